From an optimization exercise on the open Yosys and OpenROAD flow, aimed at small area, a short achievable clock period and few clock cycles; shortcuts taken in it are not production practice.
In this exercise RTL edits were held to simulation tests only and were not proved equivalent to the original.
The runs stand in the order in which they began. Some may have run side by side, so a run need not build on the results above it, and the first need not be the original design.
Some runs may be left out. An edit can pass the tests and still lose a function that they never use.
Power is estimated from default activity; no workload was simulated.

==> design.v <==
`timescale 1ns/10ps
module  CONV(
	input		clk,
	input		reset,
	output	reg	busy,	
	input		ready,	
	output reg [11:0] iaddr,
	input	[19:0]	idata,	
	output reg cwr,
	output reg [11:0] 	caddr_wr,
	output reg [19:0] 	cdata_wr,
	output reg crd,
	output reg [11:0] 	caddr_rd,
	input	 [19:0]	cdata_rd,
	output reg [2:0] 	csel
	);
  parameter RST   = 4'd0,
            READY = 4'd1,
            CONV_R0= 4'd2,
            CONV0  = 4'd3,
            CONV_W0  = 4'd4,
            MAX_R = 4'd5,
            MAX   = 4'd6,
            MAX_W   = 4'd7,
            WAIT = 4'd8,
            FC_R = 4'd9,
            FC = 4'd10,
            FC_W = 4'd11,
            DONE  = 4'd12;
  reg [3:0] state, n_state;
  reg [3:0] counter;
  reg signed [6:0] row, col;
  reg signed [19:0] ifmap;
  reg signed [19:0] weight;
  reg signed [39:0] answer_temp;
  reg signed [19:0] answer;
  reg conv0_done;
  reg conv1_done;
  reg max0_done;
  reg max1_done;
  reg signed [19:0] max_value;
  reg toggle;
  always@(posedge clk or posedge reset)begin
    if(reset)begin
      state <= RST;
    end else begin
      state <= n_state;
    end
  end
  always@(posedge clk or posedge reset)begin
    if(reset)begin
      counter <= 4'd0;
    end else if(state!=n_state || counter==4'd10)begin
      counter <= 4'd0;
    end else begin
      counter <= counter + 4'd1;
    end
  end
  always@(posedge clk or posedge reset)begin
    if(reset)begin
      row <= -7'd1;
      col <= 7'd63;
    end else if(state==CONV_R0)begin
      if(row==7'd63 && col==7'd63)begin
        row <= 7'd0;
        col <= 7'd0;
      end else if(col==7'd63)begin
        row <= row + 7'd1;
        col <= 7'd0;
      end else begin
        row <= row;
        col <= col + 7'd1;
      end
    end else if(state==WAIT)begin
      row <= 7'd0;
      col <= -7'd2;
    end else if(state==MAX_R)begin
      if(row==7'd62 && col==7'd62)begin
        row <= 7'd0;
        col <= 7'd0;
      end else if(col==7'd62)begin
        row <= row + 7'd2;
        col <= 7'd0;
      end else begin
        row <= row;
        col <= col + 7'd2;
      end
    end
  end
  always@(posedge clk)begin
    case(counter)
      4'd0:iaddr <= {row[5:0]-6'd1, col[5:0]-6'd1};
      4'd1:iaddr <= {row[5:0]-6'd1, col[5:0]     };
      4'd2:iaddr <= {row[5:0]-6'd1, col[5:0]+6'd1};
      4'd3:iaddr <= {row[5:0]     , col[5:0]-6'd1};
      4'd4:iaddr <= {row[5:0]     , col[5:0]     };
      4'd5:iaddr <= {row[5:0]     , col[5:0]+6'd1};
      4'd6:iaddr <= {row[5:0]+6'd1, col[5:0]-6'd1};
      4'd7:iaddr <= {row[5:0]+6'd1, col[5:0]     };
      4'd8:iaddr <= {row[5:0]+6'd1, col[5:0]+6'd1};
      default:iaddr <= 12'd0;
    endcase
  end
  always@(posedge clk)begin
    if(state==WAIT || state==FC_R)begin
      caddr_rd <= 12'd0;
    end else if(state==FC_W && ~toggle)begin
      caddr_rd <= caddr_rd + 12'd1;
    end else if(n_state>=FC)begin
      caddr_rd <= caddr_rd;
    end else begin
      case(counter)
        4'd0:caddr_rd <= {row[5:0]     , col[5:0]     };
        4'd1:caddr_rd <= {row[5:0]     , col[5:0]+6'd1};
        4'd2:caddr_rd <= {row[5:0]+6'd1, col[5:0]     };
        4'd3:caddr_rd <= {row[5:0]+6'd1, col[5:0]+6'd1};
        default:caddr_rd <= 12'd0;
      endcase
    end
  end
  always@(posedge clk)begin
    crd <= 1'b1;
  end
  always@(posedge clk)begin
    case(counter)
      4'd1:ifmap <= (row==7'd0  || col==7'd0 )?20'd0:idata;
      4'd2:ifmap <= (row==7'd0               )?20'd0:idata;
      4'd3:ifmap <= (row==7'd0  || col==7'd63)?20'd0:idata;
      4'd4:ifmap <= (              col==7'd0 )?20'd0:idata;
      4'd5:ifmap <=                                  idata;
      4'd6:ifmap <= (              col==7'd63)?20'd0:idata;
      4'd7:ifmap <= (row==7'd63 || col==7'd0 )?20'd0:idata;
      4'd8:ifmap <= (row==7'd63 || col==7'd0 )?20'd0:idata;
      4'd9:ifmap <= (row==7'd63 || col==7'd63)?20'd0:idata;
      default:ifmap <= idata;
    endcase
  end
  always@(posedge clk)begin
    if(counter==4'd1)begin
      max_value <= cdata_rd;
    end else begin
      max_value <= (cdata_rd>max_value)?cdata_rd:max_value;
    end
  end
  always@(*)begin
    answer <= (answer_temp[39] && answer_temp[15])?{answer_temp[39], answer_temp[34:16]}-20'd1:
              (~answer_temp[39] && answer_temp[15])?{answer_temp[39], answer_temp[34:16]}+20'd1:
              {answer_temp[39], answer_temp[34:16]};
  end
  always@(posedge clk)begin
    if(state==CONV_W0)begin
      cdata_wr <= (answer[19])?20'd0:answer;
    end else if(state==MAX_W)begin
      cdata_wr <= max_value;
    end else if(state==FC)begin
      cdata_wr <= cdata_rd;
    end
  end
  always@(posedge clk or posedge reset)begin
    if(reset)begin
      caddr_wr <= 12'b1111_1111_1111;
    end else if(state==CONV_W0)begin
      caddr_wr <= caddr_wr + 12'd1;
    end else if(state==MAX_W)begin
      if(caddr_wr==12'd1023)begin
        caddr_wr <= 12'd0;
      end else begin
        caddr_wr <= caddr_wr + 12'd1;
      end
    end else if(state==FC_R)begin
      caddr_wr <= 12'd0;
    end else if(state==FC_W)begin
      caddr_wr <= caddr_wr + 12'd1;
    end
  end
  always@(posedge clk)begin
    cwr <= (state==CONV_W0 || state==MAX_W || state==FC)?1'b1:1'b0;
  end
  always@(posedge clk)begin
    csel <= (~conv0_done)?3'b001:
            (~conv1_done)?3'b010:
            (n_state==MAX && ~max0_done)?3'b001:
            (n_state==MAX && max0_done)?3'b010:
            (~max0_done)?3'b011:
            (~max1_done)?3'b100:
            (n_state==FC && ~toggle)?3'b011:
            (n_state==FC &&  toggle)?3'b100:
            (n_state==FC_W)?3'b101:
            3'b000;
  end
  always@(posedge clk)begin
    if(~conv0_done)begin
      case(counter)
        4'd1:weight <= 20'h0A89E;
        4'd2:weight <= 20'h092D5;
        4'd3:weight <= 20'h06D43;
        4'd4:weight <= 20'h01004;
        4'd5:weight <= 20'hF8F71;
        4'd6:weight <= 20'hF6E54;
        4'd7:weight <= 20'hFA6D7;
        4'd8:weight <= 20'hFC834;
        4'd9:weight <= 20'hFAC19;
        default:weight <= 20'd0;
      endcase
    end else begin
      case(counter)
        4'd1:weight <= 20'hFDB55;
        4'd2:weight <= 20'h02992;
        4'd3:weight <= 20'hFC994;
        4'd4:weight <= 20'h050FD;
        4'd5:weight <= 20'h02F20;
        4'd6:weight <= 20'h0202D;
        4'd7:weight <= 20'h03BD7;
        4'd8:weight <= 20'hFD369;
        4'd9:weight <= 20'h05E68;
        default:weight <= 20'd0;
      endcase
    end
  end
  always@(posedge clk)begin
    if(counter==4'd0 && state==CONV0)begin
      answer_temp <= (~conv0_done)?$signed({20'h01310, 16'd0}):$signed({20'hF7295, 16'd0});
    end else begin
      answer_temp <= answer_temp + ifmap*weight;
    end
  end
  always@(posedge clk or posedge reset)begin
    if(reset)begin
      conv0_done <= 1'b0;
    end else if(n_state==CONV_R0 && row==7'd63 && col==7'd63)begin
      conv0_done <= 1'b1;
    end
  end
  always@(posedge clk or posedge reset)begin
    if(reset)begin
      conv1_done <= 1'b0;
    end else if(state==WAIT && row==7'd63 && col==7'd63)begin
      conv1_done <= 1'b1;
    end
  end
  always@(posedge clk or posedge reset)begin
    if(reset)begin
      max0_done <= 1'b0;
    end else if(state==MAX_R && row==7'd62 && col==7'd62)begin
      max0_done <= 1'b1;
    end
  end
  always@(posedge clk or posedge reset)begin
    if(reset)begin
      max1_done <= 1'b0;
    end else if(state==WAIT && row==7'd62 && col==7'd62)begin
      max1_done <= 1'b1;
    end
  end
  always@(posedge clk or posedge reset)begin
    if(reset)begin
      toggle <= 1'b0;
    end else if(state==FC_R)begin
      toggle <= 1'b1;
    end else if(state==FC_W)begin
      toggle <= ~toggle;
    end
  end
  always@(posedge clk or posedge reset)begin
    if(reset)begin
      busy <= 1'b0;
    end else if(n_state==CONV_R0)begin
      busy <= 1'b1;
    end else if(n_state==DONE)begin
      busy <= 1'b0;
    end else begin
      busy <= busy;
    end
  end
  always@(*)begin
    case(state)
      RST:begin
        n_state = (~reset)?READY:RST;
      end
      READY:begin
        n_state = (ready)?CONV_R0:READY;
      end
      CONV_R0:begin
        n_state = CONV0;
      end
      CONV0:begin
        n_state = (counter==4'd10)?CONV_W0:
                  CONV0;
      end
      CONV_W0:begin
        n_state = (row==7'd63 && col==7'd63 && conv0_done)?WAIT:
                  CONV_R0;
      end
      WAIT:begin
        n_state = (max0_done)?FC_R:
                  MAX_R;
      end
      MAX_R:begin
        n_state = MAX;
      end
      MAX:begin
        n_state = (counter==4'd4)?MAX_W:
                  MAX;
      end
      MAX_W:begin
        n_state = (row==7'd62 && col==7'd62 && max0_done)?WAIT:
                  MAX_R;
      end
      FC_R:begin
        n_state = FC;
      end
      FC:begin
        n_state = FC_W;
      end
      FC_W:begin
        n_state = (caddr_wr==12'd2047)?DONE:
                  FC;
      end
      DONE:begin
        n_state = DONE;
      end
      default:begin
        n_state = RST;
      end
    endcase
  end
endmodule
==> run.sh <==
#!/bin/bash
# synth_recipe.tcl (not shown) runs the flow's synth.tcl, then flattens the netlist and writes it again
# the make line also repeats each setting of config.mk as NAME=value (left out here)
make -C /OpenROAD-flow-scripts/flow DESIGN_CONFIG=/design/flow/config.mk WORK_HOME=/design/flow/orfs CLKGATE_MAP_FILE= SYNTH_SCRIPT=/design/flow/synth_recipe.tcl finish
==> config.mk <==
export PLATFORM = sky130hd
export DESIGN_NAME = CONV
export DESIGN_NICKNAME = CONV
export VERILOG_FILES = /design/flow/design.v
export SDC_FILE = /design/flow/constraint.sdc
export NUM_CORES = 4
export LEC_CHECK = 0
export CAP_MARGIN = 20
export CORE_MARGIN = 2
export CORE_UTILIZATION = 40
export SLEW_MARGIN = 20
==> constraint.sdc <==
create_clock -name core_clock -period 9.0 [get_ports {clk}]
set_input_delay 1.8000 -clock core_clock [delete_from_list [all_inputs] [get_ports {clk}]]
set_output_delay 1.8000 -clock core_clock [all_outputs]
set_load 0.01 [all_outputs]
==> qor.txt, run 1 <==
Setup CP Type - flip-flop to flip-flop
DR vias/cell - 5.04
Critical Path RT - 9.39 ns
clock root buffer - clkbuf_16
Critical Path Sink Type - flip-flop
synth unique cells - 97
Buf/Inv on CP - 3
Starting Density - 40.4%
num rows - 94
worst hold margin - 0.486 ns
Setup Buffers After CTS - 0
syn_nets - 3668
most common cell in the synthesized netlist - inv_1
n_diodes - 0
GRT Residual Overflow - 0
setup total negative slack - 0 ns
layout net count - 3681
area grow syn2layout - 8.97%
antenna-violating nets left - 0
largest area contributor in the netlist - fa_1
clock tree buffer depth - 2
via count - 19600
clk sink count - 185
Synth Cell Area - 0.0265 mm2
First-pass DRT Iterations - 5
drt drc - 0
Seq. cell area - 0.00434 mm2
htree depth - 4
Final Skew - 0.0241 ns
clock latency (worst-skew pair) - 0.50 ns
CP Launch Type - flip-flop
outcome - timing/DRC/antenna clean
dpl hpwl - 53500 um
Worst Tran Pin Value - 1.05 ns
Synth top area share - 34.8%
Synth Register Bits - 185
layout cells sized above 1 - 4.11%
Post-Syn Area per Cell - 8.87 um2
Overall Global Routing Usage - 20.2%
Die Y - 262 um
hold_buf cts - 0
ys flop type - dfxtp_1
CTS Buf Count - 17
Min-Delay Path Class - flip-flop to flip-flop
max incr delay on CP - 1.03 ns
Worst Path Arrival - 8.09 ns
fraction of the cycle the final worst path needs - 85.6%
RSZ-0062 raised after global routing - no
DR WL/cell - 16.9 um
initial antenna violation count - 2
Die X-Extent - 262 um
Worst path top cell family by delay - adder cells
largest net degree at the start of global routing - 50
I/O Pins - 105
Synth top cells by count - inv_1 (689), fa_1 (461), nand2_1 (318)
endpoints failing hold - 0
Placer Congestion - 0.875
fillers - 6462
Final Max Slew Viols - 0
Crit-path slowest cell - fa_1
CP max FO - 20
first-pass GRT wire length - 108000 um
Synth Warn # - 1
register area share after synthesis - 16.3%
CTS resizes - 0
vias in the first global route - 20200
CTS tree - done
EDFF count, synth - 40
# setup viols final - 0
Area contributors post-synth - fa_1 (35%), inv_1 (9.7%), ha_1 (8.1%)
ys async rst share - 21.6%
Core ar. - 0.0657 mm2
IO buf count - 103
max_cap viols - 0
initial drt markers - 1190
final wirelength - 65700 um
Die Area - 0.0684 mm2
Mapped Cells - 2993
f_max - 130 MHz
Worst slew margin - 30.0%
Clock transition at path regs - 0.08 ns
crit-path most repeated cell - fa_1
footprint of the multi-input gates - 0.0191 mm2
Final Critical Period - 7.70 ns
crit path cell chain - nand2_1 > fa_1 > fa_1 > inv_1 > fa_1 > fa_1 > fa_1 > fa_1 > inv_1 > fa_1 > inv_1 > ha_1 > nand2_1 > o21ai_0 > nor2_1 > nand2_1 > a21oi_1 > nor2_1 > a311o_1 > mux2i_1 > nor4_1
[routing by layer]
metal	up-vias	GRT usage (%)	part of all wire, %
met3	52	2.81	4.4
met1	9860	26.2	43
met4	0	4.25	1.3
met2	408	35.9	52
met5	-	0	0
li1	9264	-	-
[layout make-up]
type,count,area share (%)
clock buffers,17,1.47
clock inverters,15,0.662
inverters,693,8.99
multi-input cells,1982,66.0
flip-flops and latches,185,15.0
well taps,864,3.74
repair buffers,127,4.19
[worst register-to-register path, stage by stage (launching register included)]
cell	delay (ns)
dfxtp_1	0.86
nand2_1	0.30
fa_1	0.66
fa_1	1.03
inv_1	0.18
fa_1	0.54
fa_1	0.44
fa_1	0.50
fa_1	0.50
inv_1	0.05
fa_1	0.47
inv_1	0.04
ha_1	0.34
nand2_1	0.11
o21ai_0	0.14
nor2_1	0.13
nand2_1	0.06
a21oi_1	0.33
nor2_1	0.17
a311o_1	0.35
mux2i_1	0.12
nor4_1	0.26
[flip-flops by register name, summed over array words and instances (netlist names)]
register,count
max0_done,1
caddr_wr,12
ifmap,20
max_value,20
counter,4
cdata_wr,20
weight,17
iaddr,12
row,7
answer_temp,40
busy,1
col,7
cwr,1
max1_done,1
toggle,1
caddr_rd,12
conv0_done,1
conv1_done,1
csel,3
state,4
[kinds of logic (layout without fill, tap and decap cells)]
kind of cell	count (synthesis)	count (layout)	share of synthesized area [%]
fa+ha+maj	634	634	42.9
buf+inv	826	852	11.8
mux	10	10	0.391
simple gates	828	828	15.5
compound gates	422	422	10.2
flops	185	185	16.3
other cells	1	1	0.0141
xor+xnor	87	87	2.87
[worst paths after layout]
path | startpoint | endpoint | slack (ns) | cells after the start
max in group asynchronous | reset | row[5] | 6.31 | 3
hold reg to reg | caddr_rd[11] | caddr_rd[11] | 0.49 | 2
hold / removal | caddr_rd[11] | caddr_rd[11] | 0.49 | 2
min in group asynchronous | reset | conv1_done | 1.84 | 2
setup reg to reg | weight[2] | answer_temp[39] | 1.30 | 21
setup / recovery | weight[2] | answer_temp[39] | 1.30 | 21
[through the flow]
step | cells | util [%] | cell area (um2) | setup WS, ns
after floorplan | 2993 | - | 26500 | 1.79
final | 3883 | 44.0 | 28900 | 1.30
after global routing | 3883 | 44.0 | 28900 | 0.772
after global placement | 3851 | 43.1 | 28300 | 1.51
after CTS | 3883 | 44.0 | 28900 | 1.36
after detailed placement | 3851 | 43.1 | 28300 | 1.39
[cells in the final DEF (no fill, tap or decap), drive strengths merged, types with 12 or more instances in the layout]
cell,netlist,layout
xor2,22,22
a31oi,19,19
a22oi,31,31
dfrtp,15,15
dfstp,25,25
fa,461,461
inv,691,701
o31ai,15,15
a21oi,105,105
buf,24,24
nand4,21,21
xnor2,65,65
nor3,27,27
and2,169,169
clkdlybuf4s50,0,103
nand2b,23,23
and3,18,18
o22ai,17,17
ha,171,171
a21o,22,22
nor2,131,131
nand2,321,321
o21ai,128,128
dfxtp,105,105
nand3,36,36
nor2b,41,41
edfxtp,40,40
nor4,12,12
clkbuf,109,17
Testbench counts, summed over its fixed seeds: cycles 749,598.
Power of run 1 is not shown: default switching activity piles up to over one toggle a cycle in this logic, so the estimate is an artifact.
==> inputs of run 2 (changes only) <==
==> design.v (replaced) <==
`timescale 1ns/10ps
module CONV(
  input             clk,
  input             reset,
  output reg        busy,
  input             ready,
  output reg [11:0] iaddr,
  input      [19:0] idata,
  output reg        cwr,
  output reg [11:0] caddr_wr,
  output reg [19:0] cdata_wr,
  output            crd,
  output reg [11:0] caddr_rd,
  input      [19:0] cdata_rd,
  output reg [2:0]  csel
);
  assign crd = 1'b1;
  localparam S_IDLE = 2'd0, S_OPS = 2'd1, S_FLUSH = 2'd2, S_DONE = 2'd3;
  reg [1:0] st;
  reg [6:0] R;             
  reg [5:0] c;
  reg [1:0] ph;
  reg [6:0] n;             
  reg       op1, fl1;
  reg [6:0] R1; reg [5:0] c1; reg [1:0] ph1; reg [6:0] n1;
  reg       op2, fl2;
  reg [6:0] R2; reg [5:0] c2; reg [1:0] ph2; reg [6:0] n2;
  reg signed [19:0] X;
  reg [19:0] O1;           
  reg [19:0] m0, m1;       
  reg [19:0] b0, b1;       
  reg pcap0, pcap1, pev0, pev1, ccap0, ccap1, last;
  wire first2 = (ph2 == ((R2 == 7'd0) ? 2'd1 : 2'd0));
  wire col0   = (c2 == 6'd0);
  wire [1:0] slot2 = ph2 - ((R2 == 7'd0) ? 2'd1 : 2'd0);
  wire [6:0] WR = (c2 >= 6'd2) ? R2 : R2 - 7'd1;
  wire [5:0] WC = c2 - 6'd2;    
  wire WRok = ~WR[6] && (WR <= 7'd63);
  wire WRodd = WR[0];
  wire [6:0] rr1 = R1 + {5'd0, ph1} - 7'd1;
  wire [6:0] rr0 = R + {5'd0, ph} - 7'd1;
  wire signed [20:0] F0 = X;
  wire signed [23:0] F1 = F0 + (F0 <<< 2);  
  wire signed [22:0] F2 = F0 - (F0 <<< 2);  
  wire signed [25:0] F3 = F1 + (F0 <<< 4);  
  wire signed [24:0] F4 = F0 + (F0 <<< 3);  
  wire signed [27:0] F5 = F1 - (F1 <<< 4);  
  wire signed [23:0] F6 = F0 - (F0 <<< 3);  
  wire signed [28:0] F7 = F0 + (F0 <<< 7);  
  wire signed [35:0] F8 = F0 - (F3 <<< 10);  
  wire signed [30:0] F9 = F5 - (F0 <<< 9);  
  wire signed [31:0] F10 = F0 + (F0 <<< 10);  
  wire signed [37:0] M000 = (F1 <<< 5) -(F8 <<< 1);  
  wire signed [37:0] M001 = (F3 <<< 0) -(F9 <<< 6);  
  wire signed [37:0] M002 = (F0 <<< 15) -(F2 <<< 0) +(F5 <<< 6);  
  wire signed [37:0] M010 = (F10 <<< 2);  
  wire signed [37:0] M011 = (F0 <<< 0) -(F4 <<< 4) +(F6 <<< 12);  
  wire signed [37:0] M012 = -(F0 <<< 15) +(F3 <<< 2) -(F4 <<< 9);  
  wire signed [37:0] M020 = -(F0 <<< 0) -(F1 <<< 3) +(F1 <<< 11) -(F7 <<< 8);  
  wire signed [37:0] M021 = (F0 <<< 6) +(F2 <<< 2) +(F6 <<< 11);  
  wire signed [37:0] M022 = -(F2 <<< 3) +(F8 <<< 0);  
  wire signed [37:0] M100 = (F1 <<< 0) +(F9 <<< 4);  
  wire signed [37:0] M101 = -(F0 <<< 7) +(F3 <<< 9) +(F4 <<< 1);  
  wire signed [37:0] M102 = (F1 <<< 2) +(F1 <<< 9) -(F7 <<< 7);  
  wire signed [37:0] M110 = (F0 <<< 8) +(F1 <<< 12) +(F2 <<< 0);  
  wire signed [37:0] M111 = -(F2 <<< 12) +(F6 <<< 5);  
  wire signed [37:0] M112 = (F0 <<< 0) -(F1 <<< 2) +(F7 <<< 6);  
  wire signed [37:0] M120 = (F0 <<< 14) -(F1 <<< 3) -(F10 <<< 0);  
  wire signed [37:0] M121 = -(F0 <<< 14) -(F1 <<< 5) +(F1 <<< 10) +(F4 <<< 0);  
  wire signed [37:0] M122 = (F2 <<< 3) +(F2 <<< 7) -(F2 <<< 13);  
  reg signed [37:0] P00;
  always @* case (ph2) 2'd0: P00 = M000; 2'd1: P00 = M010; default: P00 = M020; endcase
  reg signed [37:0] P01;
  always @* case (ph2) 2'd0: P01 = M001; 2'd1: P01 = M011; default: P01 = M021; endcase
  reg signed [37:0] P02;
  always @* case (ph2) 2'd0: P02 = M002; 2'd1: P02 = M012; default: P02 = M022; endcase
  reg signed [37:0] P10;
  always @* case (ph2) 2'd0: P10 = M100; 2'd1: P10 = M110; default: P10 = M120; endcase
  reg signed [37:0] P11;
  always @* case (ph2) 2'd0: P11 = M101; 2'd1: P11 = M111; default: P11 = M121; endcase
  reg signed [37:0] P12;
  always @* case (ph2) 2'd0: P12 = M102; 2'd1: P12 = M112; default: P12 = M122; endcase
  wire signed [37:0] BIAS0 = 38'sh00_1310_0000;
  wire signed [37:0] BIAS1 = {{2{1'b1}}, 36'hF_7295_0000};
  reg signed [37:0] A0, B0, C0, A1, B1, C1;
  wire skipB = col0 && (ph2 == 2'd2);
  always @(posedge clk) begin
    A0 <= (first2 ? B0 : A0) + (col0 ? 38'sd0 : P02);
    B0 <= (first2 ? (col0 ? BIAS0 : C0) : B0) + (skipB ? 38'sd0 : P01);
    C0 <= (first2 ? BIAS0 : C0) + P00;
    A1 <= (first2 ? B1 : A1) + (col0 ? 38'sd0 : P12);
    B1 <= (first2 ? (col0 ? BIAS1 : C1) : B1) + (skipB ? 38'sd0 : P11);
    C1 <= (first2 ? BIAS1 : C1) + P10;
  end
  function [19:0] rnd;
    input [37:0] a;
    reg [19:0] t;
    begin
      t = {a[37], a[34:16]};
      if (a[15]) t = a[37] ? t - 20'd1 : t + 20'd1;
      rnd = t[19] ? 20'd0 : t;
    end
  endfunction
  wire [19:0] R0v = rnd(A0);
  wire [19:0] R1v = rnd(A1);
  reg        fc_do, ch_do, ch_rd;
  reg        fk;
  reg [4:0]  fj, fp;
  always @* begin
    fc_do = 1'b0; ch_do = 1'b0; ch_rd = 1'b0; fk = 1'b0; fj = 5'd0;
    fp = (WRodd && WC != 6'd0) ? WR[5:1] : WR[5:1] - 5'd1;
    if (fl2) fp = 5'd31;
    if (op2 && slot2 == 2'd2) begin
      if (WRok && WRodd && WC != 6'd0) begin
        fc_do = 1'b1; fk = ~WC[0]; fj = WC[0] ? WC[5:1] : WC[5:1] - 5'd1;
      end else if (WRok && !WRodd && WR >= 7'd2 && WC == 6'd0) begin
        fc_do = 1'b1; fk = 1'b1; fj = 5'd31;
      end else if (WRok && !WRodd && WR >= 7'd2) begin
        ch_do = 1'b1; fk = ~WC[0]; fj = WC[0] ? WC[5:1] : WC[5:1] - 5'd1;
        ch_rd = (fj != 5'd31);
      end else if (WRok && WRodd && WR >= 7'd3 && WC == 6'd0) begin
        ch_do = 1'b1; fk = 1'b1; fj = 5'd31;
      end
    end else if (fl2) begin
      if (n2 == 7'd0) begin
        fc_do = 1'b1; fk = 1'b1; fj = 5'd31;
      end else begin
        ch_do = 1'b1; fk = ~n2[0]; fj = n2[0] ? n2[5:1] : n2[5:1] - 5'd1;
        ch_rd = (fj != 5'd31);
      end
    end
  end
  wire [4:0] fj1 = fj + 5'd1;
  always @(posedge clk or posedge reset) begin
    if (reset) begin
      st <= S_IDLE; busy <= 1'b0; cwr <= 1'b0;
      R <= 7'd0; c <= 6'd0; ph <= 2'd0; n <= 7'd0;
      op1 <= 1'b0; fl1 <= 1'b0; op2 <= 1'b0; fl2 <= 1'b0;
      pcap0 <= 1'b0; pcap1 <= 1'b0; ccap0 <= 1'b0; ccap1 <= 1'b0; last <= 1'b0;
    end else begin
      case (st)
        S_IDLE: if (ready) begin
          st <= S_OPS; busy <= 1'b1; R <= 7'd0; c <= 6'd0; ph <= 2'd1;
        end
        S_OPS: begin
          if (ph == 2'd2) begin
            ph <= 2'd0;
            if ((R == 7'd64) ? (c == 6'd1) : (c == 6'd63)) begin
              c <= 6'd0; R <= R + 7'd1;
              if (R == 7'd64) begin st <= S_FLUSH; n <= 7'd0; end
            end else c <= c + 6'd1;
          end else ph <= ph + 2'd1;
        end
        S_FLUSH: begin
          if (n == 7'd64) st <= S_DONE;
          n <= n + 7'd1;
        end
        default: ;
      endcase
      op1 <= (st == S_OPS); fl1 <= (st == S_FLUSH);
      op2 <= op1; fl2 <= fl1;
      cwr <= 1'b0;
      pcap0 <= 1'b0; pcap1 <= 1'b0; ccap0 <= 1'b0; ccap1 <= 1'b0;
      if (op2 && WRok && slot2 == 2'd0) begin
        cwr <= 1'b1; pcap0 <= WRodd;
      end
      if (op2 && WRok && slot2 == 2'd1) begin
        cwr <= 1'b1; pcap1 <= WRodd;
      end
      if (fc_do || ch_do) cwr <= 1'b1;
      if (ch_do && ch_rd) begin ccap0 <= ~fk; ccap1 <= fk; end
      last <= fl2 && (n2 == 7'd64);
      if (last) busy <= 1'b0;
    end
  end
  always @(posedge clk) begin
    {R1, c1, ph1, n1} <= {R, c, ph, n};
    {R2, c2, ph2, n2} <= {R1, c1, ph1, n1};
    iaddr <= {rr0[5:0], c};
    X <= (op1 && !rr1[6] && rr1 <= 7'd63) ? idata : 20'sd0;
    if (op2 && slot2 == 2'd0) O1 <= R1v;
    if (op2 && slot2 == 2'd0) begin
      cdata_wr <= R0v; csel <= 3'd1; caddr_wr <= {WR[5:0], WC};
      caddr_rd <= {WR[5:0] - 6'd1, WC};
      pev0 <= ~WC[0];
    end else if (op2 && slot2 == 2'd1) begin
      cdata_wr <= O1; csel <= 3'd2; caddr_wr <= {WR[5:0], WC};
      pev1 <= ~WC[0];
    end else if (fc_do) begin
      cdata_wr <= fk ? m1 : m0;
      csel <= fj[0] ? 3'd5 : (fk ? 3'd4 : 3'd3);
      caddr_wr <= fj[0] ? {fp, fj, fk} : {2'd0, fp, fj};
      if (fj == 5'd0) begin
        if (fk) b1 <= m1; else b0 <= m0;
      end
    end else if (ch_do) begin
      cdata_wr <= fk ? b1 : b0;
      csel <= fj[0] ? (fk ? 3'd4 : 3'd3) : 3'd5;
      caddr_wr <= fj[0] ? {2'd0, fp, fj} : {fp, fj, fk};
      caddr_rd <= fj1[0] ? {fp, fj1, fk} : {2'd0, fp, fj1};
    end
    if (ccap0) b0 <= cdata_rd;
    if (ccap1) b1 <= cdata_rd;
    if (pcap0) m0 <= pev0 ? max2(cdata_rd, cdata_wr) : max2(m0, max2(cdata_rd, cdata_wr));
    if (pcap1) m1 <= pev1 ? max2(cdata_rd, cdata_wr) : max2(m1, max2(cdata_rd, cdata_wr));
  end
  function [19:0] max2;
    input [19:0] a, b;
    max2 = (a > b) ? a : b;
  endfunction
endmodule
==> qor.txt, run 2 <==
Synth Warn # - 1 (unchanged)
outcome - finished with violations
register area share after synthesis - 14.9% (-1.5 points)
Mapped Cells - 9613 (+220%)
crit-path most repeated cell - buf_4
DR vias/cell - 5.84 (+16%)
num rows - 159 (+69%)
Setup CP Type - flip-flop to flip-flop
final wirelength - 387000 um (+490%)
max_cap viols - 0 (unchanged)
endpoints failing hold - 0 (unchanged)
Core ar. - 0.188 mm2 (+190%)
DR WL/cell - 27.3 um (+61%)
post-layout util - 53.5% (+9.5 points)
Synth Register Bits - 481 (+160%)
dpl hpwl - 320000 um (+500%)
largest net degree at the start of global routing - 113 (+130%)
layout cells sized above 1 - 24.6% (+20 points)
syn_nets - 11100 (+200%)
CTS Buf Count - 67 (+50)
Area contributors post-synth - ha_1 (20%), dfxtp_1 (8.0%), xnor2_1 (6.9%)
Final Max Slew Viols - 0 (unchanged)
Clock transition at path regs - 0.06 ns (-0.02 ns)
f_max - 110 MHz (-15%)
layout net count - 13100 (+260%)
Die Y - 439 um (+68%)
largest area contributor in the netlist - ha_1
leading cell type in the layout, fill and taps excluded - buf_4
flop2flop setup slack - -0.11 ns (-1.40 ns)
CTS tree - done
# setup viols final - 5 (+5)
most common cell in the synthesized netlist - ha_1
setup ws final - -0.107 ns (-1.40 ns)
Die X-Extent - 439 um (+68%)
Crit-path slowest cell - fa_1
area grow syn2layout - 32.9%
fraction of the cycle the final worst path needs - 101% (+16 points)
Buf/Inv on CP - 6 (+3)
first-pass GRT wire length - 546000 um (+410%)
IO buf count - 103 (unchanged)
synth unique cells - 103 (+6.2%)
Post-Syn Area per Cell - 7.87 um2 (-11%)
via count - 82800 (+320%)
initial antenna violation count - 36 (+34)
Overall Global Routing Usage - 38.9% (+19 points)
Placer Congestion - 1.08 (+23%)
Die Area - 0.193 mm2 (+180%)
Critical Path RT - 9.58 ns (+0.19 ns)
Final Critical Period - 9.11 ns (+1.40 ns)
RSZ-0062 raised after global routing - yes
CP Launch Type - flip-flop
Synth Cell Area - 0.0757 mm2 (+180%)
antenna-violating nets left - 0 (unchanged)
ys async rst share - 7.28% (-14 points)
Worst Tran Pin Value - 1.18 ns (+0.131 ns)
placed cells - 14000 (+260%)
most frequent cells in the layout - buf_4 (2055), ha_1 (1145), nand2_1 (853)
ys flop type - dfxtp_1
clk sink count - 481 (+160%)
Starting Density - 40.3% (-0.092 points)
fin cells - 14200 (+270%)
Worst path top cell family by delay - compound AO/OA/AOI/OAI gates
Worst Path Arrival - 9.68 ns (+1.59 ns)
Min-Delay Path Class - flip-flop to flip-flop
Critical Path Sink Type - flip-flop
vias in the first global route - 79800 (+300%)
clock latency (worst-skew pair) - 0.74 ns (+0.24 ns)
max incr delay on CP - 0.51 ns (-0.52 ns)
htree depth - 3 (-1)
violated checks - setup timing
Final Skew - 0.0584 ns (+0.0343 ns)
Synth top area share - 19.7% (-15 points)
EDFF count, synth - 145 (+260%)
CP max FO - 7 (-65%)
drt drc - 0 (unchanged)
Synth top cells by count - ha_1 (1194), a21oi_1 (882), nand2_1 (866)
clock tree buffer depth - 3 (+1)
GRT Residual Overflow - 0 (unchanged)
clock root buffer - clkbuf_16
First-pass DRT Iterations - 17 (+12)
Worst slew margin - 20.7% (-9.3 points)
initial drt markers - 8250 (+590%)
I/O Pins - 105 (unchanged)
[run 2: area by class of cell]
class | instances | area (um2)
multi-input cells | 8006 | 63300
fillers | 18000 | 87300
flip-flops and latches | 481 | 11300
repair buffers | 2206 | 17200
well taps | 2495 | 3120
inverters | 856 | 3240
clock inverters | 36 | 487
clock buffers | 86 | 1880
diodes | 9 | 22.5
[run 2: routing by layer]
| metal | part of all wire (%) | wire [um] | up-vias | GRT usage (%) |
|---|---|---|---|---|
| li1 | - | - | 38100 | - |
| met1 | 42 | 164000 | 40000 | 52.3 |
| met2 | 42 | 164000 | 3773 | 59.9 |
| met3 | 9.5 | 36800 | 846 | 7.33 |
| met4 | 5.7 | 22000 | 22 | 18.4 |
| met5 | 0.040 | 154 | - | 0 |
[run 2: cell families (layout without fill, tap and decap cells)]
kind of cell / after synthesis / count (layout) / synth area share, %
AOI/OAI and AO/OA: 2839 / 2839 / 23.9
xor gates and xnor gates: 895 / 895 / 10.4
adders and majority gates: 1462 / 1462 / 26.6
buffers and inverters: 1126 / 3184 / 5.62
DFF: 481 / 481 / 14.9
muxes: 145 / 145 / 2.04
other: 1 / 10 / 0.00496
and+or+nand+nor: 2664 / 2664 / 16.5
[run 2: path summary, 6_finish.rpt]
check | from | to | cells after the start
max in group asynchronous | reset | c[1] | 3
min in group asynchronous | reset | cwr | 3
setup / recovery | X[10] | A0[37] | 40
hold reg to reg | n1[3] | n2[3] | 0
setup reg to reg | X[10] | A0[37] | 40
hold / removal | n1[3] | n2[3] | 0
[run 2: metrics by stage]
| step | worst slack, ns | hold WS [ns] | TNS (ns) | instance area (um2) |
|---|---|---|---|---|
| floorplan | -0.297 | 0.310 | -1.75 | 76300 |
| global placement | -0.625 | 0.311 | -7.87 | 94800 |
| detailed placement | -0.751 | 0.312 | -10.51 | 94800 |
| CTS | -0.0462 | 0.328 | -0.0462 | 98200 |
| global route | -0.389 | 0.332 | -3.68 | 101000 |
| finish | -0.107 | 0.327 | -0.269 | 101000 |
[run 2: what timing repair did]
item | CTS | global route
gates cloned | 0 | 0
hold buffers | 0 | 0
pin swaps | 74 | 194
setup buffers | 35 | 61
endpoints found under the setup margin | 42 | 49
gates resized for setup | 154 | 408
Testbench counts for the RTL of run 2, summed over its fixed seeds: cycles 74,172.
Power of run 2 is left out for the same reason.
==> inputs of run 3 (changes only) <==
--- a/design.v
+++ b/design.v
@@ -25,7 +25,7 @@
   reg [6:0] R1; reg [5:0] c1; reg [1:0] ph1; reg [6:0] n1;
   reg       op2, fl2;
   reg [6:0] R2; reg [5:0] c2; reg [1:0] ph2; reg [6:0] n2;
-  reg signed [19:0] X;
+  wire signed [19:0] Xin = (op1 && !rr1[6] && rr1 <= 7'd63) ? idata : 20'sd0;
   reg [19:0] O1;           
   reg [19:0] m0, m1;       
   reg [19:0] b0, b1;       
@@ -39,58 +39,207 @@
   wire WRodd = WR[0];
   wire [6:0] rr1 = R1 + {5'd0, ph1} - 7'd1;
   wire [6:0] rr0 = R + {5'd0, ph} - 7'd1;
-  wire signed [20:0] F0 = X;
-  wire signed [23:0] F1 = F0 + (F0 <<< 2);  
-  wire signed [22:0] F2 = F0 - (F0 <<< 2);  
-  wire signed [25:0] F3 = F1 + (F0 <<< 4);  
-  wire signed [24:0] F4 = F0 + (F0 <<< 3);  
-  wire signed [27:0] F5 = F1 - (F1 <<< 4);  
-  wire signed [23:0] F6 = F0 - (F0 <<< 3);  
-  wire signed [28:0] F7 = F0 + (F0 <<< 7);  
-  wire signed [35:0] F8 = F0 - (F3 <<< 10);  
-  wire signed [30:0] F9 = F5 - (F0 <<< 9);  
-  wire signed [31:0] F10 = F0 + (F0 <<< 10);  
-  wire signed [37:0] M000 = (F1 <<< 5) -(F8 <<< 1);  
-  wire signed [37:0] M001 = (F3 <<< 0) -(F9 <<< 6);  
-  wire signed [37:0] M002 = (F0 <<< 15) -(F2 <<< 0) +(F5 <<< 6);  
-  wire signed [37:0] M010 = (F10 <<< 2);  
-  wire signed [37:0] M011 = (F0 <<< 0) -(F4 <<< 4) +(F6 <<< 12);  
-  wire signed [37:0] M012 = -(F0 <<< 15) +(F3 <<< 2) -(F4 <<< 9);  
-  wire signed [37:0] M020 = -(F0 <<< 0) -(F1 <<< 3) +(F1 <<< 11) -(F7 <<< 8);  
-  wire signed [37:0] M021 = (F0 <<< 6) +(F2 <<< 2) +(F6 <<< 11);  
-  wire signed [37:0] M022 = -(F2 <<< 3) +(F8 <<< 0);  
-  wire signed [37:0] M100 = (F1 <<< 0) +(F9 <<< 4);  
-  wire signed [37:0] M101 = -(F0 <<< 7) +(F3 <<< 9) +(F4 <<< 1);  
-  wire signed [37:0] M102 = (F1 <<< 2) +(F1 <<< 9) -(F7 <<< 7);  
-  wire signed [37:0] M110 = (F0 <<< 8) +(F1 <<< 12) +(F2 <<< 0);  
-  wire signed [37:0] M111 = -(F2 <<< 12) +(F6 <<< 5);  
-  wire signed [37:0] M112 = (F0 <<< 0) -(F1 <<< 2) +(F7 <<< 6);  
-  wire signed [37:0] M120 = (F0 <<< 14) -(F1 <<< 3) -(F10 <<< 0);  
-  wire signed [37:0] M121 = -(F0 <<< 14) -(F1 <<< 5) +(F1 <<< 10) +(F4 <<< 0);  
-  wire signed [37:0] M122 = (F2 <<< 3) +(F2 <<< 7) -(F2 <<< 13);  
-  reg signed [37:0] P00;
-  always @* case (ph2) 2'd0: P00 = M000; 2'd1: P00 = M010; default: P00 = M020; endcase
-  reg signed [37:0] P01;
-  always @* case (ph2) 2'd0: P01 = M001; 2'd1: P01 = M011; default: P01 = M021; endcase
-  reg signed [37:0] P02;
-  always @* case (ph2) 2'd0: P02 = M002; 2'd1: P02 = M012; default: P02 = M022; endcase
-  reg signed [37:0] P10;
-  always @* case (ph2) 2'd0: P10 = M100; 2'd1: P10 = M110; default: P10 = M120; endcase
-  reg signed [37:0] P11;
-  always @* case (ph2) 2'd0: P11 = M101; 2'd1: P11 = M111; default: P11 = M121; endcase
-  reg signed [37:0] P12;
-  always @* case (ph2) 2'd0: P12 = M102; 2'd1: P12 = M112; default: P12 = M122; endcase
+  wire signed [37:0] G1 = Xin;
+  reg signed [19:0] F1r;
+  wire signed [37:0] F1 = F1r;
+  wire signed [37:0] G3 = G1 + (G1 <<< 1);  
+  reg signed [21:0] F3r;
+  wire signed [37:0] F3 = F3r;
+  wire signed [37:0] G5 = G1 + (G1 <<< 2);  
+  reg signed [22:0] F5r;
+  wire signed [37:0] F5 = F5r;
+  wire signed [37:0] G9 = G1 + (G1 <<< 3);  
+  wire signed [37:0] G13 = G1 + (G3 <<< 2);  
+  reg signed [23:0] F13r;
+  wire signed [37:0] F13 = F13r;
+  wire signed [37:0] G169 = G9 + (G5 <<< 5);  
+  reg signed [27:0] F169r;
+  wire signed [37:0] F169 = F169r;
+  wire signed [37:0] G1169 = G1 + (G9 <<< 4) + (G1 <<< 10);  
+  reg signed [30:0] F1169r;
+  wire signed [37:0] F1169 = F1169r;
+  always @(posedge clk) begin
+    F1r <= Xin;
+    F3r <= G3[21:0];
+    F5r <= G5[22:0];
+    F13r <= G13[23:0];
+    F169r <= G169[27:0];
+    F1169r <= G1169[30:0];
+  end
+  wire skipA = col0;
+  wire skipB = col0 && (ph2 == 2'd2);
+  reg signed [37:0] T00_0; reg N00_0;
+  always @* begin
+    T00_0 = 38'sd0; N00_0 = 1'b0;
+    if (!1'b0) case (ph2)
+      2'd0: T00_0 = (F169 <<< 8);
+      2'd1: T00_0 = (F1 <<< 12);
+      default: begin T00_0 = ~(F169 <<< 7); N00_0 = 1'b1; end
+    endcase
+  end
+  reg signed [37:0] T00_1; reg N00_1;
+  always @* begin
+    T00_1 = 38'sd0; N00_1 = 1'b0;
+    if (!1'b0) case (ph2)
+      2'd0: begin T00_1 = ~(F1 <<< 1); N00_1 = 1'b1; end
+      2'd1: ;
+      default: begin T00_1 = ~(F1 <<< 10); N00_1 = 1'b1; end
+    endcase
+  end
+  reg signed [37:0] T00_2; reg N00_2;
+  always @* begin
+    T00_2 = 38'sd0; N00_2 = 1'b0;
+    if (!1'b0) case (ph2)
+      2'd0: begin T00_2 = ~(F3 <<< 5); N00_2 = 1'b1; end
+      2'd1: T00_2 = (F1 <<< 2);
+      default: begin T00_2 = ~(F169 <<< 0); N00_2 = 1'b1; end
+    endcase
+  end
+  reg signed [37:0] T01_0; reg N01_0;
+  always @* begin
+    T01_0 = 38'sd0; N01_0 = 1'b0;
+    if (!skipB) case (ph2)
+      2'd0: T01_0 = (F169 <<< 0);
+      2'd1: begin T01_0 = ~(F3 <<< 13); N01_0 = 1'b1; end
+      default: begin T01_0 = ~(F3 <<< 13); N01_0 = 1'b1; end
+    endcase
+  end
+  reg signed [37:0] T01_1; reg N01_1;
+  always @* begin
+    T01_1 = 38'sd0; N01_1 = 1'b0;
+    if (!skipB) case (ph2)
+      2'd0: T01_1 = (F3 <<< 2);
+      2'd1: begin T01_1 = ~(F169 <<< 5); N01_1 = 1'b1; end
+      default: T01_1 = (F5 <<< 11);
+    endcase
+  end
+  reg signed [37:0] T01_2; reg N01_2;
+  always @* begin
+    T01_2 = 38'sd0; N01_2 = 1'b0;
+    if (!skipB) case (ph2)
+      2'd0: T01_2 = (F1169 <<< 5);
+      2'd1: T01_2 = (F1169 <<< 0);
+      default: T01_2 = (F13 <<< 2);
+    endcase
+  end
+  reg signed [37:0] T02_0; reg N02_0;
+  always @* begin
+    T02_0 = 38'sd0; N02_0 = 1'b0;
+    if (!skipA) case (ph2)
+      2'd0: T02_0 = (F13 <<< 11);
+      2'd1: T02_0 = (F1 <<< 6);
+      default: begin T02_0 = ~(F1 <<< 4); N02_0 = 1'b1; end
+    endcase
+  end
+  reg signed [37:0] T02_1; reg N02_1;
+  always @* begin
+    T02_1 = 38'sd0; N02_1 = 1'b0;
+    if (!skipA) case (ph2)
+      2'd0: begin T02_1 = ~(F5 <<< 0); N02_1 = 1'b1; end
+      2'd1: begin T02_1 = ~(F1169 <<< 5); N02_1 = 1'b1; end
+      default: begin T02_1 = ~(F169 <<< 7); N02_1 = 1'b1; end
+    endcase
+  end
+  reg signed [37:0] T02_2; reg N02_2;
+  always @* begin
+    T02_2 = 38'sd0; N02_2 = 1'b0;
+    if (!skipA) case (ph2)
+      2'd0: T02_2 = (F169 <<< 3);
+      2'd1: T02_2 = (F13 <<< 2);
+      default: T02_2 = (F169 <<< 0);
+    endcase
+  end
+  reg signed [37:0] T10_0; reg N10_0;
+  always @* begin
+    T10_0 = 38'sd0; N10_0 = 1'b0;
+    if (!1'b0) case (ph2)
+      2'd0: begin T10_0 = ~(F3 <<< 0); N10_0 = 1'b1; end
+      2'd1: begin T10_0 = ~(F3 <<< 0); N10_0 = 1'b1; end
+      default: begin T10_0 = ~(F1169 <<< 0); N10_0 = 1'b1; end
+    endcase
+  end
+  reg signed [37:0] T10_1; reg N10_1;
+  always @* begin
+    T10_1 = 38'sd0; N10_1 = 1'b0;
+    if (!1'b0) case (ph2)
+      2'd0: begin T10_1 = ~(F1169 <<< 3); N10_1 = 1'b1; end
+      2'd1: T10_1 = (F5 <<< 12);
+      default: T10_1 = (F1 <<< 14);
+    endcase
+  end
+  reg signed [37:0] T10_2; reg N10_2;
+  always @* begin
+    T10_2 = 38'sd0; N10_2 = 1'b0;
+    if (!1'b0) case (ph2)
+      2'd0: begin T10_2 = ~(F1 <<< 5); N10_2 = 1'b1; end
+      2'd1: T10_2 = (F1 <<< 8);
+      default: T10_2 = (F13 <<< 3);
+    endcase
+  end
+  reg signed [37:0] T11_0; reg N11_0;
+  always @* begin
+    T11_0 = 38'sd0; N11_0 = 1'b0;
+    if (!skipB) case (ph2)
+      2'd0: begin T11_0 = ~(F5 <<< 0); N11_0 = 1'b1; end
+      2'd1: ;
+      default: begin T11_0 = ~(F3 <<< 8); N11_0 = 1'b1; end
+    endcase
+  end
+  reg signed [37:0] T11_1; reg N11_1;
+  always @* begin
+    T11_1 = 38'sd0; N11_1 = 1'b0;
+    if (!skipB) case (ph2)
+      2'd0: begin T11_1 = ~(F169 <<< 0); N11_1 = 1'b1; end
+      2'd1: T11_1 = (F13 <<< 9);
+      default: T11_1 = (F169 <<< 0);
+    endcase
+  end
+  reg signed [37:0] T11_2; reg N11_2;
+  always @* begin
+    T11_2 = 38'sd0; N11_2 = 1'b0;
+    if (!skipB) case (ph2)
+      2'd0: T11_2 = (F169 <<< 6);
+      2'd1: T11_2 = (F169 <<< 5);
+      default: begin T11_2 = ~(F169 <<< 6); N11_2 = 1'b1; end
+    endcase
+  end
+  reg signed [37:0] T12_0; reg N12_0;
+  always @* begin
+    T12_0 = 38'sd0; N12_0 = 1'b0;
+    if (!skipA) case (ph2)
+      2'd0: begin T12_0 = ~(F13 <<< 10); N12_0 = 1'b1; end
+      2'd1: T12_0 = (F5 <<< 0);
+      default: T12_0 = (F13 <<< 10);
+    endcase
+  end
+  reg signed [37:0] T12_1; reg N12_1;
+  always @* begin
+    T12_1 = 38'sd0; N12_1 = 1'b0;
+    if (!skipA) case (ph2)
+      2'd0: begin T12_1 = ~(F5 <<< 7); N12_1 = 1'b1; end
+      2'd1: T12_1 = (F1 <<< 13);
+      default: T12_1 = (F169 <<< 6);
+    endcase
+  end
+  reg signed [37:0] T12_2; reg N12_2;
+  always @* begin
+    T12_2 = 38'sd0; N12_2 = 1'b0;
+    if (!skipA) case (ph2)
+      2'd0: T12_2 = (F5 <<< 2);
+      2'd1: T12_2 = (F5 <<< 3);
+      default: T12_2 = (F5 <<< 3);
+    endcase
+  end
   wire signed [37:0] BIAS0 = 38'sh00_1310_0000;
   wire signed [37:0] BIAS1 = {{2{1'b1}}, 36'hF_7295_0000};
   reg signed [37:0] A0, B0, C0, A1, B1, C1;
-  wire skipB = col0 && (ph2 == 2'd2);
   always @(posedge clk) begin
-    A0 <= (first2 ? B0 : A0) + (col0 ? 38'sd0 : P02);
-    B0 <= (first2 ? (col0 ? BIAS0 : C0) : B0) + (skipB ? 38'sd0 : P01);
-    C0 <= (first2 ? BIAS0 : C0) + P00;
-    A1 <= (first2 ? B1 : A1) + (col0 ? 38'sd0 : P12);
-    B1 <= (first2 ? (col0 ? BIAS1 : C1) : B1) + (skipB ? 38'sd0 : P11);
-    C1 <= (first2 ? BIAS1 : C1) + P10;
+    A0 <= (first2 ? B0 : A0) + T02_0 + T02_1 + T02_2 + {37'd0, N02_0} + {37'd0, N02_1} + {37'd0, N02_2};
+    B0 <= (first2 ? (col0 ? BIAS0 : C0) : B0) + T01_0 + T01_1 + T01_2 + {37'd0, N01_0} + {37'd0, N01_1} + {37'd0, N01_2};
+    C0 <= (first2 ? BIAS0 : C0) + T00_0 + T00_1 + T00_2 + {37'd0, N00_0} + {37'd0, N00_1} + {37'd0, N00_2};
+    A1 <= (first2 ? B1 : A1) + T12_0 + T12_1 + T12_2 + {37'd0, N12_0} + {37'd0, N12_1} + {37'd0, N12_2};
+    B1 <= (first2 ? (col0 ? BIAS1 : C1) : B1) + T11_0 + T11_1 + T11_2 + {37'd0, N11_0} + {37'd0, N11_1} + {37'd0, N11_2};
+    C1 <= (first2 ? BIAS1 : C1) + T10_0 + T10_1 + T10_2 + {37'd0, N10_0} + {37'd0, N10_1} + {37'd0, N10_2};
   end
   function [19:0] rnd;
     input [37:0] a;
@@ -177,7 +326,6 @@
     {R1, c1, ph1, n1} <= {R, c, ph, n};
     {R2, c2, ph2, n2} <= {R1, c1, ph1, n1};
     iaddr <= {rr0[5:0], c};
-    X <= (op1 && !rr1[6] && rr1 <= 7'd63) ? idata : 20'sd0;
     if (op2 && slot2 == 2'd0) O1 <= R1v;
     if (op2 && slot2 == 2'd0) begin
       cdata_wr <= R0v; csel <= 3'd1; caddr_wr <= {WR[5:0], WC};
==> qor.txt, run 3 <==
Synth Register Bits - 594 (+23%)
I/O Pins - 105 (unchanged)
Synth Cell Area - 0.0590 mm2 (-22%)
Worst Path Arrival - 8.28 ns (-1.40 ns)
final wirelength - 217000 um (-44%)
EDFF count, synth - 145 (unchanged)
Hold Path Stages - 0 (unchanged)
Die Y - 388 um (-12%)
ys flop type - dfxtp_1
initial drt markers - 5840 (-29%)
crit-path most repeated cell - inv_1
Clock transition at path regs - 0.06 ns (about the same)
flop2flop setup slack - 1.29 ns (+1.39 ns)
clock tree buffer depth - 3 (unchanged)
antenna-violating nets left - 0 (unchanged)
num rows - 140 (-12%)
CTS tree - done
clock root buffer - clkbuf_16
Overall Global Routing Usage - 28.2% (-11 points)
clk sink count - 594 (+23%)
CP Launch Type - flip-flop
Mapped Cells - 7108 (-26%)
vias in the first global route - 52000 (-35%)
dpl hpwl - 171000 um (-47%)
fillers - 14500 (-19%)
placed cells - 8900 (-36%)
hold_sp - n1[1]
drt drc - 0 (unchanged)
DR WL/cell - 24.0 um (-12%)
leading cell type in the layout, fill and taps excluded - nand2_1
CP max FO - 32 (+25)
endpoints failing hold - 0 (unchanged)
fraction of the cycle the final worst path needs - 85.7% (-15 points)
Synth Warn # - 1 (unchanged)
Die X-Extent - 388 um (-12%)
CTS Buf Count - 78 (+16%)
WHS Endpoint - n2[1]
largest area contributor in the netlist - fa_1
First-pass DRT Iterations - 6 (-11)
synth unique cells - 92 (-11%)
via count - 52800 (-36%)
most frequent cells in the layout - nand2_1 (932), inv_1 (665), o21ai_0 (529)
register area share after synthesis - 22.9% (+8.0 points)
Final Max Slew Viols - 0 (unchanged)
Area contributors post-synth - fa_1 (15%), dfxtp_1 (14%), ha_1 (11%)
GRT Residual Overflow - 0 (unchanged)
Crit-path slowest cell - a311oi_1
outcome - timing/DRC/antenna clean
Setup Buffers After CTS - 0 (-100%)
Placer Congestion - 1.02 (-5.2%)
Starting Density - 40.4% (+0.098 points)
Post-Syn Area per Cell - 8.30 um2 (+5.5%)
setup total negative slack - 0 ns (+0.269 ns)
ys async rst share - 5.89% (-1.4 points)
Final Skew - 0.0430 ns (-0.0154 ns)
# setup viols final - 0 (-5)
Synth top cells by count - nand2_1 (934), inv_1 (669), o21ai_0 (530)
Setup CP Type - flip-flop to flip-flop
RSZ-0062 raised after global routing - no
layout cells sized above 1 - 5.14% (-19 points)
Min-Delay Path Class - flip-flop to flip-flop
max_cap viols - 0 (unchanged)
Critical Path RT - 9.56 ns (-0.02 ns)
clock latency (worst-skew pair) - 0.73 ns (about the same)
Worst Tran Pin Value - 1.13 ns (-0.0520 ns)
htree depth - 3 (unchanged)
largest net degree at the start of global routing - 196 (+73%)
hold_buf cts - 0 (unchanged)
syn_nets - 8098 (-27%)
R2R depth - 30 (-25%)
area grow syn2layout - 9.69%
fin cells - 9045 (-36%)
worst r2r src - R1[1]
DR vias/cell - 5.84 (about the same)
Critical Path Sink Type - flip-flop
initial antenna violation count - 3 (-92%)
f_max - 130 MHz (+18%)
Die Area - 0.151 mm2 (-22%)
max incr delay on CP - 0.55 ns (+0.04 ns)
Synth top area share - 15.0% (-4.8 points)
layout net count - 8053 (-39%)
Final Critical Period - 7.71 ns (-1.39 ns)
most common cell in the synthesized netlist - nand2_1
CTS resizes - 0 (-100%)
Core ar. - 0.146 mm2 (-22%)
Crit Reg-Reg Endpoint - F169r[26]
Worst slew margin - 24.0% (+3.2 points)
first-pass GRT wire length - 324000 um (-41%)
IO buf count - 103 (unchanged)
-- run 3: cell types whose count changed after synthesis, moves of 67 or more --
cell	delta
ha_1	-688
xor2_1	-184
dfxtp_1	+113
a211oi_1	-67
o21bai_1	-125
nand3_1	-77
nand2_1	+68
fa_1	+190
xnor2_1	-341
a21o_1	-169
inv_1	-180
nand2b_1	-71
a21oi_1	-385
nor2_1	-203
-- run 3: critical path, delay by kind of cell (launching register included) --
family	cells	cell delay (ns)
buf+inv	6	0.65
fa+ha+maj	7	1.95
xor+xnor	1	0.29
flops	1	0.32
compound gates	11	3.02
simple gates	5	1.33
-- run 3: cell families after synthesis --
| group | count (synthesis) | share of synthesized area (%) |
|---|---|---|
| fa+ha+maj | 951 | 25.8 |
| xor+xnor | 368 | 5.48 |
| compound gates | 1860 | 19.8 |
| mux | 161 | 2.87 |
| buf+inv | 983 | 6.31 |
| other cells | 1 | 0.00636 |
| simple gates | 2190 | 16.9 |
| flops | 594 | 22.9 |
-- run 3: routing by layer --
metal / up-vias / track usage (%) / part of all wire (%)
met1: 25500 / 38.1 / 42
met5: - / 0 / 0.022
met3: 514 / 4.97 / 9.0
met2: 2502 / 44.2 / 44
li1: 24300 / - / -
met4: 6 / 12.4 / 4.8
-- run 3: stage by stage --
stage / hold slack [ns] / instance area, um2 / worst slack, ns / util, %
after floorplan: 0.310 / 59000 / 0.479 / -
after global placement: 0.312 / 62000 / 1.00 / 42.4
after detailed placement: 0.312 / 62000 / 0.891 / 42.4
after CTS: 0.326 / 64700 / 1.33 / 44.3
after global routing: 0.331 / 64700 / 0.548 / 44.3
final: 0.326 / 64700 / 1.29 / 44.3
-- run 3: final cells by class --
type / count / area (um2) / share of cell area (%)
Multi-Input combinational cell: 5531 / 41900 / 64.7
Antenna cell: 2 / 5.00 / 0.00773
Timing Repair Buffer: 187 / 1700 / 2.63
Clock inverter: 43 / 574 / 0.888
Tap cell: 1917 / 2400 / 3.71
Clock buffer: 100 / 2120 / 3.27
Inverter: 671 / 2520 / 3.90
Sequential cell: 594 / 13500 / 20.9
-- run 3: worst max path at each step --
stage | from | to | slack (ns)
after detailed placement | idata[4] | F1169r[28] | 0.89
after global placement | idata[4] | F1169r[28] | 1.00
final | R1[1] | F169r[26] | 1.29
after floorplan | cdata_rd[5] | m1[0] | 0.48
after global routing | R1[1] | F169r[27] | 0.55
after CTS | ph1[1] | F169r[26] | 1.33
Testbench counts for the RTL of run 3, summed over its fixed seeds: cycles 74,172.
Power of run 3 is not shown: the default activity estimate is doubtful for this run.
==> inputs of run 4 (changes only) <==
--- a/design.v
+++ b/design.v
@@ -23,9 +23,12 @@
   reg [6:0] n;             
   reg       op1, fl1;
   reg [6:0] R1; reg [5:0] c1; reg [1:0] ph1; reg [6:0] n1;
+  reg       opm, flm;
+  reg [6:0] Rm; reg [5:0] cm; reg [1:0] phm; reg [6:0] nm;
   reg       op2, fl2;
   reg [6:0] R2; reg [5:0] c2; reg [1:0] ph2; reg [6:0] n2;
-  wire signed [19:0] Xin = (op1 && !rr1[6] && rr1 <= 7'd63) ? idata : 20'sd0;
+  reg v1;   
+  wire signed [19:0] Xin = v1 ? idata : 20'sd0;
   reg [19:0] O1;           
   reg [19:0] m0, m1;       
   reg [19:0] b0, b1;       
@@ -39,32 +42,67 @@
   wire WRodd = WR[0];
   wire [6:0] rr1 = R1 + {5'd0, ph1} - 7'd1;
   wire [6:0] rr0 = R + {5'd0, ph} - 7'd1;
-  wire signed [37:0] G1 = Xin;
+  reg signed [19:0] Xr;
   reg signed [19:0] F1r;
   wire signed [37:0] F1 = F1r;
-  wire signed [37:0] G3 = G1 + (G1 <<< 1);  
+  wire signed [21:0] G3x = Xr;
+  wire [21:0] G3 = (G3x <<< 0) + (G3x <<< 1);  
   reg signed [21:0] F3r;
   wire signed [37:0] F3 = F3r;
-  wire signed [37:0] G5 = G1 + (G1 <<< 2);  
+  wire signed [22:0] G5x = Xr;
+  wire [22:0] G5 = (G5x <<< 0) + (G5x <<< 2);  
   reg signed [22:0] F5r;
   wire signed [37:0] F5 = F5r;
-  wire signed [37:0] G9 = G1 + (G1 <<< 3);  
-  wire signed [37:0] G13 = G1 + (G3 <<< 2);  
+  wire signed [23:0] G13x = Xr;
+  wire [23:0] cs1a = (G13x <<< 0);
+  wire [23:0] cs1b = (G13x <<< 2);
+  wire [23:0] cs1c = (G13x <<< 3);
+  wire [23:0] cs1s = cs1a ^ cs1b ^ cs1c;
+  wire [23:0] cs1m = (cs1a & cs1b) | (cs1a & cs1c) | (cs1b & cs1c);
+  wire [23:0] cs1k = {cs1m[22:0], 1'b0};
+  wire [23:0] G13 = cs1s + cs1k;  
   reg signed [23:0] F13r;
   wire signed [37:0] F13 = F13r;
-  wire signed [37:0] G169 = G9 + (G5 <<< 5);  
+  wire signed [27:0] G169x = Xr;
+  wire [27:0] cs2a = (G169x <<< 0);
+  wire [27:0] cs2b = (G169x <<< 3);
+  wire [27:0] cs2c = (G169x <<< 5);
+  wire [27:0] cs2s = cs2a ^ cs2b ^ cs2c;
+  wire [27:0] cs2m = (cs2a & cs2b) | (cs2a & cs2c) | (cs2b & cs2c);
+  wire [27:0] cs2k = {cs2m[26:0], 1'b0};
+  wire [27:0] cs3a = (G169x <<< 7);
+  wire [27:0] cs3b = cs2s;
+  wire [27:0] cs3c = cs2k;
+  wire [27:0] cs3s = cs3a ^ cs3b ^ cs3c;
+  wire [27:0] cs3m = (cs3a & cs3b) | (cs3a & cs3c) | (cs3b & cs3c);
+  wire [27:0] cs3k = {cs3m[26:0], 1'b0};
+  wire [27:0] G169 = cs3s + cs3k;  
   reg signed [27:0] F169r;
   wire signed [37:0] F169 = F169r;
-  wire signed [37:0] G1169 = G1 + (G9 <<< 4) + (G1 <<< 10);  
+  wire signed [30:0] G1169x = Xr;
+  wire [30:0] cs4a = (G1169x <<< 0);
+  wire [30:0] cs4b = (G1169x <<< 4);
+  wire [30:0] cs4c = (G1169x <<< 7);
+  wire [30:0] cs4s = cs4a ^ cs4b ^ cs4c;
+  wire [30:0] cs4m = (cs4a & cs4b) | (cs4a & cs4c) | (cs4b & cs4c);
+  wire [30:0] cs4k = {cs4m[29:0], 1'b0};
+  wire [30:0] cs5a = (G1169x <<< 10);
+  wire [30:0] cs5b = cs4s;
+  wire [30:0] cs5c = cs4k;
+  wire [30:0] cs5s = cs5a ^ cs5b ^ cs5c;
+  wire [30:0] cs5m = (cs5a & cs5b) | (cs5a & cs5c) | (cs5b & cs5c);
+  wire [30:0] cs5k = {cs5m[29:0], 1'b0};
+  wire [30:0] G1169 = cs5s + cs5k;  
   reg signed [30:0] F1169r;
   wire signed [37:0] F1169 = F1169r;
   always @(posedge clk) begin
-    F1r <= Xin;
-    F3r <= G3[21:0];
-    F5r <= G5[22:0];
-    F13r <= G13[23:0];
-    F169r <= G169[27:0];
-    F1169r <= G1169[30:0];
+    Xr <= Xin;
+    F1r <= Xr;
+    F3r <= G3;
+    F5r <= G5;
+    F13r <= G13;
+    F169r <= G169;
+    F1169r <= G1169;
   end
   wire skipA = col0;
   wire skipB = col0 && (ph2 == 2'd2);
@@ -73,7 +111,7 @@
     T00_0 = 38'sd0; N00_0 = 1'b0;
     if (!1'b0) case (ph2)
       2'd0: T00_0 = (F169 <<< 8);
-      2'd1: T00_0 = (F1 <<< 12);
+      2'd1: T00_0 = (F1 <<< 2);
       default: begin T00_0 = ~(F169 <<< 7); N00_0 = 1'b1; end
     endcase
   end
@@ -82,7 +120,7 @@
     T00_1 = 38'sd0; N00_1 = 1'b0;
     if (!1'b0) case (ph2)
       2'd0: begin T00_1 = ~(F1 <<< 1); N00_1 = 1'b1; end
-      2'd1: ;
+      2'd1: T00_1 = (F1 <<< 12);
       default: begin T00_1 = ~(F1 <<< 10); N00_1 = 1'b1; end
     endcase
   end
@@ -91,7 +129,7 @@
     T00_2 = 38'sd0; N00_2 = 1'b0;
     if (!1'b0) case (ph2)
       2'd0: begin T00_2 = ~(F3 <<< 5); N00_2 = 1'b1; end
-      2'd1: T00_2 = (F1 <<< 2);
+      2'd1: ;
       default: begin T00_2 = ~(F169 <<< 0); N00_2 = 1'b1; end
     endcase
   end
@@ -190,7 +228,7 @@
     T11_1 = 38'sd0; N11_1 = 1'b0;
     if (!skipB) case (ph2)
       2'd0: begin T11_1 = ~(F169 <<< 0); N11_1 = 1'b1; end
-      2'd1: T11_1 = (F13 <<< 9);
+      2'd1: T11_1 = (F169 <<< 5);
       default: T11_1 = (F169 <<< 0);
     endcase
   end
@@ -199,7 +237,7 @@
     T11_2 = 38'sd0; N11_2 = 1'b0;
     if (!skipB) case (ph2)
       2'd0: T11_2 = (F169 <<< 6);
-      2'd1: T11_2 = (F169 <<< 5);
+      2'd1: T11_2 = (F13 <<< 9);
       default: begin T11_2 = ~(F169 <<< 6); N11_2 = 1'b1; end
     endcase
   end
@@ -233,13 +271,91 @@
   wire signed [37:0] BIAS0 = 38'sh00_1310_0000;
   wire signed [37:0] BIAS1 = {{2{1'b1}}, 36'hF_7295_0000};
   reg signed [37:0] A0, B0, C0, A1, B1, C1;
+  wire [37:0] cs6a = (first2 ? BIAS0 : C0);
+  wire [37:0] cs6b = T00_0;
+  wire [37:0] cs6c = T00_1;
+  wire [37:0] cs6s = cs6a ^ cs6b ^ cs6c;
+  wire [37:0] cs6m = (cs6a & cs6b) | (cs6a & cs6c) | (cs6b & cs6c);
+  wire [37:0] cs6k = {cs6m[36:0], N00_0};
+  wire [37:0] cs7a = T00_2;
+  wire [37:0] cs7b = cs6s;
+  wire [37:0] cs7c = cs6k;
+  wire [37:0] cs7s = cs7a ^ cs7b ^ cs7c;
+  wire [37:0] cs7m = (cs7a & cs7b) | (cs7a & cs7c) | (cs7b & cs7c);
+  wire [37:0] cs7k = {cs7m[36:0], N00_1};
+  wire [37:0] NX00 = cs7s + cs7k + N00_2;
+  wire [37:0] cs8a = (first2 ? (col0 ? BIAS0 : C0) : B0);
+  wire [37:0] cs8b = T01_0;
+  wire [37:0] cs8c = T01_1;
+  wire [37:0] cs8s = cs8a ^ cs8b ^ cs8c;
+  wire [37:0] cs8m = (cs8a & cs8b) | (cs8a & cs8c) | (cs8b & cs8c);
+  wire [37:0] cs8k = {cs8m[36:0], N01_0};
+  wire [37:0] cs9a = T01_2;
+  wire [37:0] cs9b = cs8s;
+  wire [37:0] cs9c = cs8k;
+  wire [37:0] cs9s = cs9a ^ cs9b ^ cs9c;
+  wire [37:0] cs9m = (cs9a & cs9b) | (cs9a & cs9c) | (cs9b & cs9c);
+  wire [37:0] cs9k = {cs9m[36:0], N01_1};
+  wire [37:0] NX01 = cs9s + cs9k + N01_2;
+  wire [37:0] cs10a = (first2 ? B0 : A0);
+  wire [37:0] cs10b = T02_0;
+  wire [37:0] cs10c = T02_1;
+  wire [37:0] cs10s = cs10a ^ cs10b ^ cs10c;
+  wire [37:0] cs10m = (cs10a & cs10b) | (cs10a & cs10c) | (cs10b & cs10c);
+  wire [37:0] cs10k = {cs10m[36:0], N02_0};
+  wire [37:0] cs11a = T02_2;
+  wire [37:0] cs11b = cs10s;
+  wire [37:0] cs11c = cs10k;
+  wire [37:0] cs11s = cs11a ^ cs11b ^ cs11c;
+  wire [37:0] cs11m = (cs11a & cs11b) | (cs11a & cs11c) | (cs11b & cs11c);
+  wire [37:0] cs11k = {cs11m[36:0], N02_1};
+  wire [37:0] NX02 = cs11s + cs11k + N02_2;
+  wire [37:0] cs12a = (first2 ? BIAS1 : C1);
+  wire [37:0] cs12b = T10_0;
+  wire [37:0] cs12c = T10_1;
+  wire [37:0] cs12s = cs12a ^ cs12b ^ cs12c;
+  wire [37:0] cs12m = (cs12a & cs12b) | (cs12a & cs12c) | (cs12b & cs12c);
+  wire [37:0] cs12k = {cs12m[36:0], N10_0};
+  wire [37:0] cs13a = T10_2;
+  wire [37:0] cs13b = cs12s;
+  wire [37:0] cs13c = cs12k;
+  wire [37:0] cs13s = cs13a ^ cs13b ^ cs13c;
+  wire [37:0] cs13m = (cs13a & cs13b) | (cs13a & cs13c) | (cs13b & cs13c);
+  wire [37:0] cs13k = {cs13m[36:0], N10_1};
+  wire [37:0] NX10 = cs13s + cs13k + N10_2;
+  wire [37:0] cs14a = (first2 ? (col0 ? BIAS1 : C1) : B1);
+  wire [37:0] cs14b = T11_0;
+  wire [37:0] cs14c = T11_1;
+  wire [37:0] cs14s = cs14a ^ cs14b ^ cs14c;
+  wire [37:0] cs14m = (cs14a & cs14b) | (cs14a & cs14c) | (cs14b & cs14c);
+  wire [37:0] cs14k = {cs14m[36:0], N11_0};
+  wire [37:0] cs15a = T11_2;
+  wire [37:0] cs15b = cs14s;
+  wire [37:0] cs15c = cs14k;
+  wire [37:0] cs15s = cs15a ^ cs15b ^ cs15c;
+  wire [37:0] cs15m = (cs15a & cs15b) | (cs15a & cs15c) | (cs15b & cs15c);
+  wire [37:0] cs15k = {cs15m[36:0], N11_1};
+  wire [37:0] NX11 = cs15s + cs15k + N11_2;
+  wire [37:0] cs16a = (first2 ? B1 : A1);
+  wire [37:0] cs16b = T12_0;
+  wire [37:0] cs16c = T12_1;
+  wire [37:0] cs16s = cs16a ^ cs16b ^ cs16c;
+  wire [37:0] cs16m = (cs16a & cs16b) | (cs16a & cs16c) | (cs16b & cs16c);
+  wire [37:0] cs16k = {cs16m[36:0], N12_0};
+  wire [37:0] cs17a = T12_2;
+  wire [37:0] cs17b = cs16s;
+  wire [37:0] cs17c = cs16k;
+  wire [37:0] cs17s = cs17a ^ cs17b ^ cs17c;
+  wire [37:0] cs17m = (cs17a & cs17b) | (cs17a & cs17c) | (cs17b & cs17c);
+  wire [37:0] cs17k = {cs17m[36:0], N12_1};
+  wire [37:0] NX12 = cs17s + cs17k + N12_2;
   always @(posedge clk) begin
-    A0 <= (first2 ? B0 : A0) + T02_0 + T02_1 + T02_2 + {37'd0, N02_0} + {37'd0, N02_1} + {37'd0, N02_2};
-    B0 <= (first2 ? (col0 ? BIAS0 : C0) : B0) + T01_0 + T01_1 + T01_2 + {37'd0, N01_0} + {37'd0, N01_1} + {37'd0, N01_2};
-    C0 <= (first2 ? BIAS0 : C0) + T00_0 + T00_1 + T00_2 + {37'd0, N00_0} + {37'd0, N00_1} + {37'd0, N00_2};
-    A1 <= (first2 ? B1 : A1) + T12_0 + T12_1 + T12_2 + {37'd0, N12_0} + {37'd0, N12_1} + {37'd0, N12_2};
-    B1 <= (first2 ? (col0 ? BIAS1 : C1) : B1) + T11_0 + T11_1 + T11_2 + {37'd0, N11_0} + {37'd0, N11_1} + {37'd0, N11_2};
-    C1 <= (first2 ? BIAS1 : C1) + T10_0 + T10_1 + T10_2 + {37'd0, N10_0} + {37'd0, N10_1} + {37'd0, N10_2};
+    A0 <= NX02;
+    B0 <= NX01;
+    C0 <= NX00;
+    A1 <= NX12;
+    B1 <= NX11;
+    C1 <= NX10;
   end
   function [19:0] rnd;
     input [37:0] a;
@@ -284,7 +400,7 @@
     if (reset) begin
       st <= S_IDLE; busy <= 1'b0; cwr <= 1'b0;
       R <= 7'd0; c <= 6'd0; ph <= 2'd0; n <= 7'd0;
-      op1 <= 1'b0; fl1 <= 1'b0; op2 <= 1'b0; fl2 <= 1'b0;
+      op1 <= 1'b0; fl1 <= 1'b0; opm <= 1'b0; flm <= 1'b0; op2 <= 1'b0; fl2 <= 1'b0;
       pcap0 <= 1'b0; pcap1 <= 1'b0; ccap0 <= 1'b0; ccap1 <= 1'b0; last <= 1'b0;
     end else begin
       case (st)
@@ -307,7 +423,7 @@
         default: ;
       endcase
       op1 <= (st == S_OPS); fl1 <= (st == S_FLUSH);
-      op2 <= op1; fl2 <= fl1;
+      opm <= op1; flm <= fl1; op2 <= opm; fl2 <= flm;
       cwr <= 1'b0;
       pcap0 <= 1'b0; pcap1 <= 1'b0; ccap0 <= 1'b0; ccap1 <= 1'b0;
       if (op2 && WRok && slot2 == 2'd0) begin
@@ -324,8 +440,10 @@
   end
   always @(posedge clk) begin
     {R1, c1, ph1, n1} <= {R, c, ph, n};
-    {R2, c2, ph2, n2} <= {R1, c1, ph1, n1};
+    {Rm, cm, phm, nm} <= {R1, c1, ph1, n1};
+    {R2, c2, ph2, n2} <= {Rm, cm, phm, nm};
     iaddr <= {rr0[5:0], c};
+    v1 <= (st == S_OPS) && !rr0[6] && rr0 <= 7'd63;
     if (op2 && slot2 == 2'd0) O1 <= R1v;
     if (op2 && slot2 == 2'd0) begin
       cdata_wr <= R0v; csel <= 3'd1; caddr_wr <= {WR[5:0], WC};
@@ -349,9 +467,18 @@
     end
     if (ccap0) b0 <= cdata_rd;
     if (ccap1) b1 <= cdata_rd;
-    if (pcap0) m0 <= pev0 ? max2(cdata_rd, cdata_wr) : max2(m0, max2(cdata_rd, cdata_wr));
-    if (pcap1) m1 <= pev1 ? max2(cdata_rd, cdata_wr) : max2(m1, max2(cdata_rd, cdata_wr));
+    if (pcap0) m0 <= max3(pev0, m0, cdata_rd, cdata_wr);
+    if (pcap1) m1 <= max3(pev1, m1, cdata_rd, cdata_wr);
   end
+  function [19:0] max3;
+    input fresh;
+    input [19:0] m, r, v;
+    reg rv, rm, vm;
+    begin
+      rv = r > v; rm = fresh || r > m; vm = fresh || v > m;
+      max3 = (rv && rm) ? r : (!rv && vm) ? v : m;
+    end
+  endfunction
   function [19:0] max2;
     input [19:0] a, b;
     max2 = (a > b) ? a : b;
==> qor.txt, run 4 <==
outcome - timing/DRC/antenna clean
Crit Reg-Reg Endpoint - B1[36]
clk sink count - 639 (+7.6%)
syn_nets - 8239 (+1.7%)
antenna-violating nets left - 0 (unchanged)
Critical Path RT - 9.61 ns (+0.05 ns)
Post-Syn Area per Cell - 8.59 um2 (+3.5%)
via count - 54600 (+3.3%)
CTS resizes - 0 (unchanged)
worst hold margin - 0.323 ns (-0.00272 ns)
worst r2r src - c2[1]
EDFF count, synth - 145 (unchanged)
Core ar. - 0.152 mm2 (+4.1%)
Placer Congestion - 1.06 (+3.8%)
First-pass DRT Iterations - 7 (+1)
largest area contributor in the netlist - fa_1
Final Critical Period - 8.35 ns (+0.636 ns)
initial drt markers - 6601 (+13%)
drt drc - 0 (unchanged)
CP Launch Type - flip-flop
hold_buf cts - 0 (unchanged)
Clock transition at path regs - 0.06 ns (about the same)
Setup CP Type - flip-flop to flip-flop
CP max FO - 33 (+3.1%)
Worst Tran Pin Value - 1.21 ns (+0.0766 ns)
max_cap viols - 0 (unchanged)
largest net degree at the start of global routing - 92 (-53%)
Hold Path Stages - 0 (unchanged)
hold_sp - R1[2]
clock root buffer - clkbuf_16
Die Y - 396 um (+2.0%)
vias in the first global route - 53500 (+2.9%)
CTS tree - done
ys flop type - dfxtp_1
layout cells sized above 1 - 4.77% (-0.36 points)
num rows - 143 (+2.1%)
layout net count - 8233 (+2.2%)
top sig layer - met5
dpl hpwl - 181000 um (+6.1%)
synth unique cells - 94 (+2.2%)
Synth top area share - 17.3% (+2.3 points)
Worst Path Arrival - 8.96 ns (+0.68 ns)
Overall Global Routing Usage - 28.9% (+0.71 points)
flop2flop setup slack - 0.65 ns (-0.64 ns)
endpoints failing hold - 0 (unchanged)
register area share after synthesis - 23.5% (+0.59 points)
Final Skew - 0.0535 ns (+0.0105 ns)
Setup Buffers After CTS - 0 (unchanged)
final wirelength - 231000 um (+6.5%)
Worst slew margin - 19.7% (-4.3 points)
ys async rst share - 5.79% (-0.10 points)
fin cells - 9241 (+2.2%)
DR vias/cell - 5.91 (+1.1%)
RSZ-0062 raised after global routing - no
Critical Path Sink Type - flip-flop
WHS Endpoint - Rm[2]
most frequent cells in the layout - nand2_1 (749), inv_1 (725), a21oi_1 (599)
I/O Pins - 105 (unchanged)
Synth Warn # - 1 (unchanged)
setup total negative slack - 0 ns (unchanged)
Area contributors post-synth - fa_1 (17%), dfxtp_1 (15%), ha_1 (11%)
Synth top cells by count - nand2_1 (750), inv_1 (729), a21oi_1 (599)
initial antenna violation count - 9 (+6)
Die X-Extent - 396 um (+2.0%)
IO buf count - 103 (unchanged)
Mapped Cells - 7146 (+0.53%)
Met3 Wirelength - 25700 um (+32%)
Synth Register Bits - 639 (+7.6%)
GRT Residual Overflow - 0 (unchanged)
area grow syn2layout - 10.0%
DR WL/cell - 25.0 um (+4.2%)
fraction of the cycle the final worst path needs - 92.8% (+7.1 points)
Die Area - 0.157 mm2 (+4.0%)
first-pass GRT wire length - 341000 um (+5.2%)
leading cell type in the layout, fill and taps excluded - nand2_1
R2R depth - 23 (-23%)
WL met1 - 101000 um (+9.3%)
placed cell areas - 0.0646 mm2 (+4.2%)
Final Max Slew Viols - 0 (unchanged)
fillers - 15000 (+3.3%)
CTS Buf Count - 81 (+3.8%)
fin area - 0.0675 mm2 (+4.4%)
clock latency (worst-skew pair) - 0.72 ns (about the same)
# setup viols final - 0 (unchanged)
most common cell in the synthesized netlist - nand2_1
met2 routed WL - 94900 um (about the same)
placed cells - 9087 (+2.1%)
clock tree buffer depth - 3 (unchanged)
Min-Delay Path Class - flip-flop to flip-flop
Synth Cell Area - 0.0614 mm2 (+4.1%)
htree depth - 3 (unchanged)
f_max - 120 MHz (-7.6%)
Starting Density - 40.4% (about the same)
run 4: cell types whose count changed after synthesis, sizes merged, moves of 29 or more:
cell,previous run,this run
a21oi,498,599
and2,122,86
and3,43,78
dfxtp,414,457
fa,441,529
inv,669,731
mux2i,94,123
nand2,934,750
nor2b,109,72
o21ai,533,585
o22a,32,1
run 4: cells by family after synthesis:
group	count (synthesis)	synth area share (%)
other cells	1	0.00611
simple gates	1932	14.5
xor+xnor	377	5.41
flops	639	23.5
compound gates	1949	19.4
buf+inv	1022	6.32
mux	176	3.00
fa+ha+maj	1050	27.9
run 4: worst max-delay path by stage:
stage / slack (ns) / from / cells after the start / end
2_1_floorplan: 2.15 / ph2[0] / 30 / B1[36]
3_3_place_gp: 0.19 / R2[5] / 21 / A1[37]
3_5_place_dp: 0.91 / c2[1] / 23 / B1[36]
4_1_cts: 0.85 / c2[1] / 23 / B1[36]
5_1_grt: 0.61 / c2[1] / 23 / B1[36]
6_report: 0.65 / c2[1] / 23 / B1[36]
run 4: stage by stage:
stage	util [%]	worst slack, ns
after detailed placement	42.5	0.910
final	44.4	0.651
after floorplan	-	2.15
after CTS	44.4	0.850
after global placement	42.5	0.190
after global routing	44.4	0.608
run 4: cell type report:
cell class | instances | area, um2 | area share (%)
clock buffer | 103 | 2280 | 3.38
antenna | 3 | 7.51 | 0.0111
clock inverter | 48 | 624 | 0.924
tap | 2030 | 2540 | 3.76
timing repair buffer | 198 | 1740 | 2.58
multi-input combinational | 5485 | 43100 | 63.9
inverter | 735 | 2770 | 4.10
sequential | 639 | 14400 | 21.4
run 4: worst max-delay path, stage by stage, from the launching register on:
cell	delay, ns
dfxtp_1	0.55
inv_1	0.12
ha_1	0.25
and3_4	0.28
inv_4	0.32
buf_4	0.47
nor2_1	0.07
buf_4	0.23
nand2_1	0.11
buf_4	0.33
nand3_1	0.21
fa_1	0.55
inv_1	0.07
fa_1	0.46
ha_1	0.38
nand3_1	0.16
a2111oi_0	0.92
o311ai_0	0.42
a21boi_0	1.01
a21boi_0	0.28
a21o_1	0.28
a21boi_0	0.32
nor2_1	0.10
o311ai_0	0.26
run 4: layer usage:
layer,global-route usage (%),up-vias
met2,42.1,2851
li1,-,24500
met4,10.9,8
met1,41.0,26600
met5,0,-
met3,7.48,571
Testbench counts for the RTL of run 4, summed over its fixed seeds: cycles 74,178.
Power of run 4 is not shown: the default activity estimate is doubtful for this run.
==> inputs of run 5 (changes only) <==
--- a/config.mk
+++ b/config.mk
@@ -8,4 +8,5 @@
 export CAP_MARGIN = 20
 export CORE_MARGIN = 2
 export CORE_UTILIZATION = 40
+export SETUP_SLACK_MARGIN = 4.0
 export SLEW_MARGIN = 20
==> qor.txt, run 5 <==
outcome - timing/DRC/antenna clean
fraction of the cycle the final worst path needs - 62.4% (-30 points)
Final Skew - 0.0597 ns (+0.00622 ns)
EDFF count, synth - 145 (unchanged)
First-pass DRT Iterations - 13 (+6)
Synth Register Bits - 639 (unchanged)
largest net degree at the start of global routing - 89 (-3.3%)
Synth Warn # - 1 (unchanged)
RSZ-0062 raised after global routing - yes
first-pass GRT wire length - 370000 um (+8.3%)
num rows - 143 (unchanged)
Setup crit start - ph2[1]
CTS tree - done
initial drt markers - 6590 (-0.17%)
WHS Endpoint - c2[1]
syn_nets - 8239 (unchanged)
Final Critical Period - 5.61 ns (-2.73 ns)
Die Area - 0.157 mm2 (unchanged)
# setup viols final - 0 (unchanged)
via count - 57500 (+5.3%)
clock root buffer - clkbuf_16
Worst slew margin - 18.8% (-0.85 points)
Synth Cell Area - 0.0614 mm2 (unchanged)
Worst Tran Pin Value - 1.21 ns (+0.0000607 ns)
fillers - 14200 (-5.5%)
Core ar. - 0.152 mm2 (unchanged)
Hold Path Stages - 0 (unchanged)
Overall Global Routing Usage - 31.7% (+2.7 points)
footprint of the multi-input gates - 0.0471 mm2 (+9.3%)
I/O Pins - 105 (unchanged)
clk sink count - 639 (unchanged)
initial antenna violation count - 13 (+4)
worst hold margin - 0.323 ns (+0.000628 ns)
Final Max Slew Viols - 0 (unchanged)
Mapped Cells - 7146 (unchanged)
leading cell type in the layout, fill and taps excluded - nand2_1
Area contributors post-synth - fa_1 (17%), dfxtp_1 (15%), ha_1 (11%)
ys async rst share - 5.79% (unchanged)
vias in the first global route - 55900 (+4.4%)
worst r2r src - ph2[1]
htree depth - 3 (unchanged)
Die Y - 396 um (unchanged)
placed cell areas - 0.0648 mm2 (+0.22%)
clock latency (worst-skew pair) - 0.73 ns (about the same)
setup total negative slack - 0 ns (unchanged)
Worst Path Arrival - 6.22 ns (-2.74 ns)
flop2flop setup slack - 3.39 ns (+2.73 ns)
Critical Path RT - 9.61 ns (about the same)
R2R depth - 18 (-22%)
final wirelength - 256000 um (+11%)
ys flop type - dfxtp_1
CTS Buf Count - 83 (+2.5%)
CP max FO - 71 (+120%)
DR WL/cell - 26.7 um (+6.6%)
area grow syn2layout - 23.6%
n_diodes - 0 (-3)
Synth top area share - 17.3% (unchanged)
clock tree buffer depth - 3 (unchanged)
layout cells sized above 1 - 17.2% (+12 points)
f_max - 178 MHz (+49%)
CP Launch Type - flip-flop
hold_buf cts - 0 (unchanged)
Starting Density - 40.4% (unchanged)
layout net count - 8591 (+4.3%)
DR vias/cell - 5.99 (+1.4%)
Seq. cell area - 0.0145 mm2 (+0.17%)
IO buf count - 103 (unchanged)
hold_sp - cm[1]
register area share after synthesis - 23.5% (unchanged)
GRT Residual Overflow - 0 (unchanged)
Setup CP Type - flip-flop to flip-flop
most frequent cells in the layout - nand2_1 (711), inv_1 (681), fa_1 (517)
largest area contributor in the netlist - fa_1
setup ws final - 3.39 ns (+2.73 ns)
Die X-Extent - 396 um (unchanged)
pre-CTS setup slack - 1.59 ns (+0.680 ns)
synth unique cells - 94 (unchanged)
endpoints failing hold - 0 (unchanged)
Synth top cells by count - nand2_1 (750), inv_1 (729), a21oi_1 (599)
Min-Delay Path Class - flip-flop to flip-flop
fin area - 0.0759 mm2 (+12%)
Crit Reg-Reg Endpoint - A1[37]
Placer Congestion - 1.05 (-1.5%)
Clock transition at path regs - 0.06 ns (about the same)
dpl hpwl - 184000 um (+1.9%)
antenna-violating nets left - 0 (unchanged)
drt drc - 0 (unchanged)
Post-Syn Area per Cell - 8.59 um2 (unchanged)
Critical Path Sink Type - flip-flop
most common cell in the synthesized netlist - nand2_1
max_cap viols - 0 (unchanged)
run 5: changes by cell type in the layout (fill, tap and decap cells not counted), sizes merged, moves of 3 or more:
cell and change:
clkinv +7, nand2 +4, diode -3, bufbuf +13
clkbuf +5, buf +329
run 5: cell families after synthesis:
kind of cell / share of synthesized area (%)
buffers and inverters: 6.32
other: 0.00611
muxes: 3.00
xor gates and xnor gates: 5.41
DFF: 23.5
adders and majority gates: 27.9
AOI/OAI and AO/OA: 19.4
and+or+nand+nor: 14.5
run 5: worst max-delay path by stage:
stage                  end  cells after the start
floorplan           B1[34]                     30
global placement    B1[34]                     24
detailed placement  B1[34]                     24
CTS                 B1[25]                     26
global route        B1[24]                     30
finish              A1[37]                     18
run 5: stage by stage:
stage | std cells | utilization, %
after detailed placement | 9077 | 42.6
after global placement | 9077 | 42.6
after global routing | 9597 | 49.9
after CTS | 9464 | 48.2
final | 9597 | 49.9
after floorplan | 7146 | -
run 5: final cells by class:
cell class	instances	area share, %
Clock buffer	105	3.03
Clock inverter	49	0.824
Inverter	735	3.76
Multi-Input combinational cell	5492	62.1
Sequential cell	639	19.1
Tap cell	2030	3.35
Timing Repair Buffer	543	7.82
Timing Repair inverter	4	0.0659
run 5: timing repair:
action / 4_1_cts / 5_1_grt
gates cloned: 34 / 3
buffers inserted: 199 / 129
pin swaps: 228 / 327
gates resized for setup: 680 / 364
endpoints found under the setup margin: 351 / 283
run 5: layer usage:
layer	up-vias	track usage [%]	share of wire [%]
met1	28000	43.1	41
met3	879	9.23	12
li1	25300	-	-
met4	12	15.2	6.1
met2	3299	45.9	41
met5	-	0.708	0.082
run 5: worst max-delay path, stage by stage (launching register included):
cell       delay, ns
dfxtp_4         0.51
inv_16          0.15
nor2_1          0.82
nor3b_1         0.29
fa_1            0.60
inv_1           0.06
fa_1            0.49
inv_1           0.06
ha_4            0.30
and4_4          0.24
nand4_1         0.21
o211ai_1        0.63
a21oi_2         0.11
buf_6           0.16
o31ai_4         0.25
a2111oi_2       0.11
o21bai_1        0.22
a21oi_2         0.08
xnor2_1         0.12
Power of run 5 is not shown: the default activity estimate is doubtful for this run.
==> run 6: too many edits to list; what changed since run 5 <==
design.v: 486 -> 1681 lines; modules unchanged: 0
  CONV: edited, 485 -> 1680 lines, shown in part
==> module CONV, changes in run 6, first 48 of 1803 lines <==
@@ -32,12 +32,19 @@
   reg [19:0] m0, m1;       
   reg [19:0] b0, b1;       
   reg pcap0, pcap1, pev0, pev1, ccap0, ccap1, last;
-  wire first2 = (ph2 == ((R2 == 7'd0) ? 2'd1 : 2'd0));
-  wire col0   = (c2 == 6'd0);
-  wire [1:0] slot2 = ph2 - ((R2 == 7'd0) ? 2'd1 : 2'd0);
-  wire [6:0] WR = (c2 >= 6'd2) ? R2 : R2 - 7'd1;
-  wire [5:0] WC = c2 - 6'd2;    
-  wire WRok = ~WR[6] && (WR <= 7'd63);
+  reg first2, col0, WRok;
+  reg [1:0] slot2;
+  reg [6:0] WR;            
+  reg [5:0] WC;
+  wire [6:0] WRm = (cm >= 6'd2) ? Rm : Rm - 7'd1;
+  always @(posedge clk) begin
+    first2 <= (phm == ((Rm == 7'd0) ? 2'd1 : 2'd0));
+    col0   <= (cm == 6'd0);
+    slot2  <= phm - ((Rm == 7'd0) ? 2'd1 : 2'd0);
+    WR     <= WRm;
+    WC     <= cm - 6'd2;   
+    WRok   <= ~WRm[6] && (WRm <= 7'd63);
+  end
   wire WRodd = WR[0];
   wire [6:0] rr1 = R1 + {5'd0, ph1} - 7'd1;
   wire [6:0] rr0 = R + {5'd0, ph} - 7'd1;
@@ -45,53 +52,516 @@
   reg signed [19:0] F1r;
   wire signed [37:0] F1 = F1r;
   wire signed [21:0] G3x = Xr;
-  wire [21:0] G3 = (G3x <<< 0) + (G3x <<< 1);  
+  wire [21:0] bk1a = (G3x <<< 0);
+  wire [21:0] bk1b = (G3x <<< 1);
+  wire [21:0] bk1p = bk1a ^ bk1b;
+  wire [21:0] bk1g0 = bk1a & bk1b;
+  wire bk1G0 = bk1g0[0] | (bk1p[0] & 1'b0);
+  wire bk1G_1 = bk1g0[1] | (bk1p[1] & bk1G0);
+  wire bk1P_1 = bk1p[1] & bk1p[0];
+  wire bk1G_2 = bk1g0[3] | (bk1p[3] & bk1g0[2]);
+  wire bk1P_2 = bk1p[3] & bk1p[2];
+  wire bk1G_3 = bk1g0[5] | (bk1p[5] & bk1g0[4]);
+  wire bk1P_3 = bk1p[5] & bk1p[4];
+  wire bk1G_4 = bk1g0[7] | (bk1p[7] & bk1g0[6]);
+  wire bk1P_4 = bk1p[7] & bk1p[6];
+  wire bk1G_5 = bk1g0[9] | (bk1p[9] & bk1g0[8]);
+  wire bk1P_5 = bk1p[9] & bk1p[8];
+  wire bk1G_6 = bk1g0[11] | (bk1p[11] & bk1g0[10]);
+  wire bk1P_6 = bk1p[11] & bk1p[10];
==> qor.txt, run 6 <==
Synth top cells by count - inv_1 (1044), fa_1 (684), dfxtp_1 (469)
most frequent cells in the layout - inv_1 (1023), fa_1 (665), ha_1 (441)
via count - 46800 (-19%)
Worst Tran Pin Value - 1.11 ns (-0.0956 ns)
Hold Path Stages - 0 (unchanged)
Setup CP Type - flip-flop to flip-flop
area grow syn2layout - 16.8%
layout net count - 7391 (-14%)
largest area contributor in the netlist - fa_1
endpoints failing hold - 0 (unchanged)
initial antenna violation count - 6 (-7)
Final Skew - 0.0404 ns (-0.0193 ns)
Critical Path RT - 9.63 ns (+0.02 ns)
leading cell type in the layout, fill and taps excluded - inv_1
fraction of the cycle the final worst path needs - 59.8% (-2.6 points)
IO buf count - 103 (unchanged)
Synth Cell Area - 0.0580 mm2 (-5.5%)
met2 usage - 41.0% (-4.8 points)
Overall Global Routing Usage - 27.0% (-4.6 points)
Starting Density - 40.3% (about the same)
First-pass DRT Iterations - 10 (-3)
syn_nets - 7217 (-12%)
Synth top area share - 23.6% (+6.3 points)
clk sink count - 651 (+1.9%)
Seq. cell area - 0.0148 mm2 (+2.2%)
num rows - 139 (-2.8%)
Placer Congestion - 0.967 (-7.4%)
max_cap viols - 0 (unchanged)
I/O Pins - 105 (unchanged)
Core ar. - 0.144 mm2 (-5.4%)
setup total negative slack - 0 ns (unchanged)
Clock transition at path regs - 0.06 ns (about the same)
Min-Delay Path Class - flip-flop to flip-flop
R2R depth - 21 (+3)
Die X-Extent - 385 um (-2.7%)
largest net degree at the start of global routing - 68 (-24%)
Area contributors post-synth - fa_1 (24%), dfxtp_1 (16%), ha_1 (10%)
clock latency (worst-skew pair) - 0.72 ns (about the same)
fillers - 13500 (-4.9%)
Worst Path Arrival - 6.02 ns (-0.20 ns)
register area share after synthesis - 25.3% (+1.8 points)
Die Area - 0.148 mm2 (-5.4%)
Final Max Slew Viols - 0 (unchanged)
layer with the highest usage - met2
met1 GRT Util - 36.3% (-6.7 points)
vias in the first global route - 47000 (-16%)
drt drc - 0 (unchanged)
hold_buf cts - 0 (unchanged)
final wirelength - 205000 um (-20%)
initial drt markers - 4804 (-27%)
outcome - timing/DRC/antenna clean
clock root buffer - clkbuf_16
ys flop type - dfxtp_1
synth unique cells - 90 (-4.3%)
Post-Syn Area per Cell - 9.63 um2 (+12%)
EDFF count, synth - 145 (unchanged)
RSZ-0062 raised after global routing - yes
DR vias/cell - 5.72 (-4.4%)
met3 usage - 7.14% (-2.1 points)
CP max FO - 9 (-87%)
f_max - 186 MHz (+4.3%)
footprint of the multi-input gates - 0.0397 mm2 (-16%)
GRT Residual Overflow - 0 (unchanged)
ys async rst share - 5.68% (-0.11 points)
Synth Warn # - 1 (unchanged)
Final Critical Period - 5.38 ns (-0.230 ns)
flop2flop setup slack - 3.62 ns (+0.23 ns)
dpl hpwl - 146000 um (-21%)
CP Launch Type - flip-flop
Mapped Cells - 6024 (-16%)
antenna-violating nets left - 0 (unchanged)
Critical Path Sink Type - flip-flop
DR WL/cell - 25.0 um (-6.2%)
Synth Register Bits - 651 (+1.9%)
CTS tree - done
Worst slew margin - 26.0% (+7.2 points)
# setup viols final - 0 (unchanged)
most common cell in the synthesized netlist - inv_1
first-pass GRT wire length - 300000 um (-19%)
Die Y - 385 um (-2.7%)
htree depth - 3 (unchanged)
CTS Buf Count - 84 (+1.2%)
clock tree buffer depth - 3 (unchanged)
layout cells sized above 1 - 13.7% (-3.5 points)
## run 6: layout make-up
class,instances,share of cell area [%]
well taps,1903,3.51
flip-flops and latches,651,21.8
multi-input cells,4057,58.5
clock buffers,115,3.50
inverters,1048,5.93
diodes,2,0.00738
clock inverters,43,0.698
repair buffers,356,6.01
## run 6: path summary, 6_finish.rpt
| path | startpoint | endpoint |
|---|---|---|
| worst max-delay path | SEL0[2] | C0[37] |
| worst min-delay path | ph1[0] | phm[0] |
| worst max register to register | SEL0[2] | C0[37] |
| worst min register to register | ph1[0] | phm[0] |
| max in group asynchronous | reset | R[6] |
| min in group asynchronous | reset | cwr |
## run 6: per-stage QoR
step / instance area (um2) / utilization, % / setup WS (ns) / hold slack [ns] / std cells
2_1_floorplan: 58700 / - / 3.95 / 0.310 / 6024
4_1_cts: 66200 / 46.1 / 3.60 / 0.321 / 8098
5_1_grt: 67800 / 47.1 / 3.51 / 0.329 / 8174
6_report: 67800 / 47.1 / 3.62 / 0.319 / 8175
3_5_place_dp: 61500 / 42.7 / 2.34 / 0.312 / 7846
3_3_place_gp: 61500 / 42.7 / 2.46 / 0.311 / 7845
## run 6: worst max-delay path, cell delays in order (launching register included)
cell and delay [ns]:
dfxtp_4 0.48, clkinv_8 0.15, nor2_2 0.27, nor2_1 0.11
fa_1 0.51, fa_1 0.61, inv_1 0.06, ha_1 0.30
and4_4 0.23, a221oi_4 0.32, nand3_2 0.20, a21oi_4 0.26
o21ai_2 0.10, a41oi_2 0.17, nand2_1 0.09, a41o_1 0.26
fa_2 0.38, xnor2_2 0.14, xnor2_1 0.13, xnor2_1 0.14
xnor2_1 0.23, xnor2_1 0.14
## run 6: per-layer routing
| layer | wire length, um | share of wire, % |
|---|---|---|
| met3 | 21200 | 10 |
| met4 | 11100 | 5.4 |
| met2 | 87800 | 43 |
| met1 | 84400 | 41 |
| met5 | 12 | 0.0059 |
## run 6: kinds of logic after synthesis
group	after synthesis	synth area share, %
compound gates	1340	15.5
xor+xnor	261	3.95
fa+ha+maj	1151	33.7
buf+inv	1317	8.59
flops	651	25.3
mux	218	4.09
other cells	1	0.00646
simple gates	1085	8.91
## run 6: what timing repair did
item,4_1_cts,5_1_grt
endpoints found under the setup margin,133,52
pin swaps,54,73
buffers inserted,79,62
gates cloned,15,12
resized for setup,219,192
Testbench counts for the RTL of run 6, summed over its fixed seeds: cycles 74,178.
Power of run 6 is not shown: the default activity estimate is doubtful for this run.
==> inputs of run 7 (changes only) <==
--- a/config.mk
+++ b/config.mk
@@ -8,5 +8,5 @@
 export CAP_MARGIN = 20
 export CORE_MARGIN = 2
 export CORE_UTILIZATION = 40
-export SETUP_SLACK_MARGIN = 4.0
+export SETUP_SLACK_MARGIN = 5.0
 export SLEW_MARGIN = 20
==> qor.txt, run 7 <==
first-pass GRT wire length - 309000 um (+3.1%)
Synth Warn # - 1 (unchanged)
Setup crit start - first2
clock tree buffer depth - 3 (unchanged)
crit path cell chain - nor2b_4 > buf_12 > nand2_4 > o21ai_4 > fa_1 > fa_1 > ha_2 > fa_2 > a211oi_4 > o21ai_2 > a31oi_2 > o211ai_1 > buf_4 > buf_4 > buf_6 > buf_6 > buf_6 > a21oi_4 > o21bai_1 > a21o_1 > a21o_1 > a21oi_2 > fa_2 > inv_1
dpl hpwl - 147000 um (+1.0%)
Critical Path Sink Type - flip-flop
ys flop type - dfxtp_1
layout cells sized above 1 - 21.3% (+7.6 points)
largest area contributor in the netlist - fa_1
clock latency (worst-skew pair) - 0.74 ns (+0.02 ns)
clock root buffer - clkbuf_16
R2R depth - 24 (+14%)
First-pass DRT Iterations - 10 (unchanged)
ys async rst share - 5.68% (unchanged)
fin area - 0.0720 mm2 (+6.2%)
IO buf count - 103 (unchanged)
GRT Residual Overflow - 0 (unchanged)
placed cells - 7843 (-0.038%)
CTS Buf Count - 84 (unchanged)
area grow syn2layout - 24.1%
Core ar. - 0.144 mm2 (unchanged)
hold_sp - n1[6]
Worst Tran Pin Value - 1.02 ns (-0.0900 ns)
Final Skew - 0.0753 ns (+0.0349 ns)
register area share after synthesis - 25.3% (unchanged)
most frequent cells in the layout - inv_1 (991), fa_1 (582), ha_1 (404)
Hold Path Stages - 0 (unchanged)
Worst slew margin - 31.3% (+5.3 points)
placed cell areas - 0.0621 mm2 (+0.96%)
Starting Density - 40.3% (unchanged)
CTS tree - done
Die Y - 385 um (unchanged)
most common cell in the synthesized netlist - inv_1
largest net degree at the start of global routing - 47 (-31%)
Critical Path RT - 9.67 ns (+0.04 ns)
Mapped Cells - 6024 (unchanged)
CP max FO - 8 (-1)
Final Critical Period - 5.23 ns (-0.158 ns)
Synth top area share - 23.6% (unchanged)
fraction of the cycle the final worst path needs - 58.1% (-1.8 points)
Setup CP Type - flip-flop to flip-flop
Crit-path slowest cell - fa_1
crit-path most repeated cell - buf_6
Synth top cells by count - inv_1 (1044), fa_1 (684), dfxtp_1 (469)
initial antenna violation count - 6 (unchanged)
Synth Register Bits - 651 (unchanged)
top sig layer - met5
outcome - timing/DRC/antenna clean
Final Max Slew Viols - 0 (unchanged)
RSZ-0062 raised after global routing - yes
antenna-violating nets left - 0 (unchanged)
Overall Global Routing Usage - 28.0% (+0.92 points)
f_max - 191 MHz (+3.0%)
Die Area - 0.148 mm2 (unchanged)
Synth Cell Area - 0.0580 mm2 (unchanged)
# setup viols final - 0 (unchanged)
via count - 48100 (+2.8%)
hold_buf cts - 0 (unchanged)
Clock transition at path regs - 0.07 ns (about the same)
Post-Syn Area per Cell - 9.63 um2 (unchanged)
Die X-Extent - 385 um (unchanged)
I/O Pins - 105 (unchanged)
syn_nets - 7217 (unchanged)
fin cells - 8393 (+2.7%)
num rows - 139 (unchanged)
leading cell type in the layout, fill and taps excluded - inv_1
WL met1 - 85900 um (+1.8%)
max incr delay on CP - 0.50 ns (-0.11 ns)
clk sink count - 651 (unchanged)
EDFF count, synth - 145 (unchanged)
Placer Congestion - 0.976 (+0.92%)
layout net count - 7610 (+3.0%)
worst r2r src - first2
endpoints failing hold - 0 (unchanged)
final wirelength - 212000 um (+3.5%)
worst hold margin - 0.321 ns (+0.00149 ns)
htree depth - 3 (unchanged)
setup total negative slack - 0 ns (unchanged)
synth unique cells - 90 (unchanged)
drt drc - 0 (unchanged)
Worst Path Arrival - 5.90 ns (-0.12 ns)
Met3 Wirelength - 23100 um (+8.8%)
max_cap viols - 0 (unchanged)
vias in the first global route - 48700 (+3.7%)
met2 routed WL - 91400 um (+4.1%)
initial drt markers - 5274 (+9.8%)
Area contributors post-synth - fa_1 (24%), dfxtp_1 (16%), ha_1 (10%)
Min-Delay Path Class - flip-flop to flip-flop
DR WL/cell - 25.2 um (+0.82%)
DR vias/cell - 5.73 (+0.18%)
CP Launch Type - flip-flop
==> run 7: cell counts after synthesis <==
Identical to the previous run, type by type.
==> run 7: cells by family after synthesis <==
logic type	Yosys count	share of synthesized area [%]
AOI/OAI and AO/OA	1340	15.5
xor gates and xnor gates	261	3.95
adders and majority gates	1151	33.7
buffers and inverters	1317	8.59
DFF	651	25.3
muxes	218	4.09
other	1	0.00646
and+or+nand+nor	1085	8.91
==> run 7: cell type report <==
cell class | count | area, um2
sequential | 651 | 14900
multi-input combinational | 4062 | 41400
antenna | 4 | 10.0
timing repair inverter | 4 | 37.5
clock inverter | 48 | 727
tap | 1903 | 2380
inverter | 1048 | 4060
fill | 12800 | 71800
clock buffer | 107 | 2360
timing repair buffer | 566 | 6260
==> run 7: final timing paths <==
check	endpoint	slack, ns
max	B0[22]	3.77
min	nm[6]	0.32
max reg2reg	B0[22]	3.77
min reg2reg	nm[6]	0.32
max in group asynchronous	n[4]	7.10
min in group asynchronous	cwr	1.48
==> run 7: timing repair <==
action	4_1_cts	5_1_grt
gates resized for setup	496	297
pin swaps	167	205
setup buffers	243	110
cloned	30	8
endpoints found under the hold margin	0	0
setup endpoints to repair	302	292
==> run 7: worst max-delay path: cells and delay by family, from the launching register on <==
kind            cells  cell delay [ns]
fa+ha+maj           5             2.03
simple gates        2             0.27
buf+inv             7             0.86
flops               1             0.48
compound gates     10             1.53
==> run 7: routing by layer <==
metal / global-route usage (%) / up-vias
met5: 0 / -
met4: 12.3 / 6
met3: 7.92 / 685
met2: 42.3 / 2554
met1: 37.2 / 23800
li1: - / 21100
==> run 7: per-stage QoR <==
| stage | utilization, % | setup WS (ns) |
|---|---|---|
| floorplan | - | 3.99 |
| global placement | 43.1 | 2.63 |
| detailed placement | 43.2 | 2.62 |
| CTS | 48.5 | 3.73 |
| global route | 50.1 | 3.59 |
| finish | 50.1 | 3.77 |
Power of run 7 is not shown: the default activity estimate is doubtful for this run.
==> inputs of run 8 (changes only) <==
==> design.v (replaced) <==
`timescale 1ns/10ps
module CONV(
  input             clk,
  input             reset,
  output reg        busy,
  input             ready,
  output reg [11:0] iaddr,
  input      [19:0] idata,
  output reg        cwr,
  output reg [11:0] caddr_wr,
  output reg [19:0] cdata_wr,
  output            crd,
  output reg [11:0] caddr_rd,
  input      [19:0] cdata_rd,
  output reg [2:0]  csel
);
  assign crd = 1'b1;
  localparam S_IDLE = 2'd0, S_OPS = 2'd1, S_FLUSH = 2'd2, S_DONE = 2'd3;
  reg [1:0] st;
  reg [6:0] R;             
  reg [5:0] c;
  reg [1:0] ph;
  reg [6:0] n;             
  reg       op1, fl1;
  reg [6:0] R1; reg [5:0] c1; reg [1:0] ph1; reg [6:0] n1;
  reg       opm, flm;
  reg [6:0] Rm; reg [5:0] cm; reg [1:0] phm; reg [6:0] nm;
  reg       op2, fl2;
  reg [6:0] R2; reg [5:0] c2; reg [1:0] ph2; reg [6:0] n2;
  reg v1;   
  wire signed [19:0] Xin = v1 ? idata : 20'sd0;
  reg [19:0] m0, m1;       
  reg [19:0] b0, b1;       
  reg pcap0, pcap1, pev0, pev1, ccap0, ccap1, last;
  reg first2, col0, WRok;
  reg [1:0] slot2;
  reg [6:0] WR;            
  reg [5:0] WC;
  wire [6:0] WRm = (cm >= 6'd2) ? Rm : Rm - 7'd1;
  always @(posedge clk) begin
    first2 <= (phm == ((Rm == 7'd0) ? 2'd1 : 2'd0));
    col0   <= (cm == 6'd0);
    slot2  <= phm - ((Rm == 7'd0) ? 2'd1 : 2'd0);
    WR     <= WRm;
    WC     <= cm - 6'd2;   
    WRok   <= ~WRm[6] && (WRm <= 7'd63);
  end
  reg op3, fl3, WRok3;
  reg [1:0] slot3;
  reg [6:0] WR3, n3;
  reg [5:0] WC3;
  always @(posedge clk) begin
    slot3 <= slot2; WR3 <= WR; WC3 <= WC; WRok3 <= WRok; n3 <= n2;
  end
  wire WRodd = WR3[0];
  wire [6:0] rr1 = R1 + {5'd0, ph1} - 7'd1;
  wire [6:0] rr0 = R + {5'd0, ph} - 7'd1;
  reg signed [19:0] Xr;
  reg signed [19:0] F1r;
  wire signed [37:0] F1 = F1r;
  wire signed [21:0] G3x = Xr;
  wire [21:0] G3 = (G3x <<< 0) + (G3x <<< 1);  
  reg signed [21:0] F3r;
  wire signed [37:0] F3 = F3r;
  wire signed [22:0] G5x = Xr;
  wire [22:0] G5 = (G5x <<< 0) + (G5x <<< 2);  
  reg signed [22:0] F5r;
  wire signed [37:0] F5 = F5r;
  wire signed [23:0] G13x = Xr;
  wire [23:0] cs1a = (G13x <<< 0);
  wire [23:0] cs1b = (G13x <<< 2);
  wire [23:0] cs1c = (G13x <<< 3);
  wire [23:0] cs1s = cs1a ^ cs1b ^ cs1c;
  wire [23:0] cs1m = (cs1a & cs1b) | (cs1a & cs1c) | (cs1b & cs1c);
  wire [23:0] cs1k = {cs1m[22:0], 1'b0};
  wire [23:0] G13 = cs1s + cs1k;  
  reg signed [23:0] F13r;
  wire signed [37:0] F13 = F13r;
  wire signed [27:0] G169x = Xr;
  wire [27:0] cs2a = (G169x <<< 0);
  wire [27:0] cs2b = (G169x <<< 3);
  wire [27:0] cs2c = (G169x <<< 5);
  wire [27:0] cs2s = cs2a ^ cs2b ^ cs2c;
  wire [27:0] cs2m = (cs2a & cs2b) | (cs2a & cs2c) | (cs2b & cs2c);
  wire [27:0] cs2k = {cs2m[26:0], 1'b0};
  wire [27:0] cs3a = (G169x <<< 7);
  wire [27:0] cs3b = cs2s;
  wire [27:0] cs3c = cs2k;
  wire [27:0] cs3s = cs3a ^ cs3b ^ cs3c;
  wire [27:0] cs3m = (cs3a & cs3b) | (cs3a & cs3c) | (cs3b & cs3c);
  wire [27:0] cs3k = {cs3m[26:0], 1'b0};
  wire [27:0] G169 = cs3s + cs3k;  
  reg signed [27:0] F169r;
  wire signed [37:0] F169 = F169r;
  wire signed [30:0] G1169x = Xr;
  wire [30:0] cs4a = (G1169x <<< 0);
  wire [30:0] cs4b = (G1169x <<< 4);
  wire [30:0] cs4c = (G1169x <<< 7);
  wire [30:0] cs4s = cs4a ^ cs4b ^ cs4c;
  wire [30:0] cs4m = (cs4a & cs4b) | (cs4a & cs4c) | (cs4b & cs4c);
  wire [30:0] cs4k = {cs4m[29:0], 1'b0};
  wire [30:0] cs5a = (G1169x <<< 10);
  wire [30:0] cs5b = cs4s;
  wire [30:0] cs5c = cs4k;
  wire [30:0] cs5s = cs5a ^ cs5b ^ cs5c;
  wire [30:0] cs5m = (cs5a & cs5b) | (cs5a & cs5c) | (cs5b & cs5c);
  wire [30:0] cs5k = {cs5m[29:0], 1'b0};
  wire [30:0] G1169 = cs5s + cs5k;  
  reg signed [30:0] F1169r;
  wire signed [37:0] F1169 = F1169r;
  always @(posedge clk) begin
    Xr <= Xin;
    F1r <= Xr;
    F3r <= G3;
    F5r <= G5;
    F13r <= G13;
    F169r <= G169;
    F1169r <= G1169;
  end
  reg [2:0] SEL0, SEL1, SEL2;
  always @(posedge clk) begin
    SEL0 <= {phm == 2'd2, phm == 2'd1, phm == 2'd0};
    SEL1 <= (cm == 6'd0 && phm == 2'd2) ? 3'b000 : {phm == 2'd2, phm == 2'd1, phm == 2'd0};
    SEL2 <= (cm == 6'd0) ? 3'b000 : {phm == 2'd2, phm == 2'd1, phm == 2'd0};
  end
  wire [37:0] T00_0 = ({38{SEL0[0]}} & (F169 <<< 8)) | ({38{SEL0[1]}} & (F1 <<< 12)) | ({38{SEL0[2]}} & ~(F169 <<< 7));
  wire N00_0 = SEL0[2];
  wire [37:0] T00_1 = ({38{SEL0[0]}} & ~(F1 <<< 1)) | ({38{SEL0[2]}} & ~(F1 <<< 10));
  wire N00_1 = SEL0[0] | SEL0[2];
  wire [37:0] T00_2 = ({38{SEL0[0]}} & ~(F3 <<< 5)) | ({38{SEL0[1]}} & (F1 <<< 2)) | ({38{SEL0[2]}} & ~(F169 <<< 0));
  wire N00_2 = SEL0[0] | SEL0[2];
  wire [37:0] T01_0 = ({38{SEL1[0]}} & (F169 <<< 0)) | ({38{SEL1[1]}} & ~(F3 <<< 13)) | ({38{SEL1[2]}} & ~(F3 <<< 13));
  wire N01_0 = SEL1[1] | SEL1[2];
  wire [37:0] T01_1 = ({38{SEL1[0]}} & (F3 <<< 2)) | ({38{SEL1[1]}} & ~(F169 <<< 5)) | ({38{SEL1[2]}} & (F5 <<< 11));
  wire N01_1 = SEL1[1];
  wire [37:0] T01_2 = ({38{SEL1[0]}} & (F1169 <<< 5)) | ({38{SEL1[1]}} & (F1169 <<< 0)) | ({38{SEL1[2]}} & (F13 <<< 2));
  wire N01_2 = 1'b0;
  wire [37:0] T02_0 = ({38{SEL2[0]}} & (F13 <<< 11)) | ({38{SEL2[1]}} & (F1 <<< 6)) | ({38{SEL2[2]}} & ~(F1 <<< 4));
  wire N02_0 = SEL2[2];
  wire [37:0] T02_1 = ({38{SEL2[0]}} & ~(F5 <<< 0)) | ({38{SEL2[1]}} & ~(F1169 <<< 5)) | ({38{SEL2[2]}} & ~(F169 <<< 7));
  wire N02_1 = SEL2[0] | SEL2[1] | SEL2[2];
  wire [37:0] T02_2 = ({38{SEL2[0]}} & (F169 <<< 3)) | ({38{SEL2[1]}} & (F13 <<< 2)) | ({38{SEL2[2]}} & (F169 <<< 0));
  wire N02_2 = 1'b0;
  wire [37:0] T10_0 = ({38{SEL0[0]}} & ~(F3 <<< 0)) | ({38{SEL0[1]}} & ~(F3 <<< 0)) | ({38{SEL0[2]}} & ~(F1169 <<< 0));
  wire N10_0 = SEL0[0] | SEL0[1] | SEL0[2];
  wire [37:0] T10_1 = ({38{SEL0[0]}} & ~(F1169 <<< 3)) | ({38{SEL0[1]}} & (F5 <<< 12)) | ({38{SEL0[2]}} & (F1 <<< 14));
  wire N10_1 = SEL0[0];
  wire [37:0] T10_2 = ({38{SEL0[0]}} & ~(F1 <<< 5)) | ({38{SEL0[1]}} & (F1 <<< 8)) | ({38{SEL0[2]}} & (F13 <<< 3));
  wire N10_2 = SEL0[0];
  wire [37:0] T11_0 = ({38{SEL1[0]}} & ~(F5 <<< 0)) | ({38{SEL1[2]}} & ~(F3 <<< 8));
  wire N11_0 = SEL1[0] | SEL1[2];
  wire [37:0] T11_1 = ({38{SEL1[0]}} & ~(F169 <<< 0)) | ({38{SEL1[1]}} & (F169 <<< 5)) | ({38{SEL1[2]}} & (F169 <<< 0));
  wire N11_1 = SEL1[0];
  wire [37:0] T11_2 = ({38{SEL1[0]}} & (F169 <<< 6)) | ({38{SEL1[1]}} & (F13 <<< 9)) | ({38{SEL1[2]}} & ~(F169 <<< 6));
  wire N11_2 = SEL1[2];
  wire [37:0] T12_0 = ({38{SEL2[0]}} & ~(F13 <<< 10)) | ({38{SEL2[1]}} & (F5 <<< 0)) | ({38{SEL2[2]}} & (F13 <<< 10));
  wire N12_0 = SEL2[0];
  wire [37:0] T12_1 = ({38{SEL2[0]}} & ~(F5 <<< 7)) | ({38{SEL2[1]}} & (F1 <<< 13)) | ({38{SEL2[2]}} & (F169 <<< 6));
  wire N12_1 = SEL2[0];
  wire [37:0] T12_2 = ({38{SEL2[0]}} & (F5 <<< 2)) | ({38{SEL2[1]}} & (F5 <<< 3)) | ({38{SEL2[2]}} & (F5 <<< 3));
  wire N12_2 = 1'b0;
  wire signed [37:0] BIAS0 = 38'sh00_1310_0000;
  wire signed [37:0] BIAS1 = {{2{1'b1}}, 36'hF_7295_0000};
  reg [37:0] AS0, AK0, BS0, BK0, CS0, CK0, AS1, AK1, BS1, BK1, CS1, CK1;
  wire [37:0] cs6a = (first2 ? BIAS0 : CS0);
  wire [37:0] cs6b = (first2 ? 38'd0 : CK0);
  wire [37:0] cs6c = T00_0;
  wire [37:0] cs6s = cs6a ^ cs6b ^ cs6c;
  wire [37:0] cs6m = (cs6a & cs6b) | (cs6a & cs6c) | (cs6b & cs6c);
  wire [37:0] cs6k = {cs6m[36:0], N00_0};
  wire [37:0] cs7a = T00_1;
  wire [37:0] cs7b = T00_2;
  wire [37:0] cs7c = cs6s;
  wire [37:0] cs7s = cs7a ^ cs7b ^ cs7c;
  wire [37:0] cs7m = (cs7a & cs7b) | (cs7a & cs7c) | (cs7b & cs7c);
  wire [37:0] cs7k = {cs7m[36:0], N00_1};
  wire [37:0] cs8a = cs6k;
  wire [37:0] cs8b = cs7s;
  wire [37:0] cs8c = cs7k;
  wire [37:0] cs8s = cs8a ^ cs8b ^ cs8c;
  wire [37:0] cs8m = (cs8a & cs8b) | (cs8a & cs8c) | (cs8b & cs8c);
  wire [37:0] cs8k = {cs8m[36:0], N00_2};
  wire [37:0] NS00 = cs8s;
  wire [37:0] NK00 = cs8k;
  wire [37:0] cs9a = (first2 ? (col0 ? BIAS0 : CS0) : BS0);
  wire [37:0] cs9b = (first2 ? (col0 ? 38'd0 : CK0) : BK0);
  wire [37:0] cs9c = T01_0;
  wire [37:0] cs9s = cs9a ^ cs9b ^ cs9c;
  wire [37:0] cs9m = (cs9a & cs9b) | (cs9a & cs9c) | (cs9b & cs9c);
  wire [37:0] cs9k = {cs9m[36:0], N01_0};
  wire [37:0] cs10a = T01_1;
  wire [37:0] cs10b = T01_2;
  wire [37:0] cs10c = cs9s;
  wire [37:0] cs10s = cs10a ^ cs10b ^ cs10c;
  wire [37:0] cs10m = (cs10a & cs10b) | (cs10a & cs10c) | (cs10b & cs10c);
  wire [37:0] cs10k = {cs10m[36:0], N01_1};
  wire [37:0] cs11a = cs9k;
  wire [37:0] cs11b = cs10s;
  wire [37:0] cs11c = cs10k;
  wire [37:0] cs11s = cs11a ^ cs11b ^ cs11c;
  wire [37:0] cs11m = (cs11a & cs11b) | (cs11a & cs11c) | (cs11b & cs11c);
  wire [37:0] cs11k = {cs11m[36:0], N01_2};
  wire [37:0] NS01 = cs11s;
  wire [37:0] NK01 = cs11k;
  wire [37:0] cs12a = (first2 ? BS0 : AS0);
  wire [37:0] cs12b = (first2 ? BK0 : AK0);
  wire [37:0] cs12c = T02_0;
  wire [37:0] cs12s = cs12a ^ cs12b ^ cs12c;
  wire [37:0] cs12m = (cs12a & cs12b) | (cs12a & cs12c) | (cs12b & cs12c);
  wire [37:0] cs12k = {cs12m[36:0], N02_0};
  wire [37:0] cs13a = T02_1;
  wire [37:0] cs13b = T02_2;
  wire [37:0] cs13c = cs12s;
  wire [37:0] cs13s = cs13a ^ cs13b ^ cs13c;
  wire [37:0] cs13m = (cs13a & cs13b) | (cs13a & cs13c) | (cs13b & cs13c);
  wire [37:0] cs13k = {cs13m[36:0], N02_1};
  wire [37:0] cs14a = cs12k;
  wire [37:0] cs14b = cs13s;
  wire [37:0] cs14c = cs13k;
  wire [37:0] cs14s = cs14a ^ cs14b ^ cs14c;
  wire [37:0] cs14m = (cs14a & cs14b) | (cs14a & cs14c) | (cs14b & cs14c);
  wire [37:0] cs14k = {cs14m[36:0], N02_2};
  wire [37:0] NS02 = cs14s;
  wire [37:0] NK02 = cs14k;
  wire [37:0] cs15a = (first2 ? BIAS1 : CS1);
  wire [37:0] cs15b = (first2 ? 38'd0 : CK1);
  wire [37:0] cs15c = T10_0;
  wire [37:0] cs15s = cs15a ^ cs15b ^ cs15c;
  wire [37:0] cs15m = (cs15a & cs15b) | (cs15a & cs15c) | (cs15b & cs15c);
  wire [37:0] cs15k = {cs15m[36:0], N10_0};
  wire [37:0] cs16a = T10_1;
  wire [37:0] cs16b = T10_2;
  wire [37:0] cs16c = cs15s;
  wire [37:0] cs16s = cs16a ^ cs16b ^ cs16c;
  wire [37:0] cs16m = (cs16a & cs16b) | (cs16a & cs16c) | (cs16b & cs16c);
  wire [37:0] cs16k = {cs16m[36:0], N10_1};
  wire [37:0] cs17a = cs15k;
  wire [37:0] cs17b = cs16s;
  wire [37:0] cs17c = cs16k;
  wire [37:0] cs17s = cs17a ^ cs17b ^ cs17c;
  wire [37:0] cs17m = (cs17a & cs17b) | (cs17a & cs17c) | (cs17b & cs17c);
  wire [37:0] cs17k = {cs17m[36:0], N10_2};
  wire [37:0] NS10 = cs17s;
  wire [37:0] NK10 = cs17k;
  wire [37:0] cs18a = (first2 ? (col0 ? BIAS1 : CS1) : BS1);
  wire [37:0] cs18b = (first2 ? (col0 ? 38'd0 : CK1) : BK1);
  wire [37:0] cs18c = T11_0;
  wire [37:0] cs18s = cs18a ^ cs18b ^ cs18c;
  wire [37:0] cs18m = (cs18a & cs18b) | (cs18a & cs18c) | (cs18b & cs18c);
  wire [37:0] cs18k = {cs18m[36:0], N11_0};
  wire [37:0] cs19a = T11_1;
  wire [37:0] cs19b = T11_2;
  wire [37:0] cs19c = cs18s;
  wire [37:0] cs19s = cs19a ^ cs19b ^ cs19c;
  wire [37:0] cs19m = (cs19a & cs19b) | (cs19a & cs19c) | (cs19b & cs19c);
  wire [37:0] cs19k = {cs19m[36:0], N11_1};
  wire [37:0] cs20a = cs18k;
  wire [37:0] cs20b = cs19s;
  wire [37:0] cs20c = cs19k;
  wire [37:0] cs20s = cs20a ^ cs20b ^ cs20c;
  wire [37:0] cs20m = (cs20a & cs20b) | (cs20a & cs20c) | (cs20b & cs20c);
  wire [37:0] cs20k = {cs20m[36:0], N11_2};
  wire [37:0] NS11 = cs20s;
  wire [37:0] NK11 = cs20k;
  wire [37:0] cs21a = (first2 ? BS1 : AS1);
  wire [37:0] cs21b = (first2 ? BK1 : AK1);
  wire [37:0] cs21c = T12_0;
  wire [37:0] cs21s = cs21a ^ cs21b ^ cs21c;
  wire [37:0] cs21m = (cs21a & cs21b) | (cs21a & cs21c) | (cs21b & cs21c);
  wire [37:0] cs21k = {cs21m[36:0], N12_0};
  wire [37:0] cs22a = T12_1;
  wire [37:0] cs22b = T12_2;
  wire [37:0] cs22c = cs21s;
  wire [37:0] cs22s = cs22a ^ cs22b ^ cs22c;
  wire [37:0] cs22m = (cs22a & cs22b) | (cs22a & cs22c) | (cs22b & cs22c);
  wire [37:0] cs22k = {cs22m[36:0], N12_1};
  wire [37:0] cs23a = cs21k;
  wire [37:0] cs23b = cs22s;
  wire [37:0] cs23c = cs22k;
  wire [37:0] cs23s = cs23a ^ cs23b ^ cs23c;
  wire [37:0] cs23m = (cs23a & cs23b) | (cs23a & cs23c) | (cs23b & cs23c);
  wire [37:0] cs23k = {cs23m[36:0], N12_2};
  wire [37:0] NS12 = cs23s;
  wire [37:0] NK12 = cs23k;
  always @(posedge clk) begin
    AS0 <= NS02;
    AK0 <= NK02;
    BS0 <= NS01;
    BK0 <= NK01;
    CS0 <= NS00;
    CK0 <= NK00;
    AS1 <= NS12;
    AK1 <= NK12;
    BS1 <= NS11;
    BK1 <= NK11;
    CS1 <= NS10;
    CK1 <= NK10;
  end
  reg [20:0] E0, E1;              
  wire [37:0] bk24a = AS0;
  wire [37:0] bk24b = AK0;
  wire [37:0] bk24p = bk24a ^ bk24b;
  wire [37:0] bk24g0 = bk24a & bk24b;
  wire bk24G0 = bk24g0[0] | (bk24p[0] & 1'b0);
  wire bk24G_1 = bk24g0[1] | (bk24p[1] & bk24G0);
  wire bk24P_1 = bk24p[1] & bk24p[0];
  wire bk24G_2 = bk24g0[3] | (bk24p[3] & bk24g0[2]);
  wire bk24P_2 = bk24p[3] & bk24p[2];
  wire bk24G_3 = bk24g0[5] | (bk24p[5] & bk24g0[4]);
  wire bk24P_3 = bk24p[5] & bk24p[4];
  wire bk24G_4 = bk24g0[7] | (bk24p[7] & bk24g0[6]);
  wire bk24P_4 = bk24p[7] & bk24p[6];
  wire bk24G_5 = bk24g0[9] | (bk24p[9] & bk24g0[8]);
  wire bk24P_5 = bk24p[9] & bk24p[8];
  wire bk24G_6 = bk24g0[11] | (bk24p[11] & bk24g0[10]);
  wire bk24P_6 = bk24p[11] & bk24p[10];
  wire bk24G_7 = bk24g0[13] | (bk24p[13] & bk24g0[12]);
  wire bk24P_7 = bk24p[13] & bk24p[12];
  wire bk24G_8 = bk24g0[15] | (bk24p[15] & bk24g0[14]);
  wire bk24P_8 = bk24p[15] & bk24p[14];
  wire bk24G_9 = bk24g0[17] | (bk24p[17] & bk24g0[16]);
  wire bk24P_9 = bk24p[17] & bk24p[16];
  wire bk24G_10 = bk24g0[19] | (bk24p[19] & bk24g0[18]);
  wire bk24P_10 = bk24p[19] & bk24p[18];
  wire bk24G_11 = bk24g0[21] | (bk24p[21] & bk24g0[20]);
  wire bk24P_11 = bk24p[21] & bk24p[20];
  wire bk24G_12 = bk24g0[23] | (bk24p[23] & bk24g0[22]);
  wire bk24P_12 = bk24p[23] & bk24p[22];
  wire bk24G_13 = bk24g0[25] | (bk24p[25] & bk24g0[24]);
  wire bk24P_13 = bk24p[25] & bk24p[24];
  wire bk24G_14 = bk24g0[27] | (bk24p[27] & bk24g0[26]);
  wire bk24P_14 = bk24p[27] & bk24p[26];
  wire bk24G_15 = bk24g0[29] | (bk24p[29] & bk24g0[28]);
  wire bk24P_15 = bk24p[29] & bk24p[28];
  wire bk24G_16 = bk24g0[31] | (bk24p[31] & bk24g0[30]);
  wire bk24P_16 = bk24p[31] & bk24p[30];
  wire bk24G_17 = bk24g0[33] | (bk24p[33] & bk24g0[32]);
  wire bk24P_17 = bk24p[33] & bk24p[32];
  wire bk24G_18 = bk24g0[35] | (bk24p[35] & bk24g0[34]);
  wire bk24P_18 = bk24p[35] & bk24p[34];
  wire bk24G_19 = bk24g0[37] | (bk24p[37] & bk24g0[36]);
  wire bk24P_19 = bk24p[37] & bk24p[36];
  wire bk24G_20 = bk24G_2 | (bk24P_2 & bk24G_1);
  wire bk24P_20 = bk24P_2 & bk24P_1;
  wire bk24G_21 = bk24G_4 | (bk24P_4 & bk24G_3);
  wire bk24P_21 = bk24P_4 & bk24P_3;
  wire bk24G_22 = bk24G_6 | (bk24P_6 & bk24G_5);
  wire bk24P_22 = bk24P_6 & bk24P_5;
  wire bk24G_23 = bk24G_8 | (bk24P_8 & bk24G_7);
  wire bk24P_23 = bk24P_8 & bk24P_7;
  wire bk24G_24 = bk24G_10 | (bk24P_10 & bk24G_9);
  wire bk24P_24 = bk24P_10 & bk24P_9;
  wire bk24G_25 = bk24G_12 | (bk24P_12 & bk24G_11);
  wire bk24P_25 = bk24P_12 & bk24P_11;
  wire bk24G_26 = bk24G_14 | (bk24P_14 & bk24G_13);
  wire bk24P_26 = bk24P_14 & bk24P_13;
  wire bk24G_27 = bk24G_16 | (bk24P_16 & bk24G_15);
  wire bk24P_27 = bk24P_16 & bk24P_15;
  wire bk24G_28 = bk24G_18 | (bk24P_18 & bk24G_17);
  wire bk24P_28 = bk24P_18 & bk24P_17;
  wire bk24G_29 = bk24G_21 | (bk24P_21 & bk24G_20);
  wire bk24P_29 = bk24P_21 & bk24P_20;
  wire bk24G_30 = bk24G_23 | (bk24P_23 & bk24G_22);
  wire bk24P_30 = bk24P_23 & bk24P_22;
  wire bk24G_31 = bk24G_25 | (bk24P_25 & bk24G_24);
  wire bk24P_31 = bk24P_25 & bk24P_24;
  wire bk24G_32 = bk24G_27 | (bk24P_27 & bk24G_26);
  wire bk24P_32 = bk24P_27 & bk24P_26;
  wire bk24G_33 = bk24G_30 | (bk24P_30 & bk24G_29);
  wire bk24P_33 = bk24P_30 & bk24P_29;
  wire bk24G_34 = bk24G_32 | (bk24P_32 & bk24G_31);
  wire bk24P_34 = bk24P_32 & bk24P_31;
  wire bk24G_35 = bk24G_34 | (bk24P_34 & bk24G_33);
  wire bk24P_35 = bk24P_34 & bk24P_33;
  wire bk24G_36 = bk24G_31 | (bk24P_31 & bk24G_33);
  wire bk24P_36 = bk24P_31 & bk24P_33;
  wire bk24G_37 = bk24G_22 | (bk24P_22 & bk24G_29);
  wire bk24P_37 = bk24P_22 & bk24P_29;
  wire bk24G_38 = bk24G_24 | (bk24P_24 & bk24G_33);
  wire bk24P_38 = bk24P_24 & bk24P_33;
  wire bk24G_39 = bk24G_26 | (bk24P_26 & bk24G_36);
  wire bk24P_39 = bk24P_26 & bk24P_36;
  wire bk24G_40 = bk24G_28 | (bk24P_28 & bk24G_35);
  wire bk24P_40 = bk24P_28 & bk24P_35;
  wire bk24G_41 = bk24G_3 | (bk24P_3 & bk24G_20);
  wire bk24P_41 = bk24P_3 & bk24P_20;
  wire bk24G_42 = bk24G_5 | (bk24P_5 & bk24G_29);
  wire bk24P_42 = bk24P_5 & bk24P_29;
  wire bk24G_43 = bk24G_7 | (bk24P_7 & bk24G_37);
  wire bk24P_43 = bk24P_7 & bk24P_37;
  wire bk24G_44 = bk24G_9 | (bk24P_9 & bk24G_33);
  wire bk24P_44 = bk24P_9 & bk24P_33;
  wire bk24G_45 = bk24G_11 | (bk24P_11 & bk24G_38);
  wire bk24P_45 = bk24P_11 & bk24P_38;
  wire bk24G_46 = bk24G_13 | (bk24P_13 & bk24G_36);
  wire bk24P_46 = bk24P_13 & bk24P_36;
  wire bk24G_47 = bk24G_15 | (bk24P_15 & bk24G_39);
  wire bk24P_47 = bk24P_15 & bk24P_39;
  wire bk24G_48 = bk24G_17 | (bk24P_17 & bk24G_35);
  wire bk24P_48 = bk24P_17 & bk24P_35;
  wire bk24G_49 = bk24G_19 | (bk24P_19 & bk24G_40);
  wire bk24P_49 = bk24P_19 & bk24P_40;
  wire bk24G_50 = bk24g0[2] | (bk24p[2] & bk24G_1);
  wire bk24P_50 = bk24p[2] & bk24P_1;
  wire bk24G_51 = bk24g0[4] | (bk24p[4] & bk24G_20);
  wire bk24P_51 = bk24p[4] & bk24P_20;
  wire bk24G_52 = bk24g0[6] | (bk24p[6] & bk24G_41);
  wire bk24P_52 = bk24p[6] & bk24P_41;
  wire bk24G_53 = bk24g0[8] | (bk24p[8] & bk24G_29);
  wire bk24P_53 = bk24p[8] & bk24P_29;
  wire bk24G_54 = bk24g0[10] | (bk24p[10] & bk24G_42);
  wire bk24P_54 = bk24p[10] & bk24P_42;
  wire bk24G_55 = bk24g0[12] | (bk24p[12] & bk24G_37);
  wire bk24P_55 = bk24p[12] & bk24P_37;
  wire bk24G_56 = bk24g0[14] | (bk24p[14] & bk24G_43);
  wire bk24P_56 = bk24p[14] & bk24P_43;
  wire bk24G_57 = bk24g0[16] | (bk24p[16] & bk24G_33);
  wire bk24P_57 = bk24p[16] & bk24P_33;
  wire bk24G_58 = bk24g0[18] | (bk24p[18] & bk24G_44);
  wire bk24P_58 = bk24p[18] & bk24P_44;
  wire bk24G_59 = bk24g0[20] | (bk24p[20] & bk24G_38);
  wire bk24P_59 = bk24p[20] & bk24P_38;
  wire bk24G_60 = bk24g0[22] | (bk24p[22] & bk24G_45);
  wire bk24P_60 = bk24p[22] & bk24P_45;
  wire bk24G_61 = bk24g0[24] | (bk24p[24] & bk24G_36);
  wire bk24P_61 = bk24p[24] & bk24P_36;
  wire bk24G_62 = bk24g0[26] | (bk24p[26] & bk24G_46);
  wire bk24P_62 = bk24p[26] & bk24P_46;
  wire bk24G_63 = bk24g0[28] | (bk24p[28] & bk24G_39);
  wire bk24P_63 = bk24p[28] & bk24P_39;
  wire bk24G_64 = bk24g0[30] | (bk24p[30] & bk24G_47);
  wire bk24P_64 = bk24p[30] & bk24P_47;
  wire bk24G_65 = bk24g0[32] | (bk24p[32] & bk24G_35);
  wire bk24P_65 = bk24p[32] & bk24P_35;
  wire bk24G_66 = bk24g0[34] | (bk24p[34] & bk24G_48);
  wire bk24P_66 = bk24p[34] & bk24P_48;
  wire bk24G_67 = bk24g0[36] | (bk24p[36] & bk24G_40);
  wire bk24P_67 = bk24p[36] & bk24P_40;
  wire [37:0] bk24c = {bk24G_67, bk24G_40, bk24G_66, bk24G_48, bk24G_65, bk24G_35, bk24G_64, bk24G_47, bk24G_63, bk24G_39, bk24G_62, bk24G_46, bk24G_61, bk24G_36, bk24G_60, bk24G_45, bk24G_59, bk24G_38, bk24G_58, bk24G_44, bk24G_57, bk24G_33, bk24G_56, bk24G_43, bk24G_55, bk24G_37, bk24G_54, bk24G_42, bk24G_53, bk24G_29, bk24G_52, bk24G_41, bk24G_51, bk24G_20, bk24G_50, bk24G_1, bk24G0, 1'b0};
  wire [37:0] bk24s = bk24p ^ bk24c;
  wire [37:0] bk25a = AS1;
  wire [37:0] bk25b = AK1;
  wire [37:0] bk25p = bk25a ^ bk25b;
  wire [37:0] bk25g0 = bk25a & bk25b;
  wire bk25G0 = bk25g0[0] | (bk25p[0] & 1'b0);
  wire bk25G_1 = bk25g0[1] | (bk25p[1] & bk25G0);
  wire bk25P_1 = bk25p[1] & bk25p[0];
  wire bk25G_2 = bk25g0[3] | (bk25p[3] & bk25g0[2]);
  wire bk25P_2 = bk25p[3] & bk25p[2];
  wire bk25G_3 = bk25g0[5] | (bk25p[5] & bk25g0[4]);
  wire bk25P_3 = bk25p[5] & bk25p[4];
  wire bk25G_4 = bk25g0[7] | (bk25p[7] & bk25g0[6]);
  wire bk25P_4 = bk25p[7] & bk25p[6];
  wire bk25G_5 = bk25g0[9] | (bk25p[9] & bk25g0[8]);
  wire bk25P_5 = bk25p[9] & bk25p[8];
  wire bk25G_6 = bk25g0[11] | (bk25p[11] & bk25g0[10]);
  wire bk25P_6 = bk25p[11] & bk25p[10];
  wire bk25G_7 = bk25g0[13] | (bk25p[13] & bk25g0[12]);
  wire bk25P_7 = bk25p[13] & bk25p[12];
  wire bk25G_8 = bk25g0[15] | (bk25p[15] & bk25g0[14]);
  wire bk25P_8 = bk25p[15] & bk25p[14];
  wire bk25G_9 = bk25g0[17] | (bk25p[17] & bk25g0[16]);
  wire bk25P_9 = bk25p[17] & bk25p[16];
  wire bk25G_10 = bk25g0[19] | (bk25p[19] & bk25g0[18]);
  wire bk25P_10 = bk25p[19] & bk25p[18];
  wire bk25G_11 = bk25g0[21] | (bk25p[21] & bk25g0[20]);
  wire bk25P_11 = bk25p[21] & bk25p[20];
  wire bk25G_12 = bk25g0[23] | (bk25p[23] & bk25g0[22]);
  wire bk25P_12 = bk25p[23] & bk25p[22];
  wire bk25G_13 = bk25g0[25] | (bk25p[25] & bk25g0[24]);
  wire bk25P_13 = bk25p[25] & bk25p[24];
  wire bk25G_14 = bk25g0[27] | (bk25p[27] & bk25g0[26]);
  wire bk25P_14 = bk25p[27] & bk25p[26];
  wire bk25G_15 = bk25g0[29] | (bk25p[29] & bk25g0[28]);
  wire bk25P_15 = bk25p[29] & bk25p[28];
  wire bk25G_16 = bk25g0[31] | (bk25p[31] & bk25g0[30]);
  wire bk25P_16 = bk25p[31] & bk25p[30];
  wire bk25G_17 = bk25g0[33] | (bk25p[33] & bk25g0[32]);
  wire bk25P_17 = bk25p[33] & bk25p[32];
  wire bk25G_18 = bk25g0[35] | (bk25p[35] & bk25g0[34]);
  wire bk25P_18 = bk25p[35] & bk25p[34];
  wire bk25G_19 = bk25g0[37] | (bk25p[37] & bk25g0[36]);
  wire bk25P_19 = bk25p[37] & bk25p[36];
  wire bk25G_20 = bk25G_2 | (bk25P_2 & bk25G_1);
  wire bk25P_20 = bk25P_2 & bk25P_1;
  wire bk25G_21 = bk25G_4 | (bk25P_4 & bk25G_3);
  wire bk25P_21 = bk25P_4 & bk25P_3;
  wire bk25G_22 = bk25G_6 | (bk25P_6 & bk25G_5);
  wire bk25P_22 = bk25P_6 & bk25P_5;
  wire bk25G_23 = bk25G_8 | (bk25P_8 & bk25G_7);
  wire bk25P_23 = bk25P_8 & bk25P_7;
  wire bk25G_24 = bk25G_10 | (bk25P_10 & bk25G_9);
  wire bk25P_24 = bk25P_10 & bk25P_9;
  wire bk25G_25 = bk25G_12 | (bk25P_12 & bk25G_11);
  wire bk25P_25 = bk25P_12 & bk25P_11;
  wire bk25G_26 = bk25G_14 | (bk25P_14 & bk25G_13);
  wire bk25P_26 = bk25P_14 & bk25P_13;
  wire bk25G_27 = bk25G_16 | (bk25P_16 & bk25G_15);
  wire bk25P_27 = bk25P_16 & bk25P_15;
  wire bk25G_28 = bk25G_18 | (bk25P_18 & bk25G_17);
  wire bk25P_28 = bk25P_18 & bk25P_17;
  wire bk25G_29 = bk25G_21 | (bk25P_21 & bk25G_20);
  wire bk25P_29 = bk25P_21 & bk25P_20;
  wire bk25G_30 = bk25G_23 | (bk25P_23 & bk25G_22);
  wire bk25P_30 = bk25P_23 & bk25P_22;
  wire bk25G_31 = bk25G_25 | (bk25P_25 & bk25G_24);
  wire bk25P_31 = bk25P_25 & bk25P_24;
  wire bk25G_32 = bk25G_27 | (bk25P_27 & bk25G_26);
  wire bk25P_32 = bk25P_27 & bk25P_26;
  wire bk25G_33 = bk25G_30 | (bk25P_30 & bk25G_29);
  wire bk25P_33 = bk25P_30 & bk25P_29;
  wire bk25G_34 = bk25G_32 | (bk25P_32 & bk25G_31);
  wire bk25P_34 = bk25P_32 & bk25P_31;
  wire bk25G_35 = bk25G_34 | (bk25P_34 & bk25G_33);
  wire bk25P_35 = bk25P_34 & bk25P_33;
  wire bk25G_36 = bk25G_31 | (bk25P_31 & bk25G_33);
  wire bk25P_36 = bk25P_31 & bk25P_33;
  wire bk25G_37 = bk25G_22 | (bk25P_22 & bk25G_29);
  wire bk25P_37 = bk25P_22 & bk25P_29;
  wire bk25G_38 = bk25G_24 | (bk25P_24 & bk25G_33);
  wire bk25P_38 = bk25P_24 & bk25P_33;
  wire bk25G_39 = bk25G_26 | (bk25P_26 & bk25G_36);
  wire bk25P_39 = bk25P_26 & bk25P_36;
  wire bk25G_40 = bk25G_28 | (bk25P_28 & bk25G_35);
  wire bk25P_40 = bk25P_28 & bk25P_35;
  wire bk25G_41 = bk25G_3 | (bk25P_3 & bk25G_20);
  wire bk25P_41 = bk25P_3 & bk25P_20;
  wire bk25G_42 = bk25G_5 | (bk25P_5 & bk25G_29);
  wire bk25P_42 = bk25P_5 & bk25P_29;
  wire bk25G_43 = bk25G_7 | (bk25P_7 & bk25G_37);
  wire bk25P_43 = bk25P_7 & bk25P_37;
  wire bk25G_44 = bk25G_9 | (bk25P_9 & bk25G_33);
  wire bk25P_44 = bk25P_9 & bk25P_33;
  wire bk25G_45 = bk25G_11 | (bk25P_11 & bk25G_38);
  wire bk25P_45 = bk25P_11 & bk25P_38;
  wire bk25G_46 = bk25G_13 | (bk25P_13 & bk25G_36);
  wire bk25P_46 = bk25P_13 & bk25P_36;
  wire bk25G_47 = bk25G_15 | (bk25P_15 & bk25G_39);
  wire bk25P_47 = bk25P_15 & bk25P_39;
  wire bk25G_48 = bk25G_17 | (bk25P_17 & bk25G_35);
  wire bk25P_48 = bk25P_17 & bk25P_35;
  wire bk25G_49 = bk25G_19 | (bk25P_19 & bk25G_40);
  wire bk25P_49 = bk25P_19 & bk25P_40;
  wire bk25G_50 = bk25g0[2] | (bk25p[2] & bk25G_1);
  wire bk25P_50 = bk25p[2] & bk25P_1;
  wire bk25G_51 = bk25g0[4] | (bk25p[4] & bk25G_20);
  wire bk25P_51 = bk25p[4] & bk25P_20;
  wire bk25G_52 = bk25g0[6] | (bk25p[6] & bk25G_41);
  wire bk25P_52 = bk25p[6] & bk25P_41;
  wire bk25G_53 = bk25g0[8] | (bk25p[8] & bk25G_29);
  wire bk25P_53 = bk25p[8] & bk25P_29;
  wire bk25G_54 = bk25g0[10] | (bk25p[10] & bk25G_42);
  wire bk25P_54 = bk25p[10] & bk25P_42;
  wire bk25G_55 = bk25g0[12] | (bk25p[12] & bk25G_37);
  wire bk25P_55 = bk25p[12] & bk25P_37;
  wire bk25G_56 = bk25g0[14] | (bk25p[14] & bk25G_43);
  wire bk25P_56 = bk25p[14] & bk25P_43;
  wire bk25G_57 = bk25g0[16] | (bk25p[16] & bk25G_33);
  wire bk25P_57 = bk25p[16] & bk25P_33;
  wire bk25G_58 = bk25g0[18] | (bk25p[18] & bk25G_44);
  wire bk25P_58 = bk25p[18] & bk25P_44;
  wire bk25G_59 = bk25g0[20] | (bk25p[20] & bk25G_38);
  wire bk25P_59 = bk25p[20] & bk25P_38;
  wire bk25G_60 = bk25g0[22] | (bk25p[22] & bk25G_45);
  wire bk25P_60 = bk25p[22] & bk25P_45;
  wire bk25G_61 = bk25g0[24] | (bk25p[24] & bk25G_36);
  wire bk25P_61 = bk25p[24] & bk25P_36;
  wire bk25G_62 = bk25g0[26] | (bk25p[26] & bk25G_46);
  wire bk25P_62 = bk25p[26] & bk25P_46;
  wire bk25G_63 = bk25g0[28] | (bk25p[28] & bk25G_39);
  wire bk25P_63 = bk25p[28] & bk25P_39;
  wire bk25G_64 = bk25g0[30] | (bk25p[30] & bk25G_47);
  wire bk25P_64 = bk25p[30] & bk25P_47;
  wire bk25G_65 = bk25g0[32] | (bk25p[32] & bk25G_35);
  wire bk25P_65 = bk25p[32] & bk25P_35;
  wire bk25G_66 = bk25g0[34] | (bk25p[34] & bk25G_48);
  wire bk25P_66 = bk25p[34] & bk25P_48;
  wire bk25G_67 = bk25g0[36] | (bk25p[36] & bk25G_40);
  wire bk25P_67 = bk25p[36] & bk25P_40;
  wire [37:0] bk25c = {bk25G_67, bk25G_40, bk25G_66, bk25G_48, bk25G_65, bk25G_35, bk25G_64, bk25G_47, bk25G_63, bk25G_39, bk25G_62, bk25G_46, bk25G_61, bk25G_36, bk25G_60, bk25G_45, bk25G_59, bk25G_38, bk25G_58, bk25G_44, bk25G_57, bk25G_33, bk25G_56, bk25G_43, bk25G_55, bk25G_37, bk25G_54, bk25G_42, bk25G_53, bk25G_29, bk25G_52, bk25G_41, bk25G_51, bk25G_20, bk25G_50, bk25G_1, bk25G0, 1'b0};
  wire [37:0] bk25s = bk25p ^ bk25c;
  always @(posedge clk) begin
    E0 <= {bk24s[37], bk24s[34:15]};
    if (op2 && slot2 == 2'd0) E1 <= {bk25s[37], bk25s[34:15]};
  end
  wire [20:0] EE = (slot3 == 2'd1) ? E1 : E0;
  wire [37:0] EA = {EE[20], 2'b00, EE[19:0], 15'd0};
  function [19:0] rnd;
    input [37:0] a;
    reg [19:0] t;
    begin
      t = {a[37], a[34:16]};
      if (a[15]) t = a[37] ? t - 20'd1 : t + 20'd1;
      rnd = t[19] ? 20'd0 : t;
    end
  endfunction
  wire [19:0] RV = rnd(EA);
  reg        fc_do, ch_do, ch_rd;
  reg        fk;
  reg [4:0]  fj, fp;
  always @* begin
    fc_do = 1'b0; ch_do = 1'b0; ch_rd = 1'b0; fk = 1'b0; fj = 5'd0;
    fp = (WRodd && WC3 != 6'd0) ? WR3[5:1] : WR3[5:1] - 5'd1;
    if (fl3) fp = 5'd31;
    if (op3 && slot3 == 2'd2) begin
      if (WRok3 && WRodd && WC3 != 6'd0) begin
        fc_do = 1'b1; fk = ~WC3[0]; fj = WC3[0] ? WC3[5:1] : WC3[5:1] - 5'd1;
      end else if (WRok3 && !WRodd && WR3 >= 7'd2 && WC3 == 6'd0) begin
        fc_do = 1'b1; fk = 1'b1; fj = 5'd31;
      end else if (WRok3 && !WRodd && WR3 >= 7'd2) begin
        ch_do = 1'b1; fk = ~WC3[0]; fj = WC3[0] ? WC3[5:1] : WC3[5:1] - 5'd1;
        ch_rd = (fj != 5'd31);
      end else if (WRok3 && WRodd && WR3 >= 7'd3 && WC3 == 6'd0) begin
        ch_do = 1'b1; fk = 1'b1; fj = 5'd31;
      end
    end else if (fl3) begin
      if (n3 == 7'd0) begin
        fc_do = 1'b1; fk = 1'b1; fj = 5'd31;
      end else begin
        ch_do = 1'b1; fk = ~n3[0]; fj = n3[0] ? n3[5:1] : n3[5:1] - 5'd1;
        ch_rd = (fj != 5'd31);
      end
    end
  end
  wire [4:0] fj1 = fj + 5'd1;
  wire [19:0] mx = max3(pcap0 ? pev0 : pev1, pcap0 ? m0 : m1, cdata_rd, cdata_wr);
  always @(posedge clk or posedge reset) begin
    if (reset) begin
      st <= S_IDLE; busy <= 1'b0; cwr <= 1'b0;
      R <= 7'd0; c <= 6'd0; ph <= 2'd0; n <= 7'd0;
      op1 <= 1'b0; fl1 <= 1'b0; opm <= 1'b0; flm <= 1'b0; op2 <= 1'b0; fl2 <= 1'b0; op3 <= 1'b0; fl3 <= 1'b0;
      pcap0 <= 1'b0; pcap1 <= 1'b0; ccap0 <= 1'b0; ccap1 <= 1'b0; last <= 1'b0;
    end else begin
      case (st)
        S_IDLE: if (ready) begin
          st <= S_OPS; busy <= 1'b1; R <= 7'd0; c <= 6'd0; ph <= 2'd1;
        end
        S_OPS: begin
          if (ph == 2'd2) begin
            ph <= 2'd0;
            if ((R == 7'd64) ? (c == 6'd1) : (c == 6'd63)) begin
              c <= 6'd0; R <= R + 7'd1;
              if (R == 7'd64) begin st <= S_FLUSH; n <= 7'd0; end
            end else c <= c + 6'd1;
          end else ph <= ph + 2'd1;
        end
        S_FLUSH: begin
          if (n == 7'd64) st <= S_DONE;
          n <= n + 7'd1;
        end
        default: ;
      endcase
      op1 <= (st == S_OPS); fl1 <= (st == S_FLUSH);
      opm <= op1; flm <= fl1; op2 <= opm; fl2 <= flm; op3 <= op2; fl3 <= fl2;
      cwr <= 1'b0;
      pcap0 <= 1'b0; pcap1 <= 1'b0; ccap0 <= 1'b0; ccap1 <= 1'b0;
      if (op3 && WRok3 && slot3 == 2'd0) begin
        cwr <= 1'b1; pcap0 <= WRodd;
      end
      if (op3 && WRok3 && slot3 == 2'd1) begin
        cwr <= 1'b1; pcap1 <= WRodd;
      end
      if (fc_do || ch_do) cwr <= 1'b1;
      if (ch_do && ch_rd) begin ccap0 <= ~fk; ccap1 <= fk; end
      last <= fl3 && (n3 == 7'd64);
      if (last) busy <= 1'b0;
    end
  end
  always @(posedge clk) begin
    {R1, c1, ph1, n1} <= {R, c, ph, n};
    {Rm, cm, phm, nm} <= {R1, c1, ph1, n1};
    {R2, c2, ph2, n2} <= {Rm, cm, phm, nm};
    iaddr <= {rr0[5:0], c};
    v1 <= (st == S_OPS) && !rr0[6] && rr0 <= 7'd63;
    if (op3 && slot3 == 2'd0) begin
      cdata_wr <= RV; csel <= 3'd1; caddr_wr <= {WR3[5:0], WC3};
      caddr_rd <= {WR3[5:0] - 6'd1, WC3};
      pev0 <= ~WC3[0];
    end else if (op3 && slot3 == 2'd1) begin
      cdata_wr <= RV; csel <= 3'd2; caddr_wr <= {WR3[5:0], WC3};
      pev1 <= ~WC3[0];
    end else if (fc_do) begin
      cdata_wr <= fk ? m1 : m0;
      csel <= fj[0] ? 3'd5 : (fk ? 3'd4 : 3'd3);
      caddr_wr <= fj[0] ? {fp, fj, fk} : {2'd0, fp, fj};
      if (fj == 5'd0) begin
        if (fk) b1 <= m1; else b0 <= m0;
      end
    end else if (ch_do) begin
      cdata_wr <= fk ? b1 : b0;
      csel <= fj[0] ? (fk ? 3'd4 : 3'd3) : 3'd5;
      caddr_wr <= fj[0] ? {2'd0, fp, fj} : {fp, fj, fk};
      caddr_rd <= fj1[0] ? {fp, fj1, fk} : {2'd0, fp, fj1};
    end
    if (ccap0) b0 <= cdata_rd;
    if (ccap1) b1 <= cdata_rd;
    if (pcap0) m0 <= mx;
    if (pcap1) m1 <= mx;
  end
  function [19:0] max3;
    input fresh;
    input [19:0] m, r, v;
    reg rv, rm, vm;
    begin
      rv = r > v; rm = fresh || r > m; vm = fresh || v > m;
      max3 = (rv && rm) ? r : (!rv && vm) ? v : m;
    end
  endfunction
  function [19:0] max2;
    input [19:0] a, b;
    max2 = (a > b) ? a : b;
  endfunction
endmodule
==> qor.txt, run 8 <==
largest net degree at the start of global routing - 97 (+110%)
Synth Cell Area - 0.0632 mm2 (+8.8%)
most common cell in the synthesized netlist - inv_1
via count - 46500 (-3.3%)
Worst Path Arrival - 4.52 ns (-1.38 ns)
flop2flop setup slack - 5.09 ns (+1.31 ns)
Setup CP Type - flip-flop to flip-flop
clk sink count - 924 (+42%)
# setup viols final - 0 (unchanged)
most frequent cells in the layout - inv_1 (935), fa_1 (757), dfxtp_1 (721)
fillers - 14600 (+14%)
Clock transition at path regs - 0.06 ns (about the same)
first-pass GRT wire length - 297000 um (-4.0%)
max incr delay on CP - 0.80 ns (+0.30 ns)
Worst slew margin - 27.2% (-4.1 points)
Critical Path RT - 9.61 ns (-0.06 ns)
layout net count - 7279 (-4.3%)
GRT Residual Overflow - 0 (unchanged)
Final Skew - 0.0659 ns (-0.00935 ns)
Synth top area share - 24.0% (+0.43 points)
crit-path most repeated cell - inv_1
max_cap viols - 0 (unchanged)
ys async rst share - 4.22% (-1.5 points)
clock latency (worst-skew pair) - 0.78 ns (+0.04 ns)
fraction of the cycle the final worst path needs - 43.5% (-15 points)
Worst Tran Pin Value - 1.09 ns (+0.0724 ns)
Die X-Extent - 401 um (+4.3%)
Mapped Cells - 6127 (+1.7%)
EDFF count, synth - 147 (+1.4%)
Final Max Slew Viols - 0 (unchanged)
drt drc - 0 (unchanged)
CTS Buf Count - 107 (+27%)
f_max - 255 MHz (+34%)
ys flop type - dfxtp_1
DR WL/cell - 23.4 um (-7.3%)
final wirelength - 195000 um (-8.1%)
Buf/Inv on CP - 4 (-3)
Synth top cells by count - inv_1 (940), fa_1 (758), dfxtp_1 (738)
Min-Delay Path Class - flip-flop to flip-flop
Die Area - 0.161 mm2 (+8.7%)
CTS tree - done
vias in the first global route - 48000 (-1.5%)
syn_nets - 7244 (+0.37%)
Final Critical Period - 3.91 ns (-1.31 ns)
RSZ-0062 raised after global routing - yes
Starting Density - 40.3% (about the same)
Overall Global Routing Usage - 24.1% (-3.8 points)
num rows - 145 (+4.3%)
CP max FO - 49 (+41)
layout cells sized above 1 - 9.83% (-11 points)
clock tree buffer depth - 3 (unchanged)
setup total negative slack - 0 ns (unchanged)
CP Launch Type - flip-flop
Critical Path Sink Type - flip-flop
Seq. cell area - 0.0202 mm2 (+36%)
Die Y - 401 um (+4.3%)
antenna-violating nets left - 0 (unchanged)
area grow syn2layout - 12.0%
post-layout util - 45.2% (-4.9 points)
First-pass DRT Iterations - 12 (+2)
Synth Register Bits - 924 (+42%)
IO buf count - 103 (unchanged)
Area contributors post-synth - fa_1 (24%), dfxtp_1 (23%), edfxtp_1 (7.0%)
Placer Congestion - 0.923 (-5.4%)
Post-Syn Area per Cell - 10.3 um2 (+7.0%)
Worst path top cell family by delay - buffers and inverters
DR vias/cell - 5.59 (-2.4%)
Crit-path slowest cell - dfxtp_4
crit path cell chain - inv_1 > buf_4 > nand2_1 > a21o_1 > inv_1 > fa_1 > inv_1 > fa_1
largest area contributor in the netlist - fa_1
I/O Pins - 105 (unchanged)
hold_buf cts - 0 (unchanged)
leading cell type in the layout, fill and taps excluded - inv_1
Core ar. - 0.157 mm2 (+8.9%)
outcome - timing/DRC/antenna clean
htree depth - 3 (unchanged)
footprint of the multi-input gates - 0.0386 mm2 (-6.8%)
register area share after synthesis - 31.9% (+6.6 points)
synth unique cells - 94 (+4.4%)
dpl hpwl - 141000 um (-4.4%)
clock root buffer - clkbuf_16
Synth Warn # - 1 (unchanged)
initial antenna violation count - 9 (+3)
initial drt markers - 5033 (-4.6%)
endpoints failing hold - 0 (unchanged)
-- run 8: layout make-up --
class                           instances  area share [%]
Timing Repair inverter                  1          0.0106
Sequential cell                       924            28.6
Antenna cell                            6          0.0212
Clock buffer                          150            4.41
Timing Repair Buffer                  218            2.93
Inverter                              942            5.01
Multi-Input combinational cell       3968            54.5
Tap cell                             2058            3.64
Clock inverter                         53           0.932
-- run 8: logic make-up after synthesis --
family	count (synthesis)	synth area share [%]
flip-flops	924	31.9
multiplexers	338	6.13
AND/OR/NAND/NOR	1124	8.61
other	1	0.00594
buffers and inverters	1235	7.41
XOR/XNOR	196	2.73
adder cells (fa/ha/maj)	1074	30.3
AO/OA/AOI/OAI	1235	12.9
-- run 8: through the flow --
stage | setup slack [ns] | instances | hold WS, ns | area [um2]
3_3_place_gp | 3.96 | 8077 | 0.310 | 66300
4_1_cts | 5.01 | 8292 | 0.326 | 70300
5_1_grt | 4.88 | 8315 | 0.329 | 70800
2_1_floorplan | 5.04 | 6127 | 0.310 | 63200
6_report | 5.09 | 8320 | 0.324 | 70800
3_5_place_dp | 3.93 | 8078 | 0.312 | 66300
-- run 8: what timing repair did --
action                                  in CTS  in global routing
endpoints found under the setup margin     293                187
pin swaps                                    3                  9
buffers inserted                            10                 22
resized for setup                           33                 42
gates cloned                                 1                  0
-- run 8: path summary, 6_finish.rpt --
check,from,end,depth (start not counted)
max in group asynchronous,reset,ccap1,2
min in group asynchronous,reset,last,2
max reg2reg,SEL1[2],BS0[34],8
max,SEL1[2],BS0[34],8
min,n2[1],n3[1],0
min reg2reg,n2[1],n3[1],0
-- run 8: layer usage --
metal | vias up | part of all wire (%) | GRT usage [%]
met4 | 4 | 4.1 | 9.51
met2 | 2391 | 43 | 36.4
met1 | 23100 | 42 | 33.2
li1 | 20500 | - | -
met5 | - | 0.011 | 0
met3 | 477 | 11 | 5.96
-- run 8: worst register-to-register path, delay by kind of cell (launching register included) --
kind	cells	cell delay, ns
buffers and inverters	4	1.05
AOI/OAI and AO/OA	1	0.27
adders and majority gates	2	0.95
DFF	1	0.80
and+or+nand+nor	1	0.67
Testbench counts for the RTL of run 8, summed over its fixed seeds: cycles 74,184.
Power of run 8 is not shown: the default activity estimate is doubtful for this run.
==> inputs of run 9 (changes only) <==
--- a/config.mk
+++ b/config.mk
@@ -7,6 +7,6 @@
 export LEC_CHECK = 0
 export CAP_MARGIN = 20
 export CORE_MARGIN = 2
-export CORE_UTILIZATION = 40
-export SETUP_SLACK_MARGIN = 5.0
+export CORE_UTILIZATION = 60
+export SETUP_SLACK_MARGIN = 4.5
 export SLEW_MARGIN = 20
==> qor.txt, run 9 <==
fillers - 8441 (-42%)
most frequent cells in the layout - inv_1 (936), fa_1 (758), dfxtp_1 (724)
htree depth - 3 (unchanged)
initial drt markers - 5251 (+4.3%)
Seq. cell area - 0.0202 mm2 (about the same)
setup total negative slack - 0 ns (unchanged)
Worst Path Arrival - 4.77 ns (+0.25 ns)
via count - 46700 (+0.28%)
hold_buf cts - 0 (unchanged)
layout net count - 7248 (-0.43%)
max incr delay on CP - 0.52 ns (-0.28 ns)
I/O Pins - 105 (unchanged)
ys async rst share - 4.22% (unchanged)
IO buf count - 103 (unchanged)
GRT Residual Overflow - 0 (unchanged)
syn_nets - 7244 (unchanged)
footprint of the multi-input gates - 0.0384 mm2 (-0.28%)
Synth top cells by count - inv_1 (940), fa_1 (758), dfxtp_1 (738)
DR WL/cell - 26.2 um (+12%)
Final Critical Period - 4.33 ns (+0.419 ns)
worst r2r src - WR3[2]
largest net degree at the start of global routing - 191 (+97%)
Die X-Extent - 328 um (-18%)
max_cap viols - 0 (unchanged)
CP Launch Type - input port
Clock transition at path regs - 0.06 ns (about the same)
# setup viols final - 0 (unchanged)
Worst path top cell family by delay - buffers and inverters
num rows - 119 (-18%)
Met3 Wirelength - 21700 um (+1.6%)
leading cell type in the layout, fill and taps excluded - inv_1
register area share after synthesis - 31.9% (unchanged)
endpoints failing hold - 0 (unchanged)
ys flop type - dfxtp_1
WHS Endpoint - WR3[4]
EDFF count, synth - 147 (unchanged)
clock root buffer - clkbuf_16
Starting Density - 60.3% (+20 points)
final wirelength - 199000 um (+2.5%)
hold_sp - WR[4]
Crit-path slowest cell - clkdlybuf4s50_1
Area contributors post-synth - fa_1 (24%), dfxtp_1 (23%), edfxtp_1 (7.0%)
drt drc - 0 (unchanged)
fraction of the cycle the final worst path needs - 48.1% (+4.7 points)
Min-Delay Path Class - flip-flop to flip-flop
Worst slew margin - 23.7% (-3.5 points)
first-pass GRT wire length - 302000 um (+1.8%)
most common cell in the synthesized netlist - inv_1
layout cells sized above 1 - 9.01% (-0.82 points)
synth unique cells - 94 (unchanged)
met2 routed WL - 85500 um (+2.0%)
Post-Syn Area per Cell - 10.3 um2 (unchanged)
Die Area - 0.108 mm2 (-33%)
number of cells on the critical path - 10 (+2)
flop2flop setup slack - 4.70 ns (-0.39 ns)
top sig layer - met5
DR vias/cell - 6.13 (+9.6%)
clk sink count - 924 (unchanged)
Buf/Inv on CP - 2 (-2)
area grow syn2layout - 9.91%
R2R depth - 13 (+5)
dpl hpwl - 144000 um (+2.4%)
Final Skew - 0.0276 ns (-0.0383 ns)
Critical Path RT - 9.44 ns (-0.17 ns)
initial antenna violation count - 9 (unchanged)
Setup CP Type - input port to flip-flop
Synth Cell Area - 0.0632 mm2 (unchanged)
clock tree buffer depth - 3 (unchanged)
Mapped Cells - 6127 (unchanged)
RSZ-0062 raised after global routing - yes
Synth Register Bits - 924 (unchanged)
Overall Global Routing Usage - 37.6% (+13 points)
clock latency (worst-skew pair) - 0.73 ns (-0.05 ns)
Die Y - 328 um (-18%)
Synth Warn # - 1 (unchanged)
antenna-violating nets left - 0 (unchanged)
Placer Congestion - 0.995 (+7.7%)
Critical Path Sink Type - flip-flop
Crit Reg-Reg Endpoint - b0[1]
crit path cell chain - clkdlybuf4s50_1 > ha_1 > nand4_1 > nor4_2 > o21ai_1 > o211ai_1 > a2bb2oi_4 > buf_4 > mux2i_1 > a221oi_1
CTS tree - done
Final Max Slew Viols - 0 (unchanged)
Hold Path Stages - 0 (unchanged)
CP max FO - 13 (-73%)
outcome - timing/DRC/antenna clean
First-pass DRT Iterations - 10 (-2)
WL met1 - 79900 um (-1.7%)
Synth top area share - 24.0% (unchanged)
vias in the first global route - 47700 (-0.63%)
Worst Tran Pin Value - 1.14 ns (+0.0498 ns)
CTS Buf Count - 105 (-1.9%)
Core ar. - 0.105 mm2 (-33%)
largest area contributor in the netlist - fa_1
f_max - 231 MHz (-9.7%)
run 9: cell count changes in the layout (fill, tap and decap cells not counted), moves of 3 or more:
cell | before | now
buf_6 | 10 | 0
dfxtp_4 | 12 | 7
buf_4 | 93 | 80
diode_2 | 6 | 2
bufinv_16 | 8 | 14
a21oi_1 | 296 | 299
buf_8 | 4 | 0
clkbuf_8 | 22 | 13
clkinvlp_4 | 13 | 7
buf_12 | 7 | 4
clkinv_2 | 18 | 21
dfxtp_1 | 721 | 724
run 9: cell type report:
cell class              count  share of cell area, %
inverters                 942                   5.10
repair buffers            189                   2.52
well taps                1391                   2.51
clock inverters            56                   1.15
flip-flops and latches    924                   29.1
multi-input cells        3968                   55.4
clock buffers             138                   4.24
diodes                      2                0.00721
repair inverters            1                0.00721
run 9: timing repair:
item | in CTS | in global routing
gates cloned | 1 | 0
resized for setup | 5 | 9
buffers inserted | 5 | 0
endpoints found under the setup margin | 17 | 37
run 9: kinds of logic after synthesis:
| group | share of synthesized area [%] |
|---|---|
| compound gates | 12.9 |
| xor+xnor | 2.73 |
| fa+ha+maj | 30.3 |
| buf+inv | 7.41 |
| flops | 31.9 |
| mux | 6.13 |
| other cells | 0.00594 |
| simple gates | 8.61 |
run 9: through the flow:
step	instance area, um2	worst slack [ns]	std cells	utilization, %	hold slack (ns)
after global routing	69400	4.43	7609	66.2	0.326
after global placement	65500	3.46	7407	62.5	0.310
after floorplan	63200	4.79	6127	-	0.310
after CTS	69300	4.58	7607	66.2	0.311
after detailed placement	65500	3.39	7407	62.5	0.312
final	69400	4.67	7611	66.2	0.317
run 9: metal layers:
layer  vias up  global-route usage, %
met5         -                      0
met4        10                   19.4
met3       636                   10.7
met2      2447                   55.1
met1     23100                   50.9
li1      20500                      -
run 9: worst max-delay path by stage:
stage                 startpoint      endpoint  slack, ns
finish              cdata_rd[14]         m1[1]       4.67
global route            slot3[0]  cdata_wr[18]       4.43
CTS                        Xr[3]    F1169r[29]       4.58
detailed placement  cdata_rd[13]        m0[11]       3.39
global placement    cdata_rd[13]         m0[0]       3.46
floorplan               slot3[0]  cdata_wr[18]       4.79
Power of run 9 is not shown: the default activity estimate is doubtful for this run.
==> inputs of run 10 (changes only) <==
--- a/design.v
+++ b/design.v
@@ -71,7 +71,7 @@
   wire [23:0] cs1b = (G13x <<< 2);
   wire [23:0] cs1c = (G13x <<< 3);
   wire [23:0] cs1s = cs1a ^ cs1b ^ cs1c;
-  wire [23:0] cs1m = (cs1a & cs1b) | (cs1a & cs1c) | (cs1b & cs1c);
+  wire [23:0] cs1m = (cs1a & cs1b) | (cs1c & (cs1a ^ cs1b));
   wire [23:0] cs1k = {cs1m[22:0], 1'b0};
   wire [23:0] G13 = cs1s + cs1k;  
   reg signed [23:0] F13r;
@@ -81,13 +81,13 @@
   wire [27:0] cs2b = (G169x <<< 3);
   wire [27:0] cs2c = (G169x <<< 5);
   wire [27:0] cs2s = cs2a ^ cs2b ^ cs2c;
-  wire [27:0] cs2m = (cs2a & cs2b) | (cs2a & cs2c) | (cs2b & cs2c);
+  wire [27:0] cs2m = (cs2a & cs2b) | (cs2c & (cs2a ^ cs2b));
   wire [27:0] cs2k = {cs2m[26:0], 1'b0};
   wire [27:0] cs3a = (G169x <<< 7);
   wire [27:0] cs3b = cs2s;
   wire [27:0] cs3c = cs2k;
   wire [27:0] cs3s = cs3a ^ cs3b ^ cs3c;
-  wire [27:0] cs3m = (cs3a & cs3b) | (cs3a & cs3c) | (cs3b & cs3c);
+  wire [27:0] cs3m = (cs3a & cs3b) | (cs3c & (cs3a ^ cs3b));
   wire [27:0] cs3k = {cs3m[26:0], 1'b0};
   wire [27:0] G169 = cs3s + cs3k;  
   reg signed [27:0] F169r;
@@ -97,13 +97,13 @@
   wire [30:0] cs4b = (G1169x <<< 4);
   wire [30:0] cs4c = (G1169x <<< 7);
   wire [30:0] cs4s = cs4a ^ cs4b ^ cs4c;
-  wire [30:0] cs4m = (cs4a & cs4b) | (cs4a & cs4c) | (cs4b & cs4c);
+  wire [30:0] cs4m = (cs4a & cs4b) | (cs4c & (cs4a ^ cs4b));
   wire [30:0] cs4k = {cs4m[29:0], 1'b0};
   wire [30:0] cs5a = (G1169x <<< 10);
   wire [30:0] cs5b = cs4s;
   wire [30:0] cs5c = cs4k;
   wire [30:0] cs5s = cs5a ^ cs5b ^ cs5c;
-  wire [30:0] cs5m = (cs5a & cs5b) | (cs5a & cs5c) | (cs5b & cs5c);
+  wire [30:0] cs5m = (cs5a & cs5b) | (cs5c & (cs5a ^ cs5b));
   wire [30:0] cs5k = {cs5m[29:0], 1'b0};
   wire [30:0] G1169 = cs5s + cs5k;  
   reg signed [30:0] F1169r;
@@ -149,9 +149,9 @@
   wire N10_2 = SEL0[0];
   wire [37:0] T11_0 = ({38{SEL1[0]}} & ~(F5 <<< 0)) | ({38{SEL1[2]}} & ~(F3 <<< 8));
   wire N11_0 = SEL1[0] | SEL1[2];
-  wire [37:0] T11_1 = ({38{SEL1[0]}} & ~(F169 <<< 0)) | ({38{SEL1[1]}} & (F169 <<< 5)) | ({38{SEL1[2]}} & (F169 <<< 0));
+  wire [37:0] T11_1 = ({38{SEL1[0]}} & ~(F169 <<< 0)) | ({38{SEL1[1]}} & (F13 <<< 9)) | ({38{SEL1[2]}} & (F169 <<< 0));
   wire N11_1 = SEL1[0];
-  wire [37:0] T11_2 = ({38{SEL1[0]}} & (F169 <<< 6)) | ({38{SEL1[1]}} & (F13 <<< 9)) | ({38{SEL1[2]}} & ~(F169 <<< 6));
+  wire [37:0] T11_2 = ({38{SEL1[0]}} & (F169 <<< 6)) | ({38{SEL1[1]}} & (F169 <<< 5)) | ({38{SEL1[2]}} & ~(F169 <<< 6));
   wire N11_2 = SEL1[2];
   wire [37:0] T12_0 = ({38{SEL2[0]}} & ~(F13 <<< 10)) | ({38{SEL2[1]}} & (F5 <<< 0)) | ({38{SEL2[2]}} & (F13 <<< 10));
   wire N12_0 = SEL2[0];
@@ -166,19 +166,19 @@
   wire [37:0] cs6b = (first2 ? 38'd0 : CK0);
   wire [37:0] cs6c = T00_0;
   wire [37:0] cs6s = cs6a ^ cs6b ^ cs6c;
-  wire [37:0] cs6m = (cs6a & cs6b) | (cs6a & cs6c) | (cs6b & cs6c);
+  wire [37:0] cs6m = (cs6a & cs6b) | (cs6c & (cs6a ^ cs6b));
   wire [37:0] cs6k = {cs6m[36:0], N00_0};
   wire [37:0] cs7a = T00_1;
   wire [37:0] cs7b = T00_2;
   wire [37:0] cs7c = cs6s;
   wire [37:0] cs7s = cs7a ^ cs7b ^ cs7c;
-  wire [37:0] cs7m = (cs7a & cs7b) | (cs7a & cs7c) | (cs7b & cs7c);
+  wire [37:0] cs7m = (cs7a & cs7b) | (cs7c & (cs7a ^ cs7b));
   wire [37:0] cs7k = {cs7m[36:0], N00_1};
   wire [37:0] cs8a = cs6k;
   wire [37:0] cs8b = cs7s;
   wire [37:0] cs8c = cs7k;
   wire [37:0] cs8s = cs8a ^ cs8b ^ cs8c;
-  wire [37:0] cs8m = (cs8a & cs8b) | (cs8a & cs8c) | (cs8b & cs8c);
+  wire [37:0] cs8m = (cs8a & cs8b) | (cs8c & (cs8a ^ cs8b));
   wire [37:0] cs8k = {cs8m[36:0], N00_2};
   wire [37:0] NS00 = cs8s;
   wire [37:0] NK00 = cs8k;
@@ -186,19 +186,19 @@
   wire [37:0] cs9b = (first2 ? (col0 ? 38'd0 : CK0) : BK0);
   wire [37:0] cs9c = T01_0;
   wire [37:0] cs9s = cs9a ^ cs9b ^ cs9c;
-  wire [37:0] cs9m = (cs9a & cs9b) | (cs9a & cs9c) | (cs9b & cs9c);
+  wire [37:0] cs9m = (cs9a & cs9b) | (cs9c & (cs9a ^ cs9b));
   wire [37:0] cs9k = {cs9m[36:0], N01_0};
   wire [37:0] cs10a = T01_1;
   wire [37:0] cs10b = T01_2;
   wire [37:0] cs10c = cs9s;
   wire [37:0] cs10s = cs10a ^ cs10b ^ cs10c;
-  wire [37:0] cs10m = (cs10a & cs10b) | (cs10a & cs10c) | (cs10b & cs10c);
+  wire [37:0] cs10m = (cs10a & cs10b) | (cs10c & (cs10a ^ cs10b));
   wire [37:0] cs10k = {cs10m[36:0], N01_1};
   wire [37:0] cs11a = cs9k;
   wire [37:0] cs11b = cs10s;
   wire [37:0] cs11c = cs10k;
   wire [37:0] cs11s = cs11a ^ cs11b ^ cs11c;
-  wire [37:0] cs11m = (cs11a & cs11b) | (cs11a & cs11c) | (cs11b & cs11c);
+  wire [37:0] cs11m = (cs11a & cs11b) | (cs11c & (cs11a ^ cs11b));
   wire [37:0] cs11k = {cs11m[36:0], N01_2};
   wire [37:0] NS01 = cs11s;
   wire [37:0] NK01 = cs11k;
@@ -206,19 +206,19 @@
   wire [37:0] cs12b = (first2 ? BK0 : AK0);
   wire [37:0] cs12c = T02_0;
   wire [37:0] cs12s = cs12a ^ cs12b ^ cs12c;
-  wire [37:0] cs12m = (cs12a & cs12b) | (cs12a & cs12c) | (cs12b & cs12c);
+  wire [37:0] cs12m = (cs12a & cs12b) | (cs12c & (cs12a ^ cs12b));
   wire [37:0] cs12k = {cs12m[36:0], N02_0};
   wire [37:0] cs13a = T02_1;
   wire [37:0] cs13b = T02_2;
   wire [37:0] cs13c = cs12s;
   wire [37:0] cs13s = cs13a ^ cs13b ^ cs13c;
-  wire [37:0] cs13m = (cs13a & cs13b) | (cs13a & cs13c) | (cs13b & cs13c);
+  wire [37:0] cs13m = (cs13a & cs13b) | (cs13c & (cs13a ^ cs13b));
   wire [37:0] cs13k = {cs13m[36:0], N02_1};
   wire [37:0] cs14a = cs12k;
   wire [37:0] cs14b = cs13s;
   wire [37:0] cs14c = cs13k;
   wire [37:0] cs14s = cs14a ^ cs14b ^ cs14c;
-  wire [37:0] cs14m = (cs14a & cs14b) | (cs14a & cs14c) | (cs14b & cs14c);
+  wire [37:0] cs14m = (cs14a & cs14b) | (cs14c & (cs14a ^ cs14b));
   wire [37:0] cs14k = {cs14m[36:0], N02_2};
   wire [37:0] NS02 = cs14s;
   wire [37:0] NK02 = cs14k;
@@ -226,19 +226,19 @@
   wire [37:0] cs15b = (first2 ? 38'd0 : CK1);
   wire [37:0] cs15c = T10_0;
   wire [37:0] cs15s = cs15a ^ cs15b ^ cs15c;
-  wire [37:0] cs15m = (cs15a & cs15b) | (cs15a & cs15c) | (cs15b & cs15c);
+  wire [37:0] cs15m = (cs15a & cs15b) | (cs15c & (cs15a ^ cs15b));
   wire [37:0] cs15k = {cs15m[36:0], N10_0};
   wire [37:0] cs16a = T10_1;
   wire [37:0] cs16b = T10_2;
   wire [37:0] cs16c = cs15s;
   wire [37:0] cs16s = cs16a ^ cs16b ^ cs16c;
-  wire [37:0] cs16m = (cs16a & cs16b) | (cs16a & cs16c) | (cs16b & cs16c);
+  wire [37:0] cs16m = (cs16a & cs16b) | (cs16c & (cs16a ^ cs16b));
   wire [37:0] cs16k = {cs16m[36:0], N10_1};
   wire [37:0] cs17a = cs15k;
   wire [37:0] cs17b = cs16s;
   wire [37:0] cs17c = cs16k;
   wire [37:0] cs17s = cs17a ^ cs17b ^ cs17c;
-  wire [37:0] cs17m = (cs17a & cs17b) | (cs17a & cs17c) | (cs17b & cs17c);
+  wire [37:0] cs17m = (cs17a & cs17b) | (cs17c & (cs17a ^ cs17b));
   wire [37:0] cs17k = {cs17m[36:0], N10_2};
   wire [37:0] NS10 = cs17s;
   wire [37:0] NK10 = cs17k;
@@ -246,19 +246,19 @@
   wire [37:0] cs18b = (first2 ? (col0 ? 38'd0 : CK1) : BK1);
   wire [37:0] cs18c = T11_0;
   wire [37:0] cs18s = cs18a ^ cs18b ^ cs18c;
-  wire [37:0] cs18m = (cs18a & cs18b) | (cs18a & cs18c) | (cs18b & cs18c);
+  wire [37:0] cs18m = (cs18a & cs18b) | (cs18c & (cs18a ^ cs18b));
   wire [37:0] cs18k = {cs18m[36:0], N11_0};
   wire [37:0] cs19a = T11_1;
   wire [37:0] cs19b = T11_2;
   wire [37:0] cs19c = cs18s;
   wire [37:0] cs19s = cs19a ^ cs19b ^ cs19c;
-  wire [37:0] cs19m = (cs19a & cs19b) | (cs19a & cs19c) | (cs19b & cs19c);
+  wire [37:0] cs19m = (cs19a & cs19b) | (cs19c & (cs19a ^ cs19b));
   wire [37:0] cs19k = {cs19m[36:0], N11_1};
   wire [37:0] cs20a = cs18k;
   wire [37:0] cs20b = cs19s;
   wire [37:0] cs20c = cs19k;
   wire [37:0] cs20s = cs20a ^ cs20b ^ cs20c;
-  wire [37:0] cs20m = (cs20a & cs20b) | (cs20a & cs20c) | (cs20b & cs20c);
+  wire [37:0] cs20m = (cs20a & cs20b) | (cs20c & (cs20a ^ cs20b));
   wire [37:0] cs20k = {cs20m[36:0], N11_2};
   wire [37:0] NS11 = cs20s;
   wire [37:0] NK11 = cs20k;
@@ -266,19 +266,19 @@
   wire [37:0] cs21b = (first2 ? BK1 : AK1);
   wire [37:0] cs21c = T12_0;
   wire [37:0] cs21s = cs21a ^ cs21b ^ cs21c;
-  wire [37:0] cs21m = (cs21a & cs21b) | (cs21a & cs21c) | (cs21b & cs21c);
+  wire [37:0] cs21m = (cs21a & cs21b) | (cs21c & (cs21a ^ cs21b));
   wire [37:0] cs21k = {cs21m[36:0], N12_0};
   wire [37:0] cs22a = T12_1;
   wire [37:0] cs22b = T12_2;
   wire [37:0] cs22c = cs21s;
   wire [37:0] cs22s = cs22a ^ cs22b ^ cs22c;
-  wire [37:0] cs22m = (cs22a & cs22b) | (cs22a & cs22c) | (cs22b & cs22c);
+  wire [37:0] cs22m = (cs22a & cs22b) | (cs22c & (cs22a ^ cs22b));
   wire [37:0] cs22k = {cs22m[36:0], N12_1};
   wire [37:0] cs23a = cs21k;
   wire [37:0] cs23b = cs22s;
   wire [37:0] cs23c = cs22k;
   wire [37:0] cs23s = cs23a ^ cs23b ^ cs23c;
-  wire [37:0] cs23m = (cs23a & cs23b) | (cs23a & cs23c) | (cs23b & cs23c);
+  wire [37:0] cs23m = (cs23a & cs23b) | (cs23c & (cs23a ^ cs23b));
   wire [37:0] cs23k = {cs23m[36:0], N12_2};
   wire [37:0] NS12 = cs23s;
   wire [37:0] NK12 = cs23k;
@@ -595,34 +595,41 @@
     end
   endfunction
   wire [19:0] RV = rnd(EA);
-  reg        fc_do, ch_do, ch_rd;
-  reg        fk;
-  reg [4:0]  fj, fp;
+  reg        fc_c, ch_c, chr_c, fk_c;
+  reg [4:0]  fj_c, fp_c;
+  wire WRodd2 = WR[0];
   always @* begin
-    fc_do = 1'b0; ch_do = 1'b0; ch_rd = 1'b0; fk = 1'b0; fj = 5'd0;
-    fp = (WRodd && WC3 != 6'd0) ? WR3[5:1] : WR3[5:1] - 5'd1;
-    if (fl3) fp = 5'd31;
-    if (op3 && slot3 == 2'd2) begin
-      if (WRok3 && WRodd && WC3 != 6'd0) begin
-        fc_do = 1'b1; fk = ~WC3[0]; fj = WC3[0] ? WC3[5:1] : WC3[5:1] - 5'd1;
-      end else if (WRok3 && !WRodd && WR3 >= 7'd2 && WC3 == 6'd0) begin
-        fc_do = 1'b1; fk = 1'b1; fj = 5'd31;
-      end else if (WRok3 && !WRodd && WR3 >= 7'd2) begin
-        ch_do = 1'b1; fk = ~WC3[0]; fj = WC3[0] ? WC3[5:1] : WC3[5:1] - 5'd1;
-        ch_rd = (fj != 5'd31);
-      end else if (WRok3 && WRodd && WR3 >= 7'd3 && WC3 == 6'd0) begin
-        ch_do = 1'b1; fk = 1'b1; fj = 5'd31;
+    fc_c = 1'b0; ch_c = 1'b0; chr_c = 1'b0; fk_c = 1'b0; fj_c = 5'd0;
+    fp_c = (WRodd2 && WC != 6'd0) ? WR[5:1] : WR[5:1] - 5'd1;
+    if (fl2) fp_c = 5'd31;
+    if (op2 && slot2 == 2'd2) begin
+      if (WRok && WRodd2 && WC != 6'd0) begin
+        fc_c = 1'b1; fk_c = ~WC[0]; fj_c = WC[0] ? WC[5:1] : WC[5:1] - 5'd1;
+      end else if (WRok && !WRodd2 && WR >= 7'd2 && WC == 6'd0) begin
+        fc_c = 1'b1; fk_c = 1'b1; fj_c = 5'd31;
+      end else if (WRok && !WRodd2 && WR >= 7'd2) begin
+        ch_c = 1'b1; fk_c = ~WC[0]; fj_c = WC[0] ? WC[5:1] : WC[5:1] - 5'd1;
+        chr_c = (fj_c != 5'd31);
+      end else if (WRok && WRodd2 && WR >= 7'd3 && WC == 6'd0) begin
+        ch_c = 1'b1; fk_c = 1'b1; fj_c = 5'd31;
       end
-    end else if (fl3) begin
-      if (n3 == 7'd0) begin
-        fc_do = 1'b1; fk = 1'b1; fj = 5'd31;
+    end else if (fl2) begin
+      if (n2 == 7'd0) begin
+        fc_c = 1'b1; fk_c = 1'b1; fj_c = 5'd31;
       end else begin
-        ch_do = 1'b1; fk = ~n3[0]; fj = n3[0] ? n3[5:1] : n3[5:1] - 5'd1;
-        ch_rd = (fj != 5'd31);
+        ch_c = 1'b1; fk_c = ~n2[0]; fj_c = n2[0] ? n2[5:1] : n2[5:1] - 5'd1;
+        chr_c = (fj_c != 5'd31);
       end
     end
   end
-  wire [4:0] fj1 = fj + 5'd1;
+  reg        fc_do, ch_do, ch_rd, fk, w0, w1, s0, s1;
+  reg [4:0]  fj, fp, fj1;
+  always @(posedge clk) begin
+    fc_do <= fc_c; ch_do <= ch_c; ch_rd <= chr_c; fk <= fk_c;
+    fj <= fj_c; fp <= fp_c; fj1 <= fj_c + 5'd1;
+    s0 <= op2 && slot2 == 2'd0; s1 <= op2 && slot2 == 2'd1;
+    w0 <= op2 && WRok && slot2 == 2'd0; w1 <= op2 && WRok && slot2 == 2'd1;
+  end
   wire [19:0] mx = max3(pcap0 ? pev0 : pev1, pcap0 ? m0 : m1, cdata_rd, cdata_wr);
   always @(posedge clk or posedge reset) begin
     if (reset) begin
@@ -654,10 +661,10 @@
       opm <= op1; flm <= fl1; op2 <= opm; fl2 <= flm; op3 <= op2; fl3 <= fl2;
       cwr <= 1'b0;
       pcap0 <= 1'b0; pcap1 <= 1'b0; ccap0 <= 1'b0; ccap1 <= 1'b0;
-      if (op3 && WRok3 && slot3 == 2'd0) begin
+      if (w0) begin
         cwr <= 1'b1; pcap0 <= WRodd;
       end
-      if (op3 && WRok3 && slot3 == 2'd1) begin
+      if (w1) begin
         cwr <= 1'b1; pcap1 <= WRodd;
       end
       if (fc_do || ch_do) cwr <= 1'b1;
@@ -672,11 +679,11 @@
     {R2, c2, ph2, n2} <= {Rm, cm, phm, nm};
     iaddr <= {rr0[5:0], c};
     v1 <= (st == S_OPS) && !rr0[6] && rr0 <= 7'd63;
-    if (op3 && slot3 == 2'd0) begin
+    if (s0) begin
       cdata_wr <= RV; csel <= 3'd1; caddr_wr <= {WR3[5:0], WC3};
       caddr_rd <= {WR3[5:0] - 6'd1, WC3};
       pev0 <= ~WC3[0];
-    end else if (op3 && slot3 == 2'd1) begin
+    end else if (s1) begin
       cdata_wr <= RV; csel <= 3'd2; caddr_wr <= {WR3[5:0], WC3};
       pev1 <= ~WC3[0];
     end else if (fc_do) begin
--- a/config.mk
+++ b/config.mk
@@ -7,6 +7,6 @@
 export LEC_CHECK = 0
 export CAP_MARGIN = 20
 export CORE_MARGIN = 2
-export CORE_UTILIZATION = 60
-export SETUP_SLACK_MARGIN = 4.5
+export CORE_UTILIZATION = 40
+export SETUP_SLACK_MARGIN = 5.0
 export SLEW_MARGIN = 20
==> qor.txt, run 10 <==
ys async rst share - 4.03% (-0.19 points)
num rows - 145 (+22%)
drt drc - 0 (unchanged)
Synth top area share - 24.1% (+0.066 points)
Switching Share - 43.4%
Setup CP Type - input port to flip-flop
Clock transition at path regs - 0.06 ns (about the same)
hold_sp - nm[1]
worst r2r src - SEL0[0]
outcome - timing/DRC/antenna clean
area grow syn2layout - 13.8%
placed cells - 8035 (+8.5%)
met2 usage - 38.3% (-17 points)
Die Y - 401 um (+22%)
Synth Register Bits - 943 (+2.1%)
layout cells sized above 1 - 11.0% (+1.9 points)
endpoints failing hold - 0 (unchanged)
clock root buffer - clkbuf_16
vias in the first global route - 48300 (+1.3%)
Worst Tran Pin Value - 1.25 ns (+0.108 ns)
Core ar. - 0.156 mm2 (+49%)
Synth Cell Area - 0.0630 mm2 (-0.27%)
clk sink count - 943 (+2.1%)
syn_nets - 7207 (-0.51%)
setup ws final - 4.91 ns (+0.243 ns)
max_cap viols - 0 (unchanged)
clock latency (worst-skew pair) - 0.80 ns (+0.07 ns)
f_max - 244 MHz (+5.9%)
layer with the highest usage - met2
sequential power share - 31.9%
Final Max Slew Viols - 0 (unchanged)
GRT Residual Overflow - 0 (unchanged)
htree depth - 3 (unchanged)
fin cells - 8361 (+9.9%)
Final Critical Period - 4.09 ns (-0.243 ns)
ys flop type - dfxtp_1
largest net degree at the start of global routing - 228 (+19%)
pre-CTS setup slack - 3.09 ns (-0.305 ns)
Post-Syn Area per Cell - 10.3 um2 (+0.20%)
Critical Path Sink Type - flip-flop
Comb power frac - 48.7%
Psw - 10.4 mW
Mapped Cells - 6098 (-0.47%)
met3 usage - 6.04% (-4.7 points)
Final Skew - 0.117 ns (+0.0895 ns)
IO buf count - 103 (unchanged)
leading cell type in the layout, fill and taps excluded - inv_1
CP max FO - 7 (-6)
RSZ-0062 raised after global routing - yes
largest area contributor in the netlist - dfxtp_1
post-layout util - 45.8% (-20 points)
most frequent cells in the layout - inv_1 (843), fa_1 (755), dfxtp_1 (727)
fin area - 0.0717 mm2 (+3.2%)
layout net count - 7316 (+0.94%)
placed cell areas - 0.0661 mm2 (+0.87%)
I/O Pins - 105 (unchanged)
Pwr per Cell Area - 336 mW/mm2
CTS Buf Count - 109 (+3.8%)
worst hold margin - 0.324 ns (+0.00714 ns)
Critical Path RT - 9.49 ns (+0.05 ns)
Worst slew margin - 16.7% (-7.1 points)
DR WL/cell - 23.9 um (-8.6%)
Min-Delay Path Class - flip-flop to flip-flop
clock power share - 19.4%
hold_buf cts - 0 (unchanged)
dpl hpwl - 145000 um (+0.77%)
Max IR drop VDD - 0.191 mV
antenna-violating nets left - 0 (unchanged)
clock tree buffer depth - 3 (unchanged)
Synth Warn # - 1 (unchanged)
met1 GRT Util - 32.7% (-18 points)
synth unique cells - 93 (-1.1%)
# setup viols final - 0 (unchanged)
initial drt markers - 5033 (-4.2%)
leakage power - 32.4 nW
Setup crit start - cdata_rd[18]
fraction of the cycle the final worst path needs - 45.4% (-2.7 points)
DR vias/cell - 5.59 (-8.9%)
setup total negative slack - 0 ns (unchanged)
via count - 46700 (+0.088%)
initial antenna violation count - 4 (-5)
CTS tree - done
EDFF count, synth - 147 (unchanged)
most common cell in the synthesized netlist - inv_1
Placer Congestion - 0.964 (-3.0%)
Worst Path Arrival - 4.58 ns (-0.19 ns)
Area contributors post-synth - dfxtp_1 (24%), fa_1 (24%), edfxtp_1 (7.0%)
Die Area - 0.161 mm2 (+49%)
final wirelength - 200000 um (+0.41%)
First-pass DRT Iterations - 13 (+3)
CP Launch Type - input port
Die X-Extent - 401 um (+22%)
Starting Density - 40.3% (-20 points)
Synth top cells by count - inv_1 (864), dfxtp_1 (758), fa_1 (758)
first-pass GRT wire length - 302000 um (+0.13%)
Overall Global Routing Usage - 24.7% (-13 points)
Power, Total - 24.1 mW
internal power consumption - 13.6 mW
register area share after synthesis - 32.6% (+0.68 points)
[run 10: final timing paths]
kind / slack [ns] / end / depth (start not counted)
max: 4.91 / m1[8] / 13
min: 0.32 / n2[1] / 0
max reg2reg: 5.02 / CS0[28] / 6
min reg2reg: 0.32 / n2[1] / 0
max in group asynchronous: 7.15 / n[5] / 3
min in group asynchronous: 1.44 / cwr / 3
[run 10: power groups by stage]
stage	clock network, mW	registers, mW	logic [mW]
5_1_grt	4.90	7.72	13.6
2_1_floorplan	0	6.61	8.56
6_report	4.66	7.68	11.7
4_1_cts	4.73	7.57	11.5
3_3_place_gp	0	7.65	10.9
3_5_place_dp	0	7.66	11.3
[run 10: layer usage]
layer	routed length (um)	vias to the layer above
met5	22	-
met4	10100	4
met3	20500	536
met2	88400	2382
met1	81200	23100
li1	-	20700
[run 10: area by class of cell]
| type | instances | area [um2] |
|---|---|---|
| inverter | 870 | 3340 |
| sequential | 943 | 20600 |
| multi-input combinational | 4013 | 38900 |
| clock inverter | 59 | 706 |
| timing repair buffer | 270 | 2480 |
| clock buffer | 146 | 3060 |
| fill | 14600 | 84700 |
| antenna | 2 | 5.00 |
| tap | 2058 | 2570 |
[run 10: cell families after synthesis]
| family | synth area share, % |
|---|---|
| AND/OR/NAND/NOR | 8.94 |
| AO/OA/AOI/OAI | 12.9 |
| adder cells (fa/ha/maj) | 30.2 |
| buffers and inverters | 6.94 |
| multiplexers | 5.74 |
| XOR/XNOR | 2.67 |
| other | 0.00595 |
| flip-flops | 32.6 |
[run 10: worst max-delay path: stages]
cell	delay, ns
buf_8	0.10
ha_4	0.27
nand3_4	0.08
or3_4	0.38
or4_4	0.51
or2_4	0.25
nor2b_4	0.12
a22oi_2	0.20
buf_6	0.17
nand3_4	0.08
buf_12	0.17
mux2i_2	0.14
mux2_4	0.29
[run 10: timing repair]
item | 4_1_cts | 5_1_grt
setup buffers | 70 | 43
cloned | 5 | 0
pin swaps | 26 | 47
endpoints found under the hold margin | 0 | 0
endpoints found under the setup margin | 231 | 88
resized for setup | 151 | 88
Testbench counts for the RTL of run 10, summed over its fixed seeds: cycles 74,184.
==> inputs of run 11 (changes only) <==
--- a/design.v
+++ b/design.v
@@ -22,11 +22,11 @@
   reg [1:0] ph;
   reg [6:0] n;             
   reg       op1, fl1;
-  reg [6:0] R1; reg [5:0] c1; reg [1:0] ph1; reg [6:0] n1;
+  reg [6:0] R1; reg [5:0] c1; reg [1:0] ph1;
   reg       opm, flm;
-  reg [6:0] Rm; reg [5:0] cm; reg [1:0] phm; reg [6:0] nm;
+  reg [6:0] Rm; reg [5:0] cm; reg [1:0] phm;
   reg       op2, fl2;
-  reg [6:0] R2; reg [5:0] c2; reg [1:0] ph2; reg [6:0] n2;
+  reg [6:0] n2;            
   reg v1;   
   wire signed [19:0] Xin = v1 ? idata : 20'sd0;
   reg [19:0] m0, m1;       
@@ -123,11 +123,11 @@
     SEL1 <= (cm == 6'd0 && phm == 2'd2) ? 3'b000 : {phm == 2'd2, phm == 2'd1, phm == 2'd0};
     SEL2 <= (cm == 6'd0) ? 3'b000 : {phm == 2'd2, phm == 2'd1, phm == 2'd0};
   end
-  wire [37:0] T00_0 = ({38{SEL0[0]}} & (F169 <<< 8)) | ({38{SEL0[1]}} & (F1 <<< 12)) | ({38{SEL0[2]}} & ~(F169 <<< 7));
+  wire [37:0] T00_0 = ({38{SEL0[0]}} & (F169 <<< 8)) | ({38{SEL0[1]}} & (F1 <<< 2)) | ({38{SEL0[2]}} & ~(F169 <<< 7));
   wire N00_0 = SEL0[2];
   wire [37:0] T00_1 = ({38{SEL0[0]}} & ~(F1 <<< 1)) | ({38{SEL0[2]}} & ~(F1 <<< 10));
   wire N00_1 = SEL0[0] | SEL0[2];
-  wire [37:0] T00_2 = ({38{SEL0[0]}} & ~(F3 <<< 5)) | ({38{SEL0[1]}} & (F1 <<< 2)) | ({38{SEL0[2]}} & ~(F169 <<< 0));
+  wire [37:0] T00_2 = ({38{SEL0[0]}} & ~(F3 <<< 5)) | ({38{SEL0[1]}} & (F1 <<< 12)) | ({38{SEL0[2]}} & ~(F169 <<< 0));
   wire N00_2 = SEL0[0] | SEL0[2];
   wire [37:0] T01_0 = ({38{SEL1[0]}} & (F169 <<< 0)) | ({38{SEL1[1]}} & ~(F3 <<< 13)) | ({38{SEL1[2]}} & ~(F3 <<< 13));
   wire N01_0 = SEL1[1] | SEL1[2];
@@ -674,30 +674,27 @@
     end
   end
   always @(posedge clk) begin
-    {R1, c1, ph1, n1} <= {R, c, ph, n};
-    {Rm, cm, phm, nm} <= {R1, c1, ph1, n1};
-    {R2, c2, ph2, n2} <= {Rm, cm, phm, nm};
+    {R1, c1, ph1} <= {R, c, ph};
+    {Rm, cm, phm} <= {R1, c1, ph1};
+    n2 <= fl2 ? n2 + 7'd1 : 7'd0;
     iaddr <= {rr0[5:0], c};
     v1 <= (st == S_OPS) && !rr0[6] && rr0 <= 7'd63;
-    if (s0) begin
-      cdata_wr <= RV; csel <= 3'd1; caddr_wr <= {WR3[5:0], WC3};
-      caddr_rd <= {WR3[5:0] - 6'd1, WC3};
-      pev0 <= ~WC3[0];
-    end else if (s1) begin
-      cdata_wr <= RV; csel <= 3'd2; caddr_wr <= {WR3[5:0], WC3};
-      pev1 <= ~WC3[0];
+    caddr_rd <= (s0 | s1) ? {WR3[5:0] - 6'd1, WC3} : (fj1[0] ? {fp, fj1, fk} : {2'd0, fp, fj1});
+    if (s0 | s1) begin
+      cdata_wr <= RV; csel <= s0 ? 3'd1 : 3'd2; caddr_wr <= {WR3[5:0], WC3};
     end else if (fc_do) begin
       cdata_wr <= fk ? m1 : m0;
       csel <= fj[0] ? 3'd5 : (fk ? 3'd4 : 3'd3);
       caddr_wr <= fj[0] ? {fp, fj, fk} : {2'd0, fp, fj};
-      if (fj == 5'd0) begin
-        if (fk) b1 <= m1; else b0 <= m0;
-      end
-    end else if (ch_do) begin
+    end else begin
       cdata_wr <= fk ? b1 : b0;
       csel <= fj[0] ? (fk ? 3'd4 : 3'd3) : 3'd5;
       caddr_wr <= fj[0] ? {2'd0, fp, fj} : {fp, fj, fk};
-      caddr_rd <= fj1[0] ? {fp, fj1, fk} : {2'd0, fp, fj1};
+    end
+    if (s0) pev0 <= ~WC3[0];
+    if (s1) pev1 <= ~WC3[0];
+    if (fc_do && fj == 5'd0) begin
+      if (fk) b1 <= m1; else b0 <= m0;
     end
     if (ccap0) b0 <= cdata_rd;
     if (ccap1) b1 <= cdata_rd;
==> qor.txt, run 11 <==
Switching Share - 43.4% (about the same)
initial antenna violation count - 8 (+4)
Synth Cell Area - 0.0621 mm2 (-1.4%)
synth unique cells - 83 (-11%)
clock latency (worst-skew pair) - 0.80 ns (about the same)
Comb power frac - 48.9% (+0.2 points)
layout net count - 7281 (-0.48%)
Synth Warn # - 1 (unchanged)
fillers - 14600 (+0.082%)
I/O Pins - 105 (unchanged)
IO buf count - 103 (unchanged)
Final Max Slew Viols - 0 (unchanged)
RSZ-0062 raised after global routing - yes
Setup CP Type - input port to flip-flop
max_cap viols - 0 (unchanged)
GRT Residual Overflow - 0 (unchanged)
sequential power share - 31.5% (-0.4 points)
DR vias/cell - 5.59 (about the same)
Synth top area share - 25.4% (+1.3 points)
most common cell in the synthesized netlist - inv_1
Die X-Extent - 398 um (-0.69%)
ys flop type - dfxtp_1
Worst Tran Pin Value - 1.12 ns (-0.134 ns)
post-layout util - 45.5% (-0.36 points)
leading cell type in the layout, fill and taps excluded - inv_1
fraction of the cycle the final worst path needs - 43.6% (-1.8 points)
Die Y - 398 um (-0.69%)
ys async rst share - 4.09% (+0.061 points)
Overall Global Routing Usage - 25.2% (+0.52 points)
Post-Syn Area per Cell - 10.2 um2 (-1.2%)
setup total negative slack - 0 ns (unchanged)
Clock transition at path regs - 0.06 ns (about the same)
fin area - 0.0701 mm2 (-2.2%)
htree depth - 3 (unchanged)
# setup viols final - 0 (unchanged)
Critical Path Sink Type - flip-flop
DR WL/cell - 24.1 um (+0.50%)
clock root buffer - clkbuf_16
Max IR drop VDD - 0.196 mV (+2.2%)
leakage power - 31.9 nW (-1.4%)
most frequent cells in the layout - inv_1 (853), dfxtp_1 (758), fa_1 (758)
clock power share - 19.6% (+0.2 points)
Placer Congestion - 0.986 (+2.3%)
CP Launch Type - input port
outcome - timing/DRC/antenna clean
fin cells - 8305 (-0.67%)
Final Critical Period - 3.92 ns (-0.165 ns)
largest area contributor in the netlist - dfxtp_1
endpoints failing hold - 0 (unchanged)
antenna-violating nets left - 0 (unchanged)
clk sink count - 929 (-1.5%)
Pwr per Cell Area - 342 mW/mm2 (+1.8%)
Area contributors post-synth - dfxtp_1 (25%), fa_1 (24%), ha_1 (6.4%)
drt drc - 0 (unchanged)
Starting Density - 40.3% (about the same)
first-pass GRT wire length - 301000 um (-0.33%)
layout cells sized above 1 - 9.46% (-1.5 points)
Final Skew - 0.0903 ns (-0.0268 ns)
vias in the first global route - 48000 (-0.56%)
CP max FO - 5 (-2)
num rows - 144 (-0.69%)
placed cell areas - 0.0653 mm2 (-1.3%)
First-pass DRT Iterations - 11 (-2)
dpl hpwl - 146000 um (+0.30%)
largest net degree at the start of global routing - 145 (-36%)
Psw - 10.4 mW (-0.37%)
placed cells - 8020 (-0.19%)
via count - 46400 (-0.59%)
area grow syn2layout - 12.9%
internal power consumption - 13.5 mW (-0.50%)
f_max - 255 MHz (+4.2%)
EDFF count, synth - 103 (-30%)
Worst slew margin - 25.6% (+8.9 points)
clock tree buffer depth - 3 (unchanged)
register area share after synthesis - 31.9% (-0.70 points)
Die Area - 0.158 mm2 (-1.4%)
Synth Register Bits - 929 (-1.5%)
Critical Path RT - 9.53 ns (+0.04 ns)
Core ar. - 0.154 mm2 (-1.4%)
initial drt markers - 4775 (-5.1%)
Synth top cells by count - inv_1 (872), dfxtp_1 (788), fa_1 (758)
syn_nets - 7206 (-0.014%)
Seq. cell area - 0.0199 mm2 (-3.5%)
CTS Buf Count - 109 (unchanged)
Worst Path Arrival - 4.46 ns (-0.12 ns)
footprint of the multi-input gates - 0.0382 mm2 (-1.7%)
CTS tree - done
Min-Delay Path Class - flip-flop to flip-flop
final wirelength - 200000 um (-0.18%)
Mapped Cells - 6089 (-0.15%)
run 11: final cells by class:
cell class / instances / area share (%)
multi-input combinational: 4000 / 54.5
antenna: 5 / 0.0178
inverter: 876 / 4.77
tap: 2044 / 3.65
timing repair buffer: 248 / 3.20
clock buffer: 152 / 4.48
sequential: 929 / 28.4
clock inverter: 51 / 0.994
run 11: cells by family after synthesis:
| kind of cell | synth area share (%) |
|---|---|
| compound gates | 12.8 |
| simple gates | 9.16 |
| buf+inv | 7.07 |
| fa+ha+maj | 30.8 |
| flops | 31.9 |
| mux | 5.63 |
| xor+xnor | 2.62 |
| other cells | 0.00604 |
run 11: timing repair:
item,in CTS,in global routing
hold buffers,0,0
setup endpoints to repair,184,87
setup buffers,38,34
pin swaps,4,13
gates cloned,4,1
gates resized for setup,68,53
run 11: per-layer routing:
| layer | wire (um) | up-vias | GRT usage [%] |
|---|---|---|---|
| met5 | 68 | - | 0 |
| met4 | 8930 | 8 | 10.5 |
| met3 | 23000 | 591 | 8.17 |
| met2 | 85400 | 2441 | 37.6 |
| met1 | 82400 | 22900 | 33.5 |
| li1 | - | 20500 | - |
run 11: final timing paths:
kind                              start  endpoint  slack, ns  cells past startpoint
setup reg to reg                 AK0[7]    E0[12]       5.08                     12
max in group asynchronous         reset     pcap0       6.88                      2
min in group asynchronous         reset     ccap0       1.52                      2
hold / removal                    R1[1]     Rm[1]       0.33                      0
hold reg to reg                   R1[1]     Rm[1]       0.33                      0
setup / recovery           cdata_rd[14]    m1[19]       5.08                     11
run 11: stage by stage:
step	setup slack, ns	power, mW	hold WS [ns]
2_1_floorplan	4.95	15.2	0.310
3_3_place_gp	3.51	18.5	0.312
3_5_place_dp	3.57	18.9	0.312
4_1_cts	4.90	23.8	0.327
5_1_grt	4.87	26.2	0.333
6_report	5.08	23.9	0.326
run 11: worst max-delay path: stages:
cell	delay, ns
clkdlybuf4s50_1	0.63
ha_1	0.31
a21o_1	0.17
a21oi_2	0.16
nor2_1	0.07
a211oi_2	0.23
a22oi_2	0.14
a211oi_4	0.30
buf_2	0.27
mux2i_1	0.10
mux2_2	0.29
run 11: power groups by stage:
stage | logic, mW | clock network (mW) | registers [mW]
after detailed placement | 11.4 | 0 | 7.48
after global routing | 13.6 | 4.93 | 7.58
after global placement | 11.0 | 0 | 7.48
after floorplan | 8.66 | 0 | 6.51
final | 11.7 | 4.70 | 7.54
after CTS | 11.6 | 4.76 | 7.41
Testbench counts for the RTL of run 11, summed over its fixed seeds: cycles 74,184.
==> inputs of run 12 (changes only) <==
--- a/design.v
+++ b/design.v
@@ -123,11 +123,11 @@
     SEL1 <= (cm == 6'd0 && phm == 2'd2) ? 3'b000 : {phm == 2'd2, phm == 2'd1, phm == 2'd0};
     SEL2 <= (cm == 6'd0) ? 3'b000 : {phm == 2'd2, phm == 2'd1, phm == 2'd0};
   end
-  wire [37:0] T00_0 = ({38{SEL0[0]}} & (F169 <<< 8)) | ({38{SEL0[1]}} & (F1 <<< 2)) | ({38{SEL0[2]}} & ~(F169 <<< 7));
+  wire [37:0] T00_0 = ({38{SEL0[0]}} & (F169 <<< 8)) | ({38{SEL0[1]}} & (F1 <<< 12)) | ({38{SEL0[2]}} & ~(F169 <<< 7));
   wire N00_0 = SEL0[2];
-  wire [37:0] T00_1 = ({38{SEL0[0]}} & ~(F1 <<< 1)) | ({38{SEL0[2]}} & ~(F1 <<< 10));
+  wire [37:0] T00_1 = ({38{SEL0[0]}} & ~(F1 <<< 1)) | ({38{SEL0[1]}} & (F1 <<< 2)) | ({38{SEL0[2]}} & ~(F1 <<< 10));
   wire N00_1 = SEL0[0] | SEL0[2];
-  wire [37:0] T00_2 = ({38{SEL0[0]}} & ~(F3 <<< 5)) | ({38{SEL0[1]}} & (F1 <<< 12)) | ({38{SEL0[2]}} & ~(F169 <<< 0));
+  wire [37:0] T00_2 = ({38{SEL0[0]}} & ~(F3 <<< 5)) | ({38{SEL0[2]}} & ~(F169 <<< 0));
   wire N00_2 = SEL0[0] | SEL0[2];
   wire [37:0] T01_0 = ({38{SEL1[0]}} & (F169 <<< 0)) | ({38{SEL1[1]}} & ~(F3 <<< 13)) | ({38{SEL1[2]}} & ~(F3 <<< 13));
   wire N01_0 = SEL1[1] | SEL1[2];
@@ -149,9 +149,9 @@
   wire N10_2 = SEL0[0];
   wire [37:0] T11_0 = ({38{SEL1[0]}} & ~(F5 <<< 0)) | ({38{SEL1[2]}} & ~(F3 <<< 8));
   wire N11_0 = SEL1[0] | SEL1[2];
-  wire [37:0] T11_1 = ({38{SEL1[0]}} & ~(F169 <<< 0)) | ({38{SEL1[1]}} & (F13 <<< 9)) | ({38{SEL1[2]}} & (F169 <<< 0));
+  wire [37:0] T11_1 = ({38{SEL1[0]}} & ~(F169 <<< 0)) | ({38{SEL1[1]}} & (F169 <<< 5)) | ({38{SEL1[2]}} & (F169 <<< 0));
   wire N11_1 = SEL1[0];
-  wire [37:0] T11_2 = ({38{SEL1[0]}} & (F169 <<< 6)) | ({38{SEL1[1]}} & (F169 <<< 5)) | ({38{SEL1[2]}} & ~(F169 <<< 6));
+  wire [37:0] T11_2 = ({38{SEL1[0]}} & (F169 <<< 6)) | ({38{SEL1[1]}} & (F13 <<< 9)) | ({38{SEL1[2]}} & ~(F169 <<< 6));
   wire N11_2 = SEL1[2];
   wire [37:0] T12_0 = ({38{SEL2[0]}} & ~(F13 <<< 10)) | ({38{SEL2[1]}} & (F5 <<< 0)) | ({38{SEL2[2]}} & (F13 <<< 10));
   wire N12_0 = SEL2[0];
@@ -644,7 +644,7 @@
         end
         S_OPS: begin
           if (ph == 2'd2) begin
-            ph <= 2'd0;
+            ph <= (R == 7'd0 && c != 6'd63) ? 2'd1 : 2'd0;   
             if ((R == 7'd64) ? (c == 6'd1) : (c == 6'd63)) begin
               c <= 6'd0; R <= R + 7'd1;
               if (R == 7'd64) begin st <= S_FLUSH; n <= 7'd0; end
==> qor.txt, run 12 <==
outcome - timing/DRC/antenna clean
CP max FO - 55 (+50)
most common cell in the synthesized netlist - inv_1
drt drc - 0 (unchanged)
clk sink count - 929 (unchanged)
initial drt markers - 4726 (-1.0%)
GRT Residual Overflow - 0 (unchanged)
num rows - 144 (unchanged)
placed cells - 7955 (-0.81%)
Synth Warn # - 1 (unchanged)
Min-Delay Path Class - flip-flop to flip-flop
CTS tree - done
crit path cell chain - inv_2 > buf_4 > buf_4 > nor2_1 > a221oi_1 > fa_1 > inv_1 > fa_1 > fa_1
IO buf count - 103 (unchanged)
Die X-Extent - 397 um (-0.16%)
post-synthesis compound-gate area fraction - 12.9% (+0.070 points)
setup total negative slack - 0 ns (unchanged)
register area share after synthesis - 32.0% (+0.10 points)
Synth top cells by count - inv_1 (877), dfxtp_1 (788), fa_1 (758)
leading cell type in the layout, fill and taps excluded - inv_1
Die Y - 397 um (-0.16%)
ys flop type - dfxtp_1
Starting Density - 40.2% (about the same)
max_cap viols - 0 (unchanged)
layout cells sized above 1 - 9.36% (-0.10 points)
vias in the first global route - 47900 (-0.24%)
Placer Congestion - 0.965 (-2.2%)
# setup viols final - 0 (unchanged)
largest net degree at the start of global routing - 132 (-9.0%)
I/O Pins - 105 (unchanged)
max incr delay on CP - 0.56 ns (-0.07 ns)
clock tree buffer depth - 3 (unchanged)
footprint of the multi-input gates - 0.0379 mm2 (-0.89%)
Overall Global Routing Usage - 24.8% (-0.42 points)
f_max - 255 MHz (about the same)
DR vias/cell - 5.55 (-0.70%)
Setup CP Type - flip-flop to flip-flop
Clock transition at path regs - 0.06 ns (about the same)
Critical Path RT - 9.65 ns (+0.12 ns)
fraction of the cycle the final worst path needs - 43.6% (about the same)
ys async rst share - 4.09% (unchanged)
Final Skew - 0.0728 ns (-0.0175 ns)
area grow syn2layout - 12.5%
fillers - 14600 (-0.0069%)
layout net count - 7212 (-0.95%)
Post-Syn Area per Cell - 10.3 um2 (+0.80%)
First-pass DRT Iterations - 12 (+1)
Buf/Inv on CP - 4 (+2)
Critical Path Sink Type - flip-flop
Final Critical Period - 3.93 ns (+0.0000800 ns)
Worst slew margin - 28.2% (+2.6 points)
RSZ-0062 raised after global routing - yes
clock latency (worst-skew pair) - 0.79 ns (about the same)
largest family of logic cells by synthesized area - adder cells
Core ar. - 0.154 mm2 (-0.23%)
final wirelength - 196000 um (-2.1%)
Die Area - 0.158 mm2 (-0.32%)
synth unique cells - 94 (+13%)
Seq. cell area - 0.0199 mm2 (about the same)
htree depth - 3 (unchanged)
fin cells - 8233 (-0.87%)
CTS Buf Count - 105 (-3.7%)
dpl hpwl - 142000 um (-2.5%)
post-synthesis simple-gate area fraction - 8.66% (-0.50 points)
Final Max Slew Viols - 0 (unchanged)
Synth Area in Adders - 30.9% (+0.10 points)
post-layout util - 45.3% (-0.18 points)
DR WL/cell - 23.8 um (-1.3%)
clock root buffer - clkbuf_16
EDFF count, synth - 103 (unchanged)
via count - 45700 (-1.6%)
Worst Path Arrival - 4.57 ns (+0.11 ns)
mux cell area share after synthesis - 5.65% (+0.018 points)
Synth top area share - 25.5% (+0.082 points)
endpoints failing hold - 0 (unchanged)
Worst Tran Pin Value - 1.07 ns (-0.0475 ns)
largest area contributor in the netlist - dfxtp_1
most frequent cells in the layout - inv_1 (854), dfxtp_1 (758), fa_1 (757)
antenna-violating nets left - 0 (unchanged)
Synth Register Bits - 929 (unchanged)
Area contributors post-synth - dfxtp_1 (25%), fa_1 (25%), ha_1 (6.4%)
CP Launch Type - flip-flop
Worst path top cell family by delay - adder cells
initial antenna violation count - 5 (-3)
Mapped Cells - 6021 (-1.1%)
crit-path most repeated cell - fa_1
syn_nets - 7138 (-0.94%)
first-pass GRT wire length - 296000 um (-1.7%)
Synth Cell Area - 0.0619 mm2 (-0.32%)
Post-Synth XOR/XNOR Area - 2.76% (+0.14 points)
Crit-path slowest cell - dfxtp_4
## run 12: kinds of logic after synthesis
| kind of cell | after synthesis |
|---|---|
| adders and majority gates | 1074 |
| and+or+nand+nor | 1129 |
| DFF | 929 |
| muxes | 311 |
| other | 1 |
| buffers and inverters | 1163 |
| xor gates and xnor gates | 195 |
| AOI/OAI and AO/OA | 1219 |
## run 12: metrics by stage
stage	setup WS [ns]	cell area (um2)	hold slack (ns)
4_1_cts	4.94	69200	0.324
6_report	5.07	69700	0.326
2_1_floorplan	4.97	61900	0.310
3_5_place_dp	3.57	65000	0.312
5_1_grt	4.91	69700	0.330
3_3_place_gp	3.55	65000	0.314
## run 12: metal layers
| metal | routed length, um | track usage, % | share of wire (%) |
|---|---|---|---|
| met3 | 21800 | 6.86 | 11 |
| met2 | 83700 | 37.0 | 43 |
| met4 | 8750 | 10.1 | 4.5 |
| met5 | 140 | 0.393 | 0.072 |
| met1 | 81300 | 33.8 | 42 |
## run 12: worst register-to-register path, stage by stage (launching register included)
cell      delay (ns)
dfxtp_4         0.56
inv_2           0.21
buf_4           0.41
buf_4           0.46
nor2_1          0.11
a221oi_1        0.56
fa_1            0.51
inv_1           0.09
fa_1            0.41
fa_1            0.47
## run 12: cell type report
cell class	instances	area share, %
Multi-Input combinational cell	3930	54.3
Sequential cell	929	28.6
Inverter	879	4.83
Clock buffer	134	4.17
Tap cell	2044	3.67
Timing Repair Buffer	250	3.23
Clock inverter	63	1.15
Antenna cell	4	0.0144
## run 12: worst paths after layout
kind                              start      end  slack [ns]  cells past startpoint
worst max-delay path            SEL2[0]  AS1[21]        5.07                      9
worst min-delay path              R1[6]    Rm[6]        0.33                      0
worst max register to register  SEL2[0]  AS1[21]        5.07                      9
worst min register to register    R1[6]    Rm[6]        0.33                      0
max in group asynchronous         reset    pcap0        7.16                      3
min in group asynchronous         reset     n[4]        1.44                      3
## run 12: timing repair
action                     4_1_cts  5_1_grt
cloned                           3        0
setup endpoints to repair      258       63
setup buffers                   42       30
hold buffers                     0        0
gates resized for setup         67       39
pin swaps                        2        6
Testbench counts for the RTL of run 12, summed over its fixed seeds: cycles 73,806.
Power of run 12 is not shown: the default activity estimate is doubtful for this run.
==> inputs of run 13 (changes only) <==
--- a/config.mk
+++ b/config.mk
@@ -8,5 +8,8 @@
 export CAP_MARGIN = 20
 export CORE_MARGIN = 2
 export CORE_UTILIZATION = 40
+export CTS_BUF_LIST = sky130_fd_sc_hd__clkbuf_16
+export CTS_CLUSTER_DIAMETER = 100
+export CTS_CLUSTER_SIZE = 25
 export SETUP_SLACK_MARGIN = 5.0
 export SLEW_MARGIN = 20
==> qor.txt, run 13 <==
Die Y - 397 um (unchanged)
Die X-Extent - 397 um (unchanged)
Buf/Inv on CP - 4 (unchanged)
endpoints failing hold - 0 (unchanged)
num rows - 144 (unchanged)
Crit-path slowest cell - a221oi_1
Core ar. - 0.154 mm2 (unchanged)
fillers - 14800 (+1.3%)
Clock transition at path regs - 0.10 ns (+0.04 ns)
# setup viols final - 0 (unchanged)
max_cap viols - 0 (unchanged)
EDFF count, synth - 103 (unchanged)
number of cells on the critical path - 9 (unchanged)
Overall Global Routing Usage - 24.5% (-0.30 points)
clk sink count - 929 (unchanged)
Final Critical Period - 3.95 ns (+0.0279 ns)
leading cell type in the layout, fill and taps excluded - inv_1
Setup crit end - CS0[13]
syn_nets - 7138 (unchanged)
area grow syn2layout - 9.06%
clock root buffer - clkbuf_16
largest area contributor in the netlist - dfxtp_1
Worst slew margin - 25.1% (-3.1 points)
layout cells sized above 1 - 7.77% (-1.6 points)
f_max - 253 MHz (-0.71%)
mux cell area share after synthesis - 5.65% (unchanged)
First-pass DRT Iterations - 9 (-3)
Starting Density - 40.2% (unchanged)
htree depth - 2 (-1)
CTS tree - done
crit-path most repeated cell - fa_1
Post-Synth XOR/XNOR Area - 2.76% (unchanged)
antenna-violating nets left - 0 (unchanged)
clock latency (worst-skew pair) - 0.72 ns (-0.07 ns)
layout net count - 7155 (-0.79%)
Setup crit start - SEL0[2]
ys flop type - dfxtp_1
Worst Tran Pin Value - 1.11 ns (+0.0455 ns)
RSZ-0062 raised after global routing - yes
Mapped Cells - 6021 (unchanged)
R2R depth - 9 (unchanged)
Min-Delay Path Class - flip-flop to flip-flop
Area contributors post-synth - dfxtp_1 (25%), fa_1 (25%), ha_1 (6.4%)
clock tree buffer depth - 3 (unchanged)
worst r2r src - SEL0[2]
Synth top area share - 25.5% (unchanged)
DR WL/cell - 23.9 um (+0.45%)
Critical Path Sink Type - flip-flop
CTS Buf Count - 48 (-54%)
ys async rst share - 4.09% (unchanged)
most common cell in the synthesized netlist - inv_1
hold_buf cts - 0 (unchanged)
Placer Congestion - 0.965 (unchanged)
post-synthesis compound-gate area fraction - 12.9% (unchanged)
Critical Path RT - 9.60 ns (-0.05 ns)
vias in the first global route - 47300 (-1.2%)
I/O Pins - 105 (unchanged)
CP Launch Type - flip-flop
initial antenna violation count - 3 (-2)
Synth Cell Area - 0.0619 mm2 (unchanged)
Worst path top cell family by delay - adder cells
post-synthesis simple-gate area fraction - 8.66% (unchanged)
final wirelength - 194000 um (-0.98%)
most frequent cells in the layout - inv_1 (868), dfxtp_1 (758), fa_1 (757)
CP max FO - 35 (-36%)
crit path cell chain - inv_2 > buf_4 > buf_4 > nor2_1 > a221oi_1 > fa_1 > fa_1 > inv_1 > fa_1
Synth top cells by count - inv_1 (877), dfxtp_1 (788), fa_1 (758)
Die Area - 0.158 mm2 (unchanged)
outcome - timing/DRC/antenna clean
Post-Syn Area per Cell - 10.3 um2 (unchanged)
Final Max Slew Viols - 0 (unchanged)
Synth Register Bits - 929 (unchanged)
IO buf count - 103 (unchanged)
Worst Path Arrival - 4.55 ns (-0.02 ns)
Crit Reg-Reg Endpoint - CS0[13]
GRT Residual Overflow - 0 (unchanged)
Setup CP Type - flip-flop to flip-flop
DR vias/cell - 5.59 (+0.62%)
dpl hpwl - 142000 um (unchanged)
Synth Warn # - 1 (unchanged)
flop2flop setup slack - 5.05 ns (-0.03 ns)
drt drc - 0 (unchanged)
Final Skew - 0.0470 ns (-0.0258 ns)
initial drt markers - 4695 (-0.66%)
largest family of logic cells by synthesized area - adder cells
max incr delay on CP - 0.59 ns (+0.03 ns)
via count - 45300 (-0.81%)
fraction of the cycle the final worst path needs - 43.9% (+0.31 points)
register area share after synthesis - 32.0% (unchanged)
setup total negative slack - 0 ns (unchanged)
largest net degree at the start of global routing - 132 (unchanged)
synth unique cells - 94 (unchanged)
Synth Area in Adders - 30.9% (unchanged)
first-pass GRT wire length - 293000 um (-0.89%)
==> run 13: cell count changes in the layout (fill, tap and decap cells not counted), sizes merged, moves of 4 or more <==
cell         delta
bufinv         -11
clkbuf         -84
inv            +22
clkinv         -38
dlygate4sd2     +4
clkinvlp        -4
==> run 13: worst min-delay path by stage <==
stage | cells past startpoint | end | start | slack (ns)
2_1_floorplan | 0 | Rm[0] | R1[0] | 0.31
3_3_place_gp | 0 | Rm[3] | R1[3] | 0.31
3_5_place_dp | 0 | phm[1] | ph1[1] | 0.31
4_1_cts | 0 | phm[1] | ph1[1] | 0.34
5_1_grt | 0 | Rm[1] | R1[1] | 0.34
6_report | 0 | phm[1] | ph1[1] | 0.33
==> run 13: timing repair <==
| item | in CTS | in global routing |
|---|---|---|
| setup buffers | 40 | 32 |
| pin swaps | 3 | 5 |
| cloned | 3 | 0 |
| gates resized for setup | 70 | 41 |
| setup endpoints to repair | 242 | 69 |
==> run 13: layout make-up <==
cell class / instances / area (um2) / area share (%)
repair buffers: 250 / 2240 / 3.32
flip-flops and latches: 929 / 19900 / 29.5
well taps: 2044 / 2560 / 3.79
multi-input cells: 3930 / 37900 / 56.1
clock inverters: 32 / 290 / 0.430
clock buffers: 51 / 1280 / 1.89
diodes: 1 / 2.50 / 0.00371
inverters: 879 / 3360 / 4.98
==> run 13: logic make-up after synthesis <==
| group | count (synthesis) |
|---|---|
| flops | 929 |
| simple gates | 1129 |
| mux | 311 |
| other cells | 1 |
| buf+inv | 1163 |
| fa+ha+maj | 1074 |
| compound gates | 1219 |
| xor+xnor | 195 |
==> run 13: stage by stage <==
stage	cell area [um2]	cells	setup slack, ns	util [%]	hold WS, ns
after detailed placement	65000	7955	3.57	42.3	0.312
final	67500	8116	5.05	43.9	0.328
after global placement	65000	7955	3.55	42.3	0.314
after global routing	67500	8115	4.86	43.9	0.345
after CTS	67100	8081	4.92	43.6	0.337
after floorplan	61900	6021	4.97	-	0.310
==> run 13: layer usage <==
metal  vias to the layer above  routed length (um)  track usage [%]
met5                         -                   0                0
met4                         0                8370             8.98
met3                       501               21400             6.56
met2                      2300               82900             36.8
met1                     22500               81000             33.7
li1                      20100                   -                -
Power of run 13 is not shown: the default activity estimate is doubtful for this run.
==> inputs of run 14 (changes only) <==
==> flow/run.sh (new file) <==
#!/bin/bash
set -e
cfg="${FLOW_CONFIG:-config.mk}"
if grep -q '^export SETUP_SLACK_MARGIN' "$cfg"; then
  sed -i 's/^export SETUP_SLACK_MARGIN.*/export SETUP_SLACK_MARGIN = 5.4/' "$cfg"
else
  echo 'export SETUP_SLACK_MARGIN = 5.4' >> "$cfg"
fi
grep -n SETUP_SLACK_MARGIN "$cfg" > run_config.log
bash standard.sh > standard.log 2>&1
==> standard.sh (new file) <==
#!/bin/bash
# synth_recipe.tcl (not shown) runs the flow's synth.tcl, then flattens the netlist and writes it again
# the make line also repeats each setting of config.mk as NAME=value (left out here)
make -C /OpenROAD-flow-scripts/flow DESIGN_CONFIG=/design/flow/config.mk WORK_HOME=/design/flow/orfs CLKGATE_MAP_FILE= SYNTH_SCRIPT=/design/flow/synth_recipe.tcl "${@:-finish}"
--- a/config.mk
+++ b/config.mk
@@ -8,8 +8,5 @@
 export CAP_MARGIN = 20
 export CORE_MARGIN = 2
 export CORE_UTILIZATION = 40
-export CTS_BUF_LIST = sky130_fd_sc_hd__clkbuf_16
-export CTS_CLUSTER_DIAMETER = 100
-export CTS_CLUSTER_SIZE = 25
-export SETUP_SLACK_MARGIN = 5.0
 export SLEW_MARGIN = 20
+export SETUP_SLACK_MARGIN = 5.4
removed: run.sh
==> qor.txt, run 14 <==
Synth Cell Area - 0.0619 mm2 (unchanged)
setup total negative slack - 0 ns (unchanged)
Final Max Slew Viols - 0 (unchanged)
outcome - timing/DRC/antenna clean
GRT Residual Overflow - 0 (unchanged)
Worst Path Arrival - 4.22 ns (-0.33 ns)
Crit Reg-Reg Endpoint - F169r[27]
CP max FO - 5 (-86%)
met3 usage - 7.47% (+0.92 points)
Synth Register Bits - 929 (unchanged)
setup ws final - 5.31 ns (+0.258 ns)
drt drc - 0 (unchanged)
synth unique cells - 94 (unchanged)
most common cell in the synthesized netlist - inv_1
vias in the first global route - 48400 (+2.2%)
Worst Tran Pin Value - 1.10 ns (-0.0101 ns)
Min-Delay Path Class - flip-flop to flip-flop
clk sink count - 929 (unchanged)
CP Launch Type - input port
Hold Path Stages - 0 (unchanged)
dpl hpwl - 142000 um (about the same)
WHS Endpoint - Rm[3]
antenna-violating nets left - 0 (unchanged)
Critical Path Sink Type - flip-flop
DR vias/cell - 5.61 (+0.47%)
Starting Density - 40.2% (unchanged)
Worst slew margin - 26.4% (+1.2 points)
met2 usage - 38.3% (+1.5 points)
IO buf count - 103 (unchanged)
Placer Congestion - 0.942 (-2.3%)
fraction of the cycle the final worst path needs - 41.1% (-2.9 points)
Critical Path RT - 9.53 ns (-0.07 ns)
flop2flop setup slack - 5.37 ns (+0.32 ns)
first-pass GRT wire length - 304000 um (+3.4%)
RSZ-0062 raised after global routing - yes
First-pass DRT Iterations - 11 (+2)
Overall Global Routing Usage - 25.4% (+0.96 points)
Mapped Cells - 6021 (unchanged)
clock tree buffer depth - 3 (unchanged)
Post-Syn Area per Cell - 10.3 um2 (unchanged)
most frequent cells in the layout - inv_1 (847), fa_1 (753), dfxtp_1 (743)
footprint of the multi-input gates - 0.0387 mm2 (+2.2%)
worst hold margin - 0.324 ns (-0.00329 ns)
DR WL/cell - 24.3 um (+1.6%)
largest net degree at the start of global routing - 105 (-20%)
f_max - 271 MHz (+7.0%)
via count - 46600 (+2.7%)
I/O Pins - 105 (unchanged)
initial drt markers - 5013 (+6.8%)
R2R depth - 17 (+8)
CTS Buf Count - 107 (+120%)
ys flop type - dfxtp_1
Synth top area share - 25.5% (unchanged)
layer with the highest usage - met2
Seq. cell area - 0.0199 mm2 (+0.15%)
leading cell type in the layout, fill and taps excluded - inv_1
Setup CP Type - input port to flip-flop
syn_nets - 7138 (unchanged)
Die X-Extent - 397 um (unchanged)
htree depth - 3 (+1)
hold_sp - R1[3]
pre-CTS setup slack - 3.56 ns (-0.00686 ns)
endpoints failing hold - 0 (unchanged)
worst r2r src - Xr[5]
# setup viols final - 0 (unchanged)
post-layout util - 46.5% (+2.6 points)
fillers - 14300 (-3.2%)
Synth top cells by count - inv_1 (877), dfxtp_1 (788), fa_1 (758)
EDFF count, synth - 103 (unchanged)
num rows - 144 (unchanged)
final wirelength - 201000 um (+3.9%)
Final Critical Period - 3.69 ns (-0.258 ns)
max_cap viols - 0 (unchanged)
Final Skew - 0.0926 ns (+0.0455 ns)
layout net count - 7268 (+1.6%)
register area share after synthesis - 32.0% (unchanged)
initial antenna violation count - 3 (unchanged)
Die Area - 0.158 mm2 (unchanged)
Die Y - 397 um (unchanged)
largest area contributor in the netlist - dfxtp_1
Core ar. - 0.154 mm2 (unchanged)
hold_buf cts - 0 (unchanged)
Area contributors post-synth - dfxtp_1 (25%), fa_1 (25%), ha_1 (6.4%)
clock latency (worst-skew pair) - 0.81 ns (+0.09 ns)
ys async rst share - 4.09% (unchanged)
layout cells sized above 1 - 12.5% (+4.7 points)
Clock transition at path regs - 0.06 ns (-0.04 ns)
CTS tree - done
met1 GRT Util - 33.9% (+0.21 points)
clock root buffer - clkbuf_16
Synth Warn # - 1 (unchanged)
area grow syn2layout - 15.4%
## run 14: cell count changes in the layout (fill, tap and decap cells not counted), sizes merged
cell / delta
buf: +52
bufbuf: +6
bufinv: +14
clkbuf: +88
clkdlybuf4s15: +4
clkdlybuf4s50: -10
clkinv: +26
clkinvlp: +12
diode: +5
dlygate4sd2: +4
dlymetal6s2s: -6
inv: -16
o211a: +1
## run 14: cell families after synthesis
group                      synth area share, %
other                                  0.00606
muxes                                     5.65
DFF                                       32.0
AOI/OAI and AO/OA                         12.9
xor gates and xnor gates                  2.76
and+or+nand+nor                           8.66
buffers and inverters                     7.14
adders and majority gates                 30.9
## run 14: metal layers
layer / wire length (um) / share of wire, %
met1: 82000 / 41
met2: 86500 / 43
met3: 23000 / 11
met4: 9600 / 4.8
met5: 8 / 0.0040
## run 14: worst max-delay path by stage
| stage | start | end | cells past startpoint |
|---|---|---|---|
| 2_1_floorplan | cdata_rd[1] | m0[10] | 11 |
| 3_3_place_gp | cdata_rd[1] | m0[17] | 12 |
| 3_5_place_dp | cdata_rd[1] | m0[17] | 12 |
| 4_1_cts | Xr[6] | F169r[26] | 16 |
| 5_1_grt | Xr[5] | F169r[27] | 17 |
| 6_report | cdata_rd[1] | m0[7] | 13 |
## run 14: per-stage QoR
step                cell area, um2  std cells
floorplan                    62100       6021
global placement             65100       7950
detailed placement           65100       7950
CTS                          70600       8249
global route                 71500       8290
finish                       71500       8296
## run 14: area by class of cell
class | instances | share of cell area (%)
Multi-Input combinational cell | 3931 | 54.1
Sequential cell | 929 | 27.9
Inverter | 879 | 4.72
Clock buffer | 136 | 4.21
Timing Repair Buffer | 303 | 4.10
Tap cell | 2044 | 3.58
Clock inverter | 68 | 1.32
Antenna cell | 6 | 0.0210
## run 14: worst max-delay path, cell delays in order
cell,delay (ns)
buf_8,0.10
ha_4,0.20
nor2b_4,0.12
o21a_1,0.18
o21ai_2,0.14
a211oi_2,0.09
o41ai_2,0.41
a22oi_2,0.18
a221oi_4,0.30
buf_4,0.19
buf_6,0.13
mux2i_1,0.08
mux2_4,0.29
## run 14: repair_timing
| action | CTS | global route |
|---|---|---|
| gates resized for setup | 218 | 110 |
| buffers inserted | 85 | 39 |
| pin swaps | 54 | 48 |
| setup endpoints to repair | 527 | 134 |
| cloned | 10 | 2 |
Power of run 14 is not shown: the default activity estimate is doubtful for this run.
==> inputs of run 15 (changes only) <==
--- a/config.mk
+++ b/config.mk
@@ -8,5 +8,8 @@
 export CAP_MARGIN = 20
 export CORE_MARGIN = 2
 export CORE_UTILIZATION = 40
+export CTS_BUF_LIST = sky130_fd_sc_hd__clkbuf_16
+export CTS_CLUSTER_DIAMETER = 100
+export CTS_CLUSTER_SIZE = 25
 export SLEW_MARGIN = 20
 export SETUP_SLACK_MARGIN = 5.4
==> qor.txt, run 15 <==
vias in the first global route - 47600 (-1.6%)
fraction of the cycle the final worst path needs - 41.7% (+0.61 points)
pre-CTS setup slack - 3.56 ns (unchanged)
# setup viols final - 0 (unchanged)
Synth Area in Adders - 30.9% (unchanged)
max incr delay on CP - 0.37 ns (-0.04 ns)
Final Skew - 0.0575 ns (-0.0350 ns)
Crit-path slowest cell - o41ai_2
num rows - 144 (unchanged)
area grow syn2layout - 11.7%
clk sink count - 929 (unchanged)
Starting Density - 40.2% (unchanged)
Final Max Slew Viols - 0 (unchanged)
Clock transition at path regs - 0.10 ns (+0.04 ns)
I/O Pins - 105 (unchanged)
clock root buffer - clkbuf_16
Worst slew margin - 29.1% (+2.7 points)
hold_buf cts - 0 (unchanged)
leading cell type in the layout, fill and taps excluded - inv_1
Critical Path Sink Type - flip-flop
Die Area - 0.158 mm2 (unchanged)
clock latency (worst-skew pair) - 0.74 ns (-0.07 ns)
largest net degree at the start of global routing - 105 (unchanged)
post-layout util - 44.9% (-1.5 points)
largest area contributor in the netlist - dfxtp_1
Die Y - 397 um (unchanged)
first-pass GRT wire length - 300000 um (-1.2%)
f_max - 267 MHz (-1.5%)
DR vias/cell - 5.61 (about the same)
CP Launch Type - input port
htree depth - 2 (-1)
Synth Warn # - 1 (unchanged)
CP max FO - 6 (+1)
drt drc - 0 (unchanged)
most common cell in the synthesized netlist - inv_1
initial antenna violation count - 4 (+1)
Worst Path Arrival - 4.21 ns (about the same)
endpoints failing hold - 0 (unchanged)
Post-Syn Area per Cell - 10.3 um2 (unchanged)
setup total negative slack - 0 ns (unchanged)
Core ar. - 0.154 mm2 (unchanged)
Placer Congestion - 0.942 (unchanged)
Overall Global Routing Usage - 25.0% (-0.38 points)
outcome - timing/DRC/antenna clean
syn_nets - 7138 (unchanged)
largest family of logic cells by synthesized area - adder cells
fillers - 14500 (+1.5%)
CTS tree - done
most frequent cells in the layout - inv_1 (861), fa_1 (756), dfxtp_1 (744)
Min-Delay Path Class - flip-flop to flip-flop
Critical Path RT - 9.46 ns (-0.07 ns)
Setup CP Type - input port to flip-flop
worst hold margin - 0.333 ns (+0.00887 ns)
Mapped Cells - 6021 (unchanged)
First-pass DRT Iterations - 10 (-1)
Die X-Extent - 397 um (unchanged)
clock tree buffer depth - 3 (unchanged)
final wirelength - 199000 um (-1.0%)
mux cell area share after synthesis - 5.65% (unchanged)
antenna-violating nets left - 0 (unchanged)
layout cells sized above 1 - 10.7% (-1.8 points)
footprint of the multi-input gates - 0.0387 mm2 (about the same)
Seq. cell area - 0.0199 mm2 (about the same)
Post-Synth XOR/XNOR Area - 2.76% (unchanged)
synth unique cells - 94 (unchanged)
Synth top cells by count - inv_1 (877), dfxtp_1 (788), fa_1 (758)
IO buf count - 103 (unchanged)
post-synthesis compound-gate area fraction - 12.9% (unchanged)
GRT Residual Overflow - 0 (unchanged)
layout net count - 7200 (-0.94%)
EDFF count, synth - 103 (unchanged)
via count - 45800 (-1.6%)
setup ws final - 5.25 ns (-0.0553 ns)
Worst Tran Pin Value - 1.06 ns (-0.0404 ns)
post-synthesis simple-gate area fraction - 8.66% (unchanged)
dpl hpwl - 142000 um (unchanged)
Area contributors post-synth - dfxtp_1 (25%), fa_1 (25%), ha_1 (6.4%)
register area share after synthesis - 32.0% (unchanged)
crit path cell chain - buf_6 > ha_4 > a21o_1 > a21o_1 > a21oi_2 > nor2_1 > o41ai_2 > a22oi_2 > a221oi_4 > buf_6 > mux2i_1 > mux2_4
CTS Buf Count - 50 (-53%)
Synth Register Bits - 929 (unchanged)
RSZ-0062 raised after global routing - yes
initial drt markers - 4857 (-3.1%)
ys flop type - dfxtp_1
Synth top area share - 25.5% (unchanged)
Final Critical Period - 3.75 ns (+0.0553 ns)
Synth Cell Area - 0.0619 mm2 (unchanged)
ys async rst share - 4.09% (unchanged)
max_cap viols - 0 (unchanged)
DR WL/cell - 24.4 um (+0.54%)
run 15: cell counts after synthesis:
No cell type changed its count.
run 15: worst max-delay path: cells and delay by family:
family | cells | cell delay (ns)
fa+ha+maj | 1 | 0.23
simple gates | 1 | 0.07
buf+inv | 2 | 0.33
compound gates | 6 | 1.39
mux | 2 | 0.38
run 15: cells by family (layout without fill, tap and decap cells):
group | count (synthesis) | count (layout)
xor gates and xnor gates | 195 | 195
muxes | 311 | 311
AOI/OAI and AO/OA | 1219 | 1221
adders and majority gates | 1074 | 1074
DFF | 929 | 929
other | 1 | 6
buffers and inverters | 1163 | 1259
and+or+nand+nor | 1129 | 1129
run 15: cell type report:
type / count / share of cell area (%)
multi-input cells: 3931 / 56.0
well taps: 2044 / 3.70
clock inverters: 38 / 0.601
diodes: 5 / 0.0181
flip-flops and latches: 929 / 28.8
inverters: 879 / 4.88
repair buffers: 292 / 4.16
clock buffers: 50 / 1.81
run 15: per-stage QoR:
step           area, um2  cells
2_1_floorplan      62100   6021
3_3_place_gp       65100   7950
3_5_place_dp       65100   7950
4_1_cts            68300   8129
5_1_grt            69100   8163
6_report           69100   8168
run 15: worst paths after layout:
path | start | endpoint | slack, ns | cells after the start
max | cdata_rd[5] | m1[3] | 5.25 | 12
min | ph1[0] | phm[0] | 0.33 | 0
max reg2reg | Xr[0] | F169r[23] | 5.30 | 18
min reg2reg | ph1[0] | phm[0] | 0.33 | 0
max in group asynchronous | reset | ccap0 | 6.80 | 2
min in group asynchronous | reset | fl3 | 1.59 | 2
run 15: timing repair:
action | in CTS | in global routing
pin swaps | 50 | 49
setup endpoints to repair | 518 | 145
gates cloned | 10 | 2
resized for setup | 206 | 114
setup buffers | 81 | 32
run 15: per-layer routing:
layer | global-route usage [%] | wire, um | vias to the layer above
met5 | 0 | 32 | -
met4 | 10.0 | 9200 | 4
met3 | 7.00 | 22000 | 546
met2 | 37.9 | 86100 | 2379
met1 | 33.8 | 81800 | 22700
li1 | - | - | 20200
Power of run 15 is not shown: the default activity estimate is doubtful for this run.
==> inputs of run 16 (changes only) <==
--- a/config.mk
+++ b/config.mk
@@ -7,7 +7,7 @@
 export LEC_CHECK = 0
 export CAP_MARGIN = 20
 export CORE_MARGIN = 2
-export CORE_UTILIZATION = 40
+export CORE_UTILIZATION = 55
 export CTS_BUF_LIST = sky130_fd_sc_hd__clkbuf_16
 export CTS_CLUSTER_DIAMETER = 100
 export CTS_CLUSTER_SIZE = 25
==> qor.txt, run 16 <==
outcome - timing/DRC/antenna clean
Post-Syn Area per Cell - 10.3 um2 (unchanged)
Final Skew - 0.0353 ns (-0.0222 ns)
Synth Register Bits - 929 (unchanged)
Mapped Cells - 6021 (unchanged)
f_max - 264 MHz (-0.82%)
RSZ-0062 raised after global routing - yes
endpoints failing hold - 0 (unchanged)
I/O Pins - 105 (unchanged)
num rows - 123 (-15%)
Final Max Slew Viols - 0 (unchanged)
Die X-Extent - 340 um (-15%)
Placer Congestion - 0.951 (+0.96%)
Synth top cells by count - inv_1 (877), dfxtp_1 (788), fa_1 (758)
register area share after synthesis - 32.0% (unchanged)
Setup CP Type - flip-flop to flip-flop
Overall Global Routing Usage - 34.3% (+9.2 points)
drt drc - 0 (unchanged)
Synth top area share - 25.5% (unchanged)
Critical Path RT - 9.59 ns (+0.13 ns)
Die Y - 340 um (-15%)
fraction of the cycle the final worst path needs - 42.0% (+0.35 points)
initial drt markers - 4979 (+2.5%)
# setup viols final - 0 (unchanged)
most frequent cells in the layout - inv_1 (862), dfxtp_1 (759), fa_1 (751)
Die Area - 0.115 mm2 (-27%)
setup ws final - 5.22 ns (-0.0311 ns)
ys async rst share - 4.09% (unchanged)
First-pass DRT Iterations - 9 (-1)
setup total negative slack - 0 ns (unchanged)
met2 usage - 52.1% (+14 points)
Hold Path Stages - 0 (unchanged)
Worst Path Arrival - 4.37 ns (+0.16 ns)
met3 usage - 9.12% (+2.1 points)
WHS Endpoint - Rm[5]
largest net degree at the start of global routing - 88 (-16%)
hold_sp - R1[5]
largest area contributor in the netlist - dfxtp_1
clock tree buffer depth - 3 (unchanged)
IO buf count - 103 (unchanged)
first-pass GRT wire length - 297000 um (-1.2%)
met1 GRT Util - 47.1% (+13 points)
CP Launch Type - flip-flop
Critical Path Sink Type - flip-flop
GRT Residual Overflow - 0 (unchanged)
Synth Cell Area - 0.0619 mm2 (unchanged)
initial antenna violation count - 7 (+3)
clock root buffer - clkbuf_16
Crit Reg-Reg Endpoint - F169r[27]
max_cap viols - 0 (unchanged)
ys flop type - dfxtp_1
CP max FO - 4 (-2)
Area contributors post-synth - dfxtp_1 (25%), fa_1 (25%), ha_1 (6.4%)
area grow syn2layout - 10.4%
flop2flop setup slack - 5.22 ns (-0.08 ns)
Worst slew margin - 23.7% (-5.4 points)
Worst Tran Pin Value - 1.14 ns (+0.0806 ns)
Final Critical Period - 3.78 ns (+0.0311 ns)
pre-CTS setup slack - 3.57 ns (+0.0139 ns)
layout cells sized above 1 - 10.5% (-0.19 points)
vias in the first global route - 46600 (-2.0%)
syn_nets - 7138 (unchanged)
worst r2r src - Xr[5]
antenna-violating nets left - 0 (unchanged)
EDFF count, synth - 103 (unchanged)
clock latency (worst-skew pair) - 0.71 ns (-0.03 ns)
CTS tree - done
Starting Density - 55.3% (+15 points)
leading cell type in the layout, fill and taps excluded - inv_1
dpl hpwl - 144000 um (+1.2%)
layer with the highest usage - met2
fillers - 9531 (-34%)
most common cell in the synthesized netlist - inv_1
synth unique cells - 94 (unchanged)
clk sink count - 929 (unchanged)
R2R depth - 17 (-1)
Clock transition at path regs - 0.10 ns (about the same)
via count - 45400 (-1.0%)
CTS Buf Count - 47 (-6.0%)
layout net count - 7206 (+0.083%)
DR WL/cell - 26.2 um (+7.3%)
Min-Delay Path Class - flip-flop to flip-flop
DR vias/cell - 5.95 (+6.0%)
Core ar. - 0.112 mm2 (-27%)
htree depth - 2 (unchanged)
final wirelength - 200000 um (+0.22%)
Synth Warn # - 1 (unchanged)
[run 16: cell types whose count changed in the layout (fill, tap and decap cells not counted), sizes merged]
cell | before | now
buf | 188 | 202
bufbuf | 6 | 3
bufinv | 1 | 2
clkdlybuf4s15 | 5 | 4
clkinv | 16 | 10
diode | 5 | 3
dlygate4sd2 | 7 | 5
inv | 881 | 883
[run 16: cells by family after synthesis]
kind of cell    synth area share [%]
simple gates                    8.66
fa+ha+maj                       30.9
xor+xnor                        2.76
mux                             5.65
other cells                  0.00606
compound gates                  12.9
flops                           32.0
buf+inv                         7.14
[run 16: worst max path at each step]
stage / startpoint / endpoint / depth (start not counted)
floorplan: cdata_rd[1] / m0[10] / 11
global route: Xr[5] / F169r[27] / 17
global placement: cdata_rd[13] / m0[10] / 12
CTS: Xr[5] / F169r[27] / 17
finish: Xr[5] / F169r[27] / 17
detailed placement: cdata_rd[13] / m0[9] / 12
[run 16: final cells by class]
cell class                 count  area, um2  share of cell area (%)
tap                         1500       1880                    2.75
clock buffer                  49       1230                    1.79
inverter                     879       3370                    4.94
timing repair buffer         301       2910                    4.26
clock inverter                35        284                   0.416
sequential                   929      19900                    29.1
multi-input combinational   3931      38700                    56.7
antenna                        3       7.51                  0.0110
[run 16: layer usage]
layer / vias to the layer above / wire, um
met5: - / 39
met4: 4 / 9540
met3: 525 / 21300
met2: 2230 / 86800
met1: 22500 / 81900
li1: 20100 / -
[run 16: per-stage QoR]
step                util [%]  hold slack, ns  instances  area [um2]
floorplan                  -           0.310       6021       62100
global placement        57.5           0.314       7406       64400
detailed placement      57.5           0.316       7406       64400
CTS                     60.2           0.340       7577       67500
global route            61.0           0.352       7624       68300
finish                  61.0           0.339       7627       68300
[run 16: repair_timing]
action	CTS	global route
gates cloned	6	5
setup endpoints to repair	298	104
resized for setup	228	97
hold buffers	0	0
buffers inserted	81	42
hold endpoints to repair	0	0
pin swaps	56	52
[run 16: worst max-delay path, cell delays in order, from the launching register on]
cell and delay, ns:
dfxtp_4 0.37, clkinvlp_4 0.14, buf_6 0.15, fa_1 0.55
inv_2 0.05, ha_4 0.21, ha_4 0.17, fa_2 0.33
a21o_1 0.19, a21oi_2 0.21, o21bai_2 0.11, a211oi_2 0.23
buf_4 0.17, o221ai_4 0.10, a21o_1 0.22, and4_4 0.21
a2111oi_4 0.18, o21bai_1 0.10
Power of run 16 is not shown: the default activity estimate is doubtful for this run.
==> inputs of run 17 (changes only) <==
--- a/config.mk
+++ b/config.mk
@@ -7,9 +7,10 @@
 export LEC_CHECK = 0
 export CAP_MARGIN = 20
 export CORE_MARGIN = 2
-export CORE_UTILIZATION = 55
+export CORE_UTILIZATION = 40
 export CTS_BUF_LIST = sky130_fd_sc_hd__clkbuf_16
 export CTS_CLUSTER_DIAMETER = 100
 export CTS_CLUSTER_SIZE = 25
+export PLACE_DENSITY = 0.75
 export SLEW_MARGIN = 20
 export SETUP_SLACK_MARGIN = 5.4
==> qor.txt, run 17 <==
final wirelength - 194000 um (-2.6%)
num rows - 144 (+17%)
Die X-Extent - 397 um (+17%)
Worst Tran Pin Value - 1.06 ns (-0.0847 ns)
most frequent cells in the layout - inv_1 (861), fa_1 (756), dfxtp_1 (749)
Worst Path Arrival - 4.49 ns (+0.12 ns)
clock latency (worst-skew pair) - 0.72 ns (about the same)
endpoints failing hold - 0 (unchanged)
Clock transition at path regs - 0.10 ns (about the same)
setup ws final - 5.12 ns (-0.101 ns)
ys flop type - dfxtp_1
Die Y - 397 um (+17%)
layout cells sized above 1 - 10.7% (+0.27 points)
Met3 Wirelength - 24800 um (+16%)
EDFF count, synth - 103 (unchanged)
Min-Delay Path Class - flip-flop to flip-flop
clk sink count - 929 (unchanged)
crit-path most repeated cell - fa_1
Synth top cells by count - inv_1 (877), dfxtp_1 (788), fa_1 (758)
GRT Residual Overflow - 0 (unchanged)
syn_nets - 7138 (unchanged)
initial antenna violation count - 11 (+4)
DR vias/cell - 5.69 (-4.3%)
Mapped Cells - 6021 (unchanged)
First-pass DRT Iterations - 11 (+2)
Area contributors post-synth - dfxtp_1 (25%), fa_1 (25%), ha_1 (6.4%)
top sig layer - met5
htree depth - 2 (unchanged)
max_cap viols - 0 (unchanged)
fin area - 0.0691 mm2 (+1.1%)
clock tree buffer depth - 3 (unchanged)
antenna-violating nets left - 0 (unchanged)
Overall Global Routing Usage - 24.1% (-10 points)
Starting Density - 40.2% (-15 points)
Placer Congestion - 0.999 (+5.0%)
Synth Warn # - 1 (unchanged)
Critical Path Sink Type - flip-flop
f_max - 258 MHz (-2.6%)
outcome - timing/DRC/antenna clean
CP max FO - 4 (unchanged)
Post-Syn Area per Cell - 10.3 um2 (unchanged)
dpl hpwl - 137000 um (-4.5%)
IO buf count - 103 (unchanged)
pre-CTS setup slack - 3.64 ns (+0.0662 ns)
synth unique cells - 94 (unchanged)
Die Area - 0.158 mm2 (+37%)
fillers - 14100 (+48%)
CP Launch Type - flip-flop
Critical Path RT - 9.61 ns (+0.02 ns)
Worst path top cell family by delay - compound AO/OA/AOI/OAI gates
first-pass GRT wire length - 291000 um (-1.7%)
RSZ-0062 raised after global routing - yes
leading cell type in the layout, fill and taps excluded - inv_1
drt drc - 0 (unchanged)
Crit-path slowest cell - fa_1
ys async rst share - 4.09% (unchanged)
setup total negative slack - 0 ns (unchanged)
Core ar. - 0.154 mm2 (+37%)
most common cell in the synthesized netlist - inv_1
largest area contributor in the netlist - dfxtp_1
CTS tree - done
clock root buffer - clkbuf_16
Synth Register Bits - 929 (unchanged)
register area share after synthesis - 32.0% (unchanged)
Final Max Slew Viols - 0 (unchanged)
hold_sp - R1[4]
Setup crit start - Xr[5]
CTS Buf Count - 47 (unchanged)
Worst slew margin - 28.8% (+5.1 points)
fraction of the cycle the final worst path needs - 43.1% (+1.1 points)
placed cell areas - 0.0651 mm2 (+1.1%)
placed cells - 7954 (+7.4%)
fin cells - 8177 (+7.2%)
via count - 46500 (+2.6%)
Buf/Inv on CP - 3 (-1)
area grow syn2layout - 11.6%
WL met1 - 75200 um (-8.2%)
largest net degree at the start of global routing - 112 (+27%)
Synth Cell Area - 0.0619 mm2 (unchanged)
Synth top area share - 25.5% (unchanged)
worst r2r src - Xr[5]
max incr delay on CP - 0.58 ns (+0.03 ns)
Final Critical Period - 3.88 ns (+0.101 ns)
initial drt markers - 5672 (+14%)
DR WL/cell - 23.8 um (-9.2%)
# setup viols final - 0 (unchanged)
crit path cell chain - clkinvlp_4 > buf_12 > fa_1 > fa_1 > inv_2 > ha_4 > o21ai_1 > a21oi_2 > o41ai_4 > a2111oi_4 > nor2_1 > a211o_1 > o21bai_1 > a21oi_1 > xnor2_1
vias in the first global route - 47700 (+2.5%)
layout net count - 7216 (+0.14%)
Final Skew - 0.0459 ns (+0.0106 ns)
met2 routed WL - 84800 um (-2.3%)
I/O Pins - 105 (unchanged)
Setup CP Type - flip-flop to flip-flop
run 17: metrics by stage:
stage / utilization (%) / hold WS (ns)
2_1_floorplan: - / 0.310
3_3_place_gp: 42.3 / 0.313
3_5_place_dp: 42.3 / 0.313
4_1_cts: 44.3 / 0.336
5_1_grt: 44.9 / 0.342
6_report: 44.9 / 0.334
run 17: repair_timing:
item                       in CTS  in global routing
hold buffers                    0                  0
pin swaps                      42                 47
setup endpoints to repair     481                173
cloned                          6                  5
gates resized for setup       214                120
buffers inserted               85                 44
run 17: final timing paths:
path | endpoint | slack (ns) | cells past startpoint
max | F169r[26] | 5.12 | 15
min | Rm[4] | 0.33 | 0
max reg2reg | F169r[26] | 5.12 | 15
min reg2reg | Rm[4] | 0.33 | 0
max in group asynchronous | ccap0 | 6.81 | 2
min in group asynchronous | fl3 | 1.58 | 2
run 17: routing by layer:
layer | vias up | GRT usage (%)
met3 | 636 | 8.70
li1 | 20200 | -
met2 | 2791 | 36.9
met1 | 22900 | 30.9
met5 | - | 0
met4 | 16 | 9.60
run 17: worst register-to-register path: cells and delay by family (launching register included):
kind                     cells  cell delay (ns)
AND/OR/NAND/NOR              1             0.10
adder cells (fa/ha/maj)      3             1.35
buffers and inverters        3             0.38
XOR/XNOR                     1             0.13
AO/OA/AOI/OAI                7             1.44
flip-flops                   1             0.39
run 17: logic make-up (layout without fill, tap and decap cells):
kind of cell | Yosys count | count (layout) | share of synthesized area, %
buffers and inverters | 1163 | 1267 | 7.14
flip-flops | 929 | 929 | 32.0
AO/OA/AOI/OAI | 1219 | 1223 | 12.9
multiplexers | 311 | 311 | 5.65
AND/OR/NAND/NOR | 1129 | 1129 | 8.66
other | 1 | 5 | 0.00606
XOR/XNOR | 195 | 195 | 2.76
adder cells (fa/ha/maj) | 1074 | 1074 | 30.9
run 17: final cells by class:
type	instances	area (um2)	area share, %
Antenna cell	4	10.0	0.0145
Clock inverter	32	333	0.481
Inverter	879	3370	4.87
Multi-Input combinational cell	3933	38800	56.1
Timing Repair Buffer	309	2980	4.31
Clock buffer	47	1180	1.70
Sequential cell	929	19900	28.8
Tap cell	2044	2560	3.70
Power of run 17 is not shown: the default activity estimate is doubtful for this run.

## afterwards: timing with drivers on the ports
Ports are ideal in the flow. The routed layouts listed here were re-timed in OpenROAD. Step 1 sets driving cells, clkbuf_16 on the clock port and buf_2 on the other inputs (assumed; they add their load-dependent delay and slew). Step 2 also shifts input and output timing later by t, the mid clock arrival at the registers, as if the neighbouring blocks saw the same clock. Slacks: ideal / step 1 / step 2; pairs: ideal / step 1.
run | t (ns) | slack for setup (ns) | hold WS [ns] | worst setup path at the end | cell pins on the clock port's net
run 1 | 0.543 | 1.295 / 1.295 / 1.295 | 0.486 / 0.486 / 0.486 | register to register | 1
run 2 | 0.803 | -0.107 / -0.107 / -0.107 | 0.327 / 0.327 / 0.327 | register to register | 1
run 3 | 0.792 | 1.287 / 1.287 / 0.849 | 0.326 / 0.326 / 0.326 | input to register | 1
run 4 | 0.778 | 0.651 / 0.651 / 0.651 | 0.323 / 0.323 / 0.323 | register to register | 1
run 5 | 0.787 | 3.385 / 3.385 / 3.385 | 0.323 / 0.323 / 0.323 | register to register | 1
run 6 | 0.780 | 3.615 / 3.615 / 3.615 | 0.319 / 0.319 / 0.319 | register to register | 1
run 7 | 0.780 | 3.773 / 3.773 / 3.773 | 0.321 / 0.321 / 0.321 | register to register | 1
run 8 | 0.833 | 5.085 / 5.085 / 4.311 | 0.324 / 0.324 / 0.324 | input to register | 1
run 9 | 0.801 | 4.667 / 4.696 / 3.921 | 0.317 / 0.317 / 0.317 | input to register | 1
run 10 | 0.825 | 4.910 / 4.935 / 4.110 | 0.324 / 0.324 / 0.324 | input to register | 1
run 11 | 0.837 | 5.075 / 5.079 / 4.285 | 0.326 / 0.326 / 0.326 | input to register | 1
run 12 | 0.840 | 5.075 / 5.075 / 4.312 | 0.326 / 0.326 / 0.326 | input to register | 1
run 13 | 0.776 | 5.047 / 5.047 / 4.355 | 0.328 / 0.328 / 0.328 | input to register | 1
run 14 | 0.837 | 5.305 / 5.341 / 4.504 | 0.324 / 0.324 / 0.324 | input to register | 1
run 15 | 0.789 | 5.250 / 5.297 / 4.508 | 0.333 / 0.333 / 0.333 | input to register | 1
run 16 | 0.774 | 5.219 / 5.219 / 4.559 | 0.339 / 0.339 / 0.339 | input to register | 1
run 17 | 0.778 | 5.117 / 5.117 / 4.652 | 0.334 / 0.334 / 0.334 | input to register | 1
For run 14, which loses most, drivers alone change the setup slack by +0.036 ns; drivers and shift together by -0.801 ns.
